From an optimization exercise on the open Yosys and OpenROAD flow, aimed at small area; shortcuts taken in it are not production practice.
Function was checked by simulation only, so behaviour that the tests miss may differ from the original.
Order is by start time. A run may have started before the one above it ended, and the first run may already hold edits.
Not every run is shown, and edits may drop behaviour that the tests do not exercise.
In runs 6 to 16 and 18 to 21 the design's own scripts or RTL, not TritonCTS, make the clock network.
No driver is modelled on the clock port, so clock power and skew are understated where the tree is cut down; a real chip needs a root buffer or a tree.
Power figures rest on the tool's default switching activity, not on a simulated workload.

### design/flow/design.v
module alarma (
    input wire clk,               
    input wire rst,               
    input wire reset,             
    input wire btn_activate,      
    input wire smoke_detected,    
    output wire buzzer,           
    output wire led_alert         
);
    reg alarm_active;
    reg btn_prev;
    reg smoke_prev;
    reg reset_prev;
    reg [25:0] blink_counter;
    reg led_blink;
    always @(posedge clk) begin
        if (rst) begin
            alarm_active <= 0;
            btn_prev     <= 0;
            smoke_prev   <= 0;
            reset_prev   <= 0;
        end else begin
            if (reset && !reset_prev)
                alarm_active <= 0;
            else if ((btn_activate && !btn_prev) || (smoke_detected && !smoke_prev))
                alarm_active <= 1;
            btn_prev   <= btn_activate;
            smoke_prev <= smoke_detected;
            reset_prev <= reset;
        end
    end
    always @(posedge clk) begin
        if (rst) begin
            blink_counter <= 0;
            led_blink <= 0;
        end else if (alarm_active) begin
            if (blink_counter >= 2_500) begin
                blink_counter <= 0;
                led_blink <= ~led_blink;
            end else begin
                blink_counter <= blink_counter + 1;
            end
        end else begin
            blink_counter <= 0;
            led_blink <= 0;
        end
    end
    assign buzzer    = ~alarm_active;          
    assign led_alert = ~(alarm_active && led_blink);  
endmodule
module platform(
    input clk,                    
    input rst,                    
    input [1:0] switch_pos,       
    input stop_Up,                
    input stop_Down,              
    output reg [3:0] step_out     
);
    parameter STEP_DELAY = 100;  
    reg [22:0] step_timer;        
    reg [2:0] step_index;         
    reg [3:0] step_sequence;
    always @(*) begin
        case (step_index)
            3'd0: step_sequence = 4'b1000;  
            3'd1: step_sequence = 4'b1100;  
            3'd2: step_sequence = 4'b0100;  
            3'd3: step_sequence = 4'b0110;  
            3'd4: step_sequence = 4'b0010;  
            3'd5: step_sequence = 4'b0011;  
            3'd6: step_sequence = 4'b0001;  
            default: step_sequence = 4'b1001;  
        endcase
    end
    always @(posedge clk) begin
        if (rst) begin
            step_timer <= 0;
            step_index <= 0;
            step_out   <= 4'b0000;
        end else begin
            if (step_timer >= STEP_DELAY) begin
                step_timer <= 0;
                case (switch_pos)
                    2'b01: begin
                        if (stop_Up != 0) begin
                            if (step_index < 7)
                                step_index <= step_index + 1;
                            else
                                step_index <= 0;
                        end
                    end
                    2'b10: begin
                        if (stop_Down != 0) begin
                            if (step_index > 0)
                                step_index <= step_index - 1;
                            else
                                step_index <= 7;
                        end
                    end
                    default: begin
                        step_index <= step_index;
                    end
                endcase
            end else begin
                step_timer <= step_timer + 1;
            end
            step_out <= step_sequence;
        end
    end
endmodule
module servo_principal(
    input clk,                     
    input rst,                     
    input presence_1,              
    input presence_2,              
    output reg PWM1,               
    output reg PWM2                
);
    parameter PWM_PERIOD = 1_000;        
    parameter MIN_DUTY = 50;             
    parameter MAX_DUTY = 100;            
    parameter CLOSE_DELAY = 125_000;     
    reg [25:0] counter;
    reg [25:0] duty_1;
    reg [31:0] timer_1;
    reg [25:0] duty_2;
    reg [31:0] timer_2;
    always @(posedge clk) begin
        if (rst) begin
            counter <= 0;
            PWM1 <= 0;
            PWM2 <= 0;
        end else begin
            if (counter >= PWM_PERIOD - 1)
                counter <= 0;
            else
                counter <= counter + 1;
            PWM1 <= (counter < duty_1) ? 1 : 0;
            PWM2 <= (counter < duty_2) ? 1 : 0;
        end
    end
    always @(posedge clk) begin
        if (rst) begin
            duty_1 <= MIN_DUTY;
            timer_1 <= 0;
        end else if (!presence_1) begin
            duty_1 <= MAX_DUTY;
            timer_1 <= 0;
        end else begin
            if (timer_1 < CLOSE_DELAY)
                timer_1 <= timer_1 + 1;
            else
                duty_1 <= MIN_DUTY;
        end
    end
    always @(posedge clk) begin
        if (rst) begin
            duty_2 <= MAX_DUTY;
            timer_2 <= 0;
        end else if (!presence_2) begin
            duty_2 <= MIN_DUTY;
            timer_2 <= 0;
        end else begin
            if (timer_2 < CLOSE_DELAY)
                timer_2 <= timer_2 + 1;
            else
                duty_2 <= MAX_DUTY;
        end
    end
endmodule
module SmartLights(
    input  wire clk,             
    input  wire rst,             
    input  wire reset_n,         
    input  wire pir_input_1,     
    input  wire pir_input_2,     
    output reg  led_output_1,    
    output reg  led_output_2     
);
    parameter CLK_FREQ_HZ   = 50_000;
    parameter HOLD_TIME_SEC = 5;
    localparam integer MAX_COUNT = CLK_FREQ_HZ * HOLD_TIME_SEC;
    localparam integer CNT_W     = 28;
    wire pir1 = ~pir_input_1;                    
    wire pir2 = ~pir_input_2;                    
    reg [CNT_W-1:0] hold_cnt1;
    reg [CNT_W-1:0] hold_cnt2;
    always @(posedge clk) begin
        if (rst || !reset_n) begin
            hold_cnt1 <= 0;
            led_output_1      <= 1'b0;
        end else if (pir1) begin
            hold_cnt1 <= 0;
            led_output_1      <= 1'b1;
        end else if (hold_cnt1 < MAX_COUNT) begin
            hold_cnt1 <= hold_cnt1 + 1'b1;
            led_output_1      <= 1'b1;
        end else begin
            led_output_1 <= 1'b0;
        end
    end
    always @(posedge clk) begin
        if (rst || !reset_n) begin
            hold_cnt2 <= 0;
            led_output_2      <= 1'b0;
        end else if (pir2) begin
            hold_cnt2 <= 0;
            led_output_2      <= 1'b1;
        end else if (hold_cnt2 < MAX_COUNT) begin
            hold_cnt2 <= hold_cnt2 + 1'b1;
            led_output_2      <= 1'b1;
        end else begin
            led_output_2 <= 1'b0;
        end
    end
endmodule
module House
(
    input  wire       CLK_50,           
    input  wire       RST,              
    input  wire       RESET_ALARM,      
    input  wire       BTN_ACTIVATE,
    input  wire       SMOKE_SENSOR,
    input  wire [1:0] SWITCH_POS,
    input  wire       LIMIT_UP_N,       
    input  wire       LIMIT_DOWN_N,     
    input  wire       PRESENCE_S1,
    input  wire       PRESENCE_S2,
    input  wire       LIGHTS_RESET_N,   
    input  wire       PIR_INPUT_1,
    input  wire       PIR_INPUT_2,
    output wire       BUZZER_OUT,
    output wire       LED_ALERT_OUT,
    output wire [3:0] STEPPER_OUT,
    output wire       SERVO_PWM1,
    output wire       SERVO_PWM2,
    output wire       LED_LIGHT_1,
    output wire       LED_LIGHT_2
);
    alarma u_alarma (
        .clk            (CLK_50),
        .rst            (RST),
        .reset          (RESET_ALARM),
        .btn_activate   (BTN_ACTIVATE),
        .smoke_detected (SMOKE_SENSOR),
        .buzzer         (BUZZER_OUT),
        .led_alert      (LED_ALERT_OUT)
    );
    platform u_platform (
        .clk        (CLK_50),
        .rst        (RST),
        .switch_pos (SWITCH_POS),
        .stop_Up    (LIMIT_UP_N),
        .stop_Down  (LIMIT_DOWN_N),
        .step_out   (STEPPER_OUT)
    );
    servo_principal u_servos (
        .clk        (CLK_50),
        .rst        (RST),
        .presence_1 (PRESENCE_S1),
        .presence_2 (PRESENCE_S2),
        .PWM1       (SERVO_PWM1),
        .PWM2       (SERVO_PWM2)
    );
    SmartLights u_lights (
        .clk         (CLK_50),
        .rst         (RST),
        .reset_n     (LIGHTS_RESET_N),
        .pir_input_1 (PIR_INPUT_1),
        .pir_input_2 (PIR_INPUT_2),
        .led_output_1(LED_LIGHT_1),
        .led_output_2(LED_LIGHT_2)
    );
endmodule
### design/flow/run.sh
#!/bin/bash
# synth_recipe.tcl (not shown) runs the flow's synth.tcl, then flattens the netlist and writes it again
# the make line also repeats each setting of config.mk as NAME=value (left out here)
make -C /OpenROAD-flow-scripts/flow DESIGN_CONFIG=/design/flow/config.mk WORK_HOME=/design/flow/orfs CLKGATE_MAP_FILE= SYNTH_SCRIPT=/design/flow/synth_recipe.tcl finish
### design/flow/config.mk
export PLATFORM = sky130hd
export DESIGN_NAME = House
export DESIGN_NICKNAME = House
export VERILOG_FILES = /design/flow/design.v
export SDC_FILE = /design/flow/constraint.sdc
export NUM_CORES = 4
export LEC_CHECK = 0
export CAP_MARGIN = 20
export CORE_MARGIN = 2
export CORE_UTILIZATION = 40
export SLEW_MARGIN = 20
### design/flow/constraint.sdc
create_clock -name core_clock -period 10.0 [get_ports {CLK_50}]
set_input_delay 2.0000 -clock core_clock [delete_from_list [all_inputs] [get_ports {CLK_50}]]
set_output_delay 2.0000 -clock core_clock [all_outputs]
set_load 0.01 [all_outputs]
==> impl_metrics.prom, run 1 <==
# TYPE chip_impl_metric gauge
chip_impl_metric{name="grt_overflow",unit=""} 0
chip_impl_metric{name="floorplan.die.width",unit="um"} 147.3
chip_impl_metric{name="clock_power_share",unit="%"} 47.8
chip_impl_metric{name="drcViolationCount",unit=""} 0
chip_impl_metric{name="numClockSinks",unit=""} 215
chip_impl_info{name="min-delay-path-class",value="reg2reg"} 1
chip_impl_metric{name="drt_iter0_drc",unit=""} 232
chip_impl_metric{name="fmax",unit="MHz"} 267.1
chip_impl_metric{name="ys_ff_latch",unit=""} 215
chip_impl_metric{name="areal_power_density_over_the_cells",unit="nW/um2"} 186.3
chip_impl_metric{name="hold_depth",unit=""} 2
chip_impl_metric{name="fill_cells",unit=""} 1958
chip_impl_info{name="clockRootBuffer",value="clkbuf_16"} 1
chip_impl_metric{name="post-cts-setup-buffers",unit=""} 0
chip_impl_metric{name="share_of_total_power_in_combinational_logic",unit="%"} 3.3
chip_impl_info{name="ys.flop_type",value="dfxtp_1"} 1
chip_impl_metric{name="share_of_layout_cells_above_drive_strength_1",unit="%"} 7.376
chip_impl_metric{name="worst-path-buf-inv",unit=""} 2
chip_impl_metric{name="sequential_group_share_of_total_power",unit="%"} 48.9
chip_impl_metric{name="synth_top_area_share",unit="%"} 52.43
chip_impl_metric{name="cts-buffers-inserted",unit=""} 24
chip_impl_metric{name="worst-endpoint-arrival",unit="ns"} 4.18
chip_impl_metric{name="finalHoldViolCount",unit=""} 0
chip_impl_metric{name="numPortBuffers",unit=""} 23
chip_impl_metric{name="flop_to_flop_setup_slack",unit="ns"} 7.57
chip_impl_metric{name="maxCapViolCount",unit=""} 0
chip_impl_metric{name="io_pins",unit=""} 24
chip_impl_metric{name="endpoints_failing_setup",unit=""} 0
chip_impl_info{name="worstSetupEndpointType",value="flop"} 1
chip_impl_metric{name="synthArstFlopShare",unit="%"} 0
chip_impl_metric{name="synth_enable_flop_cells",unit=""} 0
chip_impl_info{name="holdCritStartpoint",value="u_lights.hold_cnt1[17]$_SDFFE_PP0N_"} 1
chip_impl_metric{name="floorplan.die.height",unit="um"} 147.3
chip_impl_info{name="hold-path-endpoint",value="u_lights.hold_cnt1[17]$_SDFFE_PP0N_"} 1
chip_impl_metric{name="switching_power",unit="uW"} 371.2
chip_impl_metric{name="post_synth_num_cell_types",unit=""} 58
chip_impl_metric{name="num_vias",unit=""} 5942
chip_impl_info{name="cp_cell_sequence",value="clkdlybuf4s50_1, buf_4, and2b_2, nand2_1, or4_1, nand2_1"} 1
chip_impl_metric{name="insertedDiodeCount",unit=""} 0
chip_impl_metric{name="fin_crit",unit="ns"} 3.744
chip_impl_metric{name="synth.yosys.warnings",unit=""} 4
chip_impl_metric{name="core.rowCount",unit=""} 52
chip_impl_metric{name="htreeDepth",unit=""} 1
chip_impl_info{name="tritoncts_clock_tree",value="done"} 1
chip_impl_info{name="category_of_the_worst_setup_path_launch_point",value="primary input"} 1
chip_impl_metric{name="area_of_the_mapped_netlist",unit="um2"} 8209
chip_impl_metric{name="seq_area_frac_synth",unit="%"} 52.43
chip_impl_metric{name="cell_internal_power_dissipation",unit="uW"} 1434
chip_impl_metric{name="cts_max_path_buffers",unit=""} 3
chip_impl_metric{name="timing_worst_slew_pin_value",unit="ns"} 0.9654
chip_impl_metric{name="post_synth_inst_count",unit=""} 858
chip_impl_metric{name="final_core_utilization",unit="%"} 48.03
chip_impl_info{name="timing.rr.end",value="u_servos.timer_1[14]$_SDFFE_PP0N_"} 1
chip_impl_metric{name="grt_pass1_vias",unit=""} 5563
chip_impl_metric{name="design.die.area",unit="um2"} 21680
chip_impl_metric{name="slew-limit-headroom",unit="%"} 35.15
chip_impl_metric{name="largest_net_degree_at_the_start_of_global_routing",unit=""} 26
chip_impl_metric{name="timing.clock.skew",unit="ns"} 0.02021
chip_impl_metric{name="detailed_place_hpwl",unit="um"} 9457
chip_impl_metric{name="synthesis.area_per_instance",unit="um2"} 9.568
chip_impl_info{name="r2r_path_start",value="u_servos.timer_1[24]$_SDFFE_PP0N_"} 1
chip_impl_metric{name="effective_utilization_at_floorplan",unit="%"} 40.70
chip_impl_metric{name="ant_nets",unit=""} 0
chip_impl_info{name="path_common_cell",value="nand2_1"} 1
chip_impl_metric{name="crit_required",unit="ns"} 10.44
chip_impl_info{name="run_status",value="complete, no violations"} 1
chip_impl_metric{name="finalSetupTns",unit="ns"} 0
chip_impl_metric{name="nets",unit=""} 969
chip_impl_info{name="slowest_stage",value="or4_1"} 1
chip_impl_metric{name="wire_per_inst",unit="um"} 11.73
chip_impl_metric{name="report.final.slew_viol_count",unit=""} 0
chip_impl_metric{name="postRouteWirelength",unit="um"} 14300
chip_impl_metric{name="total_leakage_power",unit="uW"} 0.003803
chip_impl_info{name="setup.worst_path.class",value="in2reg"} 1
chip_impl_metric{name="cts-resized-gates",unit=""} 0
chip_impl_metric{name="cts.clk_slew.worst_paths",unit="ns"} 0.06
chip_impl_metric{name="route.detailed.vias_per_inst",unit=""} 4.874
chip_impl_metric{name="ctsHoldBuffers",unit=""} 0
chip_impl_metric{name="fin_crit_sh",unit="%"} 37.44
chip_impl_metric{name="area_growth",unit="%"} 18.02
chip_impl_metric{name="total_power",unit="uW"} 1805
chip_impl_metric{name="core_region_area",unit="um2"} 20170
chip_impl_metric{name="grt_pass1_wl",unit="um"} 24910
chip_impl_metric{name="grt_usage",unit="%"} 13.22
chip_impl_metric{name="timing.critical_path.slowest_cell_delay",unit="ns"} 0.62
chip_impl_info{name="worst_path_dominant_cell_family",value="simple AND/OR/NAND/NOR gates"} 1
chip_impl_info{name="synth.top_cells.by_area",value="dfxtp_1 (52%), nor2_1 (4.6%), ha_1 (3.5%)"} 1
chip_impl_metric{name="rr_worst_depth",unit=""} 5
chip_impl_metric{name="power_switching_share",unit="%"} 20.57
chip_impl_metric{name="power.ir.vdd_worst",unit="uV"} 128.0
chip_impl_metric{name="place.gp.congestion",unit=""} 0.7355
chip_impl_metric{name="worst_skew_pair.late_latency",unit="ns"} 0.51
chip_impl_metric{name="worst-path-max-fanout",unit=""} 25
chip_impl_info{name="unrepaired_setup_endpoints_after_global_routing",value="no"} 1
chip_impl_info{name="yosysTopAreaCell",value="dfxtp_1"} 1
chip_impl_metric{name="detailedRoute.firstPassIterationCount",unit=""} 4
chip_impl_metric{name="grt_antenna_before_repair",unit=""} 0
[worst register-to-register path: stages (launching register included)]
cell	delay (ns)
dfxtp_1	0.31
nor4_1	0.30
nand4_1	0.41
a211oi_1	0.89
a21oi_1	0.17
a31o_2	0.24
[how the worst max path moves through the flow]
stage	start	end	slack [ns]	cells after the start
final	RST	u_lights.hold_cnt2[13]$_SDFFE_PP0N_	6.26	6
after CTS	RST	u_lights.hold_cnt2[13]$_SDFFE_PP0N_	6.26	6
after global placement	RST	u_lights.hold_cnt2[13]$_SDFFE_PP0N_	5.74	6
after detailed placement	RST	u_lights.hold_cnt2[13]$_SDFFE_PP0N_	5.75	6
after global routing	RST	u_lights.hold_cnt2[13]$_SDFFE_PP0N_	6.09	6
after floorplan	SWITCH_POS[0]	u_platform.step_index[0]$_SDFFE_PP0P_	6.89	6
[power groups by stage]
stage	logic (uW)	clock network (uW)	registers [uW]
2_1_floorplan	37.1	0	900
3_3_place_gp	59.8	0	901
3_5_place_dp	60.1	0	901
4_1_cts	60.5	891	882
5_1_grt	68.5	924	883
6_report	59.6	863	882
[synthesized netlist by cell type, types with 24 or more instances]
| master | number |
|---|---|
| nand3_1 | 25 |
| nor4_1 | 24 |
| nand4_1 | 24 |
| inv_1 | 38 |
| a21oi_1 | 38 |
| and3_1 | 28 |
| nand2_1 | 57 |
| and2_1 | 34 |
| nor2_1 | 101 |
| xnor2_1 | 28 |
| dfxtp_1 | 215 |
[metal layers]
layer	up-vias	wire (um)	track usage [%]
li1	3154	-	-
met1	2702	7300	17.94
met2	60	6255	21.59
met3	26	477	2.702
met4	0	262	3.462
met5	-	0	0
[metrics by stage]
stage | cell area, um2 | hold WS [ns] | worst slack (ns) | instances
6_report | 9688 | 0.4444 | 6.256 | 1219
4_1_cts | 9688 | 0.4459 | 6.265 | 1219
3_5_place_dp | 8884 | 0.4376 | 5.749 | 1176
3_3_place_gp | 8884 | 0.4333 | 5.744 | 1176
5_1_grt | 9688 | 0.4692 | 6.089 | 1219
2_1_floorplan | 8378 | 0.4175 | 6.893 | 903
[kinds of logic (layout without fill, tap and decap cells)]
kind of cell | count (synthesis) | in the layout | share of synthesized area [%]
AO/OA/AOI/OAI | 130 | 130 | 11.34
XOR/XNOR | 47 | 47 | 5.015
adder cells (fa/ha/maj) | 23 | 23 | 3.506
buffers and inverters | 62 | 108 | 2.865
flip-flops | 215 | 215 | 52.43
multiplexers | 8 | 8 | 0.9755
other | 1 | 46 | 0.04568
AND/OR/NAND/NOR | 372 | 372 | 23.82
[layout by cell type, fill, tap and decap left out, types with 9 or more instances in the layout]
| cell type | Yosys | final |
|---|---|---|
| inv_1 | 38 | 38 |
| nor3_1 | 23 | 23 |
| ha_1 | 23 | 23 |
| xor2_1 | 19 | 19 |
| conb_1 | 1 | 46 |
| a31o_2 | 12 | 12 |
| and2_1 | 34 | 34 |
| nand3_1 | 25 | 25 |
| nand2_1 | 57 | 57 |
| or3_1 | 12 | 12 |
| nor4_1 | 24 | 24 |
| o21ai_0 | 13 | 13 |
| dfxtp_1 | 215 | 215 |
| nor2_1 | 101 | 101 |
| nand4_1 | 24 | 24 |
| and3_1 | 28 | 28 |
| a21oi_1 | 38 | 38 |
| clkdlybuf4s50_1 | 0 | 23 |
| clkbuf_16 | 0 | 25 |
| xnor2_1 | 28 | 28 |
| a211oi_1 | 9 | 9 |
[sequential cells by signal, indices dropped and copies added (netlist names), 2 cells and up]
name                    cells
u_platform.step_timer      23
u_servos.duty_1             2
u_servos.timer_1           32
u_lights.hold_cnt1         28
u_platform.step_out         4
u_servos.duty_2             2
u_lights.hold_cnt2         28
u_servos.counter           26
u_platform.step_index       3
u_alarma.blink_counter     26
u_servos.timer_2           32
[area by class of cell]
type | instances | area [um2] | area share, %
Clock buffer | 35 | 733.2 | 7.568
Sequential cell | 215 | 4304 | 44.43
Tap cell | 270 | 337.8 | 3.487
Clock inverter | 8 | 71.32 | 0.7361
Timing Repair Buffer | 27 | 260.3 | 2.686
Multi-Input combinational cell | 626 | 3839 | 39.62
Inverter | 38 | 142.6 | 1.472
==> run 2: changes to the inputs <==
==> design/flow/design.v (replaced) <==
module alarma (
    input wire clk,
    input wire rst,
    input wire reset,
    input wire btn_activate,
    input wire smoke_detected,
    output wire buzzer,
    output wire led_alert
);
    reg alarm_active, btn_prev, smoke_prev, reset_prev;
    always @(posedge clk) begin
        if (rst) begin
            alarm_active <= 1'b0;
            btn_prev <= 1'b0;
            smoke_prev <= 1'b0;
            reset_prev <= 1'b0;
        end else begin
            if (reset && !reset_prev) alarm_active <= 1'b0;
            else if ((btn_activate && !btn_prev) || (smoke_detected && !smoke_prev)) alarm_active <= 1'b1;
            btn_prev <= btn_activate;
            smoke_prev <= smoke_detected;
            reset_prev <= reset;
        end
    end
    localparam [11:0] P  = 12'b101010101010;
    localparam [11:0] SH = 12'b110001000100;
    reg  [11:0] h;
    reg  led_blink;
    wire [11:0] s = h ^ P;
    wire isE = (~h[1] & h[2] & h[3] & h[4] & ~h[5] & ~h[6] & ~h[7] & h[8] & h[9]);
    always @(posedge clk) begin
        if (!alarm_active | isE) h <= SH;
        else h <= {s[10:0], s[11] ^ s[10]} ^ P;
        led_blink <= alarm_active & (led_blink ^ isE);
    end
    assign buzzer    = ~alarm_active;
    assign led_alert = ~(alarm_active & led_blink);
endmodule
module platform(
    input clk,
    input rst,
    input [1:0] switch_pos,
    input stop_Up,
    input stop_Down,
    output reg [3:0] step_out
);
    localparam [6:0] P  = 7'b0101010;
    localparam [6:0] SH = 7'b1100010;
    reg  [6:0] h;
    wire [6:0] s = h ^ P;
    wire isE = (h[1] & h[3] & ~h[4] & h[5] & ~h[6]);
    always @(posedge clk) begin
        if (rst | isE) h <= SH;
        else h <= {s[5:0], s[6] ^ s[5]} ^ P;
    end
    reg [2:0] step_index;
    reg [3:0] step_sequence;
    always @(*) begin
        case (step_index)
            3'd0: step_sequence = 4'b1000;
            3'd1: step_sequence = 4'b1100;
            3'd2: step_sequence = 4'b0100;
            3'd3: step_sequence = 4'b0110;
            3'd4: step_sequence = 4'b0010;
            3'd5: step_sequence = 4'b0011;
            3'd6: step_sequence = 4'b0001;
            default: step_sequence = 4'b1001;
        endcase
    end
    always @(posedge clk) begin
        if (rst) begin
            step_index <= 3'd0;
            step_out <= 4'b0000;
        end else begin
            if (isE) begin
                if (switch_pos == 2'b01 && stop_Up) step_index <= step_index + 3'd1;
                else if (switch_pos == 2'b10 && stop_Down) step_index <= step_index - 3'd1;
            end
            step_out <= step_sequence;
        end
    end
endmodule
module servo_principal(
    input clk,
    input rst,
    input presence_1,
    input presence_2,
    output reg PWM1,
    output reg PWM2
);
    reg [9:0] counter;
    wire wrap = &{counter[9],counter[8],counter[7],counter[6],counter[5],counter[2],counter[1],counter[0]};
    wire lt50  = counter < 10'd50;
    wire lt100 = counter < 10'd100;
    always @(posedge clk) begin
        if (rst | wrap) counter <= 10'd0;
        else counter <= counter + 10'd1;
    end
    localparam [16:0] P  = 17'b01010101010101010;
    localparam [16:0] SH = 17'b00010111010011111;
    reg  [16:0] h1;
    wire [16:0] s1 = h1 ^ P;
    wire z1 = ~(s1[0] | s1[1] | s1[2] | s1[3] | s1[4] | s1[5] | s1[6] | s1[7] | s1[8] | s1[9] | s1[10] | s1[12] | s1[13] | s1[14] | s1[15]);
    wire done1 = z1 & ~s1[16];
    wire fb1 = (s1[16] ^ s1[13]) & ~z1;
    always @(posedge clk) begin
        if (rst) h1 <= P;
        else if (!presence_1) h1 <= SH;
        else h1 <= {s1[15:0], fb1} ^ P;
    end
    reg  [16:0] h2;
    wire [16:0] s2 = h2 ^ P;
    wire z2 = ~(s2[0] | s2[1] | s2[2] | s2[3] | s2[4] | s2[5] | s2[6] | s2[7] | s2[8] | s2[9] | s2[10] | s2[12] | s2[13] | s2[14] | s2[15]);
    wire done2 = z2 & ~s2[16];
    wire fb2 = (s2[16] ^ s2[13]) & ~z2;
    always @(posedge clk) begin
        if (rst) h2 <= P;
        else if (!presence_2) h2 <= SH;
        else h2 <= {s2[15:0], fb2} ^ P;
    end
    always @(posedge clk) begin
        PWM1 <= ~rst & (done1 ? lt50 : lt100);
        PWM2 <= ~rst & (done2 ? lt100 : lt50);
    end
endmodule
module SmartLights(
    input  wire clk,
    input  wire rst,
    input  wire reset_n,
    input  wire pir_input_1,
    input  wire pir_input_2,
    output reg  led_output_1,
    output reg  led_output_2
);
    localparam [17:0] P  = 18'b101010101010101010;
    localparam [17:0] SH = 18'b100011000111111110;
    wire clr = rst | ~reset_n;
    reg  [17:0] h1;
    wire [17:0] s1 = h1 ^ P;
    wire z1 = ~(s1[2] | s1[3] | s1[4] | s1[5] | s1[6] | s1[7] | s1[8] | s1[9] | s1[10] | s1[11] | s1[12] | s1[13] | s1[14] | s1[15] | s1[16]);
    wire done1 = z1 & ~s1[17];
    wire fb1 = (s1[17] ^ s1[16]) & ~z1;
    wire ld1 = clr | ~pir_input_1;
    always @(posedge clk) begin
        h1 <= ld1 ? SH : ({s1[16:0], fb1} ^ P);
        led_output_1 <= ~clr & (~pir_input_1 | ~done1);
    end
    reg  [17:0] h2;
    wire [17:0] s2 = h2 ^ P;
    wire z2 = ~(s2[2] | s2[3] | s2[4] | s2[5] | s2[6] | s2[7] | s2[8] | s2[9] | s2[10] | s2[11] | s2[12] | s2[13] | s2[14] | s2[15] | s2[16]);
    wire done2 = z2 & ~s2[17];
    wire fb2 = (s2[17] ^ s2[16]) & ~z2;
    wire ld2 = clr | ~pir_input_2;
    always @(posedge clk) begin
        h2 <= ld2 ? SH : ({s2[16:0], fb2} ^ P);
        led_output_2 <= ~clr & (~pir_input_2 | ~done2);
    end
endmodule
module House
(
    input  wire       CLK_50,           
    input  wire       RST,              
    input  wire       RESET_ALARM,      
    input  wire       BTN_ACTIVATE,
    input  wire       SMOKE_SENSOR,
    input  wire [1:0] SWITCH_POS,
    input  wire       LIMIT_UP_N,       
    input  wire       LIMIT_DOWN_N,     
    input  wire       PRESENCE_S1,
    input  wire       PRESENCE_S2,
    input  wire       LIGHTS_RESET_N,   
    input  wire       PIR_INPUT_1,
    input  wire       PIR_INPUT_2,
    output wire       BUZZER_OUT,
    output wire       LED_ALERT_OUT,
    output wire [3:0] STEPPER_OUT,
    output wire       SERVO_PWM1,
    output wire       SERVO_PWM2,
    output wire       LED_LIGHT_1,
    output wire       LED_LIGHT_2
);
    alarma u_alarma (
        .clk            (CLK_50),
        .rst            (RST),
        .reset          (RESET_ALARM),
        .btn_activate   (BTN_ACTIVATE),
        .smoke_detected (SMOKE_SENSOR),
        .buzzer         (BUZZER_OUT),
        .led_alert      (LED_ALERT_OUT)
    );
    platform u_platform (
        .clk        (CLK_50),
        .rst        (RST),
        .switch_pos (SWITCH_POS),
        .stop_Up    (LIMIT_UP_N),
        .stop_Down  (LIMIT_DOWN_N),
        .step_out   (STEPPER_OUT)
    );
    servo_principal u_servos (
        .clk        (CLK_50),
        .rst        (RST),
        .presence_1 (PRESENCE_S1),
        .presence_2 (PRESENCE_S2),
        .PWM1       (SERVO_PWM1),
        .PWM2       (SERVO_PWM2)
    );
    SmartLights u_lights (
        .clk         (CLK_50),
        .rst         (RST),
        .reset_n     (LIGHTS_RESET_N),
        .pir_input_1 (PIR_INPUT_1),
        .pir_input_2 (PIR_INPUT_2),
        .led_output_1(LED_LIGHT_1),
        .led_output_2(LED_LIGHT_2)
    );
endmodule
==> impl_metrics.prom, run 2 <==
# TYPE chip_impl_metric gauge
chip_impl_info{name="run_status",value="complete, no violations"} 1
chip_impl_metric{name="area_growth",unit="%"} 24.51
chip_impl_metric{name="cell_internal_power_dissipation",unit="uW"} 829.0
chip_impl_metric{name="multiInputGateArea",unit="um2"} 1295
chip_impl_metric{name="synth_enable_flop_cells",unit=""} 0
chip_impl_metric{name="slew-limit-headroom",unit="%"} 57.15
chip_impl_metric{name="switching_power",unit="uW"} 246.8
chip_impl_metric{name="clock_power_share",unit="%"} 50.5
chip_impl_metric{name="synth_top_area_share",unit="%"} 62.82
chip_impl_metric{name="finalSetupTns",unit="ns"} 0
chip_impl_metric{name="report.final.slew_viol_count",unit=""} 0
chip_impl_metric{name="effective_utilization_at_floorplan",unit="%"} 41.62
chip_impl_metric{name="worst-endpoint-arrival",unit="ns"} 1.58
chip_impl_metric{name="numPortBuffers",unit=""} 23
chip_impl_metric{name="floorplan.die.height",unit="um"} 99.72
chip_impl_info{name="most-common-layout-cells",value="dfxtp_1 (115), nor2_1 (55), nand2_1 (52)"} 1
chip_impl_metric{name="fill_cells",unit=""} 779
chip_impl_info{name="layout.cells.most_common",value="dfxtp_1"} 1
chip_impl_metric{name="cts_max_path_buffers",unit=""} 2
chip_impl_metric{name="ff_latch_area",unit="um2"} 2302
chip_impl_metric{name="insertedDiodeCount",unit=""} 0
chip_impl_info{name="yosysTopAreaCell",value="dfxtp_1"} 1
chip_impl_metric{name="worst_skew_pair.late_latency",unit="ns"} 0.51
chip_impl_metric{name="ant_nets",unit=""} 0
chip_impl_metric{name="drt_iter0_drc",unit=""} 143
chip_impl_metric{name="wire_per_inst",unit="um"} 11.69
chip_impl_metric{name="post-cts-setup-buffers",unit=""} 0
chip_impl_metric{name="crit_required",unit="ns"} 8.00
chip_impl_metric{name="sequential_group_share_of_total_power",unit="%"} 45.3
chip_impl_metric{name="total_leakage_power",unit="uW"} 0.001758
chip_impl_metric{name="endpoints_failing_setup",unit=""} 0
chip_impl_metric{name="area_of_the_mapped_netlist",unit="um2"} 3665
chip_impl_metric{name="post_synth_inst_count",unit=""} 359
chip_impl_metric{name="timing_worst_slew_pin_value",unit="ns"} 0.6415
chip_impl_metric{name="route.detailed.vias_per_inst",unit=""} 4.797
chip_impl_info{name="worstSetupStartpoint",value="u_alarma.alarm_active$_SDFFE_PP0P_"} 1
chip_impl_metric{name="grt_pass1_vias",unit=""} 2332
chip_impl_info{name="synthMostInstantiatedCell",value="dfxtp_1"} 1
chip_impl_metric{name="maxCapViolCount",unit=""} 0
chip_impl_info{name="synth.top_cells.by_area",value="dfxtp_1 (63%), nor2_1 (5.6%), nand2_1 (5.3%)"} 1
chip_impl_info{name="category_of_the_worst_setup_path_launch_point",value="flop"} 1
chip_impl_metric{name="layoutNonFillerInstCount",unit=""} 517
chip_impl_metric{name="core.rowCount",unit=""} 34
chip_impl_metric{name="design.die.area",unit="um2"} 9943
chip_impl_metric{name="total_power",unit="uW"} 1076
chip_impl_metric{name="synthesis.area_per_instance",unit="um2"} 10.21
chip_impl_metric{name="htreeDepth",unit=""} 4
chip_impl_metric{name="fin_crit_sh",unit="%"} 35.78
chip_impl_info{name="synth_common_cells",value="dfxtp_1 (115), nor2_1 (55), nand2_1 (52)"} 1
chip_impl_metric{name="fmax",unit="MHz"} 279.5
chip_impl_metric{name="power.ir.vdd_worst",unit="uV"} 121.1
chip_impl_info{name="worstSetupEndpointType",value="primary output"} 1
chip_impl_metric{name="detailedRoute.firstPassIterationCount",unit=""} 4
chip_impl_metric{name="floorplan.die.width",unit="um"} 99.72
chip_impl_info{name="setup.worst_path.class",value="reg2out"} 1
chip_impl_metric{name="io_pins",unit=""} 24
chip_impl_metric{name="grt_overflow",unit=""} 0
chip_impl_metric{name="place.gp.congestion",unit=""} 0.7711
chip_impl_info{name="ys.flop_type",value="dfxtp_1"} 1
chip_impl_info{name="tritoncts_clock_tree",value="done"} 1
chip_impl_metric{name="seq_area_frac_synth",unit="%"} 62.82
chip_impl_metric{name="synth.yosys.warnings",unit=""} 4
chip_impl_metric{name="share_of_layout_cells_above_drive_strength_1",unit="%"} 9.535
chip_impl_info{name="clockRootBuffer",value="clkbuf_8"} 1
chip_impl_metric{name="post_synth_num_cell_types",unit=""} 41
chip_impl_metric{name="synthArstFlopShare",unit="%"} 0
chip_impl_info{name="unrepaired_setup_endpoints_after_global_routing",value="no"} 1
chip_impl_metric{name="timing.clock.skew",unit="ns"} 0.005476
chip_impl_metric{name="nets",unit=""} 417
chip_impl_metric{name="grt_antenna_before_repair",unit=""} 0
chip_impl_metric{name="cts-buffers-inserted",unit=""} 17
chip_impl_metric{name="num_vias",unit=""} 2480
chip_impl_metric{name="cts.clk_slew.worst_paths",unit="ns"} 0.06
chip_impl_metric{name="drcViolationCount",unit=""} 0
chip_impl_metric{name="worst-path-max-fanout",unit=""} 7
chip_impl_metric{name="grt_usage",unit="%"} 13.71
chip_impl_metric{name="dp_cells",unit=""} 485
chip_impl_metric{name="detailed_place_hpwl",unit="um"} 4019
chip_impl_metric{name="numClockSinks",unit=""} 115
chip_impl_metric{name="core_region_area",unit="um2"} 8806
chip_impl_info{name="min-delay-path-class",value="reg2reg"} 1
chip_impl_metric{name="largest_net_degree_at_the_start_of_global_routing",unit=""} 41
chip_impl_info{name="r2r_path_start",value="u_servos.counter[0]$_SDFF_PP0_"} 1
chip_impl_metric{name="fin_crit",unit="ns"} 3.578
chip_impl_info{name="largest_registers",value="u_lights.h1 (18), u_lights.h2 (18)"} 1
chip_impl_metric{name="power_switching_share",unit="%"} 22.94
chip_impl_metric{name="cts-resized-gates",unit=""} 0
chip_impl_metric{name="grt_pass1_wl",unit="um"} 10470
chip_impl_metric{name="finalHoldViolCount",unit=""} 0
chip_impl_info{name="holdCritStartpoint",value="u_platform.h[0]$_SDFF_PP0_"} 1
chip_impl_metric{name="share_of_total_power_in_combinational_logic",unit="%"} 4.1
chip_impl_metric{name="ys_ff_latch",unit=""} 115
chip_impl_metric{name="ctsHoldBuffers",unit=""} 0
chip_impl_metric{name="postRouteWirelength",unit="um"} 6046
chip_impl_metric{name="areal_power_density_over_the_cells",unit="nW/um2"} 235.8
-- run 2: power by group through the flow --
| stage | clock [uW] | sequential, uW | combinational, uW |
|---|---|---|---|
| after floorplan | 0 | 495 | 27.8 |
| after global placement | 0 | 497 | 44.5 |
| after detailed placement | 0 | 497 | 45.2 |
| after CTS | 558 | 488 | 45.5 |
| after global routing | 579 | 490 | 50.4 |
| final | 544 | 488 | 44.6 |
-- run 2: cell type report --
class,count,area share (%)
Inverter,12,0.9871
Clock buffer,17,9.076
Clock inverter,15,2.934
Sequential cell,115,50.45
Tap cell,108,2.961
Timing Repair Buffer,24,5.210
Multi-Input combinational cell,226,28.38
-- run 2: logic make-up (layout without fill, tap and decap cells) --
group / count (synthesis) / in the layout / synth area share (%)
fa+ha+maj: 7 / 7 / 2.390
flops: 115 / 115 / 62.82
compound gates: 30 / 30 / 5.360
xor+xnor: 14 / 14 / 3.346
simple gates: 170 / 170 / 22.87
buf+inv: 18 / 68 / 1.844
mux: 5 / 5 / 1.366
-- run 2: stage by stage --
| step | hold slack [ns] | utilization, % | cell area [um2] | setup slack [ns] |
|---|---|---|---|---|
| after floorplan | 0.3434 | - | 3665 | 7.028 |
| after global placement | 0.3457 | 45.60 | 4015 | 6.500 |
| after detailed placement | 0.3537 | 45.60 | 4015 | 6.443 |
| after CTS | 0.3685 | 51.82 | 4563 | 6.394 |
| after global routing | 0.3720 | 51.82 | 4563 | 6.282 |
| final | 0.3636 | 51.82 | 4563 | 6.422 |
-- run 2: worst max-delay path, cell delays in order (launching register included) --
cell,delay [ns]
dfxtp_1,0.44
inv_1,0.13
clkdlybuf4s50_1,0.50
-- run 2: final timing paths --
kind | end | slack, ns | cells past startpoint
max reg2reg | u_servos.counter[3]$_SDFF_PP0_ | 8.54 | 4
min | u_platform.h[1]$_SDFF_PP1_ | 0.36 | 1
max | BUZZER_OUT | 6.42 | 2
min reg2reg | u_platform.h[1]$_SDFF_PP1_ | 0.36 | 1
-- run 2: metal layers --
metal / global-route usage (%) / part of all wire [%] / up-vias
met5: 0 / 0 / -
met4: 9.800 / 2.8 / 0
met3: 4.989 / 3.8 / 16
met2: 20.32 / 45 / 37
met1: 16.37 / 48 / 1148
li1: - / - / 1279
==> run 3: changes to the inputs <==
--- a/design/flow/config.mk
+++ b/design/flow/config.mk
@@ -9,3 +9,6 @@
 export CORE_MARGIN = 2
 export CORE_UTILIZATION = 40
+export CTS_BUF_LIST = sky130_fd_sc_hd__clkbuf_8
+export CTS_CLUSTER_DIAMETER = 200
+export CTS_CLUSTER_SIZE = 40
 export SLEW_MARGIN = 20
==> impl_metrics.prom, run 3 <==
# TYPE chip_impl_metric gauge
chip_impl_info{name="run_status",value="complete, no violations"} 1
chip_impl_metric{name="largest_net_degree_at_the_start_of_global_routing",unit=""} 41
chip_impl_info{name="yosysTopAreaCell",value="dfxtp_1"} 1
chip_impl_metric{name="postRouteWirelength",unit="um"} 5980
chip_impl_metric{name="post_synth_inst_count",unit=""} 359
chip_impl_metric{name="ys_ff_latch",unit=""} 115
chip_impl_metric{name="core_region_area",unit="um2"} 8806
chip_impl_metric{name="area_growth",unit="%"} 19.60
chip_impl_info{name="worstSetupEndpointType",value="primary output"} 1
chip_impl_metric{name="worst-path-max-fanout",unit=""} 7
chip_impl_info{name="r2r_path_start",value="u_servos.counter[1]$_SDFF_PP0_"} 1
chip_impl_info{name="synth_common_cells",value="dfxtp_1 (115), nor2_1 (55), nand2_1 (52)"} 1
chip_impl_metric{name="place.gp.congestion",unit=""} 0.7711
chip_impl_metric{name="slew-limit-headroom",unit="%"} 56.35
chip_impl_metric{name="grt_pass1_wl",unit="um"} 10160
chip_impl_info{name="synthMostInstantiatedCell",value="dfxtp_1"} 1
chip_impl_metric{name="post_synth_num_cell_types",unit=""} 41
chip_impl_metric{name="power.ir.vdd_worst",unit="uV"} 91.09
chip_impl_info{name="min-delay-path-class",value="reg2reg"} 1
chip_impl_metric{name="cts-resized-gates",unit=""} 0
chip_impl_metric{name="finalHoldViolCount",unit=""} 0
chip_impl_metric{name="areal_power_density_over_the_cells",unit="nW/um2"} 209.8
chip_impl_metric{name="drt_iter0_drc",unit=""} 133
chip_impl_metric{name="post-cts-setup-buffers",unit=""} 0
chip_impl_metric{name="ant_nets",unit=""} 0
chip_impl_metric{name="drcViolationCount",unit=""} 0
chip_impl_metric{name="synth_top_area_share",unit="%"} 62.82
chip_impl_metric{name="grt_antenna_before_repair",unit=""} 0
chip_impl_metric{name="endpoints_failing_setup",unit=""} 0
chip_impl_metric{name="route.detailed.vias_per_inst",unit=""} 4.783
chip_impl_metric{name="finalSetupTns",unit="ns"} 0
chip_impl_info{name="setup.worst_path.class",value="reg2out"} 1
chip_impl_metric{name="numPortBuffers",unit=""} 23
chip_impl_metric{name="cts.clk_slew.worst_paths",unit="ns"} 0.07
chip_impl_metric{name="seq_area_frac_synth",unit="%"} 62.82
chip_impl_metric{name="timing.clock.skew",unit="ns"} 0.007914
chip_impl_metric{name="num_vias",unit=""} 2473
chip_impl_metric{name="crit_required",unit="ns"} 8.00
chip_impl_metric{name="design.die.area",unit="um2"} 9943
chip_impl_info{name="holdCritStartpoint",value="u_platform.h[0]$_SDFF_PP0_"} 1
chip_impl_metric{name="core.rowCount",unit=""} 34
chip_impl_metric{name="insertedDiodeCount",unit=""} 0
chip_impl_metric{name="floorplan.die.width",unit="um"} 99.72
chip_impl_metric{name="ctsHoldBuffers",unit=""} 0
chip_impl_metric{name="share_of_layout_cells_above_drive_strength_1",unit="%"} 9.535
chip_impl_info{name="ys.flop_type",value="dfxtp_1"} 1
chip_impl_info{name="worstSetupStartpoint",value="u_alarma.alarm_active$_SDFFE_PP0P_"} 1
chip_impl_metric{name="fin_crit_sh",unit="%"} 34.68
chip_impl_metric{name="numClockSinks",unit=""} 115
chip_impl_metric{name="report.final.slew_viol_count",unit=""} 0
chip_impl_metric{name="grt_overflow",unit=""} 0
chip_impl_metric{name="io_pins",unit=""} 24
chip_impl_metric{name="worst_skew_pair.late_latency",unit="ns"} 0.41
chip_impl_metric{name="wire_per_inst",unit="um"} 11.57
chip_impl_metric{name="synth.yosys.warnings",unit=""} 4
chip_impl_metric{name="cts-buffers-inserted",unit=""} 17
chip_impl_metric{name="detailedRoute.firstPassIterationCount",unit=""} 4
chip_impl_metric{name="fin_crit",unit="ns"} 3.468
chip_impl_metric{name="effective_utilization_at_floorplan",unit="%"} 41.62
chip_impl_info{name="largest_registers",value="u_lights.h1 (18), u_lights.h2 (18)"} 1
chip_impl_info{name="synth.top_cells.by_area",value="dfxtp_1 (63%), nor2_1 (5.6%), nand2_1 (5.3%)"} 1
chip_impl_metric{name="fin_hold_ws",unit="ns"} 0.3679
chip_impl_metric{name="timing_worst_slew_pin_value",unit="ns"} 0.6535
chip_impl_metric{name="htreeDepth",unit=""} 4
chip_impl_metric{name="grt_pass1_vias",unit=""} 2322
chip_impl_info{name="category_of_the_worst_setup_path_launch_point",value="flop"} 1
chip_impl_info{name="most-common-layout-cells",value="dfxtp_1 (115), nor2_1 (55), nand2_1 (52)"} 1
chip_impl_metric{name="detailed_place_hpwl",unit="um"} 4019
chip_impl_metric{name="synthesis.area_per_instance",unit="um2"} 10.21
chip_impl_metric{name="cts_max_path_buffers",unit=""} 2
chip_impl_metric{name="maxCapViolCount",unit=""} 0
chip_impl_metric{name="fmax",unit="MHz"} 288.3
chip_impl_info{name="layout.cells.most_common",value="dfxtp_1"} 1
chip_impl_info{name="clockRootBuffer",value="clkbuf_8"} 1
chip_impl_metric{name="total_power",unit="uW"} 919.7
chip_impl_info{name="tritoncts_clock_tree",value="done"} 1
chip_impl_metric{name="synthArstFlopShare",unit="%"} 0
chip_impl_metric{name="area_of_the_mapped_netlist",unit="um2"} 3665
chip_impl_info{name="unrepaired_setup_endpoints_after_global_routing",value="no"} 1
chip_impl_metric{name="grt_usage",unit="%"} 13.20
chip_impl_metric{name="floorplan.die.height",unit="um"} 99.72
chip_impl_metric{name="nets",unit=""} 417
chip_impl_metric{name="total_leakage_power",unit="uW"} 0.001676
chip_impl_metric{name="synth_enable_flop_cells",unit=""} 0
chip_impl_metric{name="worst-endpoint-arrival",unit="ns"} 1.47
## run 3: cell counts after synthesis
No cell type changed its count.
## run 3: critical path, stage by stage (launching register included)
cell and delay [ns]:
dfxtp_1 0.36, inv_1 0.14, clkdlybuf4s50_1 0.55
## run 3: metal layers
| metal | share of wire [%] | routed length (um) | GRT usage (%) |
|---|---|---|---|
| met5 | 0 | 0 | 0 |
| met3 | 4.1 | 246 | 5.200 |
| met2 | 46 | 2746 | 19.65 |
| met1 | 49 | 2946 | 16.22 |
| met4 | 0.67 | 40 | 7.587 |
## run 3: logic make-up (layout without fill, tap and decap cells)
kind of cell	Yosys count	after routing	synth area share (%)
flops	115	115	62.82
buf+inv	18	68	1.844
fa+ha+maj	7	7	2.390
simple gates	170	170	22.87
compound gates	30	30	5.360
mux	5	5	1.366
xor+xnor	14	14	3.346
## run 3: worst paths after layout
kind	endpoint	slack [ns]	depth (start not counted)
worst max register to register	u_servos.counter[3]$_SDFF_PP0_	8.52	4
worst max-delay path	BUZZER_OUT	6.53	2
worst min-delay path	u_platform.h[1]$_SDFF_PP1_	0.37	1
worst min register to register	u_platform.h[1]$_SDFF_PP1_	0.37	1
## run 3: area by class of cell
class / count / area [um2]
Clock buffer: 17 / 234.0
Multi-Input combinational cell: 226 / 1295
Tap cell: 108 / 135.1
Clock inverter: 15 / 133.9
Inverter: 12 / 45.04
Fill cell: 805 / 4423
Sequential cell: 115 / 2302
Timing Repair Buffer: 24 / 237.7
## run 3: where the power goes
| part | switching (uW) | internal [uW] |
|---|---|---|
| logic | 22.2 | 22.3 |
| registers | 10.8 | 476 |
| clock network | 191 | 197 |
## run 3: per-stage QoR
step | area, um2 | std cells | util [%] | setup slack [ns]
after floorplan | 3665 | 359 | - | 7.028
after CTS | 4383 | 517 | 49.77 | 6.484
after global placement | 4015 | 485 | 45.60 | 6.500
final | 4383 | 517 | 49.77 | 6.532
after detailed placement | 4015 | 485 | 45.60 | 6.443
after global routing | 4383 | 517 | 49.77 | 6.390
==> run 4: changes to the inputs <==
--- a/design/flow/config.mk
+++ b/design/flow/config.mk
@@ -9,5 +9,5 @@
 export CORE_MARGIN = 2
 export CORE_UTILIZATION = 40
-export CTS_BUF_LIST = sky130_fd_sc_hd__clkbuf_8
+export CTS_BUF_LIST = sky130_fd_sc_hd__clkbuf_4
 export CTS_CLUSTER_DIAMETER = 200
 export CTS_CLUSTER_SIZE = 40
==> impl_metrics.prom, run 4 <==
# TYPE chip_impl_metric gauge
chip_impl_metric{name="fin_crit",unit="ns"} 3.559
chip_impl_metric{name="num_vias",unit=""} 2453
chip_impl_metric{name="detailedRoute.firstPassIterationCount",unit=""} 4
chip_impl_info{name="hold-path-endpoint",value="u_servos.h1[3]$_SDFF_PP1_"} 1
chip_impl_metric{name="total_leakage_power",unit="uW"} 0.001632
chip_impl_metric{name="largest_net_degree_at_the_start_of_global_routing",unit=""} 41
chip_impl_info{name="most-common-layout-cells",value="dfxtp_1 (115), nor2_1 (55), nand2_1 (52)"} 1
chip_impl_info{name="tritoncts_clock_tree",value="done"} 1
chip_impl_metric{name="synth.yosys.warnings",unit=""} 4
chip_impl_metric{name="floorplan.die.height",unit="um"} 99.72
chip_impl_metric{name="placement.cell_area",unit="um2"} 4015
chip_impl_metric{name="timing.clock.skew",unit="ns"} 0.01945
chip_impl_metric{name="fin_ws",unit="ns"} 6.441
chip_impl_info{name="min-delay-path-class",value="reg2reg"} 1
chip_impl_metric{name="power.ir.vdd_worst",unit="uV"} 114.4
chip_impl_metric{name="synth_top_area_share",unit="%"} 62.82
chip_impl_info{name="run_status",value="complete, no violations"} 1
chip_impl_metric{name="post_synth_inst_count",unit=""} 359
chip_impl_metric{name="numPortBuffers",unit=""} 23
chip_impl_metric{name="worst-endpoint-arrival",unit="ns"} 1.56
chip_impl_info{name="setup.worst_path.class",value="reg2out"} 1
chip_impl_metric{name="io_pins",unit=""} 24
chip_impl_metric{name="endpoints_failing_setup",unit=""} 0
chip_impl_metric{name="design.die.area",unit="um2"} 9943
chip_impl_metric{name="htreeDepth",unit=""} 4
chip_impl_info{name="synthMostInstantiatedCell",value="dfxtp_1"} 1
chip_impl_metric{name="synthesis.area_per_instance",unit="um2"} 10.21
chip_impl_info{name="largest_registers",value="u_lights.h1 (18), u_lights.h2 (18)"} 1
chip_impl_metric{name="cts_max_path_buffers",unit=""} 2
chip_impl_metric{name="grt_pass1_wl",unit="um"} 10050
chip_impl_metric{name="areal_power_density_over_the_cells",unit="nW/um2"} 195.7
chip_impl_metric{name="cts.clk_slew.worst_paths",unit="ns"} 0.11
chip_impl_metric{name="stdcell_area",unit="um2"} 4277
chip_impl_metric{name="post_synth_num_cell_types",unit=""} 41
chip_impl_metric{name="worst-path-max-fanout",unit=""} 7
chip_impl_metric{name="cts-buffers-inserted",unit=""} 17
chip_impl_metric{name="ctsHoldBuffers",unit=""} 0
chip_impl_metric{name="core_region_area",unit="um2"} 8806
chip_impl_metric{name="finalHoldViolCount",unit=""} 0
chip_impl_metric{name="finalSetupTns",unit="ns"} 0
chip_impl_metric{name="cts-resized-gates",unit=""} 0
chip_impl_metric{name="postRouteWirelength",unit="um"} 5890
chip_impl_metric{name="hold_depth",unit=""} 1
chip_impl_metric{name="rr_worst_depth",unit=""} 4
chip_impl_info{name="worst_path_dominant_cell_family",value="buffers and inverters"} 1
chip_impl_info{name="synth_common_cells",value="dfxtp_1 (115), nor2_1 (55), nand2_1 (52)"} 1
chip_impl_info{name="holdCritStartpoint",value="u_servos.h1[2]$_SDFF_PP0_"} 1
chip_impl_info{name="cp_cell_sequence",value="inv_1, clkdlybuf4s50_1"} 1
chip_impl_metric{name="nets",unit=""} 417
chip_impl_metric{name="numClockSinks",unit=""} 115
chip_impl_metric{name="fmax",unit="MHz"} 280.9
chip_impl_metric{name="drcViolationCount",unit=""} 0
chip_impl_metric{name="area_of_the_mapped_netlist",unit="um2"} 3665
chip_impl_metric{name="crit_required",unit="ns"} 8.00
chip_impl_metric{name="maxCapViolCount",unit=""} 0
chip_impl_metric{name="floorplan.die.width",unit="um"} 99.72
chip_impl_metric{name="synth_enable_flop_cells",unit=""} 0
chip_impl_metric{name="place.gp.congestion",unit=""} 0.7711
chip_impl_info{name="timing.rr.end",value="u_servos.counter[4]$_SDFF_PP0_"} 1
chip_impl_metric{name="worst-path-buf-inv",unit=""} 2
chip_impl_metric{name="final_core_utilization",unit="%"} 48.56
chip_impl_metric{name="drt_iter0_drc",unit=""} 125
chip_impl_metric{name="share_of_layout_cells_above_drive_strength_1",unit="%"} 9.535
chip_impl_metric{name="insertedDiodeCount",unit=""} 0
chip_impl_metric{name="grt_overflow",unit=""} 0
chip_impl_metric{name="ant_nets",unit=""} 0
chip_impl_metric{name="cp.depth",unit=""} 2
chip_impl_info{name="layout.cells.most_common",value="dfxtp_1"} 1
chip_impl_metric{name="ys_ff_latch",unit=""} 115
chip_impl_metric{name="post-cts-setup-buffers",unit=""} 0
chip_impl_metric{name="dpl_worst_slack",unit="ns"} 6.443
chip_impl_metric{name="detailed_place_hpwl",unit="um"} 4019
chip_impl_metric{name="timing.critical_path.slowest_cell_delay",unit="ns"} 0.55
chip_impl_metric{name="fin_crit_sh",unit="%"} 35.59
chip_impl_metric{name="flop_to_flop_setup_slack",unit="ns"} 8.54
chip_impl_metric{name="grt_usage",unit="%"} 13.08
chip_impl_info{name="synth.top_cells.by_area",value="dfxtp_1 (63%), nor2_1 (5.6%), nand2_1 (5.3%)"} 1
chip_impl_info{name="ys.flop_type",value="dfxtp_1"} 1
chip_impl_metric{name="timing_worst_slew_pin_value",unit="ns"} 0.6416
chip_impl_metric{name="core.rowCount",unit=""} 34
chip_impl_metric{name="slew-limit-headroom",unit="%"} 57.14
chip_impl_metric{name="fin_hold_ws",unit="ns"} 0.3754
chip_impl_info{name="r2r_path_start",value="u_servos.counter[0]$_SDFF_PP0_"} 1
chip_impl_info{name="worstSetupEndpointType",value="primary output"} 1
chip_impl_metric{name="route.detailed.vias_per_inst",unit=""} 4.745
chip_impl_metric{name="seq_area_frac_synth",unit="%"} 62.82
chip_impl_info{name="clockRootBuffer",value="clkbuf_4"} 1
chip_impl_metric{name="report.final.slew_viol_count",unit=""} 0
chip_impl_info{name="yosysTopAreaCell",value="dfxtp_1"} 1
chip_impl_metric{name="effective_utilization_at_floorplan",unit="%"} 41.62
chip_impl_metric{name="wire_per_inst",unit="um"} 11.39
chip_impl_metric{name="grt_antenna_before_repair",unit=""} 0
chip_impl_info{name="category_of_the_worst_setup_path_launch_point",value="flop"} 1
chip_impl_info{name="slowest_stage",value="clkdlybuf4s50_1"} 1
chip_impl_metric{name="area_growth",unit="%"} 16.70
chip_impl_metric{name="grt_pass1_vias",unit=""} 2297
chip_impl_info{name="unrepaired_setup_endpoints_after_global_routing",value="no"} 1
chip_impl_metric{name="worst_skew_pair.late_latency",unit="ns"} 0.50
chip_impl_metric{name="synthArstFlopShare",unit="%"} 0
==> run 4: changes by cell type in the layout (fill, tap and decap cells not counted) <==
cell / delta
clkbuf_4: +17
clkbuf_8: -17
==> run 4: per-stage QoR <==
step,power (uW),cells
finish,836.8,517
global route,877.0,517
CTS,850.0,517
detailed placement,542.3,485
global placement,541.6,485
floorplan,523.0,359
==> run 4: worst max-delay path by stage <==
| stage | slack, ns | end | start |
|---|---|---|---|
| finish | 6.44 | BUZZER_OUT | u_alarma.alarm_active$_SDFFE_PP0P_ |
| CTS | 6.38 | BUZZER_OUT | u_alarma.alarm_active$_SDFFE_PP0P_ |
| global route | 6.27 | BUZZER_OUT | u_alarma.alarm_active$_SDFFE_PP0P_ |
| floorplan | 7.03 | u_platform.step_index[1]$_SDFFE_PP0P_ | SWITCH_POS[1] |
| global placement | 6.50 | u_lights.h2[17]$_SDFF_PP1_ | RST |
| detailed placement | 6.44 | u_lights.h2[4]$_SDFF_PP1_ | RST |
==> run 4: layout make-up <==
cell class / count / area, um2
multi-input combinational: 226 / 1295
clock inverter: 15 / 133.9
tap: 108 / 135.1
inverter: 12 / 45.04
timing repair buffer: 24 / 237.7
fill: 812 / 4529
clock buffer: 17 / 127.6
sequential: 115 / 2302
==> run 4: cell families (layout without fill, tap and decap cells) <==
family / after synthesis / after routing / synth area share (%)
AO/OA/AOI/OAI: 30 / 30 / 5.360
XOR/XNOR: 14 / 14 / 3.346
adder cells (fa/ha/maj): 7 / 7 / 2.390
buffers and inverters: 18 / 68 / 1.844
flip-flops: 115 / 115 / 62.82
multiplexers: 5 / 5 / 1.366
AND/OR/NAND/NOR: 170 / 170 / 22.87
==> run 4: per-layer routing <==
metal  part of all wire, %  vias up  GRT usage (%)
met5                     0        -              0
met4                  0.93        0          6.322
met3                   4.8        5          6.254
met2                    44       42          19.13
met1                    50     1121          16.17
li1                      -     1285              -
==> run 4: report_power, final <==
part	internal, uW	leakage, uW	switching (uW)
clock	125	0.000138	181
combinational	22.3	0.000550	22.1
sequential	476	0.000943	10.8
total	623	0.00163	214
==> run 4: worst reg2reg max path: stages, from the launching register on <==
cell and delay (ns):
dfxtp_1 0.37, ha_1 0.24, nand3_1 0.09, o21bai_1 0.53
nor2_1 0.10
==> run 5: changes to the inputs <==
==> design/flow/flow/run.sh (new file) <==
#!/bin/bash
# Own layout flow: the standard flow (standard.sh) with two changes:
#  - the port buffers are sky130_fd_sc_hd__buf_1 (every port still gets one);
#  - the clock tree is built by flow/cts_pre.tcl (the clock port drives a few clock
#    buffers, each driving one cluster of flip-flops) in place of TritonCTS, or, when
#    flow/cts_args exists, TritonCTS runs with the arguments in that file.
# All tool output goes to standard.log here (ORFS also keeps its per-step logs in orfs/logs).
set -euo pipefail
W=$(pwd)
export BUFFER_PORTS_ARGS="-buffer_cell sky130_fd_sc_hd__buf_1"
if [[ -f $W/flow/cts_args ]]; then
  export CTS_ARGS="$(cat $W/flow/cts_args)"
else
  [[ -f $W/flow/cts_env ]] && source $W/flow/cts_env
  export PRE_CTS_TCL=$W/flow/cts_pre.tcl
fi
bash standard.sh > $W/standard.log 2>&1
==> design/flow/flow/cts_args (new file) <==
-sink_clustering_enable -repair_clock_nets -buf_list sky130_fd_sc_hd__clkbuf_4 -dont_use_dummy_load
==> design/flow/flow/cts_pre.tcl (new file) <==
# Clock tree built by hand: the clock port drives a few clock buffers directly, each
# driving one cluster of flip-flops (clusters by k-means on placed positions).
# CTS itself is then skipped; the rest of ORFS's CTS step (legalisation, timing repair) runs.
set cts_buf  [expr {[info exists ::env(MY_CTS_BUF)] ? $::env(MY_CTS_BUF) : "sky130_fd_sc_hd__clkbuf_8"}]
set cts_k    [expr {[info exists ::env(MY_CTS_K)] ? $::env(MY_CTS_K) : 4}]
set block [ord::get_db_block]
set clk_net [$block findNet CLK_50]
set sinks {}
foreach it [$clk_net getITerms] {
  set inst [$it getInst]
  lassign [$inst getLocation] x y
  set m [$inst getMaster]
  lappend sinks [list $it [expr {$x + [$m getWidth]/2}] [expr {$y + [$m getHeight]/2}]]
}
set n [llength $sinks]
puts "hand CTS: $n sinks, $cts_k buffers of $cts_buf"
# k-means, seeded along the sorted x coordinate
set sorted [lsort -real -index 1 $sinks]
set cx {}; set cy {}
for {set k 0} {$k < $cts_k} {incr k} {
  set s [lindex $sorted [expr {int(($k + 0.5) * $n / $cts_k)}]]
  lappend cx [lindex $s 1]; lappend cy [lindex $s 2]
}
for {set iter 0} {$iter < 50} {incr iter} {
  set sx [lrepeat $cts_k 0.0]; set sy [lrepeat $cts_k 0.0]; set sc [lrepeat $cts_k 0]
  set assign {}
  foreach s $sinks {
    set best 0; set bd 1e30
    for {set k 0} {$k < $cts_k} {incr k} {
      set d [expr {abs([lindex $s 1]-[lindex $cx $k]) + abs([lindex $s 2]-[lindex $cy $k])}]
      if {$d < $bd} { set bd $d; set best $k }
    }
    lappend assign $best
    lset sx $best [expr {[lindex $sx $best] + [lindex $s 1]}]
    lset sy $best [expr {[lindex $sy $best] + [lindex $s 2]}]
    lset sc $best [expr {[lindex $sc $best] + 1}]
  }
  for {set k 0} {$k < $cts_k} {incr k} {
    if {[lindex $sc $k] > 0} {
      lset cx $k [expr {[lindex $sx $k] / [lindex $sc $k]}]
      lset cy $k [expr {[lindex $sy $k] / [lindex $sc $k]}]
    }
  }
}
set master [[ord::get_db] findMaster $cts_buf]
for {set k 0} {$k < $cts_k} {incr k} {
  set inst [odb::dbInst_create $block $master "clkbuf_hand_$k"]
  set net [odb::dbNet_create $block "clknet_hand_$k"]
  $net setSigType CLOCK
  [$inst findITerm A] connect $clk_net
  [$inst findITerm X] connect $net
  $inst setLocation [expr {int([lindex $cx $k])}] [expr {int([lindex $cy $k])}]
  $inst setPlacementStatus PLACED
  lappend nets $net
  puts "cluster $k: [lindex $sc $k] sinks"
}
foreach s $sinks a $assign {
  set it [lindex $s 0]
  $it disconnect
  $it connect [lindex $nets $a]
}
$clk_net setSigType CLOCK
set_propagated_clock [all_clocks]
rename clock_tree_synthesis orig_clock_tree_synthesis
proc clock_tree_synthesis {args} { puts "clock_tree_synthesis skipped: hand-built tree" }
==> design/flow/standard.sh (new file) <==
#!/bin/bash
# synth_recipe.tcl (not shown) runs the flow's synth.tcl, then flattens the netlist and writes it again
# the make line also repeats each setting of config.mk as NAME=value (left out here)
make -C /OpenROAD-flow-scripts/flow DESIGN_CONFIG=/design/flow/config.mk WORK_HOME=/design/flow/orfs CLKGATE_MAP_FILE= SYNTH_SCRIPT=/design/flow/synth_recipe.tcl "${@:-finish}"
--- a/design/flow/config.mk
+++ b/design/flow/config.mk
@@ -9,6 +9,3 @@
 export CORE_MARGIN = 2
 export CORE_UTILIZATION = 40
-export CTS_BUF_LIST = sky130_fd_sc_hd__clkbuf_4
-export CTS_CLUSTER_DIAMETER = 200
-export CTS_CLUSTER_SIZE = 40
 export SLEW_MARGIN = 20
removed: design/flow/run.sh
==> impl_metrics.prom, run 5 <==
# TYPE chip_impl_metric gauge
chip_impl_metric{name="num_vias",unit=""} 2430
chip_impl_info{name="tritoncts_clock_tree",value="done"} 1
chip_impl_metric{name="power.ir.vdd_worst",unit="uV"} 108.0
chip_impl_metric{name="cts-buffers-inserted",unit=""} 17
chip_impl_metric{name="area_of_the_mapped_netlist",unit="um2"} 3665
chip_impl_metric{name="report.final.slew_viol_count",unit=""} 0
chip_impl_metric{name="area_growth",unit="%"} 8.945
chip_impl_metric{name="worst-path-max-fanout",unit=""} 7
chip_impl_metric{name="detailedRoute.firstPassIterationCount",unit=""} 4
chip_impl_info{name="layout.cells.most_common",value="dfxtp_1"} 1
chip_impl_metric{name="grt_overflow",unit=""} 0
chip_impl_metric{name="finalHoldViolCount",unit=""} 0
chip_impl_info{name="worst_path_dominant_cell_family",value="flip-flops"} 1
chip_impl_metric{name="cts.clk_slew.worst_paths",unit="ns"} 0.07
chip_impl_metric{name="fin_crit_sh",unit="%"} 31.66
chip_impl_metric{name="place.gp.congestion",unit=""} 0.7788
chip_impl_metric{name="maxCapViolCount",unit=""} 0
chip_impl_metric{name="grt_pass1_vias",unit=""} 2362
chip_impl_info{name="run_status",value="complete, no violations"} 1
chip_impl_metric{name="cts-resized-gates",unit=""} 0
chip_impl_info{name="worstSetupEndpointType",value="primary output"} 1
chip_impl_metric{name="worst_skew_pair.late_latency",unit="ns"} 0.47
chip_impl_metric{name="timing_worst_slew_pin_value",unit="ns"} 0.7451
chip_impl_metric{name="nets",unit=""} 416
chip_impl_info{name="synth_common_cells",value="dfxtp_1 (115), nor2_1 (55), nand2_1 (52)"} 1
chip_impl_metric{name="grt_antenna_before_repair",unit=""} 0
chip_impl_info{name="ys.flop_type",value="dfxtp_1"} 1
chip_impl_metric{name="endpoints_failing_setup",unit=""} 0
chip_impl_metric{name="wire_per_inst",unit="um"} 11.64
chip_impl_info{name="largest_registers",value="u_lights.h1 (18), u_lights.h2 (18)"} 1
chip_impl_metric{name="core_region_area",unit="um2"} 8806
chip_impl_metric{name="ys_ff_latch",unit=""} 115
chip_impl_info{name="min-delay-path-class",value="reg2reg"} 1
chip_impl_metric{name="synthArstFlopShare",unit="%"} 0
chip_impl_metric{name="post_synth_inst_count",unit=""} 359
chip_impl_info{name="cp_cell_sequence",value="inv_1, buf_1"} 1
chip_impl_metric{name="largest_net_degree_at_the_start_of_global_routing",unit=""} 41
chip_impl_metric{name="insertedDiodeCount",unit=""} 0
chip_impl_metric{name="slew-limit-headroom",unit="%"} 50.32
chip_impl_metric{name="effective_utilization_at_floorplan",unit="%"} 41.62
chip_impl_metric{name="design.die.area",unit="um2"} 9943
chip_impl_metric{name="dp_cells",unit=""} 484
chip_impl_metric{name="timing.critical_path.slowest_cell_delay",unit="ns"} 0.43
chip_impl_metric{name="worst-path-buf-inv",unit=""} 2
chip_impl_info{name="synthMostInstantiatedCell",value="dfxtp_1"} 1
chip_impl_metric{name="layoutNonFillerInstCount",unit=""} 501
chip_impl_info{name="most-common-layout-cells",value="dfxtp_1 (115), nor2_1 (55), nand2_1 (52)"} 1
chip_impl_metric{name="detailed_place_hpwl",unit="um"} 4060
chip_impl_metric{name="total_leakage_power",unit="uW"} 0.001509
chip_impl_metric{name="fmax",unit="MHz"} 315.9
chip_impl_metric{name="route.detailed.vias_per_inst",unit=""} 4.850
chip_impl_metric{name="numPortBuffers",unit=""} 23
chip_impl_metric{name="floorplan.die.width",unit="um"} 99.72
chip_impl_metric{name="finalSetupTns",unit="ns"} 0
chip_impl_metric{name="synthesis.area_per_instance",unit="um2"} 10.21
chip_impl_metric{name="post-cts-setup-buffers",unit=""} 0
chip_impl_metric{name="share_of_layout_cells_above_drive_strength_1",unit="%"} 6.107
chip_impl_metric{name="fin_crit",unit="ns"} 3.166
chip_impl_metric{name="core.rowCount",unit=""} 34
chip_impl_metric{name="flop_to_flop_setup_slack",unit="ns"} 8.48
chip_impl_metric{name="drcViolationCount",unit=""} 0
chip_impl_metric{name="numClockSinks",unit=""} 115
chip_impl_metric{name="seq_area_frac_synth",unit="%"} 62.82
chip_impl_metric{name="io_pins",unit=""} 24
chip_impl_metric{name="grt_pass1_wl",unit="um"} 10210
chip_impl_metric{name="grt_usage",unit="%"} 13.24
chip_impl_metric{name="worst-endpoint-arrival",unit="ns"} 1.17
chip_impl_metric{name="crit_required",unit="ns"} 8.00
chip_impl_info{name="yosysTopAreaCell",value="dfxtp_1"} 1
chip_impl_metric{name="synth.yosys.warnings",unit=""} 4
chip_impl_metric{name="post_synth_num_cell_types",unit=""} 41
chip_impl_metric{name="timing.clock.skew",unit="ns"} 0.02981
chip_impl_info{name="unrepaired_setup_endpoints_after_global_routing",value="no"} 1
chip_impl_info{name="slowest_stage",value="dfxtp_1"} 1
chip_impl_metric{name="ant_nets",unit=""} 0
chip_impl_metric{name="ctsHoldBuffers",unit=""} 0
chip_impl_metric{name="synth_enable_flop_cells",unit=""} 0
chip_impl_metric{name="floorplan.die.height",unit="um"} 99.72
chip_impl_metric{name="synth_top_area_share",unit="%"} 62.82
chip_impl_metric{name="drt_iter0_drc",unit=""} 101
chip_impl_metric{name="areal_power_density_over_the_cells",unit="nW/um2"} 184.0
chip_impl_metric{name="postRouteWirelength",unit="um"} 5831
chip_impl_info{name="synth.top_cells.by_area",value="dfxtp_1 (63%), nor2_1 (5.6%), nand2_1 (5.3%)"} 1
chip_impl_info{name="setup.worst_path.class",value="reg2out"} 1
chip_impl_info{name="category_of_the_worst_setup_path_launch_point",value="flop"} 1
[run 5: cell counts after synthesis]
Identical to the previous run, type by type.
[run 5: metrics by stage]
step,power (uW),utilization (%),setup WS (ns),instance area (um2),hold slack [ns]
2_1_floorplan,523.0,-,7.028,3665,0.3434
3_3_place_gp,535.0,43.89,6.573,3865,0.3462
3_5_place_dp,536.1,43.89,6.503,3865,0.3511
4_1_cts,745.0,45.34,6.785,3993,0.3679
5_1_grt,777.0,45.34,6.685,3993,0.3857
6_report,734.5,45.34,6.834,3993,0.3651
[run 5: kinds of logic after synthesis]
logic type	count (synthesis)	share of synthesized area (%)
AO/OA/AOI/OAI	30	5.360
XOR/XNOR	14	3.346
adder cells (fa/ha/maj)	7	2.390
buffers and inverters	18	1.844
flip-flops	115	62.82
multiplexers	5	1.366
AND/OR/NAND/NOR	170	22.87
[run 5: layer usage]
metal	vias to the layer above	track usage, %	wire (um)	share of wire [%]
li1	1273	-	-	-
met1	1101	15.91	2860	49
met2	49	20.27	2630	45
met3	7	5.692	252	4.3
met4	0	6.639	88	1.5
met5	-	0	0	0
[run 5: path summary, 6_finish.rpt]
path                                 startpoint                    endpoint  cells past startpoint
max          u_alarma.alarm_active$_SDFFE_PP0P_                  BUZZER_OUT                      2
min                  u_platform.h[0]$_SDFF_PP0_  u_platform.h[1]$_SDFF_PP1_                      1
max reg2reg           u_servos.h1[6]$_SDFF_PP0_       u_servos.PWM1$_DFF_P_                      4
min reg2reg          u_platform.h[0]$_SDFF_PP0_  u_platform.h[1]$_SDFF_PP1_                      1
[run 5: worst reg2reg max path, delay by kind of cell, from the launching register on]
kind | cells | cell delay [ns]
DFF | 1 | 0.32
muxes | 1 | 0.23
and+or+nand+nor | 3 | 0.86
[run 5: area by class of cell, clock buffers not listed]
| type | count | area (um2) |
|---|---|---|
| Fill cell | 864 | 4813 |
| Inverter | 12 | 45.04 |
| Multi-Input combinational cell | 226 | 1295 |
| Sequential cell | 115 | 2302 |
| Tap cell | 108 | 135.1 |
| Timing Repair Buffer | 23 | 87.58 |
[run 5: where the power goes]
| part | switching [uW] | internal (uW) |
|---|---|---|
| Combinational | 22.4 | 16.0 |
| Clock | 132 | 77.5 |
| Sequential | 10.4 | 476 |
| Total | 165 | 570 |
==> run 6: changes to the inputs <==
==> design/flow/flow/cts_env (new file) <==
export MY_CTS_BUF=sky130_fd_sc_hd__clkbuf_16
export MY_CTS_K=4
--- a/design/flow/config.mk
+++ b/design/flow/config.mk
@@ -8,4 +8,4 @@
 export CAP_MARGIN = 20
 export CORE_MARGIN = 2
-export CORE_UTILIZATION = 40
+export CORE_UTILIZATION = 70
 export SLEW_MARGIN = 20
removed: design/flow/flow/cts_args
==> impl_metrics.prom, run 6 <==
# TYPE chip_impl_metric gauge
chip_impl_metric{name="finalHoldViolCount",unit=""} 0
chip_impl_info{name="r2r_path_start",value="u_servos.h1[2]$_SDFF_PP0_"} 1
chip_impl_metric{name="flop_to_flop_setup_slack",unit="ns"} 8.50
chip_impl_info{name="synth_common_cells",value="dfxtp_1 (115), nor2_1 (55), nand2_1 (52)"} 1
chip_impl_metric{name="grt_pass1_vias",unit=""} 2410
chip_impl_info{name="category_of_the_worst_setup_path_launch_point",value="primary input"} 1
chip_impl_metric{name="hold_depth",unit=""} 1
chip_impl_metric{name="cts.clk_slew.worst_paths",unit="ns"} 0.11
chip_impl_metric{name="design.die.area",unit="um2"} 5830
chip_impl_info{name="setup.worst_path.class",value="in2reg"} 1
chip_impl_info{name="synth.top_cells.by_area",value="dfxtp_1 (63%), nor2_1 (5.6%), nand2_1 (5.3%)"} 1
chip_impl_info{name="synthMostInstantiatedCell",value="dfxtp_1"} 1
chip_impl_metric{name="area_growth",unit="%"} 7.067
chip_impl_metric{name="area_of_the_mapped_netlist",unit="um2"} 3665
chip_impl_metric{name="cts-resized-gates",unit=""} 0
chip_impl_metric{name="grt_usage",unit="%"} 20.50
chip_impl_metric{name="ys_ff_latch",unit=""} 115
chip_impl_info{name="unrepaired_setup_endpoints_after_global_routing",value="no"} 1
chip_impl_metric{name="share_of_layout_cells_above_drive_strength_1",unit="%"} 2.887
chip_impl_metric{name="io_pins",unit=""} 24
chip_impl_metric{name="drcViolationCount",unit=""} 0
chip_impl_metric{name="detailedRoute.firstPassIterationCount",unit=""} 4
chip_impl_info{name="layout.cells.most_common",value="dfxtp_1"} 1
chip_impl_metric{name="detailed_place_hpwl",unit="um"} 4054
chip_impl_metric{name="cell_internal_power_dissipation",unit="uW"} 565.9
chip_impl_metric{name="fin_crit_sh",unit="%"} 29.94
chip_impl_metric{name="synthesis.area_per_instance",unit="um2"} 10.21
chip_impl_metric{name="fmax",unit="MHz"} 334.0
chip_impl_metric{name="timing.critical_path.slowest_cell_delay",unit="ns"} 0.38
chip_impl_info{name="slowest_stage",value="and2_1"} 1
chip_impl_info{name="cp_cell_sequence",value="buf_1, buf_4, nor2b_1, and2_1, nand2_1"} 1
chip_impl_metric{name="num_vias",unit=""} 2416
chip_impl_metric{name="wire_per_inst",unit="um"} 12.81
chip_impl_metric{name="worst-endpoint-arrival",unit="ns"} 3.05
chip_impl_info{name="worstSetupStartpoint",value="RST"} 1
chip_impl_info{name="holdCritStartpoint",value="u_lights.h1[0]$_SDFF_PP0_"} 1
chip_impl_info{name="largest_registers",value="u_lights.h1 (18), u_lights.h2 (18)"} 1
chip_impl_metric{name="effective_utilization_at_floorplan",unit="%"} 72.21
chip_impl_metric{name="switching_power",unit="uW"} 135.9
chip_impl_info{name="min-delay-path-class",value="reg2reg"} 1
chip_impl_metric{name="maxCapViolCount",unit=""} 0
chip_impl_metric{name="total_leakage_power",unit="uW"} 0.001481
chip_impl_metric{name="clock_power_share",unit="%"} 25.1
chip_impl_metric{name="ctsHoldBuffers",unit=""} 0
chip_impl_metric{name="power.ir.vdd_worst",unit="uV"} 181.9
chip_impl_info{name="most-common-layout-cells",value="dfxtp_1 (115), nor2_1 (55), nand2_1 (52)"} 1
chip_impl_metric{name="floorplan.die.height",unit="um"} 76.36
chip_impl_metric{name="areal_power_density_over_the_cells",unit="nW/um2"} 178.9
chip_impl_info{name="ys.flop_type",value="dfxtp_1"} 1
chip_impl_metric{name="post_synth_inst_count",unit=""} 359
chip_impl_metric{name="drt_iter0_drc",unit=""} 80
chip_impl_metric{name="dpl_worst_slack",unit="ns"} 6.800
chip_impl_metric{name="core_region_area",unit="um2"} 5075
chip_impl_metric{name="core.rowCount",unit=""} 26
chip_impl_metric{name="postRouteWirelength",unit="um"} 5779
chip_impl_metric{name="grt_pass1_wl",unit="um"} 10310
chip_impl_metric{name="endpoints_failing_setup",unit=""} 0
chip_impl_metric{name="worst-path-max-fanout",unit=""} 40
chip_impl_metric{name="grt_overflow",unit=""} 0
chip_impl_metric{name="place.gp.congestion",unit=""} 0.7829
chip_impl_metric{name="fin_ws",unit="ns"} 7.006
chip_impl_info{name="crit_end",value="u_lights.h1[12]$_SDFF_PP1_"} 1
chip_impl_metric{name="nets",unit=""} 404
chip_impl_metric{name="rr_worst_depth",unit=""} 4
chip_impl_metric{name="finalSetupTns",unit="ns"} 0
chip_impl_metric{name="power_switching_share",unit="%"} 19.36
chip_impl_metric{name="post-cts-setup-buffers",unit=""} 0
chip_impl_metric{name="slew-limit-headroom",unit="%"} 60.23
chip_impl_metric{name="insertedDiodeCount",unit=""} 0
chip_impl_metric{name="worst_skew_pair.late_latency",unit="ns"} 0.17
chip_impl_info{name="run_status",value="complete, no violations"} 1
chip_impl_metric{name="ant_nets",unit=""} 0
chip_impl_metric{name="fin_crit",unit="ns"} 2.994
chip_impl_metric{name="largest_net_degree_at_the_start_of_global_routing",unit=""} 41
chip_impl_metric{name="fin_hold_ws",unit="ns"} 0.3811
chip_impl_metric{name="report.final.slew_viol_count",unit=""} 0
chip_impl_info{name="worstSetupEndpointType",value="flop"} 1
chip_impl_info{name="yosysTopAreaCell",value="dfxtp_1"} 1
chip_impl_metric{name="synth_top_area_share",unit="%"} 62.82
chip_impl_metric{name="crit_required",unit="ns"} 10.06
chip_impl_metric{name="share_of_total_power_in_combinational_logic",unit="%"} 5.6
chip_impl_metric{name="synth_enable_flop_cells",unit=""} 0
chip_impl_metric{name="timing_worst_slew_pin_value",unit="ns"} 0.5953
chip_impl_metric{name="post_synth_num_cell_types",unit=""} 41
chip_impl_metric{name="floorplan.die.width",unit="um"} 76.36
chip_impl_metric{name="numPortBuffers",unit=""} 23
chip_impl_metric{name="route.detailed.vias_per_inst",unit=""} 5.357
chip_impl_metric{name="synth.yosys.warnings",unit=""} 4
chip_impl_metric{name="seq_area_frac_synth",unit="%"} 62.82
chip_impl_metric{name="sequential_group_share_of_total_power",unit="%"} 69.3
chip_impl_metric{name="synthArstFlopShare",unit="%"} 0
chip_impl_info{name="timing.rr.end",value="u_servos.PWM1$_DFF_P_"} 1
chip_impl_metric{name="grt_antenna_before_repair",unit=""} 0
chip_impl_metric{name="timing.clock.skew",unit="ns"} 0.01767
-- run 6: worst max-delay path, delay by kind of cell --
family | cells | cell delay (ns)
and+or+nand+nor | 3 | 0.74
buffers and inverters | 2 | 0.31
-- run 6: routing by layer --
metal | vias to the layer above | global-route usage [%] | wire, um
met4 | 0 | 4.182 | 118
met1 | 1124 | 27.42 | 2686
li1 | 1242 | - | -
met3 | 12 | 1.659 | 151
met5 | - | 0 | 0
met2 | 38 | 36.73 | 2823
-- run 6: kinds of logic after synthesis --
| kind of cell | count (synthesis) | synth area share, % |
|---|---|---|
| flops | 115 | 62.82 |
| mux | 5 | 1.366 |
| buf+inv | 18 | 1.844 |
| compound gates | 30 | 5.360 |
| xor+xnor | 14 | 3.346 |
| fa+ha+maj | 7 | 2.390 |
| simple gates | 170 | 22.87 |
-- run 6: stage by stage --
stage	instance area, um2	total power, uW	cells	utilization [%]
floorplan	3665	523.0	359	-
global placement	3824	534.3	447	75.35
detailed placement	3824	535.8	447	75.35
CTS	3924	706.1	451	77.32
global route	3924	732.1	451	77.32
finish	3924	701.8	451	77.32
-- run 6: area by class of cell --
cell class,count,area (um2)
tap,70,87.58
inverter,12,45.04
buffer,4,100.1
multi-input combinational,226,1295
timing repair buffer,24,93.84
fill,378,1151
sequential,115,2302
-- run 6: power groups by stage --
| stage | logic (uW) | clock network (uW) | registers, uW |
|---|---|---|---|
| final | 39.0 | 176 | 487 |
| after global routing | 44.7 | 199 | 489 |
| after CTS | 39.6 | 180 | 487 |
| after detailed placement | 39.1 | 0 | 497 |
| after global placement | 37.8 | 0 | 497 |
| after floorplan | 27.8 | 0 | 495 |
-- run 6: how the worst min path moves through the flow --
stage | to | slack, ns
after global placement | u_lights.h1[2]$_SDFF_PP1_ | 0.35
after floorplan | u_lights.h1[1]$_SDFF_PP1_ | 0.34
after CTS | u_lights.h1[1]$_SDFF_PP1_ | 0.38
final | u_lights.h1[1]$_SDFF_PP1_ | 0.38
after global routing | u_lights.h1[1]$_SDFF_PP1_ | 0.39
after detailed placement | u_lights.h2[1]$_SDFF_PP1_ | 0.35
==> run 7: changes to the inputs <==
--- a/design/flow/design.v
+++ b/design/flow/design.v
@@ -68,4 +68,8 @@
         endcase
     end
+    wire en = isE & (switch_pos[0] ? (~switch_pos[1] & stop_Up) : (switch_pos[1] & stop_Down));
+    wire dn = switch_pos[1];
+    wire c1 = en & (step_index[0] ^ dn);
+    wire c2 = c1 & (step_index[1] ^ dn);
     always @(posedge clk) begin
         if (rst) begin
@@ -73,8 +77,5 @@
             step_out <= 4'b0000;
         end else begin
-            if (isE) begin
-                if (switch_pos == 2'b01 && stop_Up) step_index <= step_index + 3'd1;
-                else if (switch_pos == 2'b10 && stop_Down) step_index <= step_index - 3'd1;
-            end
+            step_index <= step_index ^ {c2, c1, en};
             step_out <= step_sequence;
         end
@@ -89,11 +90,17 @@
     output reg PWM2
 );
-    reg [9:0] counter;
-    wire wrap = &{counter[9],counter[8],counter[7],counter[6],counter[5],counter[2],counter[1],counter[0]};
-    wire lt50  = counter < 10'd50;
-    wire lt100 = counter < 10'd100;
-    always @(posedge clk) begin
-        if (rst | wrap) counter <= 10'd0;
-        else counter <= counter + 10'd1;
+    localparam [9:0] CP  = 10'b1010101010;
+    localparam [9:0] CSH = 10'b0101110110;
+    reg  [9:0] ch;
+    wire [9:0] cs = ch ^ CP;
+    wire wrap = (~ch[0] & ch[1] & ~ch[3] & ch[4] & ~ch[5] & ch[6] & ~ch[7] & ch[8] & ~ch[9]);
+    wire at49 = (~ch[0] & ch[1] & ~ch[2] & ch[3] & ~ch[4] & ch[5] & ~ch[6] & ch[7] & ch[9]);
+    wire at99 = (ch[0] & ~ch[1] & ~ch[2] & ch[3] & ~ch[4] & ch[5] & ch[6] & ch[8] & ch[9]);
+    reg lt50, lt100;
+    always @(posedge clk) begin
+        if (rst | wrap) ch <= CSH;
+        else ch <= {cs[8:0], cs[9] ^ cs[6]} ^ CP;
+        lt50  <= rst | wrap | (lt50 & ~at49);
+        lt100 <= rst | wrap | (lt100 & ~at99);
     end
     localparam [16:0] P  = 17'b01010101010101010;
==> impl_metrics.prom, run 7 <==
# TYPE chip_impl_metric gauge
chip_impl_metric{name="io_pins",unit=""} 24
chip_impl_metric{name="synthesis.area_per_instance",unit="um2"} 10.57
chip_impl_metric{name="finalSetupTns",unit="ns"} 0
chip_impl_metric{name="slew-limit-headroom",unit="%"} 55.96
chip_impl_metric{name="crit_required",unit="ns"} 10.04
chip_impl_info{name="setup.worst_path.class",value="in2reg"} 1
chip_impl_metric{name="effective_utilization_at_floorplan",unit="%"} 73.13
chip_impl_metric{name="grt_pass1_wl",unit="um"} 9204
chip_impl_metric{name="seq_area_frac_synth",unit="%"} 67.36
chip_impl_metric{name="core_region_area",unit="um2"} 4755
chip_impl_metric{name="cts-resized-gates",unit=""} 0
chip_impl_metric{name="postRouteWirelength",unit="um"} 5637
chip_impl_metric{name="ff_latch_area",unit="um2"} 2342
chip_impl_info{name="category_of_the_worst_setup_path_launch_point",value="primary input"} 1
chip_impl_info{name="yosysTopAreaCell",value="dfxtp_1"} 1
chip_impl_metric{name="areal_power_density_over_the_cells",unit="nW/um2"} 190.3
chip_impl_metric{name="synthArstFlopShare",unit="%"} 0
chip_impl_metric{name="grt_overflow",unit=""} 0
chip_impl_metric{name="dpl_worst_slack",unit="ns"} 6.800
chip_impl_metric{name="stdcell_area",unit="um2"} 3732
chip_impl_metric{name="floorplan.die.height",unit="um"} 74.48
chip_impl_metric{name="num_vias",unit=""} 2207
chip_impl_metric{name="design.die.area",unit="um2"} 5547
chip_impl_metric{name="drcViolationCount",unit=""} 0
chip_impl_metric{name="timing.clock.skew",unit="ns"} 0.01715
chip_impl_info{name="ys.flop_type",value="dfxtp_1"} 1
chip_impl_info{name="unrepaired_setup_endpoints_after_global_routing",value="no"} 1
chip_impl_metric{name="grt_pass1_vias",unit=""} 2079
chip_impl_info{name="most-common-layout-cells",value="dfxtp_1 (117), nand2_1 (55), nor2_1 (43)"} 1
chip_impl_info{name="slowest_stage",value="and2_1"} 1
chip_impl_info{name="synthMostInstantiatedCell",value="dfxtp_1"} 1
chip_impl_metric{name="detailedRoute.firstPassIterationCount",unit=""} 4
chip_impl_metric{name="fin_crit",unit="ns"} 3.035
chip_impl_metric{name="drt_iter0_drc",unit=""} 168
chip_impl_metric{name="total_leakage_power",unit="uW"} 0.001419
chip_impl_metric{name="fin_crit_sh",unit="%"} 30.35
chip_impl_metric{name="largest_net_degree_at_the_start_of_global_routing",unit=""} 44
chip_impl_info{name="min-delay-path-class",value="reg2reg"} 1
chip_impl_info{name="run_status",value="complete, no violations"} 1
chip_impl_metric{name="synth_top_area_share",unit="%"} 67.36
chip_impl_info{name="synth_common_cells",value="dfxtp_1 (117), nand2_1 (55), nor2_1 (43)"} 1
chip_impl_metric{name="worst_skew_pair.late_latency",unit="ns"} 0.17
chip_impl_metric{name="synth.yosys.warnings",unit=""} 4
chip_impl_metric{name="power.ir.vdd_worst",unit="uV"} 142.8
chip_impl_info{name="largest_registers",value="u_lights.h1 (18), u_lights.h2 (18)"} 1
chip_impl_metric{name="numPortBuffers",unit=""} 23
chip_impl_metric{name="fmax",unit="MHz"} 329.5
chip_impl_metric{name="share_of_layout_cells_above_drive_strength_1",unit="%"} 2.279
chip_impl_metric{name="ant_nets",unit=""} 0
chip_impl_metric{name="synth_enable_flop_cells",unit=""} 0
chip_impl_info{name="synth.top_cells.by_area",value="dfxtp_1 (67%), nand2_1 (5.9%), nor2_1 (4.6%)"} 1
chip_impl_metric{name="multiInputGateArea",unit="um2"} 1086
chip_impl_metric{name="grt_usage",unit="%"} 20.60
chip_impl_metric{name="worst-path-max-fanout",unit=""} 43
chip_impl_metric{name="floorplan.die.width",unit="um"} 74.48
chip_impl_info{name="cp_cell_sequence",value="buf_1, buf_4, nor2b_1, and2_1, nand2_1"} 1
chip_impl_metric{name="fill_cells",unit=""} 331
chip_impl_metric{name="report.final.slew_viol_count",unit=""} 0
chip_impl_metric{name="placement.cell_area",unit="um2"} 3632
chip_impl_metric{name="area_growth",unit="%"} 7.341
chip_impl_metric{name="timing.critical_path.slowest_cell_delay",unit="ns"} 0.38
chip_impl_metric{name="core.rowCount",unit=""} 25
chip_impl_metric{name="ctsHoldBuffers",unit=""} 0
chip_impl_metric{name="worst-endpoint-arrival",unit="ns"} 3.07
chip_impl_metric{name="area_of_the_mapped_netlist",unit="um2"} 3477
chip_impl_metric{name="maxCapViolCount",unit=""} 0
chip_impl_metric{name="grt_antenna_before_repair",unit=""} 0
chip_impl_metric{name="worst-path-buf-inv",unit=""} 2
chip_impl_metric{name="ys_ff_latch",unit=""} 117
chip_impl_metric{name="nets",unit=""} 367
chip_impl_metric{name="fin_ws",unit="ns"} 6.965
chip_impl_info{name="layout.cells.most_common",value="dfxtp_1"} 1
chip_impl_metric{name="post-cts-setup-buffers",unit=""} 0
chip_impl_metric{name="timing_worst_slew_pin_value",unit="ns"} 0.6575
chip_impl_metric{name="wire_per_inst",unit="um"} 13.49
chip_impl_metric{name="cts.clk_slew.worst_paths",unit="ns"} 0.11
chip_impl_info{name="worst_path_dominant_cell_family",value="simple AND/OR/NAND/NOR gates"} 1
chip_impl_metric{name="place.gp.congestion",unit=""} 0.8017
chip_impl_metric{name="final_core_utilization",unit="%"} 78.50
chip_impl_metric{name="detailed_place_hpwl",unit="um"} 3971
chip_impl_metric{name="finalHoldViolCount",unit=""} 0
chip_impl_metric{name="insertedDiodeCount",unit=""} 0
chip_impl_metric{name="route.detailed.vias_per_inst",unit=""} 5.280
chip_impl_metric{name="post_synth_inst_count",unit=""} 329
chip_impl_metric{name="post_synth_num_cell_types",unit=""} 35
chip_impl_info{name="worstSetupEndpointType",value="flop"} 1
chip_impl_metric{name="endpoints_failing_setup",unit=""} 0
run 7: cell types whose count changed in the layout (fill, tap and decap cells not counted), sizes merged, moves of 4 or more:
cell,change
nor2b,+4
ha,-7
nand2b,+4
nor2,-12
nor4,-6
inv,-5
nand3,-7
run 7: per-layer routing:
layer  wire length [um]  GRT usage [%]  part of all wire (%)
met1               2591          27.85                    46
met2               2789          36.77                    49
met3                137          1.491                   2.4
met4                119          3.968                   2.1
met5                  0              0                     0
run 7: kinds of logic (layout without fill, tap and decap cells):
family,Yosys count,count (layout),synth area share (%)
simple gates,161,161,23.25
flops,117,117,67.36
compound gates,24,24,4.246
buf+inv,13,35,1.403
xor+xnor,10,10,2.519
mux,4,4,1.223
run 7: area by class of cell:
| type | count | area share (%) |
|---|---|---|
| buffer | 4 | 2.682 |
| inverter | 7 | 0.7040 |
| multi-input combinational | 199 | 29.10 |
| sequential | 117 | 62.76 |
| tap | 67 | 2.246 |
| timing repair buffer | 24 | 2.514 |
run 7: power by group:
part	switching [uW]	total (uW)	leakage [uW]	internal [uW]
sequential	11.3	496	0.000961	485
clock	105	179	0.0000493	73.9
combinational	19.8	34.6	0.000409	14.8
total	137	710	0.00142	573
run 7: metrics by stage:
stage / total power, uW / hold slack (ns) / instances
4_1_cts: 712.2 / 0.3812 / 418
3_5_place_dp: 540.7 / 0.3521 / 414
6_report: 710.1 / 0.3771 / 418
5_1_grt: 734.6 / 0.3990 / 418
2_1_floorplan: 527.7 / 0.3434 / 329
3_3_place_gp: 538.3 / 0.3455 / 414
run 7: path summary, 6_finish.rpt:
path                                                           from                                  end  slack [ns]  depth (start not counted)
worst max-delay path                                            RST            u_lights.h1[2]$_SDFF_PP1_        6.96                          5
worst min-delay path                      u_lights.h1[4]$_SDFF_PP1_            u_lights.h1[5]$_SDFF_PP1_        0.38                          1
worst max register to register  u_platform.step_index[1]$_SDFF_PP0_  u_platform.step_index[2]$_SDFF_PP0_        8.60                          4
worst min register to register            u_lights.h1[4]$_SDFF_PP1_            u_lights.h1[5]$_SDFF_PP1_        0.38                          1
==> run 8: changes to the inputs <==
--- a/design/flow/design.v
+++ b/design/flow/design.v
@@ -106,4 +106,5 @@
     localparam [16:0] P  = 17'b01010101010101010;
     localparam [16:0] SH = 17'b00010111010011111;
+    localparam [16:0] RH = 17'b00010101010101010;
     reg  [16:0] h1;
     wire [16:0] s1 = h1 ^ P;
@@ -112,5 +113,5 @@
     wire fb1 = (s1[16] ^ s1[13]) & ~z1;
     always @(posedge clk) begin
-        if (rst) h1 <= P;
+        if (rst) h1 <= RH;
         else if (!presence_1) h1 <= SH;
         else h1 <= {s1[15:0], fb1} ^ P;
@@ -122,5 +123,5 @@
     wire fb2 = (s2[16] ^ s2[13]) & ~z2;
     always @(posedge clk) begin
-        if (rst) h2 <= P;
+        if (rst) h2 <= RH;
         else if (!presence_2) h2 <= SH;
         else h2 <= {s2[15:0], fb2} ^ P;
==> design/flow/flow/run.sh (replaced) <==
#!/bin/bash
set -euo pipefail
W=$(pwd)
rm -rf "$W/scripts_abc"
cp -r "$FLOW_HOME/scripts" "$W/scripts_abc"
cp "$W/flow/abc_area_map.script" "$W/scripts_abc/abc_speed.script"
SCRIPTS_DIR="$W/scripts_abc" bash standard.sh synth > "$W/synth.log" 2>&1
export BUFFER_PORTS_ARGS="-buffer_cell sky130_fd_sc_hd__buf_1"
export PRE_CTS_TCL=$W/flow/cts_pre.tcl
bash standard.sh > "$W/layout.log" 2>&1
==> design/flow/flow/abc_area_map.script (new file) <==
strash
dch
map -a
topo
--- a/design/flow/flow/cts_pre.tcl
+++ b/design/flow/flow/cts_pre.tcl
@@ -2,5 +2,9 @@
 # driving one cluster of flip-flops (clusters by k-means on placed positions).
 # CTS itself is then skipped; the rest of ORFS's CTS step (legalisation, timing repair) runs.
-set cts_buf  [expr {[info exists ::env(MY_CTS_BUF)] ? $::env(MY_CTS_BUF) : "sky130_fd_sc_hd__clkbuf_8"}]
+set cts_buf  [expr {[info exists ::env(MY_CTS_BUF)] ? $::env(MY_CTS_BUF) : "sky130_fd_sc_hd__clkbuf_16"}]
+# smaller buffers tried per cluster, largest first, kept while the estimated clock-pin
+# slew stays under cts_slew_target (ns)
+set cts_smaller {sky130_fd_sc_hd__buf_12 sky130_fd_sc_hd__buf_8 sky130_fd_sc_hd__clkbuf_8}
+set cts_slew_target 0.110
 set cts_k    [expr {[info exists ::env(MY_CTS_K)] ? $::env(MY_CTS_K) : 4}]
 set block [ord::get_db_block]
@@ -62,4 +66,31 @@
 $clk_net setSigType CLOCK
 set_propagated_clock [all_clocks]
+proc hand_cluster_slew {net} {
+  set mx 0.0
+  foreach it [$net getITerms] {
+    if {[$it isInputSignal]} {
+      set pin [get_pins [[$it getInst] getName]/[[$it getMTerm] getName]]
+      set s [get_property $pin slew_max]
+      if {$s > $mx} { set mx $s }
+    }
+  }
+  return $mx
+}
+for {set k 0} {$k < $cts_k} {incr k} {
+  set inst [$block findInst "clkbuf_hand_$k"]
+  set net [lindex $nets $k]
+  foreach cand $cts_smaller {
+    set prev [[$inst getMaster] getName]
+    replace_cell [$inst getName] $cand
+    estimate_parasitics -placement
+    set s [hand_cluster_slew $net]
+    if {$s > $cts_slew_target} {
+      replace_cell [$inst getName] $prev
+      estimate_parasitics -placement
+      break
+    }
+  }
+  puts "cluster $k: [[$inst getMaster] getName], slew [hand_cluster_slew $net]"
+}
 rename clock_tree_synthesis orig_clock_tree_synthesis
 proc clock_tree_synthesis {args} { puts "clock_tree_synthesis skipped: hand-built tree" }
removed: design/flow/flow/cts_env
==> impl_metrics.prom, run 8 <==
# TYPE chip_impl_metric gauge
chip_impl_metric{name="largest_net_degree_at_the_start_of_global_routing",unit=""} 32
chip_impl_metric{name="grt_overflow",unit=""} 0
chip_impl_metric{name="area_growth",unit="%"} 6.882
chip_impl_info{name="timing.rr.end",value="u_lights.led_output_2$_DFF_P_"} 1
chip_impl_metric{name="synthArstFlopShare",unit="%"} 0
chip_impl_metric{name="num_vias",unit=""} 2277
chip_impl_metric{name="nets",unit=""} 395
chip_impl_info{name="synthMostInstantiatedCell",value="dfxtp_1"} 1
chip_impl_info{name="min-delay-path-class",value="reg2reg"} 1
chip_impl_metric{name="share_of_layout_cells_above_drive_strength_1",unit="%"} 3.166
chip_impl_info{name="hold-path-endpoint",value="u_lights.h2[2]$_SDFF_PP1_"} 1
chip_impl_metric{name="total_leakage_power",unit="uW"} 0.001401
chip_impl_metric{name="area_of_the_mapped_netlist",unit="um2"} 3400
chip_impl_metric{name="post_synth_inst_count",unit=""} 352
chip_impl_info{name="layout.cells.most_common",value="dfxtp_1"} 1
chip_impl_metric{name="worst_skew_pair.late_latency",unit="ns"} 0.14
chip_impl_metric{name="worst-endpoint-arrival",unit="ns"} 4.11
chip_impl_info{name="run_status",value="complete, no violations"} 1
chip_impl_metric{name="drt_iter0_drc",unit=""} 119
chip_impl_info{name="ys.flop_type",value="dfxtp_1"} 1
chip_impl_metric{name="detailedRoute.firstPassIterationCount",unit=""} 4
chip_impl_metric{name="fin_ws",unit="ns"} 5.968
chip_impl_metric{name="floorplan.die.height",unit="um"} 73.69
chip_impl_info{name="synth_common_cells",value="dfxtp_1 (117), nand2_1 (74), nor2_1 (55)"} 1
chip_impl_metric{name="io_pins",unit=""} 24
chip_impl_info{name="category_of_the_worst_setup_path_launch_point",value="primary input"} 1
chip_impl_metric{name="maxCapViolCount",unit=""} 0
chip_impl_metric{name="rr_worst_depth",unit=""} 6
chip_impl_metric{name="cts.clk_slew.worst_paths",unit="ns"} 0.10
chip_impl_metric{name="grt_antenna_before_repair",unit=""} 0
chip_impl_metric{name="synth_enable_flop_cells",unit=""} 0
chip_impl_metric{name="flop_to_flop_setup_slack",unit="ns"} 8.34
chip_impl_metric{name="synthesis.area_per_instance",unit="um2"} 9.658
chip_impl_metric{name="core.rowCount",unit=""} 25
chip_impl_info{name="r2r_path_start",value="u_lights.h2[2]$_SDFF_PP1_"} 1
chip_impl_metric{name="post-cts-setup-buffers",unit=""} 0
chip_impl_info{name="most-common-layout-cells",value="dfxtp_1 (117), nand2_1 (74), nor2_1 (55)"} 1
chip_impl_metric{name="report.final.slew_viol_count",unit=""} 0
chip_impl_metric{name="core_region_area",unit="um2"} 4692
chip_impl_metric{name="fin_crit",unit="ns"} 4.032
chip_impl_info{name="largest_registers",value="u_lights.h1 (18), u_lights.h2 (18)"} 1
chip_impl_metric{name="finalHoldViolCount",unit=""} 0
chip_impl_metric{name="place.gp.congestion",unit=""} 0.8009
chip_impl_metric{name="floorplan.die.width",unit="um"} 73.69
chip_impl_metric{name="cts-resized-gates",unit=""} 0
chip_impl_metric{name="grt_pass1_wl",unit="um"} 8797
chip_impl_metric{name="grt_pass1_vias",unit=""} 2045
chip_impl_info{name="setup.worst_path.class",value="in2reg"} 1
chip_impl_metric{name="dpl_worst_slack",unit="ns"} 5.815
chip_impl_metric{name="areal_power_density_over_the_cells",unit="nW/um2"} 193.6
chip_impl_metric{name="ys_ff_latch",unit=""} 117
chip_impl_metric{name="insertedDiodeCount",unit=""} 0
chip_impl_metric{name="worst-path-max-fanout",unit=""} 17
chip_impl_metric{name="timing_worst_slew_pin_value",unit="ns"} 0.8091
chip_impl_metric{name="postRouteWirelength",unit="um"} 5366
chip_impl_metric{name="grt_usage",unit="%"} 19.91
chip_impl_metric{name="fmax",unit="MHz"} 248.0
chip_impl_metric{name="effective_utilization_at_floorplan",unit="%"} 72.45
chip_impl_metric{name="ctsHoldBuffers",unit=""} 0
chip_impl_metric{name="drcViolationCount",unit=""} 0
chip_impl_metric{name="fin_crit_sh",unit="%"} 40.32
chip_impl_metric{name="crit_required",unit="ns"} 10.08
chip_impl_metric{name="route.detailed.vias_per_inst",unit=""} 5.259
chip_impl_metric{name="slew-limit-headroom",unit="%"} 46.06
chip_impl_metric{name="synth.yosys.warnings",unit=""} 4
chip_impl_metric{name="hold_depth",unit=""} 1
chip_impl_metric{name="power.ir.vdd_worst",unit="uV"} 163.8
chip_impl_info{name="worstSetupEndpointType",value="flop"} 1
chip_impl_metric{name="endpoints_failing_setup",unit=""} 0
chip_impl_metric{name="numPortBuffers",unit=""} 23
chip_impl_metric{name="timing.clock.skew",unit="ns"} 0.007578
chip_impl_metric{name="post_synth_num_cell_types",unit=""} 22
chip_impl_metric{name="total_power",unit="uW"} 703.6
chip_impl_metric{name="design.die.area",unit="um2"} 5430
chip_impl_info{name="synth.top_cells.by_area",value="dfxtp_1 (69%), nand2_1 (8.2%), nor2_1 (6.1%)"} 1
chip_impl_info{name="yosysTopAreaCell",value="dfxtp_1"} 1
chip_impl_metric{name="seq_area_frac_synth",unit="%"} 68.90
chip_impl_metric{name="wire_per_inst",unit="um"} 12.39
chip_impl_metric{name="finalSetupTns",unit="ns"} 0
chip_impl_metric{name="detailed_place_hpwl",unit="um"} 3826
chip_impl_metric{name="synth_top_area_share",unit="%"} 68.90
chip_impl_info{name="holdCritStartpoint",value="u_lights.h2[1]$_SDFF_PP1_"} 1
chip_impl_info{name="unrepaired_setup_endpoints_after_global_routing",value="no"} 1
chip_impl_metric{name="ant_nets",unit=""} 0
[run 8: changes by cell type in the layout (fill, tap and decap cells not counted), moves of 7 or more]
cell / previous run / this run
nand2_1: 55 / 74
a21oi_1: 11 / 18
nand3_1: 0 / 7
nand2b_1: 9 / 0
nor2b_1: 12 / 0
nor2_1: 43 / 55
inv_1: 7 / 0
clkinv_1: 0 / 30
[run 8: cell families (layout without fill, tap and decap cells)]
| logic type | count (synthesis) | in the layout | synth area share, % |
|---|---|---|---|
| buffers and inverters | 30 | 57 | 3.313 |
| AOI/OAI and AO/OA | 36 | 36 | 5.963 |
| and+or+nand+nor | 165 | 165 | 20.80 |
| xor gates and xnor gates | 4 | 4 | 1.031 |
| DFF | 117 | 117 | 68.90 |
[run 8: worst max path at each step]
stage          from                    endpoint  slack [ns]  cells past startpoint
6_report        RST   u_lights.h1[5]$_SDFF_PP1_        5.97                      7
5_1_grt         RST  u_lights.h2[17]$_SDFF_PP1_        5.72                      7
4_1_cts         RST  u_lights.h2[17]$_SDFF_PP1_        5.95                      7
3_5_place_dp    RST   u_lights.h2[4]$_SDFF_PP1_        5.81                      7
3_3_place_gp    RST   u_lights.h1[1]$_SDFF_PP1_        5.95                      7
2_1_floorplan   RST  u_lights.h1[12]$_SDFF_PP1_        7.05                      6
[run 8: critical path: stages]
cell      delay (ns)
buf_1           0.59
clkinv_1        0.53
nand2_1         0.24
clkinv_1        0.10
nand2_1         0.21
clkinv_1        0.29
nand2_1         0.13
[run 8: stage by stage]
stage | util (%) | std cells | area (um2) | hold slack [ns]
floorplan | - | 352 | 3400 | 0.3508
global placement | 75.73 | 429 | 3553 | 0.3572
global route | 77.44 | 433 | 3633 | 0.3862
finish | 77.44 | 433 | 3633 | 0.3770
CTS | 77.44 | 433 | 3633 | 0.3840
detailed placement | 75.73 | 429 | 3553 | 0.3596
[run 8: report_power, final]
part / internal [uW] / switching, uW
sequential: 486 / 12.1
combinational: 12.4 / 22.2
clock: 65.3 / 105
[run 8: area by class of cell]
type | count | area (um2)
plain buffers | 4 | 80.08
multi-input cells | 205 | 944.7
flip-flops and latches | 117 | 2342
fillers | 338 | 1059
inverters | 30 | 112.6
repair buffers | 23 | 86.33
well taps | 54 | 67.56
[run 8: per-layer routing]
metal | global-route usage [%] | wire (um)
met5 | 0 | 0
met2 | 31.75 | 2354
met4 | 3.232 | 73
met1 | 29.91 | 2739
met3 | 2.195 | 199
==> run 9: changes to the inputs <==
==> design/flow/flow/abc_area_map.script (replaced) <==
strash
&get -n
&st
&dch -f
&nf -a -R 1000 -F 10 -A 10
&put
==> impl_metrics.prom, run 9 <==
# TYPE chip_impl_metric gauge
chip_impl_info{name="run_status",value="complete, no violations"} 1
chip_impl_metric{name="nets",unit=""} 372
chip_impl_info{name="synth.top_cells.by_area",value="dfxtp_1 (69%), nand2_1 (7.2%), nor2_1 (5.9%)"} 1
chip_impl_metric{name="fmax",unit="MHz"} 318.2
chip_impl_metric{name="grt_antenna_before_repair",unit=""} 0
chip_impl_metric{name="numPortBuffers",unit=""} 23
chip_impl_metric{name="synth.yosys.warnings",unit=""} 4
chip_impl_metric{name="post_synth_inst_count",unit=""} 328
chip_impl_metric{name="synth_enable_flop_cells",unit=""} 0
chip_impl_metric{name="core_region_area",unit="um2"} 4692
chip_impl_metric{name="endpoints_failing_setup",unit=""} 0
chip_impl_info{name="worstSetupEndpointType",value="flop"} 1
chip_impl_metric{name="seq_area_frac_synth",unit="%"} 69.44
chip_impl_info{name="slowest_stage",value="and2_0"} 1
chip_impl_metric{name="report.final.slew_viol_count",unit=""} 0
chip_impl_metric{name="fin_crit",unit="ns"} 3.142
chip_impl_metric{name="detailedRoute.firstPassIterationCount",unit=""} 4
chip_impl_metric{name="synth_top_area_share",unit="%"} 69.44
chip_impl_metric{name="drt_iter0_drc",unit=""} 81
chip_impl_info{name="layout.cells.most_common",value="dfxtp_1"} 1
chip_impl_metric{name="synthArstFlopShare",unit="%"} 0
chip_impl_info{name="setup.worst_path.class",value="in2reg"} 1
chip_impl_metric{name="crit_required",unit="ns"} 10.02
chip_impl_metric{name="io_pins",unit=""} 24
chip_impl_metric{name="power.ir.vdd_worst",unit="uV"} 156.5
chip_impl_metric{name="timing.critical_path.slowest_cell_delay",unit="ns"} 0.48
chip_impl_metric{name="synthesis.area_per_instance",unit="um2"} 10.28
chip_impl_metric{name="wire_per_inst",unit="um"} 12.34
chip_impl_metric{name="effective_utilization_at_floorplan",unit="%"} 71.89
chip_impl_metric{name="design.die.area",unit="um2"} 5391
chip_impl_metric{name="areal_power_density_over_the_cells",unit="nW/um2"} 194.1
chip_impl_metric{name="total_power",unit="uW"} 702.5
chip_impl_metric{name="slew-limit-headroom",unit="%"} 58.93
chip_impl_metric{name="worst-endpoint-arrival",unit="ns"} 3.16
chip_impl_info{name="synth_common_cells",value="dfxtp_1 (117), nand2_1 (65), nor2_1 (53)"} 1
chip_impl_metric{name="grt_overflow",unit=""} 0
chip_impl_metric{name="ant_nets",unit=""} 0
chip_impl_metric{name="place.gp.congestion",unit=""} 0.7620
chip_impl_metric{name="finalSetupTns",unit="ns"} 0
chip_impl_metric{name="grt_pass1_wl",unit="um"} 8721
chip_impl_info{name="ys.flop_type",value="dfxtp_1"} 1
chip_impl_metric{name="maxCapViolCount",unit=""} 0
chip_impl_metric{name="grt_usage",unit="%"} 19.56
chip_impl_metric{name="worst-path-max-fanout",unit=""} 35
chip_impl_info{name="yosysTopAreaCell",value="dfxtp_1"} 1
chip_impl_metric{name="timing.clock.skew",unit="ns"} 0.04793
chip_impl_metric{name="cts.clk_slew.worst_paths",unit="ns"} 0.11
chip_impl_metric{name="total_leakage_power",unit="uW"} 0.001377
chip_impl_metric{name="grt_pass1_vias",unit=""} 2046
chip_impl_metric{name="ctsHoldBuffers",unit=""} 0
chip_impl_metric{name="num_vias",unit=""} 2156
chip_impl_info{name="unrepaired_setup_endpoints_after_global_routing",value="no"} 1
chip_impl_metric{name="worst_skew_pair.late_latency",unit="ns"} 0.17
chip_impl_info{name="largest_registers",value="u_lights.h1 (18), u_lights.h2 (18)"} 1
chip_impl_info{name="min-delay-path-class",value="reg2reg"} 1
chip_impl_info{name="most-common-layout-cells",value="dfxtp_1 (117), nand2_1 (65), nor2_1 (53)"} 1
chip_impl_metric{name="detailed_place_hpwl",unit="um"} 3688
chip_impl_metric{name="post_synth_num_cell_types",unit=""} 29
chip_impl_metric{name="area_of_the_mapped_netlist",unit="um2"} 3373
chip_impl_metric{name="timing_worst_slew_pin_value",unit="ns"} 0.6160
chip_impl_metric{name="finalHoldViolCount",unit=""} 0
chip_impl_metric{name="post-cts-setup-buffers",unit=""} 0
chip_impl_metric{name="share_of_layout_cells_above_drive_strength_1",unit="%"} 1.404
chip_impl_metric{name="insertedDiodeCount",unit=""} 0
chip_impl_info{name="synthMostInstantiatedCell",value="dfxtp_1"} 1
chip_impl_metric{name="largest_net_degree_at_the_start_of_global_routing",unit=""} 36
chip_impl_metric{name="floorplan.die.width",unit="um"} 73.42
chip_impl_metric{name="floorplan.die.height",unit="um"} 73.42
chip_impl_metric{name="drcViolationCount",unit=""} 0
chip_impl_info{name="cp_cell_sequence",value="buf_1, buf_4, nor2b_1, and2_0, nand2_1"} 1
chip_impl_metric{name="route.detailed.vias_per_inst",unit=""} 5.259
chip_impl_metric{name="cts-resized-gates",unit=""} 0
chip_impl_metric{name="core.rowCount",unit=""} 25
chip_impl_metric{name="area_growth",unit="%"} 7.307
chip_impl_metric{name="fin_crit_sh",unit="%"} 31.42
chip_impl_info{name="category_of_the_worst_setup_path_launch_point",value="primary input"} 1
chip_impl_metric{name="flop_to_flop_setup_slack",unit="ns"} 8.63
chip_impl_metric{name="postRouteWirelength",unit="um"} 5061
chip_impl_metric{name="ys_ff_latch",unit=""} 117
==> run 9: cell types whose count changed after synthesis, sizes merged, moves of 3 or more <==
cell    change
clkinv     -24
nand2       -9
a21oi       -8
nor2b       +8
o21ai       -8
nand2b      +5
nor3        +5
xor2        +5
nand4b      +4
nand4       -3
nor3b       -3
nor4        +3
==> run 9: area by class of cell <==
type / count / area [um2]
multi-input cells: 205 / 1008
repair buffers: 24 / 93.84
inverters: 6 / 22.52
well taps: 54 / 67.56
fillers: 318 / 1072
plain buffers: 4 / 85.08
flip-flops and latches: 117 / 2342
==> run 9: report_power, final <==
group	leakage (uW)	switching (uW)	total [uW]	internal, uW
registers	0.000961	12.1	498	486
logic	0.000375	19.4	33.1	13.7
clock network	0.0000405	104	171	67.5
==> run 9: final timing paths <==
kind                        startpoint                   endpoint  cells after the start
max                                RST  u_lights.h2[6]$_SDFF_PP1_                      5
max reg2reg  u_servos.ch[0]$_SDFF_PP0_  u_servos.ch[0]$_SDFF_PP0_                      4
min reg2reg  u_lights.h2[4]$_SDFF_PP1_  u_lights.h2[5]$_SDFF_PP1_                      1
min          u_lights.h2[4]$_SDFF_PP1_  u_lights.h2[5]$_SDFF_PP1_                      1
==> run 9: logic make-up after synthesis <==
group | Yosys count | synth area share [%]
and+or+nand+nor | 173 | 23.22
DFF | 117 | 69.44
AOI/OAI and AO/OA | 21 | 3.820
xor gates and xnor gates | 11 | 2.856
buffers and inverters | 6 | 0.6676
==> run 9: critical path, delay by kind of cell <==
family / cells / cell delay [ns]
and+or+nand+nor: 3 / 0.85
buffers and inverters: 2 / 0.30
==> run 9: metrics by stage <==
stage | cells | setup WS (ns) | hold slack [ns] | utilization (%) | cell area (um2)
after global placement | 406 | 6.780 | 0.3448 | 75.33 | 3535
after CTS | 410 | 6.853 | 0.3606 | 77.15 | 3620
after floorplan | 328 | 7.216 | 0.3434 | - | 3373
after detailed placement | 406 | 6.693 | 0.3526 | 75.33 | 3535
after global routing | 410 | 6.687 | 0.3706 | 77.15 | 3620
final | 410 | 6.858 | 0.3567 | 77.15 | 3620
==> run 9: routing by layer <==
metal  wire [um]  global-route usage [%]  up-vias
met3         122                   2.058        5
met4          46                   2.828        0
met2        2460                   34.83       16
li1            -                       -     1140
met1        2432                   26.48      995
met5           0                       0        -
==> run 10: changes to the inputs <==
--- a/design/flow/design.v
+++ b/design/flow/design.v
@@ -54,8 +54,24 @@
         else h <= {s[5:0], s[6] ^ s[5]} ^ P;
     end
-    reg [2:0] step_index;
+    reg [2:0] prev_index;
+    reg mv_up, mv_dn;
+    wire after_rst = mv_up & mv_dn;
+    wire mv = mv_up ^ mv_dn;
+    wire c1 = mv & (prev_index[0] ^ mv_dn);
+    wire c2 = c1 & (prev_index[1] ^ mv_dn);
+    always @(posedge clk) begin
+        if (rst) begin
+            prev_index <= 3'd0;
+            mv_up <= 1'b1;
+            mv_dn <= 1'b1;
+        end else begin
+            prev_index <= prev_index ^ {c2, c1, mv};
+            mv_up <= isE & switch_pos[0] & ~switch_pos[1] & stop_Up;
+            mv_dn <= isE & switch_pos[1] & ~switch_pos[0] & stop_Down;
+        end
+    end
     reg [3:0] step_sequence;
     always @(*) begin
-        case (step_index)
+        case (prev_index)
             3'd0: step_sequence = 4'b1000;
             3'd1: step_sequence = 4'b1100;
@@ -68,17 +84,5 @@
         endcase
     end
-    wire en = isE & (switch_pos[0] ? (~switch_pos[1] & stop_Up) : (switch_pos[1] & stop_Down));
-    wire dn = switch_pos[1];
-    wire c1 = en & (step_index[0] ^ dn);
-    wire c2 = c1 & (step_index[1] ^ dn);
-    always @(posedge clk) begin
-        if (rst) begin
-            step_index <= 3'd0;
-            step_out <= 4'b0000;
-        end else begin
-            step_index <= step_index ^ {c2, c1, en};
-            step_out <= step_sequence;
-        end
-    end
+    always @(*) step_out = after_rst ? 4'b0000 : step_sequence;
 endmodule
 module servo_principal(
==> impl_metrics.prom, run 10 <==
# TYPE chip_impl_metric gauge
chip_impl_metric{name="timing.clock.skew",unit="ns"} 0.007887
chip_impl_info{name="ys.flop_type",value="dfxtp_1"} 1
chip_impl_metric{name="post-cts-setup-buffers",unit=""} 0
chip_impl_metric{name="design.die.area",unit="um2"} 5368
chip_impl_info{name="worstSetupEndpointType",value="primary output"} 1
chip_impl_metric{name="timing_worst_slew_pin_value",unit="ns"} 0.6215
chip_impl_metric{name="core.rowCount",unit=""} 25
chip_impl_info{name="setup.worst_path.class",value="reg2out"} 1
chip_impl_metric{name="crit_required",unit="ns"} 8.00
chip_impl_metric{name="largest_net_degree_at_the_start_of_global_routing",unit=""} 36
chip_impl_info{name="synth.top_cells.by_area",value="dfxtp_1 (69%), nand2_1 (6.8%), nor2_1 (5.9%)"} 1
chip_impl_info{name="r2r_path_start",value="u_servos.ch[0]$_SDFF_PP0_"} 1
chip_impl_metric{name="synth.yosys.warnings",unit=""} 4
chip_impl_metric{name="rr_worst_depth",unit=""} 4
chip_impl_metric{name="grt_pass1_wl",unit="um"} 8618
chip_impl_metric{name="total_leakage_power",unit="uW"} 0.001374
chip_impl_metric{name="worst-path-buf-inv",unit=""} 1
chip_impl_metric{name="areal_power_density_over_the_cells",unit="nW/um2"} 196.8
chip_impl_info{name="timing.rr.end",value="u_servos.ch[0]$_SDFF_PP0_"} 1
chip_impl_metric{name="dp_cells",unit=""} 404
chip_impl_metric{name="detailedRoute.firstPassIterationCount",unit=""} 4
chip_impl_info{name="synth_common_cells",value="dfxtp_1 (115), nand2_1 (61), nor2_1 (53)"} 1
chip_impl_metric{name="report.final.slew_viol_count",unit=""} 0
chip_impl_metric{name="cp.depth",unit=""} 4
chip_impl_metric{name="power.ir.vdd_worst",unit="uV"} 145.4
chip_impl_metric{name="fmax",unit="MHz"} 302.7
chip_impl_metric{name="grt_antenna_before_repair",unit=""} 0
chip_impl_metric{name="effective_utilization_at_floorplan",unit="%"} 72.05
chip_impl_metric{name="ctsHoldBuffers",unit=""} 0
chip_impl_metric{name="ys_ff_latch",unit=""} 115
chip_impl_metric{name="grt_pass1_vias",unit=""} 2026
chip_impl_metric{name="post_synth_num_cell_types",unit=""} 31
chip_impl_info{name="worstSetupStartpoint",value="u_platform.mv_dn$_SDFF_PP1_"} 1
chip_impl_metric{name="area_growth",unit="%"} 7.191
chip_impl_metric{name="postRouteWirelength",unit="um"} 5071
chip_impl_metric{name="placement.cell_area",unit="um2"} 3520
chip_impl_metric{name="timing.critical_path.slowest_cell_delay",unit="ns"} 0.36
chip_impl_metric{name="finalHoldViolCount",unit=""} 0
chip_impl_metric{name="ant_nets",unit=""} 0
chip_impl_info{name="layout.cells.most_common",value="dfxtp_1"} 1
chip_impl_metric{name="maxCapViolCount",unit=""} 0
chip_impl_metric{name="drcViolationCount",unit=""} 0
chip_impl_info{name="yosysTopAreaCell",value="dfxtp_1"} 1
chip_impl_info{name="worst_path_dominant_cell_family",value="flip-flops"} 1
chip_impl_metric{name="grt_usage",unit="%"} 19.34
chip_impl_metric{name="detailed_place_hpwl",unit="um"} 3651
chip_impl_info{name="slowest_stage",value="dfxtp_1"} 1
chip_impl_metric{name="fin_crit_sh",unit="%"} 33.04
chip_impl_info{name="unrepaired_setup_endpoints_after_global_routing",value="no"} 1
chip_impl_metric{name="seq_area_frac_synth",unit="%"} 68.55
chip_impl_metric{name="wire_per_inst",unit="um"} 12.43
chip_impl_metric{name="fin_crit",unit="ns"} 3.304
chip_impl_metric{name="route.detailed.vias_per_inst",unit=""} 5.336
chip_impl_metric{name="slew-limit-headroom",unit="%"} 58.57
chip_impl_metric{name="stdcell_area",unit="um2"} 3600
chip_impl_info{name="largest_registers",value="u_lights.h1 (18), u_lights.h2 (18)"} 1
chip_impl_metric{name="post_synth_inst_count",unit=""} 326
chip_impl_metric{name="floorplan.die.width",unit="um"} 73.27
chip_impl_metric{name="worst_skew_pair.late_latency",unit="ns"} 0.14
chip_impl_metric{name="numPortBuffers",unit=""} 23
chip_impl_metric{name="cts.clk_slew.worst_paths",unit="ns"} 0.11
chip_impl_metric{name="io_pins",unit=""} 24
chip_impl_info{name="synthMostInstantiatedCell",value="dfxtp_1"} 1
chip_impl_metric{name="synthesis.area_per_instance",unit="um2"} 10.30
chip_impl_metric{name="nets",unit=""} 371
chip_impl_metric{name="finalSetupTns",unit="ns"} 0
chip_impl_info{name="most-common-layout-cells",value="dfxtp_1 (115), nand2_1 (61), nor2_1 (53)"} 1
chip_impl_metric{name="place.gp.congestion",unit=""} 0.7628
chip_impl_metric{name="worst-endpoint-arrival",unit="ns"} 1.30
chip_impl_metric{name="endpoints_failing_setup",unit=""} 0
chip_impl_metric{name="worst-path-max-fanout",unit=""} 3
chip_impl_metric{name="insertedDiodeCount",unit=""} 0
chip_impl_metric{name="grt_overflow",unit=""} 0
chip_impl_metric{name="area_of_the_mapped_netlist",unit="um2"} 3358
chip_impl_metric{name="cts-resized-gates",unit=""} 0
chip_impl_metric{name="floorplan.die.height",unit="um"} 73.27
chip_impl_metric{name="synth_top_area_share",unit="%"} 68.55
chip_impl_info{name="cp_cell_sequence",value="ha_1, or2_0, o22ai_1, buf_1"} 1
chip_impl_info{name="run_status",value="complete, no violations"} 1
chip_impl_metric{name="drt_iter0_drc",unit=""} 107
chip_impl_metric{name="synthArstFlopShare",unit="%"} 0
chip_impl_metric{name="synth_enable_flop_cells",unit=""} 0
chip_impl_metric{name="layoutNonFillerInstCount",unit=""} 408
chip_impl_metric{name="num_vias",unit=""} 2177
chip_impl_info{name="category_of_the_worst_setup_path_launch_point",value="flop"} 1
chip_impl_metric{name="flop_to_flop_setup_slack",unit="ns"} 8.67
chip_impl_metric{name="share_of_layout_cells_above_drive_strength_1",unit="%"} 1.412
chip_impl_info{name="min-delay-path-class",value="reg2reg"} 1
chip_impl_metric{name="core_region_area",unit="um2"} 4661
chip_impl_info{name="crit_end",value="STEPPER_OUT[1]"} 1
-- run 10: metal layers --
metal	routed length [um]	up-vias	GRT usage [%]	share of wire (%)
li1	-	1128	-	-
met1	2420	1022	26.40	48
met2	2470	21	34.23	49
met3	130	6	2.332	2.6
met4	49	0	2.058	0.97
met5	0	-	0	0
-- run 10: logic make-up (layout without fill, tap and decap cells) --
kind of cell               count (synthesis)  after routing  share of synthesized area (%)
adders and majority gates                  1              1                         0.3725
buffers and inverters                      8             36                         0.8942
xor gates and xnor gates                  11             11                          2.869
AOI/OAI and AO/OA                         23             23                          4.434
DFF                                      115            115                          68.55
and+or+nand+nor                          168            168                          22.88
-- run 10: worst reg2reg max path, stage by stage (launching register included) --
cell and delay, ns:
dfxtp_1 0.35, nand2b_1 0.13, nor4_1 0.06, a21oi_1 0.50
a21boi_0 0.23
-- run 10: per-stage QoR --
stage	setup WS [ns]	util [%]	hold slack, ns	power, uW
2_1_floorplan	6.983	-	0.3434	533.2
3_3_place_gp	6.774	75.52	0.3448	548.2
3_5_place_dp	6.689	75.52	0.3488	550.1
4_1_cts	6.681	77.23	0.3722	712.5
5_1_grt	6.624	77.23	0.3897	737.6
6_report	6.696	77.23	0.3723	708.3
-- run 10: where the power goes --
group          internal [uW]  switching [uW]
logic                   19.3            25.7
registers                480            14.5
clock network           65.3             104
total                    565             144
-- run 10: cell type report --
type | instances | area, um2
Buffer | 4 | 80.08
Fill cell | 318 | 1061
Inverter | 8 | 30.03
Multi-Input combinational cell | 203 | 1026
Sequential cell | 115 | 2302
Tap cell | 54 | 67.56
Timing Repair Buffer | 24 | 93.84
-- run 10: how the worst min path moves through the flow --
stage / start / endpoint / slack, ns / depth (start not counted)
3_5_place_dp: u_platform.h[0]$_SDFF_PP0_ / u_platform.h[1]$_SDFF_PP1_ / 0.35 / 1
3_3_place_gp: u_lights.h1[1]$_SDFF_PP1_ / u_lights.h1[2]$_SDFF_PP1_ / 0.34 / 1
4_1_cts: u_lights.h2[1]$_SDFF_PP1_ / u_lights.h2[2]$_SDFF_PP1_ / 0.37 / 1
2_1_floorplan: u_lights.h1[0]$_SDFF_PP0_ / u_lights.h1[1]$_SDFF_PP1_ / 0.34 / 1
5_1_grt: u_lights.h1[0]$_SDFF_PP0_ / u_lights.h1[1]$_SDFF_PP1_ / 0.39 / 1
6_report: u_platform.h[0]$_SDFF_PP0_ / u_platform.h[1]$_SDFF_PP1_ / 0.37 / 1
==> run 11: changes to the inputs <==
==> design/flow/flow/abc_area_map.script (replaced) <==
strash
&get -n
&st
&dch -f
&nf -a -R 1000 -F 10 -A 10
&put
strash
&get -n
&st
&dch -f
&nf -a -R 1000 -F 10 -A 10
&put
--- a/design/flow/flow/cts_pre.tcl
+++ b/design/flow/flow/cts_pre.tcl
@@ -6,5 +6,5 @@
 # slew stays under cts_slew_target (ns)
 set cts_smaller {sky130_fd_sc_hd__buf_12 sky130_fd_sc_hd__buf_8 sky130_fd_sc_hd__clkbuf_8}
-set cts_slew_target 0.110
+set cts_slew_target 0.118
 set cts_k    [expr {[info exists ::env(MY_CTS_K)] ? $::env(MY_CTS_K) : 4}]
 set block [ord::get_db_block]
--- a/design/flow/config.mk
+++ b/design/flow/config.mk
@@ -6,6 +6,6 @@
 export NUM_CORES = 4
 export LEC_CHECK = 0
-export CAP_MARGIN = 20
+export CAP_MARGIN = 0
 export CORE_MARGIN = 2
 export CORE_UTILIZATION = 70
-export SLEW_MARGIN = 20
+export SLEW_MARGIN = 0
==> impl_metrics.prom, run 11 <==
# TYPE chip_impl_metric gauge
chip_impl_info{name="run_status",value="complete, no violations"} 1
chip_impl_metric{name="sequential_group_share_of_total_power",unit="%"} 69.8
chip_impl_metric{name="effective_utilization_at_floorplan",unit="%"} 71.95
chip_impl_metric{name="switching_power",unit="uW"} 144.5
chip_impl_metric{name="drt_iter0_drc",unit=""} 66
chip_impl_metric{name="nets",unit=""} 371
chip_impl_metric{name="fin_hold_ws",unit="ns"} 0.3746
chip_impl_metric{name="timing.clock.skew",unit="ns"} 0.007535
chip_impl_metric{name="areal_power_density_over_the_cells",unit="nW/um2"} 197.2
chip_impl_metric{name="synth.yosys.warnings",unit=""} 4
chip_impl_metric{name="report.final.slew_viol_count",unit=""} 0
chip_impl_metric{name="stdcell_area",unit="um2"} 3595
chip_impl_metric{name="num_vias",unit=""} 2163
chip_impl_metric{name="maxCapViolCount",unit=""} 0
chip_impl_metric{name="post_synth_num_cell_types",unit=""} 28
chip_impl_info{name="yosysTopAreaCell",value="dfxtp_1"} 1
chip_impl_metric{name="finalSetupTns",unit="ns"} 0
chip_impl_metric{name="ys_ff_latch",unit=""} 115
chip_impl_metric{name="synth_top_area_share",unit="%"} 68.66
chip_impl_info{name="largest_registers",value="u_lights.h1 (18), u_lights.h2 (18)"} 1
chip_impl_metric{name="floorplan.die.height",unit="um"} 73.21
chip_impl_metric{name="fmax",unit="MHz"} 303.9
chip_impl_metric{name="core.rowCount",unit=""} 25
chip_impl_metric{name="drcViolationCount",unit=""} 0
chip_impl_metric{name="fin_ws",unit="ns"} 6.710
chip_impl_metric{name="wire_per_inst",unit="um"} 12.47
chip_impl_metric{name="grt_pass1_wl",unit="um"} 8921
chip_impl_metric{name="ant_nets",unit=""} 0
chip_impl_info{name="setup.worst_path.class",value="reg2out"} 1
chip_impl_metric{name="ctsHoldBuffers",unit=""} 0
chip_impl_metric{name="final_core_utilization",unit="%"} 77.13
chip_impl_metric{name="insertedDiodeCount",unit=""} 0
chip_impl_metric{name="io_pins",unit=""} 24
chip_impl_info{name="synth_common_cells",value="dfxtp_1 (115), nand2_1 (60), nor2_1 (55)"} 1
chip_impl_metric{name="synthArstFlopShare",unit="%"} 0
chip_impl_info{name="most-common-layout-cells",value="dfxtp_1 (115), nand2_1 (60), nor2_1 (55)"} 1
chip_impl_metric{name="largest_net_degree_at_the_start_of_global_routing",unit=""} 36
chip_impl_metric{name="cts.clk_slew.worst_paths",unit="ns"} 0.10
chip_impl_metric{name="crit_required",unit="ns"} 8.00
chip_impl_metric{name="area_of_the_mapped_netlist",unit="um2"} 3353
chip_impl_metric{name="post_synth_inst_count",unit=""} 326
chip_impl_metric{name="dpl_worst_slack",unit="ns"} 6.689
chip_impl_metric{name="slew-limit-headroom",unit="%"} 51.49
chip_impl_info{name="unrepaired_setup_endpoints_after_global_routing",value="no"} 1
chip_impl_info{name="ys.flop_type",value="dfxtp_1"} 1
chip_impl_info{name="category_of_the_worst_setup_path_launch_point",value="flop"} 1
chip_impl_metric{name="post-cts-setup-buffers",unit=""} 0
chip_impl_metric{name="grt_pass1_vias",unit=""} 2098
chip_impl_metric{name="endpoints_failing_setup",unit=""} 0
chip_impl_metric{name="finalHoldViolCount",unit=""} 0
chip_impl_metric{name="postRouteWirelength",unit="um"} 5088
chip_impl_metric{name="cts-resized-gates",unit=""} 0
chip_impl_metric{name="timing.critical_path.slowest_cell_delay",unit="ns"} 0.35
chip_impl_metric{name="grt_usage",unit="%"} 20.19
chip_impl_info{name="min-delay-path-class",value="reg2reg"} 1
chip_impl_metric{name="worst_skew_pair.late_latency",unit="ns"} 0.14
chip_impl_metric{name="core_region_area",unit="um2"} 4661
chip_impl_metric{name="design.die.area",unit="um2"} 5360
chip_impl_metric{name="power_switching_share",unit="%"} 20.39
chip_impl_info{name="worstSetupEndpointType",value="primary output"} 1
chip_impl_metric{name="area_growth",unit="%"} 7.202
chip_impl_metric{name="cell_internal_power_dissipation",unit="uW"} 564.3
chip_impl_info{name="cp_cell_sequence",value="ha_1, or2_0, o22ai_1, buf_1"} 1
chip_impl_info{name="slowest_stage",value="dfxtp_1"} 1
chip_impl_info{name="synthMostInstantiatedCell",value="dfxtp_1"} 1
chip_impl_metric{name="grt_overflow",unit=""} 0
chip_impl_metric{name="route.detailed.vias_per_inst",unit=""} 5.301
chip_impl_metric{name="grt_antenna_before_repair",unit=""} 0
chip_impl_metric{name="worst-path-max-fanout",unit=""} 3
chip_impl_metric{name="fin_crit_sh",unit="%"} 32.90
chip_impl_metric{name="fin_crit",unit="ns"} 3.290
chip_impl_metric{name="worst-path-buf-inv",unit=""} 1
chip_impl_info{name="worst_path_dominant_cell_family",value="flip-flops"} 1
chip_impl_metric{name="synth_enable_flop_cells",unit=""} 0
chip_impl_metric{name="share_of_layout_cells_above_drive_strength_1",unit="%"} 1.412
chip_impl_info{name="layout.cells.most_common",value="dfxtp_1"} 1
chip_impl_metric{name="seq_area_frac_synth",unit="%"} 68.66
chip_impl_metric{name="flop_to_flop_setup_slack",unit="ns"} 8.51
chip_impl_metric{name="numPortBuffers",unit=""} 23
chip_impl_metric{name="total_leakage_power",unit="uW"} 0.001375
chip_impl_metric{name="share_of_total_power_in_combinational_logic",unit="%"} 6.3
chip_impl_metric{name="synthesis.area_per_instance",unit="um2"} 10.29
chip_impl_metric{name="detailedRoute.firstPassIterationCount",unit=""} 4
chip_impl_metric{name="timing_worst_slew_pin_value",unit="ns"} 0.7243
chip_impl_metric{name="place.gp.congestion",unit=""} 0.7367
chip_impl_metric{name="worst-endpoint-arrival",unit="ns"} 1.29
chip_impl_metric{name="power.ir.vdd_worst",unit="uV"} 156.5
chip_impl_metric{name="detailed_place_hpwl",unit="um"} 3622
chip_impl_metric{name="placement.cell_area",unit="um2"} 3515
chip_impl_metric{name="clock_power_share",unit="%"} 23.8
chip_impl_metric{name="floorplan.die.width",unit="um"} 73.21
chip_impl_info{name="synth.top_cells.by_area",value="dfxtp_1 (69%), nand2_1 (6.7%), nor2_1 (6.2%)"} 1
## run 11: metal layers
layer	vias up	share of wire (%)	track usage, %
met2	27	47	36.24
met3	5	2.4	1.381
met4	0	1.5	3.292
met1	993	49	27.24
li1	1138	-	-
met5	-	0	0
## run 11: logic make-up after synthesis
group                    synth area share [%]
AO/OA/AOI/OAI                           4.552
XOR/XNOR                                2.873
adder cells (fa/ha/maj)                0.3731
buffers and inverters                  0.8956
flip-flops                              68.66
AND/OR/NAND/NOR                         22.65
## run 11: power groups by stage
stage / sequential [uW] / combinational, uW / clock (uW)
after floorplan: 502 / 31.3 / 0
after CTS: 495 / 45.5 / 170
final: 495 / 44.7 / 169
after global placement: 505 / 43.3 / 0
after global routing: 498 / 51.9 / 185
after detailed placement: 505 / 45.3 / 0
## run 11: cell type report
cell class	count	area [um2]
well taps	54	67.56
repair buffers	24	93.84
flip-flops and latches	115	2302
fillers	311	1066
inverters	8	30.03
multi-input cells	203	1021
plain buffers	4	80.08
## run 11: through the flow
step | total power [uW] | instances
after global placement | 548.0 | 404
after floorplan | 533.1 | 326
after detailed placement | 550.8 | 404
final | 708.8 | 408
after CTS | 710.2 | 408
after global routing | 735.1 | 408
## run 11: path summary, 6_finish.rpt
kind,startpoint,endpoint,cells after the start
min reg2reg,u_platform.h[0]$_SDFF_PP0_,u_platform.h[1]$_SDFF_PP1_,1
min,u_platform.h[0]$_SDFF_PP0_,u_platform.h[1]$_SDFF_PP1_,1
max,u_platform.mv_dn$_SDFF_PP1_,STEPPER_OUT[1],4
max reg2reg,u_servos.h2[10]$_SDFF_PP0_,u_servos.PWM2$_DFF_P_,6
==> run 12: changes to the inputs <==
--- a/design/flow/design.v
+++ b/design/flow/design.v
@@ -8,17 +8,17 @@
     output wire led_alert
 );
-    reg alarm_active, btn_prev, smoke_prev, reset_prev;
+    reg alarm_active, nbtn_prev, nsmoke_prev, nreset_prev;
     always @(posedge clk) begin
         if (rst) begin
             alarm_active <= 1'b0;
-            btn_prev <= 1'b0;
-            smoke_prev <= 1'b0;
-            reset_prev <= 1'b0;
+            nbtn_prev <= 1'b1;
+            nsmoke_prev <= 1'b1;
+            nreset_prev <= 1'b1;
         end else begin
-            if (reset && !reset_prev) alarm_active <= 1'b0;
-            else if ((btn_activate && !btn_prev) || (smoke_detected && !smoke_prev)) alarm_active <= 1'b1;
-            btn_prev <= btn_activate;
-            smoke_prev <= smoke_detected;
-            reset_prev <= reset;
+            if (reset && nreset_prev) alarm_active <= 1'b0;
+            else if ((btn_activate && nbtn_prev) || (smoke_detected && nsmoke_prev)) alarm_active <= 1'b1;
+            nbtn_prev <= ~btn_activate;
+            nsmoke_prev <= ~smoke_detected;
+            nreset_prev <= ~reset;
         end
     end
@@ -95,10 +95,10 @@
 );
     localparam [9:0] CP  = 10'b1010101010;
-    localparam [9:0] CSH = 10'b0101110110;
+    localparam [9:0] CSH = 10'b1010101000;
     reg  [9:0] ch;
     wire [9:0] cs = ch ^ CP;
-    wire wrap = (~ch[0] & ch[1] & ~ch[3] & ch[4] & ~ch[5] & ch[6] & ~ch[7] & ch[8] & ~ch[9]);
-    wire at49 = (~ch[0] & ch[1] & ~ch[2] & ch[3] & ~ch[4] & ch[5] & ~ch[6] & ch[7] & ch[9]);
-    wire at99 = (ch[0] & ~ch[1] & ~ch[2] & ch[3] & ~ch[4] & ch[5] & ch[6] & ch[8] & ch[9]);
+    wire wrap = (~ch[0] & ch[1] & ch[2] & ~ch[3] & ~ch[4] & ~ch[5] & ~ch[6] & ch[8] & ~ch[9]);
+    wire at49 = (ch[2] & ~ch[3] & ch[8]);
+    wire at99 = (ch[0] & ch[4] & ~ch[6] & ~ch[9]);
     reg lt50, lt100;
     always @(posedge clk) begin
==> impl_metrics.prom, run 12 <==
# TYPE chip_impl_metric gauge
chip_impl_info{name="run_status",value="complete, no violations"} 1
chip_impl_metric{name="fin_crit",unit="ns"} 3.276
chip_impl_metric{name="endpoints_failing_setup",unit=""} 0
chip_impl_metric{name="areal_power_density_over_the_cells",unit="nW/um2"} 195.4
chip_impl_metric{name="synthesis.area_per_instance",unit="um2"} 10.41
chip_impl_metric{name="seq_area_frac_synth",unit="%"} 69.36
chip_impl_metric{name="finalHoldViolCount",unit=""} 0
chip_impl_metric{name="place.gp.congestion",unit=""} 0.7932
chip_impl_metric{name="grt_pass1_vias",unit=""} 1956
chip_impl_info{name="largest_registers",value="u_lights.h1 (18), u_lights.h2 (18)"} 1
chip_impl_metric{name="stdcell_area",unit="um2"} 3561
chip_impl_metric{name="fill_cells",unit=""} 325
chip_impl_info{name="min-delay-path-class",value="reg2reg"} 1
chip_impl_metric{name="post_synth_inst_count",unit=""} 319
chip_impl_info{name="synthMostInstantiatedCell",value="dfxtp_1"} 1
chip_impl_metric{name="ys_ff_latch",unit=""} 115
chip_impl_info{name="category_of_the_worst_setup_path_launch_point",value="flop"} 1
chip_impl_metric{name="report.final.slew_viol_count",unit=""} 0
chip_impl_metric{name="rr_worst_depth",unit=""} 6
chip_impl_metric{name="power.ir.vdd_worst",unit="uV"} 138.8
chip_impl_metric{name="ant_nets",unit=""} 0
chip_impl_info{name="worstSetupEndpointType",value="primary output"} 1
chip_impl_metric{name="numPortBuffers",unit=""} 23
chip_impl_info{name="unrepaired_setup_endpoints_after_global_routing",value="no"} 1
chip_impl_metric{name="core.rowCount",unit=""} 25
chip_impl_metric{name="post-cts-setup-buffers",unit=""} 0
chip_impl_metric{name="insertedDiodeCount",unit=""} 0
chip_impl_metric{name="largest_net_degree_at_the_start_of_global_routing",unit=""} 36
chip_impl_info{name="yosysTopAreaCell",value="dfxtp_1"} 1
chip_impl_metric{name="area_of_the_mapped_netlist",unit="um2"} 3319
chip_impl_info{name="layout.cells.most_common",value="dfxtp_1"} 1
chip_impl_info{name="most-common-layout-cells",value="dfxtp_1 (115), nor2_1 (59), nand2_1 (56)"} 1
chip_impl_info{name="synth_common_cells",value="dfxtp_1 (115), nor2_1 (59), nand2_1 (56)"} 1
chip_impl_metric{name="maxCapViolCount",unit=""} 0
chip_impl_metric{name="grt_usage",unit="%"} 18.42
chip_impl_metric{name="timing.clock.skew",unit="ns"} 0.01829
chip_impl_metric{name="post_synth_num_cell_types",unit=""} 30
chip_impl_metric{name="wire_per_inst",unit="um"} 12.13
chip_impl_metric{name="io_pins",unit=""} 24
chip_impl_metric{name="detailedRoute.firstPassIterationCount",unit=""} 4
chip_impl_metric{name="worst_skew_pair.late_latency",unit="ns"} 0.14
chip_impl_metric{name="drcViolationCount",unit=""} 0
chip_impl_metric{name="cts.clk_slew.worst_paths",unit="ns"} 0.10
chip_impl_metric{name="placement.cell_area",unit="um2"} 3481
chip_impl_info{name="holdCritStartpoint",value="u_servos.h2[0]$_SDFF_PP0_"} 1
chip_impl_metric{name="postRouteWirelength",unit="um"} 4866
chip_impl_metric{name="floorplan.die.width",unit="um"} 72.86
chip_impl_metric{name="grt_pass1_wl",unit="um"} 8162
chip_impl_info{name="hold-path-endpoint",value="u_servos.h2[1]$_SDFF_PP1_"} 1
chip_impl_metric{name="core_region_area",unit="um2"} 4661
chip_impl_metric{name="design.die.area",unit="um2"} 5309
chip_impl_metric{name="nets",unit=""} 364
chip_impl_info{name="ys.flop_type",value="dfxtp_1"} 1
chip_impl_metric{name="ctsHoldBuffers",unit=""} 0
chip_impl_metric{name="route.detailed.vias_per_inst",unit=""} 5.259
chip_impl_info{name="r2r_path_start",value="u_servos.h2[8]$_SDFF_PP0_"} 1
chip_impl_metric{name="fin_crit_sh",unit="%"} 32.76
chip_impl_metric{name="slew-limit-headroom",unit="%"} 65.84
chip_impl_metric{name="share_of_layout_cells_above_drive_strength_1",unit="%"} 1.441
chip_impl_metric{name="synth_top_area_share",unit="%"} 69.36
chip_impl_metric{name="detailed_place_hpwl",unit="um"} 3482
chip_impl_metric{name="grt_overflow",unit=""} 0
chip_impl_metric{name="synthArstFlopShare",unit="%"} 0
chip_impl_info{name="setup.worst_path.class",value="reg2out"} 1
chip_impl_metric{name="timing_worst_slew_pin_value",unit="ns"} 0.5058
chip_impl_info{name="synth.top_cells.by_area",value="dfxtp_1 (69%), nor2_1 (6.7%), nand2_1 (6.3%)"} 1
chip_impl_metric{name="num_vias",unit=""} 2109
chip_impl_metric{name="flop_to_flop_setup_slack",unit="ns"} 8.43
chip_impl_metric{name="total_leakage_power",unit="uW"} 0.001369
chip_impl_metric{name="cts-resized-gates",unit=""} 0
chip_impl_metric{name="synth_enable_flop_cells",unit=""} 0
chip_impl_metric{name="effective_utilization_at_floorplan",unit="%"} 71.22
chip_impl_metric{name="crit_required",unit="ns"} 8.00
chip_impl_metric{name="floorplan.die.height",unit="um"} 72.86
chip_impl_metric{name="finalSetupTns",unit="ns"} 0
chip_impl_metric{name="grt_antenna_before_repair",unit=""} 0
chip_impl_metric{name="fmax",unit="MHz"} 305.2
chip_impl_metric{name="hold_depth",unit=""} 1
chip_impl_metric{name="drt_iter0_drc",unit=""} 91
chip_impl_metric{name="worst-path-max-fanout",unit=""} 3
chip_impl_metric{name="worst-endpoint-arrival",unit="ns"} 1.28
chip_impl_metric{name="synth.yosys.warnings",unit=""} 4
chip_impl_metric{name="area_growth",unit="%"} 7.275
chip_impl_info{name="timing.rr.end",value="u_servos.PWM2$_DFF_P_"} 1
## run 12: cell count changes in the layout (fill, tap and decap cells not counted), moves of 2 or more
cell,previous run,this run
nor3_1,13,10
nor2b_1,8,3
o41ai_1,2,0
nand2b_1,6,8
nor2_1,55,59
nand2_1,60,56
a211oi_1,0,2
## run 12: how the worst max path moves through the flow
stage                     slack [ns]                   startpoint  cells after the start                          to
after floorplan                 6.98  u_platform.mv_dn$_SDFF_PP1_                      3              STEPPER_OUT[1]
after global placement          6.77                          RST                      5  u_lights.h1[12]$_SDFF_PP1_
after detailed placement        6.73                          RST                      5   u_lights.h1[4]$_SDFF_PP1_
after CTS                       6.72  u_platform.mv_dn$_SDFF_PP1_                      4              STEPPER_OUT[1]
after global routing            6.63  u_platform.mv_dn$_SDFF_PP1_                      4              STEPPER_OUT[1]
final                           6.72  u_platform.mv_dn$_SDFF_PP1_                      4              STEPPER_OUT[1]
## run 12: critical path, cell delays in order, from the launching register on
cell and delay (ns):
dfxtp_1 0.35, ha_1 0.20, or2_0 0.26, o22ai_1 0.17, buf_1 0.17
## run 12: layer usage
metal | wire, um | up-vias | GRT usage (%) | part of all wire (%)
met3 | 119 | 4 | 1.105 | 2.4
met4 | 43 | 0 | 2.263 | 0.88
met5 | 0 | - | 0 | 0
met1 | 2375 | 985 | 24.64 | 49
li1 | - | 1104 | - | -
met2 | 2328 | 16 | 33.94 | 48
## run 12: cell type report
type	count	area, um2	share of cell area (%)
buffer	4	80.08	2.249
multi-input combinational	197	991.0	27.83
inverter	7	26.28	0.7379
sequential	115	2302	64.65
timing repair buffer	24	93.84	2.635
tap	54	67.56	1.897
## run 12: kinds of logic after synthesis
logic type,after synthesis,share of synthesized area [%]
compound gates,24,4.824
xor+xnor,12,3.166
fa+ha+maj,1,0.3769
buf+inv,7,0.7917
flops,115,69.36
simple gates,160,21.49
## run 12: power by group
part	total, uW	switching [uW]	leakage, uW	internal [uW]
combinational	39.2	22.6	0.000386	16.6
sequential	489	12.1	0.000945	477
clock	167	102	0.0000376	65.2
total	696	137	0.00137	559
## run 12: stage by stage
| step | setup slack [ns] | utilization (%) | hold WS (ns) | power [uW] | cells |
|---|---|---|---|---|---|
| global placement | 6.773 | 74.68 | 0.3448 | 537.4 | 397 |
| finish | 6.724 | 76.40 | 0.3734 | 695.7 | 401 |
| CTS | 6.716 | 76.40 | 0.3777 | 700.2 | 401 |
| global route | 6.627 | 76.40 | 0.3975 | 722.6 | 401 |
| floorplan | 6.983 | - | 0.3434 | 523.8 | 319 |
| detailed placement | 6.730 | 74.68 | 0.3508 | 539.0 | 397 |
==> run 13: changes to the inputs <==
--- a/design/flow/config.mk
+++ b/design/flow/config.mk
@@ -9,3 +9,4 @@
 export CORE_MARGIN = 2
 export CORE_UTILIZATION = 70
+export GPL_TIMING_DRIVEN = 0
 export SLEW_MARGIN = 0
==> impl_metrics.prom, run 13 <==
# TYPE chip_impl_metric gauge
chip_impl_metric{name="post-cts-setup-buffers",unit=""} 0
chip_impl_info{name="worstSetupEndpointType",value="flop"} 1
chip_impl_metric{name="grt_usage",unit="%"} 17.80
chip_impl_metric{name="postRouteWirelength",unit="um"} 4760
chip_impl_info{name="worstSetupStartpoint",value="RST"} 1
chip_impl_metric{name="synth.yosys.warnings",unit=""} 4
chip_impl_metric{name="grt_antenna_before_repair",unit=""} 0
chip_impl_metric{name="fmax",unit="MHz"} 299.3
chip_impl_metric{name="synthesis.area_per_instance",unit="um2"} 10.41
chip_impl_metric{name="ys_ff_latch",unit=""} 115
chip_impl_metric{name="finalSetupTns",unit="ns"} 0
chip_impl_metric{name="areal_power_density_over_the_cells",unit="nW/um2"} 194.3
chip_impl_metric{name="sequential_group_share_of_total_power",unit="%"} 70.9
chip_impl_info{name="cp_cell_sequence",value="clkbuf_2, nor2b_1, and2_0, nand2_1"} 1
chip_impl_info{name="synth_common_cells",value="dfxtp_1 (115), nor2_1 (59), nand2_1 (56)"} 1
chip_impl_metric{name="design.die.area",unit="um2"} 5309
chip_impl_metric{name="worst_skew_pair.late_latency",unit="ns"} 0.14
chip_impl_info{name="min-delay-path-class",value="reg2reg"} 1
chip_impl_metric{name="grt_pass1_vias",unit=""} 1974
chip_impl_metric{name="power.ir.vdd_worst",unit="uV"} 181.8
chip_impl_metric{name="core.rowCount",unit=""} 25
chip_impl_info{name="setup.worst_path.class",value="in2reg"} 1
chip_impl_metric{name="worst-path-max-fanout",unit=""} 35
chip_impl_metric{name="post_synth_num_cell_types",unit=""} 30
chip_impl_metric{name="maxCapViolCount",unit=""} 0
chip_impl_metric{name="core_region_area",unit="um2"} 4661
chip_impl_metric{name="ant_nets",unit=""} 0
chip_impl_info{name="synth.top_cells.by_area",value="dfxtp_1 (69%), nor2_1 (6.7%), nand2_1 (6.3%)"} 1
chip_impl_metric{name="endpoints_failing_setup",unit=""} 0
chip_impl_metric{name="synth_top_area_share",unit="%"} 69.36
chip_impl_metric{name="io_pins",unit=""} 24
chip_impl_metric{name="synthAdderAreaFrac",unit="%"} 0.3769
chip_impl_metric{name="layoutNonFillerInstCount",unit=""} 400
chip_impl_metric{name="cts.clk_slew.worst_paths",unit="ns"} 0.12
chip_impl_metric{name="worst-path-buf-inv",unit=""} 1
chip_impl_info{name="unrepaired_setup_endpoints_after_global_routing",value="no"} 1
chip_impl_metric{name="dp_cells",unit=""} 396
chip_impl_metric{name="report.final.slew_viol_count",unit=""} 0
chip_impl_metric{name="fin_hold_ws",unit="ns"} 0.3466
chip_impl_metric{name="ctsHoldBuffers",unit=""} 0
chip_impl_metric{name="timing.clock.skew",unit="ns"} 0.02384
chip_impl_metric{name="nets",unit=""} 363
chip_impl_metric{name="synth_enable_flop_cells",unit=""} 0
chip_impl_metric{name="num_vias",unit=""} 2124
chip_impl_metric{name="route.detailed.vias_per_inst",unit=""} 5.310
chip_impl_metric{name="synth_simple_gate_area_share",unit="%"} 21.49
chip_impl_metric{name="power_switching_share",unit="%"} 19.70
chip_impl_info{name="category_of_the_worst_setup_path_launch_point",value="primary input"} 1
chip_impl_metric{name="fraction_of_the_mapped_netlist_area_in_compound_gates",unit="%"} 4.825
chip_impl_info{name="run_status",value="complete, no violations"} 1
chip_impl_metric{name="seq_area_frac_synth",unit="%"} 69.36
chip_impl_info{name="yosysTopAreaCell",value="dfxtp_1"} 1
chip_impl_metric{name="synthArstFlopShare",unit="%"} 0
chip_impl_metric{name="detailed_place_hpwl",unit="um"} 3472
chip_impl_metric{name="share_of_total_power_in_combinational_logic",unit="%"} 5.6
chip_impl_metric{name="total_leakage_power",unit="uW"} 0.001365
chip_impl_metric{name="area_of_the_mapped_netlist",unit="um2"} 3319
chip_impl_info{name="r2r_path_start",value="u_servos.h1[15]$_SDFF_PP0_"} 1
chip_impl_info{name="most-common-layout-cells",value="dfxtp_1 (115), nor2_1 (59), nand2_1 (56)"} 1
chip_impl_info{name="largest_registers",value="u_lights.h1 (18), u_lights.h2 (18)"} 1
chip_impl_metric{name="detailedRoute.firstPassIterationCount",unit=""} 4
chip_impl_metric{name="mux_share_of_post_synthesis_cell_area",unit="%"} 0
chip_impl_metric{name="switching_power",unit="uW"} 135.9
chip_impl_metric{name="drcViolationCount",unit=""} 0
chip_impl_metric{name="clock_power_share",unit="%"} 23.5
chip_impl_metric{name="drt_iter0_drc",unit=""} 54
chip_impl_metric{name="fin_crit",unit="ns"} 3.341
chip_impl_metric{name="final_core_utilization",unit="%"} 76.16
chip_impl_info{name="holdCritStartpoint",value="u_lights.h1[1]$_SDFF_PP1_"} 1
chip_impl_metric{name="insertedDiodeCount",unit=""} 0
chip_impl_metric{name="fill_cells",unit=""} 326
chip_impl_metric{name="share_of_layout_cells_above_drive_strength_1",unit="%"} 1.445
chip_impl_info{name="ys.flop_type",value="dfxtp_1"} 1
chip_impl_metric{name="area_growth",unit="%"} 6.935
chip_impl_metric{name="floorplan.die.width",unit="um"} 72.86
chip_impl_metric{name="slew-limit-headroom",unit="%"} 55.57
chip_impl_metric{name="post_synth_xor_area_fraction",unit="%"} 3.166
chip_impl_info{name="layout.cells.most_common",value="dfxtp_1"} 1
chip_impl_metric{name="post_synth_inst_count",unit=""} 319
chip_impl_metric{name="finalHoldViolCount",unit=""} 0
chip_impl_metric{name="fin_crit_sh",unit="%"} 33.41
chip_impl_metric{name="cts-resized-gates",unit=""} 0
chip_impl_metric{name="numPortBuffers",unit=""} 23
chip_impl_metric{name="wire_per_inst",unit="um"} 11.90
chip_impl_metric{name="effective_utilization_at_floorplan",unit="%"} 71.22
chip_impl_metric{name="timing_worst_slew_pin_value",unit="ns"} 0.6665
chip_impl_metric{name="timing.critical_path.slowest_cell_delay",unit="ns"} 0.47
chip_impl_metric{name="crit_required",unit="ns"} 10.00
chip_impl_metric{name="floorplan.die.height",unit="um"} 72.86
chip_impl_metric{name="largest_net_degree_at_the_start_of_global_routing",unit=""} 36
chip_impl_info{name="combinational_family_with_the_most_area_after_synthesis",value="simple AND/OR/NAND/NOR gates"} 1
chip_impl_metric{name="cell_internal_power_dissipation",unit="uW"} 553.9
chip_impl_info{name="worst_path_dominant_cell_family",value="simple AND/OR/NAND/NOR gates"} 1
chip_impl_metric{name="place.gp.congestion",unit=""} 0.7991
chip_impl_metric{name="worst-endpoint-arrival",unit="ns"} 3.34
chip_impl_metric{name="grt_overflow",unit=""} 0
chip_impl_metric{name="total_power",unit="uW"} 689.8
chip_impl_info{name="slowest_stage",value="and2_0"} 1
chip_impl_info{name="synthMostInstantiatedCell",value="dfxtp_1"} 1
chip_impl_metric{name="grt_pass1_wl",unit="um"} 7907
-- run 13: cell counts after synthesis --
No cell type changed its count.
-- run 13: through the flow --
step / worst slack, ns / area (um2)
finish: 6.659 / 3550
global route: 6.488 / 3550
CTS: 6.250 / 3548
detailed placement: 6.082 / 3473
global placement: 6.145 / 3473
floorplan: 6.983 / 3319
-- run 13: cells by family (layout without fill, tap and decap cells) --
group,count (synthesis),in the layout
and+or+nand+nor,160,160
DFF,115,115
AOI/OAI and AO/OA,24,24
xor gates and xnor gates,12,12
buffers and inverters,7,34
adders and majority gates,1,1
-- run 13: path summary, 6_finish.rpt --
check / end / slack (ns) / depth (start not counted)
setup / recovery: u_lights.h2[2]$_SDFF_PP1_ / 6.66 / 4
hold / removal: u_lights.h1[2]$_SDFF_PP1_ / 0.35 / 1
setup reg to reg: u_servos.PWM1$_DFF_P_ / 8.49 / 7
hold reg to reg: u_lights.h1[2]$_SDFF_PP1_ / 0.35 / 1
-- run 13: final cells by class --
cell class | instances | area (um2) | area share [%]
plain buffers | 4 | 75.07 | 2.115
inverters | 7 | 26.28 | 0.7402
multi-input cells | 197 | 991.0 | 27.92
flip-flops and latches | 115 | 2302 | 64.86
well taps | 54 | 67.56 | 1.903
repair buffers | 23 | 87.58 | 2.467
-- run 13: layer usage --
layer  vias to the layer above  routed length (um)  GRT usage [%]
li1                       1109                   -              -
met1                       986                2235          23.24
met2                        27                2365          33.54
met3                         2                 121          1.381
met4                         0                  38          1.440
met5                         -                   0              0
-- run 13: power groups by stage --
stage | Clock [uW] | Combinational (uW) | Sequential [uW]
final | 162 | 38.9 | 489
after CTS | 167 | 39.7 | 489
after detailed placement | 0 | 39.6 | 499
after global routing | 181 | 44.9 | 491
after floorplan | 0 | 27.0 | 497
after global placement | 0 | 38.1 | 499
==> run 14: changes to the inputs <==
--- a/design/flow/design.v
+++ b/design/flow/design.v
@@ -55,18 +55,18 @@
     end
     reg [2:0] prev_index;
-    reg mv_up, mv_dn;
-    wire after_rst = mv_up & mv_dn;
-    wire mv = mv_up ^ mv_dn;
+    reg mv, mv_dn;
+    wire after_rst = ~mv & mv_dn;
     wire c1 = mv & (prev_index[0] ^ mv_dn);
     wire c2 = c1 & (prev_index[1] ^ mv_dn);
+    wire go = isE & (switch_pos[0] ? (~switch_pos[1] & stop_Up) : (switch_pos[1] & stop_Down));
     always @(posedge clk) begin
         if (rst) begin
             prev_index <= 3'd0;
-            mv_up <= 1'b1;
+            mv <= 1'b0;
             mv_dn <= 1'b1;
         end else begin
             prev_index <= prev_index ^ {c2, c1, mv};
-            mv_up <= isE & switch_pos[0] & ~switch_pos[1] & stop_Up;
-            mv_dn <= isE & switch_pos[1] & ~switch_pos[0] & stop_Down;
+            mv <= go;
+            mv_dn <= go & switch_pos[1];
         end
     end
==> impl_metrics.prom, run 14 <==
# TYPE chip_impl_metric gauge
chip_impl_metric{name="area_growth",unit="%"} 7.100
chip_impl_metric{name="grt_usage",unit="%"} 18.10
chip_impl_info{name="category_of_the_worst_setup_path_launch_point",value="primary input"} 1
chip_impl_info{name="min-delay-path-class",value="reg2reg"} 1
chip_impl_metric{name="worst-path-buf-inv",unit=""} 1
chip_impl_info{name="largest_registers",value="u_lights.h1 (18), u_lights.h2 (18)"} 1
chip_impl_metric{name="grt_pass1_wl",unit="um"} 7983
chip_impl_metric{name="fraction_of_the_mapped_netlist_area_in_compound_gates",unit="%"} 4.758
chip_impl_metric{name="stdcell_area",unit="um2"} 3548
chip_impl_metric{name="maxCapViolCount",unit=""} 0
chip_impl_metric{name="mux_share_of_post_synthesis_cell_area",unit="%"} 0
chip_impl_info{name="unrepaired_setup_endpoints_after_global_routing",value="no"} 1
chip_impl_metric{name="worst-endpoint-arrival",unit="ns"} 3.36
chip_impl_metric{name="share_of_layout_cells_above_drive_strength_1",unit="%"} 1.437
chip_impl_metric{name="postRouteWirelength",unit="um"} 4804
chip_impl_metric{name="areal_power_density_over_the_cells",unit="nW/um2"} 191.5
chip_impl_metric{name="grt_antenna_before_repair",unit=""} 0
chip_impl_metric{name="largest_net_degree_at_the_start_of_global_routing",unit=""} 36
chip_impl_metric{name="fmax",unit="MHz"} 300.7
chip_impl_metric{name="drt_iter0_drc",unit=""} 54
chip_impl_metric{name="post-cts-setup-buffers",unit=""} 0
chip_impl_metric{name="total_power",unit="uW"} 679.4
chip_impl_metric{name="power.ir.vdd_worst",unit="uV"} 153.3
chip_impl_metric{name="grt_overflow",unit=""} 0
chip_impl_info{name="ys.flop_type",value="dfxtp_1"} 1
chip_impl_metric{name="fin_crit",unit="ns"} 3.326
chip_impl_metric{name="crit_required",unit="ns"} 10.03
chip_impl_metric{name="wire_per_inst",unit="um"} 11.95
chip_impl_metric{name="place.gp.congestion",unit=""} 0.7744
chip_impl_metric{name="slew-limit-headroom",unit="%"} 55.32
chip_impl_info{name="cp_cell_sequence",value="clkbuf_2, nor2b_1, and2_0, nand2_1"} 1
chip_impl_metric{name="insertedDiodeCount",unit=""} 0
chip_impl_metric{name="numPortBuffers",unit=""} 23
chip_impl_metric{name="io_pins",unit=""} 24
chip_impl_metric{name="ant_nets",unit=""} 0
chip_impl_metric{name="finalHoldViolCount",unit=""} 0
chip_impl_metric{name="synth.yosys.warnings",unit=""} 4
chip_impl_metric{name="post_synth_xor_area_fraction",unit="%"} 3.172
chip_impl_metric{name="cts.clk_slew.worst_paths",unit="ns"} 0.12
chip_impl_metric{name="fin_crit_sh",unit="%"} 33.26
chip_impl_info{name="worstSetupEndpointType",value="flop"} 1
chip_impl_metric{name="worst_skew_pair.late_latency",unit="ns"} 0.15
chip_impl_metric{name="effective_utilization_at_floorplan",unit="%"} 71.57
chip_impl_metric{name="finalSetupTns",unit="ns"} 0
chip_impl_metric{name="total_leakage_power",unit="uW"} 0.001353
chip_impl_metric{name="post_synth_num_cell_types",unit=""} 28
chip_impl_metric{name="num_vias",unit=""} 2118
chip_impl_info{name="most-common-layout-cells",value="dfxtp_1 (115), nor2_1 (59), nand2_1 (58)"} 1
chip_impl_metric{name="post_synth_inst_count",unit=""} 321
chip_impl_metric{name="endpoints_failing_setup",unit=""} 0
chip_impl_metric{name="drcViolationCount",unit=""} 0
chip_impl_metric{name="report.final.slew_viol_count",unit=""} 0
chip_impl_metric{name="core_region_area",unit="um2"} 4629
chip_impl_metric{name="floorplan.die.width",unit="um"} 72.80
chip_impl_metric{name="placement.cell_area",unit="um2"} 3467
chip_impl_metric{name="timing.critical_path.slowest_cell_delay",unit="ns"} 0.50
chip_impl_info{name="combinational_family_with_the_most_area_after_synthesis",value="simple AND/OR/NAND/NOR gates"} 1
chip_impl_info{name="layout.cells.most_common",value="dfxtp_1"} 1
chip_impl_metric{name="timing_worst_slew_pin_value",unit="ns"} 0.6701
chip_impl_metric{name="synth_simple_gate_area_share",unit="%"} 21.90
chip_impl_info{name="worst_path_dominant_cell_family",value="simple AND/OR/NAND/NOR gates"} 1
chip_impl_metric{name="cts-resized-gates",unit=""} 0
chip_impl_metric{name="worst-path-max-fanout",unit=""} 35
chip_impl_metric{name="seq_area_frac_synth",unit="%"} 69.49
chip_impl_metric{name="floorplan.die.height",unit="um"} 72.80
chip_impl_info{name="run_status",value="complete, no violations"} 1
chip_impl_info{name="synthMostInstantiatedCell",value="dfxtp_1"} 1
chip_impl_metric{name="design.die.area",unit="um2"} 5299
chip_impl_metric{name="synthAdderAreaFrac",unit="%"} 0
chip_impl_metric{name="synth_enable_flop_cells",unit=""} 0
chip_impl_info{name="synth_common_cells",value="dfxtp_1 (115), nor2_1 (59), nand2_1 (58)"} 1
chip_impl_metric{name="area_of_the_mapped_netlist",unit="um2"} 3313
chip_impl_info{name="synth.top_cells.by_area",value="dfxtp_1 (69%), nor2_1 (6.7%), nand2_1 (6.6%)"} 1
chip_impl_metric{name="flop_to_flop_setup_slack",unit="ns"} 8.49
chip_impl_metric{name="grt_pass1_vias",unit=""} 1939
chip_impl_metric{name="timing.clock.skew",unit="ns"} 0.02012
chip_impl_metric{name="synthesis.area_per_instance",unit="um2"} 10.32
chip_impl_metric{name="detailedRoute.firstPassIterationCount",unit=""} 4
chip_impl_metric{name="synthArstFlopShare",unit="%"} 0
chip_impl_metric{name="synth_top_area_share",unit="%"} 69.49
chip_impl_metric{name="ctsHoldBuffers",unit=""} 0
chip_impl_metric{name="route.detailed.vias_per_inst",unit=""} 5.269
chip_impl_metric{name="ys_ff_latch",unit=""} 115
chip_impl_metric{name="detailed_place_hpwl",unit="um"} 3463
chip_impl_metric{name="nets",unit=""} 364
chip_impl_info{name="slowest_stage",value="and2_0"} 1
chip_impl_info{name="yosysTopAreaCell",value="dfxtp_1"} 1
chip_impl_metric{name="core.rowCount",unit=""} 25
chip_impl_info{name="setup.worst_path.class",value="in2reg"} 1
run 14: changes by cell type in the layout (fill, tap and decap cells not counted), sizes merged:
| cell | before | now |
|---|---|---|
| a21o | 2 | 3 |
| nand2b | 8 | 9 |
| nand2 | 56 | 58 |
| nor3 | 10 | 11 |
| o21ai | 1 | 2 |
| a41o | 3 | 1 |
| a21oi | 9 | 10 |
| clkinv | 7 | 6 |
| or2 | 1 | 0 |
| ha | 1 | 0 |
run 14: through the flow:
step                worst slack, ns  instances  hold WS, ns  utilization [%]
finish                        6.674        402       0.3639            76.65
global route                  6.495        402       0.3848            76.65
CTS                           6.184        402       0.3677            76.62
detailed placement            6.066        398       0.3527            74.89
global placement              6.099        398       0.3457            74.89
floorplan                     7.217        321       0.3434                -
run 14: kinds of logic after synthesis:
kind of cell           after synthesis
flip-flops                         115
XOR/XNOR                            12
buffers and inverters                6
AND/OR/NAND/NOR                    163
AO/OA/AOI/OAI                       25
run 14: area by class of cell:
cell class / count / area [um2]
inverters: 6 / 22.52
fillers: 323 / 1081
repair buffers: 23 / 87.58
multi-input cells: 200 / 988.4
well taps: 54 / 67.56
flip-flops and latches: 115 / 2302
plain buffers: 4 / 80.08
run 14: per-layer routing:
| metal | vias up | track usage (%) | routed length, um |
|---|---|---|---|
| met2 | 42 | 31.82 | 2131 |
| met1 | 947 | 24.25 | 2386 |
| li1 | 1117 | - | - |
| met5 | - | 0 | 0 |
| met4 | 0 | 3.909 | 108 |
| met3 | 12 | 1.934 | 177 |
run 14: worst paths after layout:
| check | startpoint | endpoint | cells past startpoint |
|---|---|---|---|
| hold / removal | u_servos.ch[7]$_SDFF_PP1_ | u_servos.ch[8]$_SDFF_PP0_ | 1 |
| setup / recovery | RST | u_lights.h1[17]$_SDFF_PP1_ | 4 |
| hold reg to reg | u_servos.ch[7]$_SDFF_PP1_ | u_servos.ch[8]$_SDFF_PP0_ | 1 |
| setup reg to reg | u_servos.h2[10]$_SDFF_PP0_ | u_servos.PWM2$_DFF_P_ | 6 |
run 14: worst reg2reg max path, delay by kind of cell (launching register included):
kind | cells | cell delay, ns
flops | 1 | 0.32
simple gates | 6 | 1.09
run 14: power by group:
| group | total, uW | internal (uW) | switching (uW) |
|---|---|---|---|
| combinational | 27.7 | 11.1 | 16.6 |
| clock | 167 | 65.3 | 102 |
| sequential | 485 | 475 | 9.58 |
| total | 679 | 551 | 128 |
==> run 15: changes to the inputs <==
--- a/design/flow/design.v
+++ b/design/flow/design.v
@@ -24,9 +24,9 @@
     end
     localparam [11:0] P  = 12'b101010101010;
-    localparam [11:0] SH = 12'b110001000100;
+    localparam [11:0] SH = 12'b010011110011;
     reg  [11:0] h;
     reg  led_blink;
     wire [11:0] s = h ^ P;
-    wire isE = (~h[1] & h[2] & h[3] & h[4] & ~h[5] & ~h[6] & ~h[7] & h[8] & h[9]);
+    wire isE = (~h[0] & h[1] & ~h[4] & h[5] & h[7] & ~h[8] & h[9] & h[10]);
     always @(posedge clk) begin
         if (!alarm_active | isE) h <= SH;
==> impl_metrics.prom, run 15 <==
# TYPE chip_impl_metric gauge
chip_impl_metric{name="worst-path-max-fanout",unit=""} 35
chip_impl_metric{name="grt_antenna_before_repair",unit=""} 0
chip_impl_metric{name="fmax",unit="MHz"} 294.9
chip_impl_metric{name="rr_worst_depth",unit=""} 7
chip_impl_info{name="synth.top_cells.by_area",value="dfxtp_1 (70%), nand2_1 (7.2%), nor2_1 (6.2%)"} 1
chip_impl_metric{name="ys_ff_latch",unit=""} 115
chip_impl_metric{name="flop_to_flop_setup_slack",unit="ns"} 8.52
chip_impl_metric{name="core.rowCount",unit=""} 24
chip_impl_info{name="synthMostInstantiatedCell",value="dfxtp_1"} 1
chip_impl_metric{name="power.ir.vdd_worst",unit="uV"} 164.4
chip_impl_metric{name="route.detailed.vias_per_inst",unit=""} 5.279
chip_impl_metric{name="design.die.area",unit="um2"} 5286
chip_impl_metric{name="synthArstFlopShare",unit="%"} 0
chip_impl_metric{name="areal_power_density_over_the_cells",unit="nW/um2"} 192.6
chip_impl_info{name="worstSetupEndpointType",value="flop"} 1
chip_impl_info{name="setup.worst_path.class",value="in2reg"} 1
chip_impl_metric{name="io_pins",unit=""} 24
chip_impl_metric{name="post-cts-setup-buffers",unit=""} 0
chip_impl_info{name="yosysTopAreaCell",value="dfxtp_1"} 1
chip_impl_metric{name="cp.depth",unit=""} 4
chip_impl_metric{name="detailedRoute.firstPassIterationCount",unit=""} 4
chip_impl_metric{name="ant_nets",unit=""} 0
chip_impl_metric{name="grt_pass1_vias",unit=""} 2041
chip_impl_metric{name="cts-resized-gates",unit=""} 0
chip_impl_metric{name="share_of_layout_cells_above_drive_strength_1",unit="%"} 1.429
chip_impl_metric{name="timing_worst_slew_pin_value",unit="ns"} 0.6574
chip_impl_metric{name="total_power",unit="uW"} 681.4
chip_impl_metric{name="area_of_the_mapped_netlist",unit="um2"} 3304
chip_impl_info{name="most-common-layout-cells",value="dfxtp_1 (115), nand2_1 (63), nor2_1 (55)"} 1
chip_impl_metric{name="insertedDiodeCount",unit=""} 0
chip_impl_metric{name="worst_skew_pair.late_latency",unit="ns"} 0.14
chip_impl_info{name="unrepaired_setup_endpoints_after_global_routing",value="no"} 1
chip_impl_metric{name="worst-endpoint-arrival",unit="ns"} 3.40
chip_impl_metric{name="drt_iter0_drc",unit=""} 61
chip_impl_metric{name="core_region_area",unit="um2"} 4444
chip_impl_metric{name="synth_top_area_share",unit="%"} 69.67
chip_impl_metric{name="report.final.slew_viol_count",unit=""} 0
chip_impl_metric{name="fin_crit_sh",unit="%"} 33.91
chip_impl_metric{name="grt_overflow",unit=""} 0
chip_impl_metric{name="postRouteWirelength",unit="um"} 4730
chip_impl_info{name="min-delay-path-class",value="reg2reg"} 1
chip_impl_metric{name="fin_crit",unit="ns"} 3.391
chip_impl_info{name="timing.rr.end",value="u_servos.PWM1$_DFF_P_"} 1
chip_impl_metric{name="hold_depth",unit=""} 1
chip_impl_metric{name="floorplan.die.width",unit="um"} 72.71
chip_impl_info{name="category_of_the_worst_setup_path_launch_point",value="primary input"} 1
chip_impl_metric{name="seq_area_frac_synth",unit="%"} 69.67
chip_impl_metric{name="grt_usage",unit="%"} 18.80
chip_impl_metric{name="num_vias",unit=""} 2122
chip_impl_metric{name="synth.yosys.warnings",unit=""} 4
chip_impl_metric{name="detailed_place_hpwl",unit="um"} 3341
chip_impl_metric{name="area_growth",unit="%"} 7.043
chip_impl_info{name="hold-path-endpoint",value="u_lights.h1[2]$_SDFF_PP1_"} 1
chip_impl_info{name="worst_path_dominant_cell_family",value="simple AND/OR/NAND/NOR gates"} 1
chip_impl_metric{name="worst-path-buf-inv",unit=""} 1
chip_impl_metric{name="synthesis.area_per_instance",unit="um2"} 10.23
chip_impl_metric{name="total_leakage_power",unit="uW"} 0.001349
chip_impl_metric{name="effective_utilization_at_floorplan",unit="%"} 74.35
chip_impl_metric{name="crit_required",unit="ns"} 10.01
chip_impl_metric{name="slew-limit-headroom",unit="%"} 56.18
chip_impl_metric{name="place.gp.congestion",unit=""} 0.7753
chip_impl_metric{name="numPortBuffers",unit=""} 23
chip_impl_info{name="r2r_path_start",value="u_servos.h1[6]$_SDFF_PP0_"} 1
chip_impl_metric{name="synth_enable_flop_cells",unit=""} 0
chip_impl_info{name="largest_registers",value="u_lights.h1 (18), u_lights.h2 (18)"} 1
chip_impl_info{name="slowest_stage",value="and2_0"} 1
chip_impl_info{name="run_status",value="complete, no violations"} 1
chip_impl_metric{name="endpoints_failing_setup",unit=""} 0
chip_impl_metric{name="finalSetupTns",unit="ns"} 0
chip_impl_info{name="cp_cell_sequence",value="clkbuf_2, nor2b_1, and2_0, nand2_1"} 1
chip_impl_metric{name="post_synth_inst_count",unit=""} 323
chip_impl_info{name="holdCritStartpoint",value="u_lights.h1[1]$_SDFF_PP1_"} 1
chip_impl_info{name="synth_common_cells",value="dfxtp_1 (115), nand2_1 (63), nor2_1 (55)"} 1
chip_impl_metric{name="maxCapViolCount",unit=""} 0
chip_impl_metric{name="finalHoldViolCount",unit=""} 0
chip_impl_metric{name="timing.clock.skew",unit="ns"} 0.009448
chip_impl_info{name="ys.flop_type",value="dfxtp_1"} 1
chip_impl_metric{name="wire_per_inst",unit="um"} 11.77
chip_impl_metric{name="floorplan.die.height",unit="um"} 72.71
chip_impl_metric{name="cts.clk_slew.worst_paths",unit="ns"} 0.11
chip_impl_metric{name="grt_pass1_wl",unit="um"} 8321
chip_impl_info{name="layout.cells.most_common",value="dfxtp_1"} 1
chip_impl_metric{name="drcViolationCount",unit=""} 0
chip_impl_metric{name="ctsHoldBuffers",unit=""} 0
chip_impl_metric{name="largest_net_degree_at_the_start_of_global_routing",unit=""} 36
chip_impl_metric{name="post_synth_num_cell_types",unit=""} 25
chip_impl_metric{name="nets",unit=""} 366
chip_impl_metric{name="timing.critical_path.slowest_cell_delay",unit="ns"} 0.50
run 15: changes by cell type after synthesis, sizes merged:
cell / before / now
nand2: 58 / 63
nor3: 11 / 16
nor2: 59 / 55
nand3: 4 / 6
nor4: 5 / 3
a21oi: 10 / 11
and4: 1 / 0
and4b: 1 / 0
clkinv: 6 / 5
nand2b: 9 / 8
nand3b: 1 / 0
o21ai: 2 / 3
xnor2: 5 / 4
run 15: worst max path at each step:
stage,to,startpoint,slack (ns)
global placement,u_lights.h1[1]$_SDFF_PP1_,RST,6.11
detailed placement,u_lights.h1[3]$_SDFF_PP1_,RST,6.09
floorplan,STEPPER_OUT[1],u_platform.mv$_SDFF_PP0_,7.22
CTS,u_lights.h1[6]$_SDFF_PP1_,RST,6.21
global route,u_lights.h1[6]$_SDFF_PP1_,RST,6.43
finish,u_lights.h1[6]$_SDFF_PP1_,RST,6.61
run 15: final cells by class:
cell class,count,area (um2)
fillers,284,907.1
multi-input cells,203,983.4
flip-flops and latches,115,2302
repair buffers,23,87.58
plain buffers,4,80.08
well taps,52,65.06
inverters,5,18.77
run 15: per-stage QoR:
stage / worst slack (ns) / cells / area (um2) / hold WS [ns] / util (%)
after floorplan: 7.217 / 323 / 3304 / 0.3434 / -
after global placement: 6.107 / 398 / 3456 / 0.3469 / 77.76
after detailed placement: 6.089 / 398 / 3456 / 0.3545 / 77.76
after CTS: 6.212 / 402 / 3536 / 0.3777 / 79.56
after global routing: 6.433 / 402 / 3537 / 0.3960 / 79.59
final: 6.609 / 402 / 3537 / 0.3757 / 79.59
run 15: layer usage:
layer	wire, um	track usage (%)	up-vias	share of wire, %
li1	-	-	1116	-
met1	2417	25.18	963	51
met2	2116	34.24	36	45
met3	131	1.105	7	2.8
met4	65	3.086	0	1.4
met5	0	0	-	0
run 15: worst reg2reg max path, stage by stage (launching register included):
cell	delay [ns]
dfxtp_1	0.33
nor3_1	0.22
nand2_1	0.08
nor4_1	0.25
nand3_1	0.15
nor2_1	0.14
nor2_1	0.05
a211oi_1	0.18
run 15: where the power goes:
group | switching, uW | total [uW] | internal [uW]
logic | 16.9 | 28.3 | 11.3
clock network | 104 | 169 | 65.3
registers | 9.11 | 484 | 475
total | 130 | 681 | 552
run 15: cells by family (layout without fill, tap and decap cells):
| kind of cell | Yosys count | after routing | synth area share [%] |
|---|---|---|---|
| AND/OR/NAND/NOR | 165 | 165 | 21.77 |
| flip-flops | 115 | 115 | 69.67 |
| AO/OA/AOI/OAI | 27 | 27 | 5.074 |
| buffers and inverters | 5 | 32 | 0.5680 |
| XOR/XNOR | 11 | 11 | 2.915 |
==> run 16: changes to the inputs <==
--- a/design/flow/config.mk
+++ b/design/flow/config.mk
@@ -8,5 +8,5 @@
 export CAP_MARGIN = 0
 export CORE_MARGIN = 2
-export CORE_UTILIZATION = 70
+export CORE_UTILIZATION = 60
 export GPL_TIMING_DRIVEN = 0
 export SLEW_MARGIN = 0
==> impl_metrics.prom, run 16 <==
# TYPE chip_impl_metric gauge
chip_impl_info{name="global_route.peak_usage_layer",value="met2"} 1
chip_impl_metric{name="final_core_utilization",unit="%"} 66.39
chip_impl_metric{name="core.rowCount",unit=""} 27
chip_impl_metric{name="detailed_place_hpwl",unit="um"} 3479
chip_impl_metric{name="areal_power_density_over_the_cells",unit="nW/um2"} 190.4
chip_impl_metric{name="area_growth",unit="%"} 8.595
chip_impl_metric{name="cts.clk_slew.worst_paths",unit="ns"} 0.11
chip_impl_metric{name="worst-endpoint-arrival",unit="ns"} 3.23
chip_impl_info{name="category_of_the_worst_setup_path_launch_point",value="primary input"} 1
chip_impl_metric{name="ctsHoldBuffers",unit=""} 0
chip_impl_metric{name="finalSetupTns",unit="ns"} 0
chip_impl_metric{name="grt.met1_usage",unit="%"} 21.53
chip_impl_metric{name="maxCapViolCount",unit=""} 0
chip_impl_metric{name="ant_nets",unit=""} 0
chip_impl_metric{name="share_of_layout_cells_above_drive_strength_1",unit="%"} 1.425
chip_impl_metric{name="floorplan.die.width",unit="um"} 78.21
chip_impl_info{name="unrepaired_setup_endpoints_after_global_routing",value="no"} 1
chip_impl_metric{name="drt_iter0_drc",unit=""} 48
chip_impl_info{name="layout.cells.most_common",value="dfxtp_1"} 1
chip_impl_metric{name="finalHoldViolCount",unit=""} 0
chip_impl_info{name="synthMostInstantiatedCell",value="dfxtp_1"} 1
chip_impl_info{name="largest_registers",value="u_lights.h1 (18), u_lights.h2 (18)"} 1
chip_impl_metric{name="timing.clock.skew",unit="ns"} 0.02155
chip_impl_metric{name="endpoints_failing_setup",unit=""} 0
chip_impl_info{name="synth_common_cells",value="dfxtp_1 (115), nand2_1 (63), nor2_1 (55)"} 1
chip_impl_metric{name="insertedDiodeCount",unit=""} 0
chip_impl_metric{name="grt_overflow",unit=""} 0
chip_impl_metric{name="worst-path-max-fanout",unit=""} 13
chip_impl_metric{name="num_vias",unit=""} 2108
chip_impl_metric{name="use_met3",unit="%"} 1.034
chip_impl_metric{name="numPortBuffers",unit=""} 23
chip_impl_metric{name="area_of_the_mapped_netlist",unit="um2"} 3304
chip_impl_metric{name="fmax",unit="MHz"} 312.2
chip_impl_info{name="min-delay-path-class",value="reg2reg"} 1
chip_impl_info{name="yosysTopAreaCell",value="dfxtp_1"} 1
chip_impl_metric{name="synth_top_area_share",unit="%"} 69.67
chip_impl_metric{name="synth_enable_flop_cells",unit=""} 0
chip_impl_metric{name="effective_utilization_at_floorplan",unit="%"} 61.13
chip_impl_metric{name="floorplan.die.height",unit="um"} 78.21
chip_impl_info{name="most-common-layout-cells",value="dfxtp_1 (115), nand2_1 (63), nor2_1 (55)"} 1
chip_impl_metric{name="power.ir.vdd_worst",unit="uV"} 152.4
chip_impl_metric{name="synth.yosys.warnings",unit=""} 4
chip_impl_metric{name="grt_usage",unit="%"} 15.71
chip_impl_info{name="setup.worst_path.class",value="in2reg"} 1
chip_impl_metric{name="core_region_area",unit="um2"} 5405
chip_impl_metric{name="detailedRoute.firstPassIterationCount",unit=""} 4
chip_impl_metric{name="fin_crit",unit="ns"} 3.203
chip_impl_metric{name="post-cts-setup-buffers",unit=""} 0
chip_impl_metric{name="post_synth_num_cell_types",unit=""} 25
chip_impl_metric{name="wire_per_inst",unit="um"} 11.24
chip_impl_metric{name="largest_net_degree_at_the_start_of_global_routing",unit=""} 34
chip_impl_metric{name="grt_pass1_vias",unit=""} 1961
chip_impl_metric{name="timing_worst_slew_pin_value",unit="ns"} 0.7185
chip_impl_metric{name="layoutNonFillerInstCount",unit=""} 423
chip_impl_metric{name="nets",unit=""} 367
chip_impl_info{name="worstSetupEndpointType",value="flop"} 1
chip_impl_metric{name="post_synth_inst_count",unit=""} 323
chip_impl_metric{name="postRouteWirelength",unit="um"} 4755
chip_impl_info{name="synth.top_cells.by_area",value="dfxtp_1 (70%), nand2_1 (7.2%), nor2_1 (6.2%)"} 1
chip_impl_metric{name="total_leakage_power",unit="uW"} 0.001359
chip_impl_metric{name="design.die.area",unit="um2"} 6117
chip_impl_metric{name="grt.met2_usage",unit="%"} 28.28
chip_impl_metric{name="io_pins",unit=""} 24
chip_impl_metric{name="seq_area_frac_synth",unit="%"} 69.67
chip_impl_metric{name="place.gp.congestion",unit=""} 0.7719
chip_impl_metric{name="dp_cells",unit=""} 419
chip_impl_metric{name="crit_required",unit="ns"} 10.03
chip_impl_metric{name="ys_ff_latch",unit=""} 115
chip_impl_metric{name="worst_skew_pair.late_latency",unit="ns"} 0.14
chip_impl_info{name="run_status",value="complete, no violations"} 1
chip_impl_metric{name="synthArstFlopShare",unit="%"} 0
chip_impl_info{name="ys.flop_type",value="dfxtp_1"} 1
chip_impl_metric{name="slew-limit-headroom",unit="%"} 52.10
chip_impl_metric{name="fin_crit_sh",unit="%"} 32.03
chip_impl_metric{name="grt_antenna_before_repair",unit=""} 0
chip_impl_metric{name="cts-resized-gates",unit=""} 0
chip_impl_metric{name="synthesis.area_per_instance",unit="um2"} 10.23
chip_impl_metric{name="report.final.slew_viol_count",unit=""} 0
chip_impl_metric{name="grt_pass1_wl",unit="um"} 8259
chip_impl_metric{name="drcViolationCount",unit=""} 0
chip_impl_metric{name="route.detailed.vias_per_inst",unit=""} 4.983
[run 16: cells by family after synthesis]
| kind of cell | share of synthesized area, % |
|---|---|
| AOI/OAI and AO/OA | 5.074 |
| xor gates and xnor gates | 2.915 |
| buffers and inverters | 0.5680 |
| DFF | 69.67 |
| and+or+nand+nor | 21.77 |
[run 16: final timing paths]
kind                                    from                         to  slack, ns  cells after the start
setup / recovery                         RST  u_lights.h1[6]$_SDFF_PP1_       6.80                      4
hold / removal     u_servos.ch[7]$_SDFF_PP1_  u_servos.ch[8]$_SDFF_PP0_       0.37                      1
setup reg to reg  u_servos.h2[10]$_SDFF_PP0_      u_servos.PWM2$_DFF_P_       8.44                      6
hold reg to reg    u_servos.ch[7]$_SDFF_PP1_  u_servos.ch[8]$_SDFF_PP0_       0.37                      1
[run 16: cell type report]
| class | instances | area, um2 |
|---|---|---|
| Buffer | 4 | 80.08 |
| Tap cell | 72 | 90.09 |
| Timing Repair Buffer | 24 | 113.9 |
| Inverter | 5 | 18.77 |
| Sequential cell | 115 | 2302 |
| Multi-Input combinational cell | 203 | 983.4 |
| Fill cell | 450 | 1817 |
[run 16: per-layer routing]
| metal | share of wire [%] | wire (um) |
|---|---|---|
| met3 | 3.6 | 171 |
| met2 | 45 | 2119 |
| met5 | 0 | 0 |
| met1 | 50 | 2388 |
| met4 | 1.6 | 76 |
[run 16: worst max-delay path, stage by stage]
cell	delay [ns]
buf_1	0.30
nor2b_1	0.31
and2_0	0.49
nand2_1	0.12
[run 16: power by group]
group | total, uW | switching (uW) | internal, uW | leakage (uW)
Combinational | 29.5 | 17.1 | 12.4 | 0.000377
Clock | 170 | 104 | 65.3 | 0.0000376
Sequential | 484 | 9.06 | 475 | 0.000944
Total | 683 | 130 | 553 | 0.00136
[run 16: through the flow]
step / setup slack, ns / power, uW / hold WS, ns / area (um2)
6_report: 6.797 / 683.1 / 0.3677 / 3588
5_1_grt: 6.587 / 708.7 / 0.3845 / 3588
4_1_cts: 6.730 / 687.8 / 0.3747 / 3588
3_5_place_dp: 6.576 / 524.7 / 0.3507 / 3508
3_3_place_gp: 6.049 / 522.6 / 0.3461 / 3481
2_1_floorplan: 7.217 / 511.2 / 0.3434 / 3304
==> run 17: changes to the inputs <==
==> design/flow/flow/cts_pre.tcl (replaced) <==
# Clock tree built by hand: the clock port drives four clock buffers directly, each
# driving one cluster of flip-flops (k-means on placed positions, then several cluster
# size splits are tried). Each buffer is the smallest from cts_bufs whose estimated
# clock-pin slew stays under cts_slew_target (ns); the split with the least buffer area
# is kept. CTS itself is then skipped; the rest of ORFS's CTS step (legalisation,
# timing repair) runs.
set cts_bufs {sky130_fd_sc_hd__clkbuf_8 sky130_fd_sc_hd__buf_8 sky130_fd_sc_hd__buf_12 sky130_fd_sc_hd__clkbuf_16}
set cts_slew_target 0.115
set cts_k 4
set block [ord::get_db_block]
set db [ord::get_db]
set clk_net [$block findNet CLK_50]
set sinks {}
foreach it [$clk_net getITerms] {
  set inst [$it getInst]
  lassign [$inst getLocation] x y
  set m [$inst getMaster]
  lappend sinks [list $it [expr {$x + [$m getWidth]/2}] [expr {$y + [$m getHeight]/2}]]
}
set n [llength $sinks]
puts "hand CTS: $n sinks"
proc dist {s cx cy k} { expr {abs([lindex $s 1]-[lindex $cx $k]) + abs([lindex $s 2]-[lindex $cy $k])} }
# k-means, seeded along the sorted x coordinate
set sorted [lsort -real -index 1 $sinks]
set cx {}; set cy {}
for {set k 0} {$k < $cts_k} {incr k} {
  set s [lindex $sorted [expr {int(($k + 0.5) * $n / $cts_k)}]]
  lappend cx [lindex $s 1]; lappend cy [lindex $s 2]
}
for {set iter 0} {$iter < 50} {incr iter} {
  set sx [lrepeat $cts_k 0.0]; set sy [lrepeat $cts_k 0.0]; set sc [lrepeat $cts_k 0]
  set kassign {}
  foreach s $sinks {
    set best 0; set bd 1e30
    for {set k 0} {$k < $cts_k} {incr k} {
      set d [dist $s $cx $cy $k]
      if {$d < $bd} { set bd $d; set best $k }
    }
    lappend kassign $best
    lset sx $best [expr {[lindex $sx $best] + [lindex $s 1]}]
    lset sy $best [expr {[lindex $sy $best] + [lindex $s 2]}]
    lset sc $best [expr {[lindex $sc $best] + 1}]
  }
  for {set k 0} {$k < $cts_k} {incr k} {
    if {[lindex $sc $k] > 0} {
      lset cx $k [expr {[lindex $sx $k] / [lindex $sc $k]}]
      lset cy $k [expr {[lindex $sy $k] / [lindex $sc $k]}]
    }
  }
}
# move sinks until no cluster holds more than its cap
proc rebalance {assign caps cx cy} {
  global sinks cts_k
  set sc [lrepeat $cts_k 0]
  foreach a $assign { lset sc $a [expr {[lindex $sc $a] + 1}] }
  for {set guard 0} {$guard < 2000} {incr guard} {
    set big -1
    for {set k 0} {$k < $cts_k} {incr k} { if {[lindex $sc $k] > [lindex $caps $k]} { set big $k; break } }
    if {$big < 0} break
    set bestd 1e30; set besti -1; set bestk -1; set i 0
    foreach s $sinks a $assign {
      if {$a == $big} {
        for {set k 0} {$k < $cts_k} {incr k} {
          if {$k == $big || [lindex $sc $k] >= [lindex $caps $k]} continue
          set d [expr {[dist $s $cx $cy $k] - [dist $s $cx $cy $big]}]
          if {$d < $bestd} { set bestd $d; set besti $i; set bestk $k }
        }
      }
      incr i
    }
    lset assign $besti $bestk
    lset sc $big [expr {[lindex $sc $big] - 1}]
    lset sc $bestk [expr {[lindex $sc $bestk] + 1}]
  }
  return $assign
}
proc hand_cluster_slew {net} {
  set mx 0.0
  foreach it [$net getITerms] {
    if {[$it isInputSignal]} {
      set pin [get_pins [[$it getInst] getName]/[[$it getMTerm] getName]]
      set s [get_property $pin slew_max]
      if {$s > $mx} { set mx $s }
    }
  }
  return $mx
}
# build the tree for an assignment, size its buffers; returns {area masters}, area 1e30
# when some cluster misses the slew target even with the largest buffer
proc build {assign} {
  global sinks cts_k cts_bufs cts_slew_target block db clk_net
  set sx [lrepeat $cts_k 0.0]; set sy [lrepeat $cts_k 0.0]; set sc [lrepeat $cts_k 0]
  foreach s $sinks a $assign {
    lset sx $a [expr {[lindex $sx $a] + [lindex $s 1]}]
    lset sy $a [expr {[lindex $sy $a] + [lindex $s 2]}]
    lset sc $a [expr {[lindex $sc $a] + 1}]
  }
  set big [$db findMaster [lindex $cts_bufs end]]
  set nets {}
  for {set k 0} {$k < $cts_k} {incr k} {
    set inst [odb::dbInst_create $block $big "clkbuf_hand_$k"]
    set net [odb::dbNet_create $block "clknet_hand_$k"]
    $net setSigType CLOCK
    [$inst findITerm A] connect $clk_net
    [$inst findITerm X] connect $net
    set c [expr {max(1, [lindex $sc $k])}]
    $inst setLocation [expr {int([lindex $sx $k] / $c)}] [expr {int([lindex $sy $k] / $c)}]
    $inst setPlacementStatus PLACED
    lappend nets $net
  }
  foreach s $sinks a $assign {
    set it [lindex $s 0]
    $it disconnect
    $it connect [lindex $nets $a]
  }
  set area 0.0; set masters {}
  for {set k 0} {$k < $cts_k} {incr k} {
    set inst [$block findInst "clkbuf_hand_$k"]
    set net [lindex $nets $k]
    set ok 0
    foreach cand $cts_bufs {
      replace_cell [$inst getName] $cand
      estimate_parasitics -placement
      if {[hand_cluster_slew $net] <= $cts_slew_target} { set ok 1; break }
    }
    set m [$inst getMaster]
    if {!$ok} { set area 1e30 }
    set area [expr {$area + [$m getWidth] * [$m getHeight] / 1e6}]
    lappend masters "[lindex $sc $k]:[$m getName]:[hand_cluster_slew $net]"
  }
  return [list $area $masters]
}
proc teardown {} {
  global sinks cts_k block clk_net
  foreach s $sinks { set it [lindex $s 0]; $it disconnect; $it connect $clk_net }
  for {set k 0} {$k < $cts_k} {incr k} {
    odb::dbInst_destroy [$block findInst "clkbuf_hand_$k"]
    odb::dbNet_destroy [$block findNet "clknet_hand_$k"]
  }
}
set_propagated_clock [all_clocks]
# candidate splits: caps per cluster, the smallest caps going to the clusters k-means
# made smallest
set order {}
set kc [lrepeat $cts_k 0]
foreach a $kassign { lset kc $a [expr {[lindex $kc $a] + 1}] }
for {set k 0} {$k < $cts_k} {incr k} { lappend order [list $k [lindex $kc $k]] }
set order [lsort -integer -index 1 $order]
set configs [list $kc]
for {set s 18} {$s <= 28} {incr s} {
  lappend configs [list $s [expr {($n - $s + 2) / 3}] [expr {($n - $s + 2) / 3}] [expr {($n - $s + 2) / 3}]]
  lappend configs [list $s $s [expr {($n - 2*$s + 1) / 2}] [expr {($n - 2*$s + 1) / 2}]]
  lappend configs [list $s $s $s [expr {$n - 3*$s}]]
}
set best_area 1e30; set best_assign {}
foreach cfg $configs {
  set caps [lrepeat $cts_k 0]
  set scfg [lsort -integer $cfg]
  for {set j 0} {$j < $cts_k} {incr j} { lset caps [lindex [lindex $order $j] 0] [lindex $scfg $j] }
  set assign [rebalance $kassign $caps $cx $cy]
  lassign [build $assign] area masters
  puts "split $cfg: area $area $masters"
  if {$area < $best_area - 1e-6} { set best_area $area; set best_assign $assign }
  teardown
}
lassign [build $best_assign] area masters
puts "hand CTS chosen: area $area $masters"
$clk_net setSigType CLOCK
rename clock_tree_synthesis orig_clock_tree_synthesis
proc clock_tree_synthesis {args} { puts "clock_tree_synthesis skipped: hand-built tree" }
--- a/design/flow/config.mk
+++ b/design/flow/config.mk
@@ -8,5 +8,5 @@
 export CAP_MARGIN = 0
 export CORE_MARGIN = 2
-export CORE_UTILIZATION = 60
+export CORE_UTILIZATION = 70
 export GPL_TIMING_DRIVEN = 0
 export SLEW_MARGIN = 0
==> impl_metrics.prom, run 17 <==
# TYPE chip_impl_metric gauge
chip_impl_metric{name="io_pins",unit=""} 24
chip_impl_metric{name="effective_utilization_at_floorplan",unit="%"} 74.35
chip_impl_metric{name="place.gp.congestion",unit=""} 0.7753
chip_impl_metric{name="mux_share_of_post_synthesis_cell_area",unit="%"} 0
chip_impl_metric{name="floorplan.die.width",unit="um"} 72.71
chip_impl_metric{name="synthAdderAreaFrac",unit="%"} 0
chip_impl_metric{name="post_synth_inst_count",unit=""} 323
chip_impl_metric{name="synth_top_area_share",unit="%"} 69.67
chip_impl_metric{name="core.rowCount",unit=""} 24
chip_impl_metric{name="synthesis.area_per_instance",unit="um2"} 10.23
chip_impl_metric{name="synth_enable_flop_cells",unit=""} 0
chip_impl_metric{name="floorplan.die.height",unit="um"} 72.71
chip_impl_metric{name="fraction_of_the_mapped_netlist_area_in_compound_gates",unit="%"} 5.074
chip_impl_metric{name="dp_cells",unit=""} 398
chip_impl_metric{name="ys_ff_latch",unit=""} 115
chip_impl_metric{name="synthArstFlopShare",unit="%"} 0
chip_impl_info{name="synthMostInstantiatedCell",value="dfxtp_1"} 1
chip_impl_info{name="ys.flop_type",value="dfxtp_1"} 1
chip_impl_info{name="error_message",value="Error: cts.tcl, 6 can't read \"cts_k\": no such variable"} 1
chip_impl_metric{name="area_of_the_mapped_netlist",unit="um2"} 3304
chip_impl_metric{name="seq_area_frac_synth",unit="%"} 69.67
chip_impl_metric{name="dpl_worst_slack",unit="ns"} 6.089
chip_impl_metric{name="numPortBuffers",unit=""} 23
chip_impl_metric{name="detailed_place_hpwl",unit="um"} 3341
chip_impl_info{name="run_status",value="did not finish"} 1
chip_impl_info{name="last-stage-reached",value="4_1_cts"} 1
chip_impl_metric{name="post_synth_num_cell_types",unit=""} 25
chip_impl_info{name="combinational_family_with_the_most_area_after_synthesis",value="simple AND/OR/NAND/NOR gates"} 1
chip_impl_metric{name="post_synth_xor_area_fraction",unit="%"} 2.916
chip_impl_metric{name="synth.yosys.warnings",unit=""} 4
chip_impl_info{name="synth.top_cells.by_area",value="dfxtp_1 (70%), nand2_1 (7.2%), nor2_1 (6.2%)"} 1
chip_impl_info{name="synth_common_cells",value="dfxtp_1 (115), nand2_1 (63), nor2_1 (55)"} 1
chip_impl_info{name="yosysTopAreaCell",value="dfxtp_1"} 1
chip_impl_metric{name="synth_simple_gate_area_share",unit="%"} 21.77
-- run 17: worst min-delay path by stage --
stage                                      to  slack [ns]  depth (start not counted)
floorplan            u_alarma.h[4]$_SDFF_PP1_        0.34                          1
global placement     u_alarma.h[7]$_SDFF_PP1_        0.35                          1
detailed placement  u_lights.h1[2]$_SDFF_PP1_        0.35                          1
-- run 17: power groups by stage --
stage	Combinational [uW]	Sequential, uW	Clock (uW)
3_3_place_gp	27.7	494	0
3_5_place_dp	28.5	495	0
2_1_floorplan	18.5	493	0
-- run 17: per-stage QoR --
| stage | instance area (um2) | total power (uW) | hold slack (ns) |
|---|---|---|---|
| after global placement | 3456 | 521.9 | 0.3469 |
| after detailed placement | 3456 | 523.1 | 0.3545 |
| after floorplan | 3304 | 511.2 | 0.3434 |
-- run 17: logic make-up after synthesis --
| group | Yosys count |
|---|---|
| compound gates | 27 |
| buf+inv | 5 |
| simple gates | 165 |
| xor+xnor | 11 |
| flops | 115 |
==> run 18: changes to the inputs <==
--- a/design/flow/flow/cts_pre.tcl
+++ b/design/flow/flow/cts_pre.tcl
@@ -5,4 +5,6 @@
 # is kept. CTS itself is then skipped; the rest of ORFS's CTS step (legalisation,
 # timing repair) runs.
+# ORFS sources this file inside a proc: make the shared names global
+global cts_bufs cts_slew_target cts_k block db clk_net sinks n
 set cts_bufs {sky130_fd_sc_hd__clkbuf_8 sky130_fd_sc_hd__buf_8 sky130_fd_sc_hd__buf_12 sky130_fd_sc_hd__clkbuf_16}
 set cts_slew_target 0.115
==> impl_metrics.prom, run 18 <==
# TYPE chip_impl_metric gauge
chip_impl_info{name="run_status",value="complete, no violations"} 1
chip_impl_info{name="ys.flop_type",value="dfxtp_1"} 1
chip_impl_metric{name="floorplan.die.height",unit="um"} 72.71
chip_impl_metric{name="timing.critical_path.slowest_cell_delay",unit="ns"} 0.51
chip_impl_metric{name="worst-path-max-fanout",unit=""} 35
chip_impl_metric{name="switching_power",unit="uW"} 130.7
chip_impl_metric{name="core.rowCount",unit=""} 24
chip_impl_metric{name="fin_crit",unit="ns"} 3.336
chip_impl_metric{name="postRouteWirelength",unit="um"} 4761
chip_impl_metric{name="design.die.area",unit="um2"} 5286
chip_impl_metric{name="grt_usage",unit="%"} 19.04
chip_impl_metric{name="ctsHoldBuffers",unit=""} 0
chip_impl_metric{name="sequential_group_share_of_total_power",unit="%"} 71.7
chip_impl_metric{name="worst-path-buf-inv",unit=""} 1
chip_impl_metric{name="grt.met1_usage",unit="%"} 26.11
chip_impl_metric{name="core_region_area",unit="um2"} 4444
chip_impl_info{name="largest_registers",value="u_lights.h1 (18), u_lights.h2 (18)"} 1
chip_impl_metric{name="ys_ff_latch",unit=""} 115
chip_impl_metric{name="areal_power_density_over_the_cells",unit="nW/um2"} 191.3
chip_impl_info{name="slowest_stage",value="and2_0"} 1
chip_impl_metric{name="floorplan.die.width",unit="um"} 72.71
chip_impl_metric{name="power.ir.vdd_worst",unit="uV"} 169.8
chip_impl_metric{name="grt_overflow",unit=""} 0
chip_impl_metric{name="fin_crit_sh",unit="%"} 33.36
chip_impl_info{name="worst_path_dominant_cell_family",value="simple AND/OR/NAND/NOR gates"} 1
chip_impl_metric{name="io_pins",unit=""} 24
chip_impl_metric{name="drt_iter0_drc",unit=""} 108
chip_impl_metric{name="detailed_place_hpwl",unit="um"} 3341
chip_impl_metric{name="worst-endpoint-arrival",unit="ns"} 3.36
chip_impl_info{name="category_of_the_worst_setup_path_launch_point",value="primary input"} 1
chip_impl_metric{name="post_synth_inst_count",unit=""} 323
chip_impl_info{name="synth_common_cells",value="dfxtp_1 (115), nand2_1 (63), nor2_1 (55)"} 1
chip_impl_info{name="global_route.peak_usage_layer",value="met2"} 1
chip_impl_metric{name="post-cts-setup-buffers",unit=""} 0
chip_impl_metric{name="endpoints_failing_setup",unit=""} 0
chip_impl_metric{name="place.gp.congestion",unit=""} 0.7753
chip_impl_metric{name="layoutNonFillerInstCount",unit=""} 402
chip_impl_metric{name="use_met3",unit="%"} 1.105
chip_impl_info{name="synth.top_cells.by_area",value="dfxtp_1 (70%), nand2_1 (7.2%), nor2_1 (6.2%)"} 1
chip_impl_metric{name="synthesis.area_per_instance",unit="um2"} 10.23
chip_impl_metric{name="timing.clock.skew",unit="ns"} 0.02379
chip_impl_metric{name="cell_internal_power_dissipation",unit="uW"} 544.7
chip_impl_metric{name="cts.clk_slew.worst_paths",unit="ns"} 0.11
chip_impl_metric{name="synth_top_area_share",unit="%"} 69.67
chip_impl_metric{name="synth_enable_flop_cells",unit=""} 0
chip_impl_info{name="min-delay-path-class",value="reg2reg"} 1
chip_impl_metric{name="grt.met2_usage",unit="%"} 34.14
chip_impl_metric{name="seq_area_frac_synth",unit="%"} 69.67
chip_impl_metric{name="share_of_total_power_in_combinational_logic",unit="%"} 4.2
chip_impl_metric{name="timing_worst_slew_pin_value",unit="ns"} 0.6593
chip_impl_metric{name="detailedRoute.firstPassIterationCount",unit=""} 4
chip_impl_metric{name="ant_nets",unit=""} 0
chip_impl_metric{name="clock_power_share",unit="%"} 24.1
chip_impl_metric{name="effective_utilization_at_floorplan",unit="%"} 74.35
chip_impl_info{name="unrepaired_setup_endpoints_after_global_routing",value="no"} 1
chip_impl_metric{name="area_growth",unit="%"} 6.854
chip_impl_metric{name="wire_per_inst",unit="um"} 11.84
chip_impl_metric{name="finalHoldViolCount",unit=""} 0
chip_impl_info{name="setup.worst_path.class",value="in2reg"} 1
chip_impl_metric{name="post_synth_num_cell_types",unit=""} 25
chip_impl_metric{name="cts-resized-gates",unit=""} 0
chip_impl_metric{name="grt_pass1_vias",unit=""} 2008
chip_impl_metric{name="power_switching_share",unit="%"} 19.35
chip_impl_metric{name="slew-limit-headroom",unit="%"} 56.05
chip_impl_metric{name="dp_cells",unit=""} 398
chip_impl_info{name="yosysTopAreaCell",value="dfxtp_1"} 1
chip_impl_info{name="synthMostInstantiatedCell",value="dfxtp_1"} 1
chip_impl_metric{name="drcViolationCount",unit=""} 0
chip_impl_metric{name="fmax",unit="MHz"} 299.7
chip_impl_metric{name="crit_required",unit="ns"} 10.03
chip_impl_metric{name="share_of_layout_cells_above_drive_strength_1",unit="%"} 1.429
chip_impl_metric{name="synth.yosys.warnings",unit=""} 4
chip_impl_metric{name="synthArstFlopShare",unit="%"} 0
chip_impl_info{name="layout.cells.most_common",value="dfxtp_1"} 1
chip_impl_metric{name="maxCapViolCount",unit=""} 0
chip_impl_metric{name="worst_skew_pair.late_latency",unit="ns"} 0.16
chip_impl_info{name="cp_cell_sequence",value="clkbuf_2, nor2b_1, and2_0, nand2_1"} 1
chip_impl_metric{name="finalSetupTns",unit="ns"} 0
chip_impl_metric{name="grt_pass1_wl",unit="um"} 8397
chip_impl_metric{name="area_of_the_mapped_netlist",unit="um2"} 3304
chip_impl_metric{name="route.detailed.vias_per_inst",unit=""} 5.343
chip_impl_info{name="worstSetupEndpointType",value="flop"} 1
chip_impl_metric{name="total_leakage_power",unit="uW"} 0.001347
chip_impl_metric{name="insertedDiodeCount",unit=""} 0
chip_impl_metric{name="num_vias",unit=""} 2148
chip_impl_info{name="most-common-layout-cells",value="dfxtp_1 (115), nand2_1 (63), nor2_1 (55)"} 1
chip_impl_metric{name="largest_net_degree_at_the_start_of_global_routing",unit=""} 36
chip_impl_metric{name="grt_antenna_before_repair",unit=""} 0
chip_impl_metric{name="report.final.slew_viol_count",unit=""} 0
chip_impl_metric{name="nets",unit=""} 366
chip_impl_metric{name="numPortBuffers",unit=""} 23
-- run 18: cell counts after synthesis --
No cell type changed its count.
-- run 18: power by group through the flow --
stage / clock, uW / sequential (uW) / combinational (uW)
CTS: 165 / 484 / 28.7
global placement: 0 / 494 / 27.7
detailed placement: 0 / 495 / 28.5
finish: 163 / 484 / 28.3
floorplan: 0 / 493 / 18.5
global route: 182 / 486 / 32.9
-- run 18: logic make-up after synthesis --
| group | after synthesis | share of synthesized area, % |
|---|---|---|
| xor gates and xnor gates | 11 | 2.915 |
| DFF | 115 | 69.67 |
| buffers and inverters | 5 | 0.5680 |
| and+or+nand+nor | 165 | 21.77 |
| AOI/OAI and AO/OA | 27 | 5.074 |
-- run 18: per-stage QoR --
step | hold WS [ns] | worst slack, ns | utilization, % | cell area [um2] | power [uW]
2_1_floorplan | 0.3434 | 7.217 | - | 3304 | 511.2
3_3_place_gp | 0.3469 | 6.107 | 77.76 | 3456 | 521.9
3_5_place_dp | 0.3545 | 6.089 | 77.76 | 3456 | 523.1
4_1_cts | 0.3795 | 6.243 | 79.42 | 3530 | 677.7
5_1_grt | 0.3973 | 6.493 | 79.45 | 3531 | 701.4
6_report | 0.3766 | 6.664 | 79.45 | 3531 | 675.4
-- run 18: layer usage --
layer / wire [um] / vias to the layer above / share of wire, %
li1: - / 1121 / -
met1: 2413 / 986 / 51
met2: 2150 / 34 / 45
met3: 127 / 7 / 2.7
met4: 70 / 0 / 1.5
met5: 0 / - / 0
-- run 18: worst paths after layout --
check | startpoint | end | slack [ns] | depth (start not counted)
setup / recovery | RST | u_lights.h1[7]$_SDFF_PP1_ | 6.66 | 4
hold / removal | u_lights.h1[1]$_SDFF_PP1_ | u_lights.h1[2]$_SDFF_PP1_ | 0.38 | 1
hold reg to reg | u_lights.h1[1]$_SDFF_PP1_ | u_lights.h1[2]$_SDFF_PP1_ | 0.38 | 1
setup reg to reg | u_servos.h2[10]$_SDFF_PP0_ | u_servos.PWM2$_DFF_P_ | 8.52 | 6
-- run 18: layout make-up --
| cell class | instances | area (um2) |
|---|---|---|
| inverters | 5 | 18.77 |
| flip-flops and latches | 115 | 2302 |
| well taps | 52 | 65.06 |
| plain buffers | 4 | 73.82 |
| repair buffers | 23 | 87.58 |
| multi-input cells | 203 | 983.4 |
| fillers | 292 | 913.4 |
==> run 19: changes to the inputs <==
--- a/design/flow/design.v
+++ b/design/flow/design.v
@@ -142,10 +142,12 @@
     input  wire pir_input_1,
     input  wire pir_input_2,
-    output reg  led_output_1,
-    output reg  led_output_2
+    output wire led_output_1,
+    output wire led_output_2
 );
     localparam [17:0] P  = 18'b101010101010101010;
-    localparam [17:0] SH = 18'b100011000111111110;
+    localparam [17:0] SH = 18'b101110011100000000;
     wire clr = rst | ~reset_n;
+    reg cleared;
+    always @(posedge clk) cleared <= clr;
     reg  [17:0] h1;
     wire [17:0] s1 = h1 ^ P;
@@ -156,6 +158,6 @@
     always @(posedge clk) begin
         h1 <= ld1 ? SH : ({s1[16:0], fb1} ^ P);
-        led_output_1 <= ~clr & (~pir_input_1 | ~done1);
-    end
+    end
+    assign led_output_1 = ~cleared & ~done1;
     reg  [17:0] h2;
     wire [17:0] s2 = h2 ^ P;
@@ -166,6 +168,6 @@
     always @(posedge clk) begin
         h2 <= ld2 ? SH : ({s2[16:0], fb2} ^ P);
-        led_output_2 <= ~clr & (~pir_input_2 | ~done2);
-    end
+    end
+    assign led_output_2 = ~cleared & ~done2;
 endmodule
 module House
==> impl_metrics.prom, run 19 <==
# TYPE chip_impl_metric gauge
chip_impl_metric{name="insertedDiodeCount",unit=""} 0
chip_impl_metric{name="synthArstFlopShare",unit="%"} 0
chip_impl_info{name="synth_common_cells",value="dfxtp_1 (114), nor2_1 (62), nand2_1 (55)"} 1
chip_impl_metric{name="io_pins",unit=""} 24
chip_impl_metric{name="fin_crit",unit="ns"} 3.448
chip_impl_info{name="worst_path_dominant_cell_family",value="simple AND/OR/NAND/NOR gates"} 1
chip_impl_info{name="worstSetupEndpointType",value="primary output"} 1
chip_impl_metric{name="timing_worst_slew_pin_value",unit="ns"} 0.6561
chip_impl_metric{name="design.die.area",unit="um2"} 5246
chip_impl_metric{name="fin_crit_sh",unit="%"} 34.48
chip_impl_metric{name="synth_simple_gate_area_share",unit="%"} 21.72
chip_impl_metric{name="finalHoldViolCount",unit=""} 0
chip_impl_metric{name="floorplan.die.height",unit="um"} 72.43
chip_impl_metric{name="report.final.slew_viol_count",unit=""} 0
chip_impl_metric{name="endpoints_failing_setup",unit=""} 0
chip_impl_metric{name="effective_utilization_at_floorplan",unit="%"} 73.76
chip_impl_metric{name="area_of_the_mapped_netlist",unit="um2"} 3278
chip_impl_info{name="layout.cells.most_common",value="dfxtp_1"} 1
chip_impl_metric{name="detailedRoute.firstPassIterationCount",unit=""} 4
chip_impl_metric{name="worst_skew_pair.late_latency",unit="ns"} 0.14
chip_impl_metric{name="power.ir.vdd_worst",unit="uV"} 153.4
chip_impl_metric{name="post_synth_inst_count",unit=""} 321
chip_impl_metric{name="maxCapViolCount",unit=""} 0
chip_impl_metric{name="worst-path-max-fanout",unit=""} 2
chip_impl_metric{name="grt_overflow",unit=""} 0
chip_impl_info{name="category_of_the_worst_setup_path_launch_point",value="flop"} 1
chip_impl_metric{name="crit_required",unit="ns"} 8.00
chip_impl_metric{name="area_growth",unit="%"} 6.946
chip_impl_info{name="unrepaired_setup_endpoints_after_global_routing",value="no"} 1
chip_impl_metric{name="post-cts-setup-buffers",unit=""} 0
chip_impl_metric{name="grt_pass1_vias",unit=""} 2076
chip_impl_info{name="slowest_stage",value="dfxtp_1"} 1
chip_impl_metric{name="mux_share_of_post_synthesis_cell_area",unit="%"} 0
chip_impl_metric{name="synthAdderAreaFrac",unit="%"} 0
chip_impl_metric{name="final_core_utilization",unit="%"} 78.89
chip_impl_info{name="most-common-layout-cells",value="dfxtp_1 (114), nor2_1 (62), nand2_1 (55)"} 1
chip_impl_info{name="setup.worst_path.class",value="reg2out"} 1
chip_impl_metric{name="fill_cells",unit=""} 289
chip_impl_metric{name="fraction_of_the_mapped_netlist_area_in_compound_gates",unit="%"} 5.038
chip_impl_metric{name="synth.yosys.warnings",unit=""} 4
chip_impl_metric{name="core_region_area",unit="um2"} 4444
chip_impl_metric{name="post_synth_xor_area_fraction",unit="%"} 2.939
chip_impl_metric{name="numPortBuffers",unit=""} 23
chip_impl_metric{name="share_of_layout_cells_above_drive_strength_1",unit="%"} 1.437
chip_impl_metric{name="finalSetupTns",unit="ns"} 0
chip_impl_metric{name="worst-path-buf-inv",unit=""} 1
chip_impl_metric{name="place.gp.congestion",unit=""} 0.7998
chip_impl_metric{name="ys_ff_latch",unit=""} 114
chip_impl_metric{name="detailed_place_hpwl",unit="um"} 3496
chip_impl_metric{name="num_vias",unit=""} 2118
chip_impl_info{name="synth.top_cells.by_area",value="dfxtp_1 (70%), nor2_1 (7.1%), nand2_1 (6.3%)"} 1
chip_impl_metric{name="seq_area_frac_synth",unit="%"} 69.62
chip_impl_metric{name="areal_power_density_over_the_cells",unit="nW/um2"} 191.6
chip_impl_metric{name="nets",unit=""} 364
chip_impl_metric{name="timing.clock.skew",unit="ns"} 0.01073
chip_impl_metric{name="drt_iter0_drc",unit=""} 117
chip_impl_metric{name="route.detailed.vias_per_inst",unit=""} 5.295
chip_impl_metric{name="slew-limit-headroom",unit="%"} 56.26
chip_impl_info{name="ys.flop_type",value="dfxtp_1"} 1
chip_impl_metric{name="cts-resized-gates",unit=""} 0
chip_impl_metric{name="post_synth_num_cell_types",unit=""} 25
chip_impl_metric{name="multiInputGateArea",unit="um2"} 973.4
chip_impl_info{name="yosysTopAreaCell",value="dfxtp_1"} 1
chip_impl_metric{name="wire_per_inst",unit="um"} 12.78
chip_impl_info{name="min-delay-path-class",value="reg2reg"} 1
chip_impl_metric{name="ctsHoldBuffers",unit=""} 0
chip_impl_info{name="combinational_family_with_the_most_area_after_synthesis",value="simple AND/OR/NAND/NOR gates"} 1
chip_impl_metric{name="largest_net_degree_at_the_start_of_global_routing",unit=""} 35
chip_impl_metric{name="synth_top_area_share",unit="%"} 69.62
chip_impl_metric{name="postRouteWirelength",unit="um"} 5113
chip_impl_metric{name="timing.critical_path.slowest_cell_delay",unit="ns"} 0.38
chip_impl_metric{name="cts.clk_slew.worst_paths",unit="ns"} 0.11
chip_impl_metric{name="synthesis.area_per_instance",unit="um2"} 10.21
chip_impl_metric{name="grt_usage",unit="%"} 20.19
chip_impl_metric{name="grt_pass1_wl",unit="um"} 8818
chip_impl_metric{name="drcViolationCount",unit=""} 0
chip_impl_metric{name="fmax",unit="MHz"} 290.0
chip_impl_metric{name="floorplan.die.width",unit="um"} 72.43
chip_impl_info{name="largest_registers",value="u_lights.h1 (18), u_lights.h2 (18)"} 1
chip_impl_metric{name="ant_nets",unit=""} 0
chip_impl_info{name="run_status",value="complete, no violations"} 1
chip_impl_metric{name="core.rowCount",unit=""} 24
chip_impl_metric{name="total_leakage_power",unit="uW"} 0.001367
chip_impl_metric{name="ff_latch_area",unit="um2"} 2282
chip_impl_info{name="synthMostInstantiatedCell",value="dfxtp_1"} 1
chip_impl_metric{name="worst-endpoint-arrival",unit="ns"} 1.45
chip_impl_metric{name="synth_enable_flop_cells",unit=""} 0
chip_impl_metric{name="grt_antenna_before_repair",unit=""} 0
chip_impl_info{name="cp_cell_sequence",value="nand4_1, nor3_1, nand3_1, nor4_1, and3_1, a21oi_1, buf_1"} 1
[run 19: final cells by class]
cell class,instances,share of cell area [%]
inverter,6,0.6424
buffer,4,2.141
tap,52,1.856
multi-input combinational,201,27.77
sequential,114,65.10
timing repair buffer,23,2.498
[run 19: through the flow]
step	hold WS [ns]	setup WS [ns]	cells	instance area (um2)	power [uW]
after floorplan	0.3434	6.981	321	3278	506.2
after global placement	0.3450	6.089	396	3430	516.8
after detailed placement	0.3566	6.017	396	3430	518.2
after CTS	0.3802	6.197	400	3505	674.6
after global routing	0.3884	6.356	400	3506	696.9
final	0.3758	6.552	400	3506	671.8
[run 19: cell families after synthesis]
kind of cell,count (synthesis)
buffers and inverters,6
AND/OR/NAND/NOR,163
flip-flops,114
AO/OA/AOI/OAI,27
XOR/XNOR,11
[run 19: power breakdown]
part | leakage (uW) | switching, uW | internal, uW
logic | 0.000395 | 17.1 | 11.0
clock network | 0.0000356 | 103 | 60.5
registers | 0.000936 | 9.20 | 471
[run 19: routing by layer]
metal	track usage (%)	vias to the layer above	routed length [um]
li1	-	1110	-
met1	27.26	993	2506
met2	37.00	11	2479
met3	1.111	4	68
met4	2.675	0	59
met5	0	-	0
[run 19: worst reg2reg max path: stages (launching register included)]
cell and delay, ns:
dfxtp_1 0.33, nor3_1 0.19, nand2_1 0.08, nor4_1 0.25
nand3_1 0.14, nor2_1 0.16, nor2_1 0.06, a211oi_1 0.21
[run 19: final timing paths]
check,from,slack (ns),endpoint,depth (start not counted)
max,u_lights.h2[11]$_SDFF_PP0_,6.55,LED_LIGHT_2,7
max reg2reg,u_servos.h1[6]$_SDFF_PP0_,8.49,u_servos.PWM1$_DFF_P_,7
min reg2reg,u_alarma.h[6]$_SDFF_PP1_,0.38,u_alarma.h[7]$_SDFF_PP1_,1
min,u_alarma.h[6]$_SDFF_PP1_,0.38,u_alarma.h[7]$_SDFF_PP1_,1
==> run 20: changes to the inputs <==
--- a/design/flow/config.mk
+++ b/design/flow/config.mk
@@ -10,3 +10,4 @@
 export CORE_UTILIZATION = 70
 export GPL_TIMING_DRIVEN = 0
+export PLACE_DENSITY = 0.9
 export SLEW_MARGIN = 0
==> impl_metrics.prom, run 20 <==
# TYPE chip_impl_metric gauge
chip_impl_metric{name="fin_hold_ws",unit="ns"} 0.3694
chip_impl_metric{name="maxCapViolCount",unit=""} 0
chip_impl_metric{name="post-cts-setup-buffers",unit=""} 0
chip_impl_metric{name="floorplan.die.width",unit="um"} 72.43
chip_impl_info{name="synth.top_cells.by_area",value="dfxtp_1 (70%), nor2_1 (7.1%), nand2_1 (6.3%)"} 1
chip_impl_info{name="ys.flop_type",value="dfxtp_1"} 1
chip_impl_metric{name="timing_worst_slew_pin_value",unit="ns"} 0.6351
chip_impl_metric{name="ys_ff_latch",unit=""} 114
chip_impl_metric{name="endpoints_failing_setup",unit=""} 0
chip_impl_metric{name="slew-limit-headroom",unit="%"} 57.66
chip_impl_metric{name="grt_antenna_before_repair",unit=""} 0
chip_impl_metric{name="worst-path-max-fanout",unit=""} 2
chip_impl_metric{name="route.detailed.vias_per_inst",unit=""} 5.430
chip_impl_metric{name="detailed_place_hpwl",unit="um"} 3548
chip_impl_metric{name="area_of_the_mapped_netlist",unit="um2"} 3278
chip_impl_metric{name="fin_crit",unit="ns"} 3.453
chip_impl_metric{name="total_leakage_power",unit="uW"} 0.001367
chip_impl_metric{name="ff_latch_area",unit="um2"} 2282
chip_impl_metric{name="seq_area_frac_synth",unit="%"} 69.62
chip_impl_info{name="yosysTopAreaCell",value="dfxtp_1"} 1
chip_impl_info{name="category_of_the_worst_setup_path_launch_point",value="flop"} 1
chip_impl_info{name="run_status",value="complete, no violations"} 1
chip_impl_info{name="worstSetupEndpointType",value="primary output"} 1
chip_impl_metric{name="fill_cells",unit=""} 254
chip_impl_info{name="synth_common_cells",value="dfxtp_1 (114), nor2_1 (62), nand2_1 (55)"} 1
chip_impl_metric{name="nets",unit=""} 364
chip_impl_info{name="r2r_path_start",value="u_servos.h1[6]$_SDFF_PP0_"} 1
chip_impl_info{name="synthMostInstantiatedCell",value="dfxtp_1"} 1
chip_impl_metric{name="place.gp.congestion",unit=""} 0.7688
chip_impl_metric{name="drt_iter0_drc",unit=""} 91
chip_impl_metric{name="multiInputGateArea",unit="um2"} 973.4
chip_impl_metric{name="total_power",unit="uW"} 671.7
chip_impl_info{name="most-common-layout-cells",value="dfxtp_1 (114), nor2_1 (62), nand2_1 (55)"} 1
chip_impl_metric{name="fmax",unit="MHz"} 289.6
chip_impl_metric{name="effective_utilization_at_floorplan",unit="%"} 73.76
chip_impl_metric{name="io_pins",unit=""} 24
chip_impl_info{name="unrepaired_setup_endpoints_after_global_routing",value="no"} 1
chip_impl_metric{name="share_of_layout_cells_above_drive_strength_1",unit="%"} 1.437
chip_impl_metric{name="detailedRoute.firstPassIterationCount",unit=""} 4
chip_impl_metric{name="ctsHoldBuffers",unit=""} 0
chip_impl_metric{name="design.die.area",unit="um2"} 5246
chip_impl_metric{name="cts.clk_slew.worst_paths",unit="ns"} 0.11
chip_impl_info{name="layout.cells.most_common",value="dfxtp_1"} 1
chip_impl_info{name="timing.rr.end",value="u_servos.PWM1$_DFF_P_"} 1
chip_impl_metric{name="ant_nets",unit=""} 0
chip_impl_metric{name="report.final.slew_viol_count",unit=""} 0
chip_impl_metric{name="fin_crit_sh",unit="%"} 34.53
chip_impl_metric{name="worst-endpoint-arrival",unit="ns"} 1.45
chip_impl_metric{name="floorplan.die.height",unit="um"} 72.43
chip_impl_metric{name="core.rowCount",unit=""} 24
chip_impl_metric{name="cts-resized-gates",unit=""} 0
chip_impl_metric{name="post_synth_inst_count",unit=""} 321
chip_impl_metric{name="insertedDiodeCount",unit=""} 0
chip_impl_metric{name="synth_top_area_share",unit="%"} 69.62
chip_impl_metric{name="postRouteWirelength",unit="um"} 5177
chip_impl_metric{name="synthesis.area_per_instance",unit="um2"} 10.21
chip_impl_metric{name="grt_overflow",unit=""} 0
chip_impl_metric{name="finalSetupTns",unit="ns"} 0
chip_impl_metric{name="synth.yosys.warnings",unit=""} 4
chip_impl_metric{name="grt_usage",unit="%"} 20.71
chip_impl_info{name="crit_end",value="LED_LIGHT_2"} 1
chip_impl_metric{name="core_region_area",unit="um2"} 4444
chip_impl_metric{name="synthArstFlopShare",unit="%"} 0
chip_impl_info{name="largest_registers",value="u_lights.h1 (18), u_lights.h2 (18)"} 1
chip_impl_info{name="setup.worst_path.class",value="reg2out"} 1
chip_impl_info{name="min-delay-path-class",value="reg2reg"} 1
chip_impl_metric{name="numPortBuffers",unit=""} 23
chip_impl_metric{name="grt_pass1_vias",unit=""} 2109
chip_impl_metric{name="timing.clock.skew",unit="ns"} 0.02277
chip_impl_metric{name="grt_pass1_wl",unit="um"} 9066
chip_impl_metric{name="drcViolationCount",unit=""} 0
chip_impl_metric{name="worst_skew_pair.late_latency",unit="ns"} 0.16
chip_impl_metric{name="power.ir.vdd_worst",unit="uV"} 123.1
chip_impl_metric{name="finalHoldViolCount",unit=""} 0
chip_impl_metric{name="post_synth_num_cell_types",unit=""} 25
chip_impl_metric{name="num_vias",unit=""} 2172
chip_impl_metric{name="crit_required",unit="ns"} 8.00
chip_impl_metric{name="synth_enable_flop_cells",unit=""} 0
chip_impl_metric{name="wire_per_inst",unit="um"} 12.94
chip_impl_metric{name="area_growth",unit="%"} 6.908
chip_impl_metric{name="largest_net_degree_at_the_start_of_global_routing",unit=""} 35
chip_impl_info{name="worstSetupStartpoint",value="u_lights.h2[9]$_SDFF_PP1_"} 1
chip_impl_metric{name="areal_power_density_over_the_cells",unit="nW/um2"} 191.7
chip_impl_metric{name="rr_worst_depth",unit=""} 7
chip_impl_metric{name="flop_to_flop_setup_slack",unit="ns"} 8.50
==> run 20: worst max-delay path, cell delays in order, from the launching register on <==
cell and delay [ns]:
dfxtp_1 0.35, nand4_1 0.08, nor3_1 0.16, nand3_1 0.10
nor4_1 0.19, and3_1 0.22, a21oi_1 0.07, buf_1 0.12
==> run 20: how the worst min path moves through the flow <==
stage | startpoint | to | slack (ns) | cells after the start
final | u_lights.h2[1]$_SDFF_PP0_ | u_lights.h2[2]$_SDFF_PP0_ | 0.37 | 1
after global routing | u_alarma.h[3]$_SDFF_PP0_ | u_alarma.h[4]$_SDFF_PP1_ | 0.39 | 1
after CTS | u_platform.h[0]$_SDFF_PP0_ | u_platform.h[1]$_SDFF_PP1_ | 0.38 | 1
after detailed placement | u_alarma.h[3]$_SDFF_PP0_ | u_alarma.h[4]$_SDFF_PP1_ | 0.35 | 1
after global placement | u_alarma.h[3]$_SDFF_PP0_ | u_alarma.h[4]$_SDFF_PP1_ | 0.35 | 1
after floorplan | u_alarma.h[3]$_SDFF_PP0_ | u_alarma.h[4]$_SDFF_PP1_ | 0.34 | 1
==> run 20: cell type report <==
class | count | area share, %
Buffer | 4 | 2.106
Inverter | 6 | 0.6426
Multi-Input combinational cell | 201 | 27.78
Sequential cell | 114 | 65.12
Tap cell | 52 | 1.856
Timing Repair Buffer | 23 | 2.499
==> run 20: where the power goes <==
group	internal (uW)	leakage [uW]	total [uW]	switching, uW
sequential	471	0.000936	480	9.35
combinational	11.0	0.000395	28.1	17.1
clock	58.4	0.0000354	164	105
total	540	0.00137	672	132
==> run 20: metal layers <==
metal / routed length, um / track usage (%)
met5: 0 / 0
met2: 2510 / 35.07
met1: 2455 / 29.12
met3: 151 / 2.639
met4: 59 / 3.704
==> run 20: logic make-up after synthesis <==
logic type             Yosys count  synth area share [%]
AND/OR/NAND/NOR                163                 21.72
flip-flops                     114                 69.62
AO/OA/AOI/OAI                   27                 5.038
XOR/XNOR                        11                 2.939
buffers and inverters            6                0.6870
==> run 20: through the flow <==
stage	cell area, um2	cells	worst slack (ns)	util (%)
detailed placement	3430	396	6.058	77.17
global placement	3430	396	6.084	77.17
CTS	3503	400	6.241	78.83
global route	3505	400	6.358	78.86
floorplan	3278	321	6.981	-
finish	3505	400	6.547	78.86
==> run 21: changes to the inputs <==
--- a/design/flow/config.mk
+++ b/design/flow/config.mk
@@ -10,4 +10,4 @@
 export CORE_UTILIZATION = 70
 export GPL_TIMING_DRIVEN = 0
-export PLACE_DENSITY = 0.9
+export PLACE_DENSITY = 0.8
 export SLEW_MARGIN = 0
==> impl_metrics.prom, run 21 <==
# TYPE chip_impl_metric gauge
chip_impl_metric{name="effective_utilization_at_floorplan",unit="%"} 73.76
chip_impl_metric{name="endpoints_failing_setup",unit=""} 0
chip_impl_metric{name="switching_power",unit="uW"} 126.0
chip_impl_metric{name="area_of_the_mapped_netlist",unit="um2"} 3278
chip_impl_metric{name="fraction_of_the_mapped_netlist_area_in_compound_gates",unit="%"} 5.038
chip_impl_info{name="run_status",value="complete, no violations"} 1
chip_impl_metric{name="detailedRoute.firstPassIterationCount",unit=""} 4
chip_impl_metric{name="finalHoldViolCount",unit=""} 0
chip_impl_metric{name="core_region_area",unit="um2"} 4444
chip_impl_info{name="unrepaired_setup_endpoints_after_global_routing",value="no"} 1
chip_impl_metric{name="timing.clock.skew",unit="ns"} 0.02816
chip_impl_metric{name="total_leakage_power",unit="uW"} 0.001367
chip_impl_metric{name="cts-resized-gates",unit=""} 0
chip_impl_metric{name="ant_nets",unit=""} 0
chip_impl_metric{name="finalSetupTns",unit="ns"} 0
chip_impl_metric{name="fmax",unit="MHz"} 293.5
chip_impl_metric{name="mux_share_of_post_synthesis_cell_area",unit="%"} 0
chip_impl_metric{name="place.gp.congestion",unit=""} 0.8007
chip_impl_info{name="synth_common_cells",value="dfxtp_1 (114), nor2_1 (62), nand2_1 (55)"} 1
chip_impl_metric{name="cell_internal_power_dissipation",unit="uW"} 540.0
chip_impl_metric{name="io_pins",unit=""} 24
chip_impl_metric{name="floorplan.die.height",unit="um"} 72.43
chip_impl_metric{name="crit_required",unit="ns"} 8.00
chip_impl_metric{name="ys_ff_latch",unit=""} 114
chip_impl_info{name="yosysTopAreaCell",value="dfxtp_1"} 1
chip_impl_metric{name="area_growth",unit="%"} 6.908
chip_impl_metric{name="power_switching_share",unit="%"} 18.92
chip_impl_metric{name="numPortBuffers",unit=""} 23
chip_impl_metric{name="postRouteWirelength",unit="um"} 4795
chip_impl_info{name="category_of_the_worst_setup_path_launch_point",value="flop"} 1
chip_impl_metric{name="fin_crit_sh",unit="%"} 34.07
chip_impl_metric{name="synth.yosys.warnings",unit=""} 4
chip_impl_metric{name="num_vias",unit=""} 2136
chip_impl_metric{name="wire_per_inst",unit="um"} 11.99
chip_impl_info{name="synthMostInstantiatedCell",value="dfxtp_1"} 1
chip_impl_metric{name="power.ir.vdd_worst",unit="uV"} 165.8
chip_impl_info{name="combinational_family_with_the_most_area_after_synthesis",value="simple AND/OR/NAND/NOR gates"} 1
chip_impl_info{name="largest_registers",value="u_lights.h1 (18), u_lights.h2 (18)"} 1
chip_impl_metric{name="sequential_group_share_of_total_power",unit="%"} 72.0
chip_impl_metric{name="seq_area_frac_synth",unit="%"} 69.62
chip_impl_metric{name="route.detailed.vias_per_inst",unit=""} 5.340
chip_impl_metric{name="worst-path-max-fanout",unit=""} 2
chip_impl_metric{name="slew-limit-headroom",unit="%"} 55.83
chip_impl_metric{name="floorplan.die.width",unit="um"} 72.43
chip_impl_metric{name="synthesis.area_per_instance",unit="um2"} 10.21
chip_impl_metric{name="drcViolationCount",unit=""} 0
chip_impl_metric{name="largest_net_degree_at_the_start_of_global_routing",unit=""} 35
chip_impl_info{name="most-common-layout-cells",value="dfxtp_1 (114), nor2_1 (62), nand2_1 (55)"} 1
chip_impl_metric{name="grt_usage",unit="%"} 19.34
chip_impl_info{name="synth.top_cells.by_area",value="dfxtp_1 (70%), nor2_1 (7.1%), nand2_1 (6.3%)"} 1
chip_impl_metric{name="synthAdderAreaFrac",unit="%"} 0
chip_impl_metric{name="grt_overflow",unit=""} 0
chip_impl_metric{name="synthArstFlopShare",unit="%"} 0
chip_impl_metric{name="grt_antenna_before_repair",unit=""} 0
chip_impl_metric{name="report.final.slew_viol_count",unit=""} 0
chip_impl_metric{name="worst_skew_pair.late_latency",unit="ns"} 0.16
chip_impl_metric{name="grt_pass1_wl",unit="um"} 8521
chip_impl_metric{name="post-cts-setup-buffers",unit=""} 0
chip_impl_metric{name="post_synth_xor_area_fraction",unit="%"} 2.939
chip_impl_metric{name="post_synth_num_cell_types",unit=""} 25
chip_impl_metric{name="clock_power_share",unit="%"} 23.8
chip_impl_metric{name="nets",unit=""} 364
chip_impl_metric{name="final_core_utilization",unit="%"} 78.86
chip_impl_metric{name="core.rowCount",unit=""} 24
chip_impl_metric{name="dpl_worst_slack",unit="ns"} 6.015
chip_impl_metric{name="timing_worst_slew_pin_value",unit="ns"} 0.6625
chip_impl_metric{name="grt_pass1_vias",unit=""} 2053
chip_impl_metric{name="design.die.area",unit="um2"} 5246
chip_impl_metric{name="drt_iter0_drc",unit=""} 116
chip_impl_metric{name="share_of_total_power_in_combinational_logic",unit="%"} 4.2
chip_impl_metric{name="cts.clk_slew.worst_paths",unit="ns"} 0.11
chip_impl_info{name="setup.worst_path.class",value="reg2out"} 1
chip_impl_info{name="worstSetupEndpointType",value="primary output"} 1
chip_impl_metric{name="fin_ws",unit="ns"} 6.593
chip_impl_info{name="min-delay-path-class",value="reg2reg"} 1
chip_impl_info{name="ys.flop_type",value="dfxtp_1"} 1
chip_impl_info{name="slowest_stage",value="dfxtp_1"} 1
chip_impl_metric{name="insertedDiodeCount",unit=""} 0
chip_impl_metric{name="synth_enable_flop_cells",unit=""} 0
chip_impl_metric{name="ctsHoldBuffers",unit=""} 0
chip_impl_metric{name="detailed_place_hpwl",unit="um"} 3458
chip_impl_metric{name="share_of_layout_cells_above_drive_strength_1",unit="%"} 1.437
chip_impl_metric{name="worst-endpoint-arrival",unit="ns"} 1.41
chip_impl_metric{name="timing.critical_path.slowest_cell_delay",unit="ns"} 0.35
chip_impl_info{name="layout.cells.most_common",value="dfxtp_1"} 1
chip_impl_metric{name="fin_crit",unit="ns"} 3.407
chip_impl_info{name="cp_cell_sequence",value="nand4_1, nor3_1, nand3_1, nor4_1, and3_1, a21oi_1, buf_1"} 1
chip_impl_metric{name="areal_power_density_over_the_cells",unit="nW/um2"} 190.0
chip_impl_metric{name="synth_top_area_share",unit="%"} 69.62
chip_impl_metric{name="maxCapViolCount",unit=""} 0
chip_impl_metric{name="post_synth_inst_count",unit=""} 321
chip_impl_metric{name="synth_simple_gate_area_share",unit="%"} 21.72
[run 21: area by class of cell]
cell class	instances	area [um2]
Fill cell	315	939.7
Tap cell	52	65.06
Inverter	6	22.52
Timing Repair Buffer	23	87.58
Buffer	4	73.82
Sequential cell	114	2282
Multi-Input combinational cell	201	973.4
[run 21: through the flow]
stage / hold WS (ns) / total power [uW] / std cells / area, um2
after floorplan: 0.3434 / 506.2 / 321 / 3278
after CTS: 0.3721 / 672.1 / 400 / 3503
after global placement: 0.3451 / 516.8 / 396 / 3430
after detailed placement: 0.3568 / 518.5 / 396 / 3430
after global routing: 0.3858 / 694.6 / 400 / 3505
final: 0.3731 / 666.0 / 400 / 3505
[run 21: kinds of logic after synthesis]
group                     count (synthesis)
and+or+nand+nor                         163
DFF                                     114
AOI/OAI and AO/OA                        27
xor gates and xnor gates                 11
buffers and inverters                     6
[run 21: power by group through the flow]
stage          clock network, uW  registers, uW  logic [uW]
6_report                     158            480        27.8
5_1_grt                      180            482        32.0
4_1_cts                      164            480        28.3
3_5_place_dp                   0            490        28.2
3_3_place_gp                   0            490        27.0
2_1_floorplan                  0            488        18.3
[run 21: worst max-delay path: cells and delay by family, from the launching register on]
kind	cells	cell delay (ns)
AOI/OAI and AO/OA	1	0.07
buffers and inverters	1	0.12
DFF	1	0.35
and+or+nand+nor	5	0.72
[run 21: worst paths after layout]
kind	to	slack, ns	depth (start not counted)	start
max reg2reg	u_servos.PWM1$_DFF_P_	8.52	7	u_servos.h1[6]$_SDFF_PP0_
max	LED_LIGHT_2	6.59	7	u_lights.h2[5]$_SDFF_PP0_
min	u_platform.h[5]$_SDFF_PP1_	0.37	1	u_platform.h[4]$_SDFF_PP0_
min reg2reg	u_platform.h[5]$_SDFF_PP1_	0.37	1	u_platform.h[4]$_SDFF_PP0_
[run 21: routing by layer]
metal / global-route usage, % / part of all wire (%) / vias to the layer above / wire [um]
met1: 26.28 / 50 / 1000 / 2375
met5: 0 / 0 / - / 0
met2: 35.07 / 47 / 18 / 2277
met3: 1.528 / 2.1 / 3 / 103
li1: - / - / 1115 / -
met4: 2.263 / 0.83 / 0 / 40

[re-timing with driven ports]
The results above use ideal ports. As a check the final layouts listed here were re-extracted and re-timed, cells and wires unchanged.
Step 1 sets driving cells, clkbuf_16 on the clock port and buf_2 on the other inputs (assumed; they add their load-dependent delay and slew).
Step 2 moves the port delays by t, midway between the first and last clock arrival at a register: inputs arrive t later, outputs are due t later. That takes back most of the time a late clock gives input paths.
a / b / c = no drivers / after step 1 / after step 2; a / b = the first two.
| run | t, ns | slack for setup (ns) | pins driven straight from the clock port |
|---|---|---|---|
| run 1 | 0.536 | 6.256 / 6.277 / 5.741 | 1 |
| run 2 | 0.540 | 6.422 / 6.391 / 6.470 | 1 |
| run 3 | 0.441 | 6.532 / 6.501 / 6.468 | 1 |
| run 4 | 0.518 | 6.441 / 6.412 / 6.476 | 1 |
| run 5 | 0.492 | 6.834 / 6.805 / 6.555 | 1 |
| run 6 | 0.230 | 7.006 / 7.060 / 6.829 | 4 |
| run 7 | 0.232 | 6.965 / 7.012 / 6.786 | 4 |
| run 8 | 0.211 | 5.968 / 6.017 / 5.806 | 4 |
| run 9 | 0.223 | 6.858 / 6.916 / 6.693 | 4 |
| run 10 | 0.212 | 6.696 / 6.618 / 6.677 | 4 |
| run 11 | 0.210 | 6.710 / 6.630 / 6.690 | 4 |
| run 12 | 0.211 | 6.724 / 6.645 / 6.728 | 4 |
| run 13 | 0.208 | 6.659 / 6.641 / 6.505 | 4 |
| run 14 | 0.214 | 6.674 / 6.733 / 6.519 | 4 |
| run 15 | 0.210 | 6.609 / 6.664 / 6.453 | 4 |
| run 16 | 0.213 | 6.797 / 6.853 / 6.640 | 4 |
| run 18 | 0.222 | 6.664 / 6.716 / 6.494 | 4 |
| run 19 | 0.213 | 6.552 / 6.476 / 6.440 | 4 |
| run 20 | 0.223 | 6.547 / 6.472 / 6.478 | 4 |
| run 21 | 0.219 | 6.593 / 6.521 / 6.469 | 4 |
After both steps setup and hold are still met in every run listed. The setup slack of run 1, which loses most, moves by +0.021 ns with the drivers and by -0.515 ns with both steps.
